Background: an optimization exercise with open tools, aiming at small area, a short achievable clock period and few clock cycles. Do not read the settings as production practice.
At most, simulation tests tie the RTL to the original design; equivalence was not proved.
The runs stand in the order in which they began. Some may have run side by side, so a run need not build on the results above it, and the first need not be the original design.
Not every run is shown, and edits may drop behaviour that the tests do not exercise.
Only the layout flow was run in runs 5 and 7; the RTL was not checked for function there.
Power is estimated from default activity; no workload was simulated.

File: design/flow/design.v
module profile_gen#(parameter SPEED_BITS=50) (
    input clk,
    input rst,
    input acc_step,
    output reg busy,
    output reg done,
    output reg signed [SPEED_BITS-1:0] speed_0,
    output reg signed [SPEED_BITS-1:0] speed_1,
    output reg signed [SPEED_BITS-1:0] speed_2,
    output reg signed [SPEED_BITS-1:0] speed_3,
    output reg signed [SPEED_BITS-1:0] speed_4,
    output reg signed [SPEED_BITS-1:0] speed_5,
    output reg signed [SPEED_BITS-1:0] speed_6,
    output reg signed [SPEED_BITS-1:0] speed_7,
    input [7:0] param_addr,
    input [31:0] param_in,
    input param_write_hi,
    input param_write_lo,
    input [7:0] abort,
    output reg [7:0] pending_aborts,
    output reg [7:0] done_aborts
);
    reg reg_write;
    reg [7:0] reg_addr;
    reg signed [63:0] reg_in;
    wire signed [63:0] reg_out;
    reg [31:0] mem0 [0:71];
    reg [31:0] mem1 [0:71];
    reg [7:0] addrB;
    wire [6:0] param_idx = {1'b0, param_addr[7:5], 3'b000} + {4'b0, param_addr[7:5]} + {2'b0, param_addr[4:0]};
    wire param_ok = (param_addr[4:0] < 5'd9);
    wire [6:0] reg_idx = {1'b0, reg_addr[7:5], 3'b000} + {4'b0, reg_addr[7:5]} + {2'b0, reg_addr[4:0]};
    wire [6:0] rd_idx = {1'b0, addrB[7:5], 3'b000} + {4'b0, addrB[7:5]} + {2'b0, addrB[4:0]};
    wire rd_ok = (addrB[4:0] < 5'd9);
    assign reg_out[31:0] = rd_ok ? mem0[rd_idx] : 32'd0;
    assign reg_out[63:32] = rd_ok ? mem1[rd_idx] : 32'd0;
    always @(posedge clk) begin
        if (param_write_lo && param_ok)
            mem0[param_idx] <= param_in;
        if (param_write_hi && param_ok)
            mem1[param_idx] <= param_in;
        if (reg_write && reg_addr[4:0] < 5'd9) begin
            mem0[reg_idx] <= reg_in[31:0];
            mem1[reg_idx] <= reg_in[63:32];
        end
        addrB <= reg_addr;
    end
    reg [7:0] next_done_aborts;
    always @(posedge clk) begin
        if (rst)
            pending_aborts <= 0;
        else
            pending_aborts <= (pending_aborts | abort) & ~done_aborts;
    end
    reg [5:0] state;
    reg [5:0] next_state;
    reg [2:0] channel;
    reg [2:0] next_channel;
    reg [4:0] reg_num;
    reg [4:0] next_reg_num;
    reg [7:0] next_abort_in_progress;
    reg [7:0] abort_in_progress;
    reg signed [63:0] arg0;
    reg signed [63:0] next_arg0;
    reg signed [63:0] arg1;
    reg signed [63:0] next_arg1;
    reg [63:0] next_speed_value;
    reg next_speed_stb;
    reg [63:0] next_reg_in;
    reg next_reg_write;
    reg next_busy;
    reg next_done;
    reg target_v_set;
    reg next_target_v_set;
    wire signed [63:0] args_sum;
    wire signed [63:0] args_sum_2;
    assign args_sum = arg0+arg1;
    assign args_sum_2 = {args_sum[63], args_sum[63:1]};
    localparam
        S_INIT=0,
        S_START=1,
        S_NEXT=2,
        S_READ_STATUS=3,
        S_READ_STATUS2=4,
        S_SAVE_V=5,
        S_START_ABORT=6,
        R_STATUS=0,
        R_V_EFF=1,
        R_V_IN=2,
        R_V_OUT=3,
        R_A=4,
        R_J=5,
        R_JJ=6,
        R_TARGET_V=7,
        R_ABORT_A=8,
        STATUS_ENABLE_BIT=0,
        STATUS_ENABLE_MASK=32'h1 << STATUS_ENABLE_BIT,
        STATUS_TARGET_V_BIT=0,
        STATUS_TARGET_V_MASK=32'h1 << STATUS_TARGET_V_BIT;
    always @(*) begin
        next_state <= state;
        next_channel <= channel;
        next_arg0 <= arg0;
        next_arg1 <= arg1;
        next_busy <= busy;
        next_target_v_set <= target_v_set;
        next_abort_in_progress <= abort_in_progress;
        next_reg_num <= 0;
        next_reg_in <= 0;
        next_reg_write <= 0;
        next_speed_value <= 0;
        next_speed_stb <= 0;
        next_done_aborts <= 0;
        next_done <= 0;
        if (rst) begin
            next_state <= S_INIT;
            next_channel <= 0;
            next_arg0 <= 0;
            next_arg1 <= 0;
            next_busy <= 0;
            next_target_v_set <= 0;
            next_abort_in_progress <= 0;
        end
        else begin
            case (state)
                S_INIT: begin
                    if (acc_step) begin
                        next_channel <= 0;
                        next_reg_num <= R_STATUS;   
                        next_state <= S_READ_STATUS;
                        next_busy <= 1;
                    end
                end
                S_READ_STATUS: begin
                    next_state <= S_READ_STATUS2;
                end
                S_READ_STATUS2: begin
                    if (!reg_out[0]) begin
                        if (pending_aborts[channel]) begin
                            next_abort_in_progress[channel] <= 0;
                            next_done_aborts[channel] <= 1;
                        end
                        if (channel == 7) begin
                            next_state <= S_INIT;
                            next_busy <= 0;
                            next_done <= 1;
                        end
                        else begin
                            next_channel <= channel+1;
                            next_reg_num <= R_STATUS;
                            next_state <= S_READ_STATUS;
                        end
                    end
                    else if (pending_aborts[channel] && !abort_in_progress[channel]) begin
                        next_reg_num <= R_STATUS;
                        next_reg_in <= reg_out | 32'b10;  
                        next_reg_write <= 1;
                        next_abort_in_progress[channel] <= 1;
                        next_state <= S_START_ABORT;
                    end
                    else begin
                        next_target_v_set <= reg_out[1];
                        next_reg_num <= R_JJ;
                        next_state <= S_START;
                    end
                end
                S_START: begin   
                    next_reg_num <= R_J;
                    next_state <= 10;
                end
                10: begin
                    next_arg0 <= reg_out;   
                    next_state <= state+1;
                end
                11: begin
                    next_arg1 <= reg_out;   
                    next_state <= state+1;
                end
                12: begin
                    next_reg_num <= R_J;
                    next_reg_in <= args_sum;  
                    next_reg_write <= 1;
                    next_state <= state+1;
                end
                13: begin   
                    next_reg_num <= R_A;
                    next_state <= state+1;
                end
                14: begin   
                    next_state <= state+1;
                end
                15: begin   
                    next_arg0 <= reg_out;   
                    next_state <= state+1;
                end
                16: begin
                    next_reg_num <= R_A;
                    next_reg_in <= args_sum;  
                    next_reg_write <= 1;
                    next_state <= state+1;
                end
                17: begin   
                    next_reg_num <= R_V_OUT;
                    next_state <= state+1;
                end
                18: begin   
                    next_state <= state+1;
                end
                19: begin
                    next_arg1 <= reg_out;
                    next_reg_num <= R_V_IN;
                    next_reg_in <= reg_out;
                    next_reg_write <= 1;
                    next_state <= state+1;
                end
                20: begin
                    if (target_v_set) begin
                        next_reg_num <= R_TARGET_V;
                        next_state <= state+1;
                    end
                    else begin
                        next_arg0 <= args_sum;
                        next_reg_num <= R_V_OUT;
                        next_reg_in <= args_sum;
                        next_reg_write <= 1;
                        next_state <= S_SAVE_V;
                    end
                end
                21: begin
                    next_state <= state+1;
                end
                22: begin
                    if (((arg1 <= reg_out) && (reg_out <= args_sum)) || ((args_sum <= reg_out) && (reg_out <= arg1))) begin
                        next_arg0 <= reg_out;
                        next_reg_num <= R_A;
                        next_reg_in <= 0;
                        next_reg_write <= 1;
                        if (abort_in_progress[channel] && (arg1 == reg_out)) begin
                            next_abort_in_progress[channel] <= 0;
                            next_done_aborts[channel] <= 1;
                        end
                        next_state <= state+1;
                    end
                    else begin
                        next_arg0 <= args_sum;
                        next_reg_num <= R_V_OUT;
                        next_reg_in <= args_sum;
                        next_reg_write <= 1;
                        next_state <= S_SAVE_V;
                    end
                end
                23: begin
                    next_reg_num <= R_J;
                    next_reg_in <= 0;
                    next_reg_write <= 1;
                    next_state <= state+1;
                end
                24: begin
                    next_reg_num <= R_JJ;
                    next_reg_in <= 0;
                    next_reg_write <= 1;
                    next_state <= state+1;
                end
                25: begin
                    next_reg_num <= R_V_OUT;
                    next_reg_in <= arg0;
                    next_reg_write <= 1;
                    next_state <= S_SAVE_V;
                end
                S_SAVE_V: begin
                    next_reg_num <= R_V_EFF;
                    next_reg_in <= args_sum_2;  
                    next_reg_write <= 1;
                    next_state <= S_NEXT;
                    next_speed_value <= args_sum_2;
                    next_speed_stb <= 1;
                end
                S_NEXT: begin
                    next_arg0 <= 0;
                    next_arg1 <= 0;
                    if (channel == 7) begin
                        next_state <= S_INIT;
                        next_busy <= 0;
                        next_done <= 1;
                    end
                    else begin
                        next_channel <= channel+1;
                        next_reg_num <= R_STATUS;
                        next_state <= S_READ_STATUS;
                    end
                end
                S_START_ABORT: begin
                    next_reg_num <= R_ABORT_A;
                    next_state <= 40;
                end
                40: begin
                    next_reg_num <= R_JJ;
                    next_reg_in <= 0;
                    next_reg_write <= 1;
                    next_state <= state+1;
                end
                41: begin
                    next_arg0 <= reg_out;
                    next_reg_num <= R_V_OUT;
                    next_state <= state+1;
                end
                42: begin
                    next_reg_num <= R_J;
                    next_reg_in <= 0;
                    next_reg_write <= 1;
                    next_state <= state+1;
                end
                43: begin
                    if (arg0 == 0)
                        next_arg0 <= -reg_out;
                    else if (reg_out > 0)
                        next_arg0 <= -arg0;
                    next_reg_num <= R_TARGET_V;
                    next_reg_in <= 0;
                    next_reg_write <= 1;
                    next_state <= state+1;
                end
                44: begin
                    next_reg_num <= R_A;
                    next_reg_in <= arg0;
                    next_reg_write <= 1;
                    next_state <= state+1;
                end
                45: begin
                    next_reg_num <= R_STATUS;
                    next_state <= S_READ_STATUS;
                end
            endcase
        end
    end
    always @(posedge clk) begin
        state <= next_state;
        channel <= next_channel;
        arg0 <= next_arg0;
        arg1 <= next_arg1;
        busy <= next_busy;
        done <= next_done;
        target_v_set <= next_target_v_set;
        done_aborts <= next_done_aborts;
        abort_in_progress <= next_abort_in_progress;
        reg_num <= next_reg_num;
        reg_in <= next_reg_in;
        reg_write <= next_reg_write;
        reg_addr <= {next_channel, next_reg_num};
    end
    always @(posedge clk) begin
        if (rst) begin
            speed_0 <= 0;
            speed_1 <= 0;
            speed_2 <= 0;
            speed_3 <= 0;
            speed_4 <= 0;
            speed_5 <= 0;
            speed_6 <= 0;
            speed_7 <= 0;
        end
        else if (next_speed_stb)
            case (next_channel)
                0: speed_0 <= next_speed_value[SPEED_BITS-1:0];
                1: speed_1 <= next_speed_value[SPEED_BITS-1:0];
                2: speed_2 <= next_speed_value[SPEED_BITS-1:0];
                3: speed_3 <= next_speed_value[SPEED_BITS-1:0];
                4: speed_4 <= next_speed_value[SPEED_BITS-1:0];
                5: speed_5 <= next_speed_value[SPEED_BITS-1:0];
                6: speed_6 <= next_speed_value[SPEED_BITS-1:0];
                7: speed_7 <= next_speed_value[SPEED_BITS-1:0];
            endcase
    end
endmodule
File: design/flow/run.sh
#!/bin/bash
# synth_recipe.tcl (not shown) runs the flow's synth.tcl, then flattens the netlist and writes it again
# the make line also repeats each setting of config.mk as NAME=value (left out here)
make -C /OpenROAD-flow-scripts/flow DESIGN_CONFIG=/design/flow/config.mk WORK_HOME=/design/flow/orfs CLKGATE_MAP_FILE= SYNTH_SCRIPT=/design/flow/synth_recipe.tcl finish
File: design/flow/config.mk
export PLATFORM = sky130hd
export DESIGN_NAME = profile_gen
export DESIGN_NICKNAME = profile_gen
export VERILOG_FILES = /design/flow/design.v
export SDC_FILE = /design/flow/constraint.sdc
export NUM_CORES = 8
export LEC_CHECK = 0
export CAP_MARGIN = 20
export CORE_MARGIN = 2
export CORE_UTILIZATION = 22
export GPL_ROUTABILITY_DRIVEN = 1
export PLACE_DENSITY = 0.4
export SLEW_MARGIN = 20
File: design/flow/constraint.sdc
create_clock -name core_clock -period 12.0 [get_ports {clk}]
set_input_delay 2.4000 -clock core_clock [delete_from_list [all_inputs] [get_ports {clk}]]
set_output_delay 2.4000 -clock core_clock [all_outputs]
set_load 0.01 [all_outputs]
==> qor.csv, run 1 <==
metric;value;unit
outcome;complete, no violations;
Fin Setup TNS;0;ps
Async SR Flop Fraction;0;%
RSZ-0062 raised after global routing;no;
Vert. Die Dim;1.096;mm
Clock Path Buffers;5;
first-pass GRT wire length;1914;mm
sequential area share after synthesis;57.60;%
met2 wire len;627.9;mm
sw frac;35.16;%
I/O pin cnt;471;
initial antenna violation count;158;
max cap viols;0;
worst skew pair latency;1140;ps
Max Used Layer;met5;
clk sink count;5248;
Final period util;90.32;%
layout cell share with drive strength beyond 1;14.11;%
fmax;92.27;MHz
Switch Pwr;0.01950;W
antenna viol nets, final;0;
largest net degree at the start of global routing;182;
DRT Wirelength;1458;mm
H-tree levels;6;
Tightest Pin Transition;1285;ps
cell mode on critical path;buf_12;
CP max stage cell;a2111oi_2;
Initial Utilization;22.05;%
Post-CTS Setup Bufs;0;
Final Max Tran Viols;0;
Clk pin slew, worst setup/hold paths;70;ps
top cell type's share of synthesized area;52.72;%
Flop pwr share;36.7;%
WL met3;171.5;mm
Num CTS Buffers;641;
DRT Pass-1 Iters;9;
wire per inst;35.09;um
Max VDD drop;0.0001200;V
Crit Path Max Fanout;62;
power per standard cell area;179.8;nW/um^2
ys flop type;edfxtp_1;
FF+latch count, synth;5248;
CP Class;register to register;
CTS tree;done;
DP Wirelength;926.5;mm
Fin Clk Skew;117.2;ps
Die Wd;1.096;mm
Fin Hold WS;451.7;ps
vias in the first global route;201300;
LEAKAGE;112.2;nW
mean post-synth cell area;10.36;um^2
Layout area overhead;17.55;%
syn_nets;25600;
Multi-input gate area;104800;um^2
Cell Rows;401;
critical path endpoint category;register;
max incr delay on CP;1200;ps
FF+latch area;151400;um^2
clock share of power;34.6;%
Total GRT Usage;23.37;%
Hold Buf Count CTS;0;
gpl congestion;0.9444;
met1 wire length;562.3;mm
filler instances;124700;
number of synthesized flops with an enable pin;4608;
DR vias/cell;5.153;
combinational share of power;28.6;%
Arr. time, crit path;11730;ps
final hold violation count;0;
largest area contributor in the netlist;edfxtp_1;
Mapped Cells;25330;
top post-synthesis cells by area;edfxtp_1 (53%), nand2_1 (18%), mux4_2 (11%);
Syn. warnings;1;
final number of setup-violating endpoints;0;
DRC viols;0;
post_cts resized;0;
CP Launch Type;register;
input/output buffers;470;
Pint;0.03596;W
Iter 0 DRT Violations;34350;
post-synth design cell area;262500;um^2
min-delay worst type;register to register;
Final min period;10840;ps
die area;1202000;um^2
max_slew headroom;14.32;%
core box area;1191000;um^2
DR vias;214000;
Synth cell types;105;
total congestion overflow;0;
worst path required time;12890;ps
CTS Root Cell;clkbuf_16;
fin nets;25330;
-- layout make-up --
cell class | instances | area share (%)
Antenna cell | 81 | 0.06570
Clock buffer | 842 | 5.633
Clock inverter | 272 | 0.7068
Inverter | 189 | 0.2299
Multi-Input combinational cell | 17670 | 33.98
Sequential cell | 5248 | 49.08
Tap cell | 15920 | 6.455
Timing Repair Buffer | 1315 | 3.852
-- worst max-delay path, delay by kind of cell, from the launching register on --
family,cells,cell delay (ps)
and+or+nand+nor,7,3010
AOI/OAI and AO/OA,8,2620
buffers and inverters,7,1700
adders and majority gates,2,1480
DFF,1,680
xor gates and xnor gates,1,650
muxes,1,200
-- layer usage --
metal  global-route usage [%]  vias up
li1                         -    87110
met1                    29.83   109600
met2                    35.43    14390
met3                    6.985     2880
met4                    12.79       66
met5                        0        -
-- stage by stage --
stage               worst slack (ps)  total power, W  util [%]  std cells  instance area, um^2
finish                          1162         0.05546     25.91      41530               308500
global route                    1129         0.05657     25.90      41470               308400
CTS                             1493         0.05514     25.89      41450               308200
detailed placement              1589         0.03607     24.25      40330               288700
global placement                1047         0.03610     24.22      40320               288300
floorplan                       4251         0.02899         -      25330               262500
-- path summary, 6_finish.rpt --
check	from	endpoint	slack, ps	cells past startpoint
setup reg to reg	addrB[6]$_DFF_P_	reg_in[55]$_SDFF_PP0_	1160	26
hold reg to reg	speed_7[22]$_SDFFE_PP0P_	speed_7[22]$_SDFFE_PP0P_	450	2
hold / removal	speed_7[22]$_SDFFE_PP0P_	speed_7[22]$_SDFFE_PP0P_	450	2
setup / recovery	addrB[6]$_DFF_P_	reg_in[55]$_SDFF_PP0_	1160	26
-- Yosys cell counts (38+ instances only) --
cell type and n:
buf_2 172, nand3_1 226, nor3_1 112, and3_1 58
xor2_1 50, a31oi_1 123, and2_1 69, or3_1 38
nand4_1 133, buf_1 300, xnor2_1 80, nor4_1 54
edfxtp_1 4608, a21o_1 62, a21oi_1 465, buf_4 85
mux2i_1 270, a211oi_1 59, a22oi_1 96, a221oi_1 55
inv_1 186, dfxtp_1 640, buf_6 72, o21ai_1 44
o21ai_0 376, clkbuf_1 1586, mux4_2 1275, ha_1 215
nand2_1 12610, nor2_1 654
-- logic make-up (layout without fill, tap and decap cells) --
| group | Yosys count | count (layout) | synth area share (%) |
|---|---|---|---|
| AND/OR/NAND/NOR | 14090 | 14090 | 20.87 |
| adder cells (fa/ha/maj) | 219 | 219 | 1.055 |
| AO/OA/AOI/OAI | 1648 | 1648 | 4.044 |
| other | 0 | 81 | 0 |
| buffers and inverters | 2410 | 2618 | 3.884 |
| multiplexers | 1578 | 1578 | 12.11 |
| flip-flops | 5248 | 5248 | 57.60 |
| XOR/XNOR | 131 | 131 | 0.4400 |
-- power groups by stage --
stage               sequential (W)  combinational (W)  clock (W)
CTS                         0.0203             0.0154     0.0194
detailed placement          0.0207             0.0153          0
global placement            0.0207             0.0154          0
global route                0.0204             0.0162     0.0200
finish                      0.0204             0.0159     0.0192
floorplan                   0.0206            0.00841          0
-- registers in the layout (all words and copies together), names as in the netlist, named ones only --
name,flops
speed_0,50
speed_6,50
addrB,7
target_v_set,1
reg_addr,5
done,1
speed_2,50
arg0,64
done_aborts,8
arg1,64
mem1,2304
reg_in,64
mem0,2304
speed_5,50
speed_1,50
channel,2
reg_write,1
state,6
speed_4,50
speed_7,50
speed_3,50
busy,1
pending_aborts,8
-- cell usage in the layout, fill, tap and decap left out, types with 57 or more instances in the layout --
| master | count |
|---|---|
| clkbuf_1 | 164 |
| xnor2_1 | 77 |
| clkinv_1 | 140 |
| nand2_4 | 58 |
| ha_1 | 214 |
| nor2_1 | 575 |
| nand4_1 | 133 |
| and2_1 | 61 |
| buf_12 | 57 |
| nand2_1 | 12510 |
| o21ai_4 | 146 |
| nor2_4 | 67 |
| mux2i_1 | 265 |
| a22oi_1 | 96 |
| a21oi_1 | 460 |
| nor3_1 | 92 |
| dfxtp_4 | 64 |
| dfxtp_1 | 574 |
| nand3_1 | 221 |
| edfxtp_1 | 4608 |
| buf_4 | 804 |
| a21o_1 | 61 |
| mux4_2 | 1275 |
| clkbuf_16 | 660 |
| o21ai_0 | 226 |
| a31oi_1 | 118 |
| clkinv_2 | 67 |
| diode_2 | 81 |
| clkdlybuf4s50_1 | 437 |
| inv_1 | 185 |
Testbench counts, summed over its fixed seeds: cycles 249,876.
==> inputs of run 2 (changes only) <==
==> design/flow/design.v (replaced) <==
module profile_gen#(parameter SPEED_BITS=50) (
    input clk,
    input rst,
    input acc_step,
    output reg busy,
    output reg done,
    output [SPEED_BITS-1:0] speed_0,
    output [SPEED_BITS-1:0] speed_1,
    output [SPEED_BITS-1:0] speed_2,
    output [SPEED_BITS-1:0] speed_3,
    output [SPEED_BITS-1:0] speed_4,
    output [SPEED_BITS-1:0] speed_5,
    output [SPEED_BITS-1:0] speed_6,
    output [SPEED_BITS-1:0] speed_7,
    input [7:0] param_addr,
    input [31:0] param_in,
    input param_write_hi,
    input param_write_lo,
    input [7:0] abort,
    output reg [7:0] pending_aborts,
    output reg [7:0] done_aborts
);
    reg [7:0] en;        
    reg [7:0] tv;        
    reg [7:0] aip;
    reg ph2;
    wire [7:0] start_ab = en & pending_aborts & ~aip;
    wire any_start = |start_ab;
    wire go_abort = acc_step & any_start;
    wire go_step = (acc_step & ~any_start) | ph2;
    wire [7:0] hit, fin;
    wire [SPEED_BITS-1:0] spd [0:7];
    assign speed_0 = spd[0];
    assign speed_1 = spd[1];
    assign speed_2 = spd[2];
    assign speed_3 = spd[3];
    assign speed_4 = spd[4];
    assign speed_5 = spd[5];
    assign speed_6 = spd[6];
    assign speed_7 = spd[7];
    wire [2:0] wch = param_addr[7:5];
    wire [4:0] wword = param_addr[4:0];
    genvar c;
    generate
        for (c = 0; c < 8; c = c + 1) begin : ch
            reg signed [63:0] V, A, J, JJ, T, AB;
            reg [SPEED_BITS-1:0] speed;
            assign spd[c] = speed;
            wire sel = (wch == c);
            wire wlo = param_write_lo & sel;
            wire whi = param_write_hi & sel;
            wire [64:0] sumx = {1'b0, A} + {1'b0, V};
            wire [63:0] sum = sumx[63:0];
            wire [63:0] nT = ~T;
            wire [63:0] cs_s = A ^ V ^ nT;
            wire [63:0] cs_c = (A & V) | (A & nT) | (V & nT);
            wire [65:0] full = {2'b0, cs_s} + {1'b0, cs_c, 1'b1};
            wire c_st = full[64] ^ sumx[64];
            wire lt_st = (sum[63] != T[63]) ? sum[63] : ~c_st;
            wire eq_st = &(cs_s ^ {cs_c[62:0], 1'b0});
            wire lt_vt = (V < T);
            wire eq_vt = (V == T);
            wire le1 = lt_vt | eq_vt;       
            wire le4 = ~lt_vt;              
            wire le2 = ~lt_st;              
            wire le3 = lt_st | eq_st;       
            assign hit[c] = tv[c] & ((le1 & le2) | (le3 & le4));
            assign fin[c] = hit[c] & aip[c] & eq_vt;
            wire signed [63:0] nv = hit[c] ? T : sum;
            wire [50:0] spT = T[50:0] + V[50:0];
            wire [49:0] spS = A[50:1] + V[49:0];
            wire [SPEED_BITS-1:0] nspeed = hit[c] ? spT[50:1] : spS;
            wire signed [63:0] nJ = hit[c] ? 64'd0 : J + JJ;
            wire signed [63:0] nA = hit[c] ? 64'd0 : A + J;
            wire ab_z = (AB == 0);
            wire [63:0] abX = ab_z ? V : AB;
            wire ab_neg = ab_z | (V > 64'sd0);
            wire signed [63:0] abA = (abX ^ {64{ab_neg}}) + {63'd0, ab_neg};
            wire stp = go_step & en[c];
            wire sab = go_abort & start_ab[c];
            always @(posedge clk) begin
                if (wlo && wword == 5'd3) V[31:0] <= param_in;
                else if (whi && wword == 5'd3) V[63:32] <= param_in;
                else if (stp) V <= nv;
                if (wlo && wword == 5'd4) A[31:0] <= param_in;
                else if (whi && wword == 5'd4) A[63:32] <= param_in;
                else if (sab) A <= abA;
                else if (stp) A <= nA;
                if (wlo && wword == 5'd5) J[31:0] <= param_in;
                else if (whi && wword == 5'd5) J[63:32] <= param_in;
                else if (sab) J <= 0;
                else if (stp) J <= nJ;
                if (wlo && wword == 5'd6) JJ[31:0] <= param_in;
                else if (whi && wword == 5'd6) JJ[63:32] <= param_in;
                else if (sab || (stp && hit[c])) JJ <= 0;
                if (wlo && wword == 5'd7) T[31:0] <= param_in;
                else if (whi && wword == 5'd7) T[63:32] <= param_in;
                else if (sab) T <= 0;
                if (wlo && wword == 5'd8) AB[31:0] <= param_in;
                else if (whi && wword == 5'd8) AB[63:32] <= param_in;
                if (wlo && wword == 5'd0) begin
                    en[c] <= param_in[0];
                    tv[c] <= param_in[1];
                end else if (sab)
                    tv[c] <= 1'b1;
                if (rst)
                    speed <= 0;
                else if (stp)
                    speed <= nspeed;
            end
        end
    endgenerate
    wire [7:0] dab = go_step ? ((~en & pending_aborts) | (en & fin)) : 8'd0;
    always @(posedge clk) begin
        if (rst) begin
            busy <= 0;
            done <= 0;
            ph2 <= 0;
            done_aborts <= 0;
            pending_aborts <= 0;
            aip <= 0;
        end else begin
            busy <= go_abort;
            ph2 <= go_abort;
            done <= go_step;
            done_aborts <= dab;
            pending_aborts <= (pending_aborts | abort) & ~dab;
            aip <= (aip | (go_abort ? start_ab : 8'd0)) & ~dab;
        end
    end
endmodule
--- a/design/flow/config.mk
+++ b/design/flow/config.mk
@@ -9,5 +9,6 @@
 export CORE_MARGIN = 2
-export CORE_UTILIZATION = 22
+export CORE_UTILIZATION = 45
 export GPL_ROUTABILITY_DRIVEN = 1
-export PLACE_DENSITY = 0.4
+export PLACE_DENSITY = 0.6
+export SETUP_SLACK_MARGIN = 5
 export SLEW_MARGIN = 20
==> run 2 against run 1 <==
  * Still clean on timing, DRC and antenna
  * Clock-buffer cell count fell by 298
  * Global-route usage up 9.2 points
  * Flip-flop and latch count down 1734
  * Synthesized area is 25% higher
  * Synthesized cell count is 50% higher
  * Clock skew decreased by 48 ps
  * Largest cell class is now multi-input combinational cells
==> qor.csv, run 2 <==
metric;value;unit
commonest non-fill, non-tap cell in the layout;a21oi_1;
Fin Setup TNS;0;ps
Mapped Cells;38020;
GR Util met3;6.221;%
Crit Path Max Fanout;41;
GRT Max-Usage Layer;met2;
Min-Delay Path Depth;2;
Initial Utilization;45.11;%
Final period util;57.06;%
CP startpoint;ch[0].V[1]$_DFFE_PP_;
Max VDD drop;0.0001381;V
gpl congestion;0.9647;
top post-synthesis cells by area;edfxtp_1 (28%), ha_1 (13%), a21oi_1 (5.8%);
Reg-to-Reg Start;ch[0].V[1]$_DFFE_PP_;
Pint;0.03519;W
H-tree levels;5;
CTS tree;done;
DRT Wirelength;1258;mm
post-synth design cell area;327400;um^2
input/output buffers;470;
dpl cells;46750;
largest area contributor in the netlist;edfxtp_1;
filler instances;68910;
Fin Clk Skew;69.04;ps
Final Max Tran Viols;0;
max cap viols;0;
Die Wd;856.9;um
fmax;146.0;MHz
DRT Pass-1 Iters;7;
clk sink count;3514;
Clk pin slew, worst setup/hold paths;60;ps
RSZ-0062 raised after global routing;yes;
most frequent cells in the layout;a21oi_1 (3,791), ha_1 (3,336), nor2_1 (3,141);
Hold Buf Count CTS;0;
DR vias/cell;6.230;
die area;734300;um^2
Iter 0 DRT Violations;36250;
Num CTS Buffers;442;
Total GRT Usage;32.53;%
CP Class;register to register;
combinational share of power;46.7;%
Clock Path Buffers;4;
LEAKAGE;149.2;nW
Synth top cells by count;a21oi_1 (3,810), ha_1 (3,336), nor2_1 (3,253);
worst skew pair latency;1140;ps
DR vias;296800;
Synth cell types;115;
sw frac;41.26;%
Async SR Flop Fraction;0;%
DRC viols;0;
Vert. Die Dim;856.9;um
Cell Rows;313;
number of synthesized flops with an enable pin;3088;
Flop pwr share;29.4;%
antenna viol nets, final;0;
reg2reg end;ch[0].speed[28]$_SDFFE_PP0P_;
first-pass GRT wire length;1826;mm
min-delay worst type;register to register;
critical path endpoint category;register;
FF+latch count, synth;3514;
total congestion overflow;0;
wire per inst;26.41;um
outcome;complete, no violations;
syn_nets;41960;
Syn. warnings;1;
Finished Layout Cells;47650;
Hold Startpoint;ch[1].speed[8]$_SDFFE_PP0P_;
Switch Pwr;0.02472;W
CTS Root Cell;clkbuf_16;
top cell type's share of synthesized area;28.32;%
final hold violation count;0;
core box area;725700;um^2
FF-to-FF setup slack;5150;ps
final number of setup-violating endpoints;0;
worst path required time;12960;ps
met1 Resource Use GR;46.28;%
layout cell share with drive strength beyond 1;4.635;%
mean post-synth cell area;8.611;um^2
hold endpoint;ch[1].speed[8]$_SDFFE_PP0P_;
Layout area overhead;9.489;%
sequential area share after synthesis;30.93;%
Tightest Pin Transition;1286;ps
Arr. time, crit path;7810;ps
largest net degree at the start of global routing;193;
fin nets;41560;
met2 Use GR;48.86;%
CP Launch Type;register;
initial antenna violation count;77;
ys flop type;edfxtp_1;
most frequent cell after synthesis;a21oi_1;
DP Wirelength;913.7;mm
power per standard cell area;167.1;nW/um^2
max_slew headroom;13.48;%
Worst R2R Path Depth;18;
Final min period;6848;ps
I/O pin cnt;471;
clock share of power;23.9;%
vias in the first global route;277100;
==> run 2: changes by cell type in the layout (fill, tap and decap cells not counted), moves of 1520 or more <==
cell / delta
a21oi_1: +3331
edfxtp_1: -1520
ha_1: +3122
inv_1: +2644
nand2_1: -9961
nor2_1: +2566
o21ai_0: +1850
xnor2_1: +1535
==> run 2: power by group through the flow <==
stage / sequential [W] / combinational [W] / clock (W)
after floorplan: 0.0166 / 0.0208 / 0
after global placement: 0.0177 / 0.0268 / 0
after detailed placement: 0.0178 / 0.0272 / 0
after CTS: 0.0175 / 0.0275 / 0.0145
after global routing: 0.0177 / 0.0310 / 0.0149
final: 0.0176 / 0.0280 / 0.0143
==> run 2: worst max-delay path, cell delays in order (launching register included) <==
cell and delay, ps:
edfxtp_1 500, inv_1 340, fa_1 280, nand2b_1 150, a21oi_1 150, o41ai_2 450, a211oi_2 220, o21ai_0 510
a211o_1 260, nand3_1 250, o31a_1 380, a21o_1 300, o41ai_1 450, o21ai_0 200, a32oi_1 370, o2111a_4 810
buf_4 570, nor3_1 140, a311o_1 340
==> run 2: what timing repair did <==
action | in CTS | in global routing
buffers inserted | 0 | 10
pin swaps | 1 | 5
gates resized for setup | 16 | 46
cloned | 1 | 4
setup endpoints to repair | 512 | 651
==> run 2: per-layer routing <==
layer / wire, um / vias to the layer above / share of wire (%)
met5: 103 / - / 0.0082
met4: 55090 / 16 / 4.4
met3: 129700 / 2159 / 10
met2: 530500 / 14340 / 42
met1: 542900 / 142400 / 43
li1: - / 137900 / -
==> run 2: worst max path at each step <==
stage / end / cells after the start
2_1_floorplan: ch[4].JJ[32]$_SDFFCE_PN0P_ / 20
3_3_place_gp: ch[0].A[54]$_DFFE_PP_ / 17
3_5_place_dp: ch[0].A[54]$_DFFE_PP_ / 17
4_1_cts: ch[0].A[54]$_DFFE_PP_ / 17
5_1_grt: ch[0].speed[20]$_SDFFE_PP0P_ / 19
6_report: ch[0].speed[28]$_SDFFE_PP0P_ / 18
==> run 2: per-stage QoR <==
step	area [um^2]	total power [W]	setup WS [ps]	hold WS [ps]	utilization, %
floorplan	327400	0.03733	5015	463.1	-
global placement	342500	0.04457	4505	437.7	47.19
detailed placement	342600	0.04500	4476	445.9	47.22
CTS	357700	0.05945	4973	454.5	49.29
global route	358300	0.06356	4919	470.3	49.38
finish	358400	0.05991	5152	451.1	49.39
==> run 2: layout make-up <==
| class | count | area, um^2 | area share (%) |
|---|---|---|---|
| sequential | 3514 | 101300 | 28.25 |
| antenna | 44 | 110.1 | 0.03072 |
| inverter | 2831 | 10630 | 2.967 |
| clock inverter | 279 | 3078 | 0.8587 |
| multi-input combinational | 29860 | 210300 | 58.68 |
| clock buffer | 544 | 11830 | 3.301 |
| timing repair buffer | 973 | 9181 | 2.561 |
| tap | 9607 | 12020 | 3.354 |
==> run 2: logic make-up after synthesis <==
family,after synthesis,synth area share [%]
adders and majority gates,3892,16.14
xor gates and xnor gates,2550,6.822
buffers and inverters,4652,5.373
and+or+nand+nor,11250,16.74
AOI/OAI and AO/OA,12000,23.50
DFF,3514,30.93
muxes,161,0.4988
Testbench counts for the RTL of run 2, summed over its fixed seeds: cycles 1,991.
==> inputs of run 3 (changes only) <==
--- a/design/flow/design.v
+++ b/design/flow/design.v
@@ -25,2 +25,3 @@
     reg [7:0] aip;
+    reg [7:0] aci;
     reg ph2;
@@ -51,29 +52,8 @@
             wire whi = param_write_hi & sel;
-            wire [64:0] sumx = {1'b0, A} + {1'b0, V};
-            wire [63:0] sum = sumx[63:0];
-            wire [63:0] nT = ~T;
-            wire [63:0] cs_s = A ^ V ^ nT;
-            wire [63:0] cs_c = (A & V) | (A & nT) | (V & nT);
-            wire [65:0] full = {2'b0, cs_s} + {1'b0, cs_c, 1'b1};
-            wire c_st = full[64] ^ sumx[64];
-            wire lt_st = (sum[63] != T[63]) ? sum[63] : ~c_st;
-            wire eq_st = &(cs_s ^ {cs_c[62:0], 1'b0});
-            wire lt_vt = (V < T);
-            wire eq_vt = (V == T);
-            wire le1 = lt_vt | eq_vt;       
-            wire le4 = ~lt_vt;              
-            wire le2 = ~lt_st;              
-            wire le3 = lt_st | eq_st;       
-            assign hit[c] = tv[c] & ((le1 & le2) | (le3 & le4));
-            assign fin[c] = hit[c] & aip[c] & eq_vt;
-            wire signed [63:0] nv = hit[c] ? T : sum;
-            wire [50:0] spT = T[50:0] + V[50:0];
-            wire [49:0] spS = A[50:1] + V[49:0];
-            wire [SPEED_BITS-1:0] nspeed = hit[c] ? spT[50:1] : spS;
-            wire signed [63:0] nJ = hit[c] ? 64'd0 : J + JJ;
-            wire signed [63:0] nA = hit[c] ? 64'd0 : A + J;
-            wire ab_z = (AB == 0);
-            wire [63:0] abX = ab_z ? V : AB;
-            wire ab_neg = ab_z | (V > 64'sd0);
-            wire signed [63:0] abA = (abX ^ {64{ab_neg}}) + {63'd0, ab_neg};
+            wire [63:0] nv, nA, nJ, abA;
+            wire [SPEED_BITS-1:0] nspeed;
+            wire ab_neg;
+            chan_dp u_dp (.V(V), .A(A), .J(J), .JJ(JJ), .T(T), .AB(AB), .aci(aci[c]),
+                          .tv(tv[c]), .aip(aip[c]), .hit(hit[c]), .fin(fin[c]), .nv(nv),
+                          .nA(nA), .nJ(nJ), .nspeed(nspeed), .abA(abA), .ab_neg(ab_neg));
             wire stp = go_step & en[c];
@@ -88,2 +68,5 @@
                 else if (stp) A <= nA;
+                if ((wlo || whi) && wword == 5'd4) aci[c] <= 1'b0;
+                else if (sab) aci[c] <= ab_neg;
+                else if (stp) aci[c] <= 1'b0;
                 if (wlo && wword == 5'd5) J[31:0] <= param_in;
@@ -131 +114,94 @@
 endmodule
+module chan_dp (
+    input [63:0] V,
+    input [63:0] A,
+    input [63:0] J,
+    input [63:0] JJ,
+    input [63:0] T,
+    input [63:0] AB,
+    input aci,
+    input tv,
+    input aip,
+    output hit,
+    output fin,
+    output [63:0] nv,
+    output [63:0] nA,
+    output [63:0] nJ,
+    output [49:0] nspeed,
+    output [63:0] abA,
+    output ab_neg
+);
+    wire [63:0] sum;
+    wire c_av;
+    pg_add #(64) u_sum (.a(A), .b(V), .ci(aci), .s(sum), .co(c_av));
+    wire [63:0] nT = ~T;
+    wire [63:0] cs_s = A ^ V ^ nT;
+    wire [63:0] cs_c = (A & V) | (A & nT) | (V & nT);
+    wire [63:0] cs_y = {cs_c[62:0], aci};
+    wire [63:0] unused_f;
+    wire co_f;
+    pg_add #(64) u_full (.a(cs_s), .b(cs_y), .ci(1'b1), .s(unused_f), .co(co_f));
+    wire c_st = cs_c[63] ^ co_f ^ c_av;
+    wire lt_st = (sum[63] != T[63]) ? sum[63] : ~c_st;
+    wire eq_st = &(cs_s ^ cs_y);
+    wire [63:0] unused_v;
+    wire co_v;
+    pg_add #(64) u_vt (.a(V), .b(nT), .ci(1'b1), .s(unused_v), .co(co_v));
+    wire lt_vt = (V[63] != T[63]) ? V[63] : ~co_v;
+    wire eq_vt = (V == T);
+    wire le1 = lt_vt | eq_vt;       
+    wire le4 = ~lt_vt;              
+    wire le2 = ~lt_st;              
+    wire le3 = lt_st | eq_st;       
+    assign hit = tv & ((le1 & le2) | (le3 & le4));
+    assign fin = hit & aip & eq_vt;
+    assign nv = hit ? T : sum;
+    wire [50:0] spT;
+    wire co_t;
+    pg_add #(51) u_spt (.a(T[50:0]), .b(V[50:0]), .ci(1'b0), .s(spT), .co(co_t));
+    wire [49:0] spS;
+    wire co_s;
+    pg_add #(50) u_sps (.a(A[50:1]), .b(V[49:0]), .ci(A[0] & aci), .s(spS), .co(co_s));
+    assign nspeed = hit ? spT[50:1] : spS;
+    wire [63:0] aj, jjj;
+    wire co_aj, co_jj;
+    pg_add #(64) u_aj (.a(A), .b(J), .ci(aci), .s(aj), .co(co_aj));
+    pg_add #(64) u_jj (.a(J), .b(JJ), .ci(1'b0), .s(jjj), .co(co_jj));
+    assign nJ = hit ? 64'd0 : jjj;
+    assign nA = hit ? 64'd0 : aj;
+    wire ab_z = ~|AB;
+    wire [63:0] abX = ab_z ? V : AB;
+    assign ab_neg = ab_z | (~V[63] & (|V));
+    assign abA = abX ^ {64{ab_neg}};
+endmodule
+module pg_add #(parameter N = 64, parameter L = 6) (
+    input [N-1:0] a,
+    input [N-1:0] b,
+    input ci,
+    output [N-1:0] s,
+    output co
+);
+    wire [(L+1)*N-1:0] g;
+    wire [(L+1)*N-1:0] p;
+    wire [N-1:0] p0 = a ^ b;
+    assign g[N-1:1] = a[N-1:1] & b[N-1:1];
+    assign g[0] = (a[0] & b[0]) | (p0[0] & ci);
+    assign p[N-1:0] = p0;
+    genvar k, i;
+    generate
+        for (k = 0; k < L; k = k + 1) begin : lv
+            for (i = 0; i < N; i = i + 1) begin : bt
+                if ((i >> k) & 1) begin : m
+                    localparam integer J = ((i >> k) << k) - 1;
+                    assign g[(k+1)*N+i] = g[k*N+i] | (p[k*N+i] & g[k*N+J]);
+                    assign p[(k+1)*N+i] = p[k*N+i] & p[k*N+J];
+                end else begin : t
+                    assign g[(k+1)*N+i] = g[k*N+i];
+                    assign p[(k+1)*N+i] = p[k*N+i];
+                end
+            end
+        end
+    endgenerate
+    assign s = p0 ^ {g[L*N+N-2:L*N], ci};
+    assign co = g[L*N+N-1];
+endmodule
==> run 3 against run 2 <==
  * Now fails the layout checks on antenna rules
  * Flip-flop and latch count up 8
  * Setup slack better by 4.0 ps
  * Largest cell class unchanged
  * Largest power group unchanged
  * Critical path type unchanged
  * Cell count down 18%
==> qor.csv, run 3 <==
metric;value;unit
antenna viol nets, final;1;
mean post-synth cell area;9.383;um^2
DRT Pass-1 Iters;9;
most frequent cell after synthesis;ha_1;
fin nets;34480;
worst path required time;12930;ps
ys flop type;edfxtp_1;
final number of setup-violating endpoints;0;
CP startpoint;ch[4].V[0]$_DFFE_PP_;
Die Wd;800.2;um
Multi-input gate area;169900;um^2
Clock Path Buffers;4;
total congestion overflow;0;
Finished Core Util;49.81;%
Hold Startpoint;ch[3].speed[23]$_SDFFE_PP0P_;
Fail Reasons;antenna rules;
CP Class;register to register;
Total GRT Usage;30.90;%
FF+latch count, synth;3522;
DR vias;237000;
core box area;632100;um^2
sequential area share after synthesis;35.55;%
Fin Clk Skew;55.52;ps
clk sink count;3522;
CP Buf/Inv Count;4;
fmax;146.1;MHz
Num CTS Buffers;429;
power per standard cell area;159.5;nW/um^2
RSZ-0062 raised after global routing;no;
layout cell share with drive strength beyond 1;4.949;%
Final min period;6843;ps
Arr. time, crit path;7770;ps
Initial Utilization;45.13;%
min-delay worst type;register to register;
top post-synthesis cells by area;edfxtp_1 (33%), ha_1 (14%), fa_1 (5.4%);
Fin Setup TNS;0;ps
post-synth design cell area;285300;um^2
Layout area overhead;10.37;%
Synth cell types;108;
DRC viols;0;
Final period util;57.03;%
syn_nets;34500;
largest net degree at the start of global routing;177;
I/O pin cnt;471;
cell family with most CP delay;compound AO/OA/AOI/OAI gates;
Max VDD drop;0.0001315;V
FF+latch area;101400;um^2
outcome;complete, but fails checks;
most frequent cells in the layout;ha_1 (3,272), edfxtp_1 (3,088), inv_1 (2,757);
DRT Wirelength;1025;mm
CTS tree;done;
H-tree levels;5;
Fin Hold WS;450.7;ps
final hold violation count;0;
max incr delay on CP;640;ps
Syn. warnings;1;
worst skew pair latency;1090;ps
Vert. Die Dim;800.2;um
largest area contributor in the netlist;edfxtp_1;
Cell Rows;292;
Clk pin slew, worst setup/hold paths;60;ps
max cap viols;0;
input/output buffers;470;
Iter 0 DRT Violations;28310;
Final Max Tran Viols;0;
max_slew headroom;12.19;%
Crit Path Max Fanout;55;
Reg-to-Reg Start;ch[4].V[0]$_DFFE_PP_;
filler instances;58590;
commonest non-fill, non-tap cell in the layout;ha_1;
wire per inst;26.16;um
critical path endpoint category;register;
LEAKAGE;133.0;nW
vias in the first global route;225800;
top cell type's share of synthesized area;32.51;%
number of synthesized flops with an enable pin;3088;
DR vias/cell;6.049;
Async SR Flop Fraction;0;%
first-pass GRT wire length;1494;mm
CP Launch Type;register;
die area;640300;um^2
CP max stage cell;a2111oi_0;
CTS Root Cell;clkbuf_16;
initial antenna violation count;68;
gpl congestion;0.9538;
worst-path cell chain;inv_1, fa_1, inv_1, fa_1, a211oi_1, o21ai_1, a21oi_1, or3_1, a2111oi_0, or3b_1, a21o_1, a31o_1, a2111oi_0, nor4_2, mux2i_4, buf_6, nand2_2, nor2_2, buf_4, a22o_1;
DP Wirelength;732.2;mm
Synth top cells by count;ha_1 (3,272), edfxtp_1 (3,088), nor2_1 (2,820);
Mapped Cells;30400;
Tightest Pin Transition;1312;ps
-- run 3: changes by cell type after synthesis, moves of 231 or more --
cell,delta
nor2_1,-433
nand2_1,-710
a221oi_1,+231
clkbuf_1,-462
nand3_1,-370
nor3_1,-332
xnor2_1,-456
a22oi_1,-323
o21ai_0,-596
a21oi_1,-1204
a21o_1,-555
-- run 3: area by class of cell --
type | instances | area share [%]
Clock buffer | 550 | 3.716
Tap cell | 8379 | 3.330
Timing Repair Buffer | 878 | 2.622
Sequential cell | 3522 | 32.21
Clock inverter | 254 | 0.8298
Antenna cell | 44 | 0.03497
Multi-Input combinational cell | 22800 | 53.97
Inverter | 2757 | 3.287
-- run 3: cell families (layout without fill, tap and decap cells) --
family | after synthesis | count (layout) | share of synthesized area (%)
XOR/XNOR | 1878 | 1878 | 5.776
other | 0 | 44 | 0
AND/OR/NAND/NOR | 8461 | 8463 | 14.26
flip-flops | 3522 | 3522 | 35.55
adder cells (fa/ha/maj) | 4049 | 4049 | 19.80
AO/OA/AOI/OAI | 8203 | 8205 | 18.46
multiplexers | 200 | 200 | 0.7088
buffers and inverters | 4089 | 4439 | 5.447
-- run 3: what timing repair did --
action	in CTS	in global routing
hold buffers	0	0
gates resized for setup	4	24
cloned	1	4
setup buffers	0	2
pin swaps	1	1
endpoints found under the setup margin	88	537
-- run 3: routing by layer --
metal,global-route usage (%),share of wire [%]
met5,0,0.0083
met4,13.84,5.2
met3,5.064,9.7
met2,47.00,43
met1,43.27,42
-- run 3: worst paths after layout --
path / cells past startpoint / slack (ps) / endpoint
min: 2 / 450 / ch[3].speed[23]$_SDFFE_PP0P_
max reg2reg: 20 / 5160 / ch[4].J[55]$_DFFE_PP_
max: 20 / 5160 / ch[4].J[55]$_DFFE_PP_
min reg2reg: 2 / 450 / ch[3].speed[23]$_SDFFE_PP0P_
-- run 3: stage by stage --
step                instances  area [um^2]  setup slack, ps  power (W)
floorplan               30400       285300             5414    0.03072
global placement        38310       299800             4882    0.03591
detailed placement      38320       300000             4804    0.03634
CTS                     39120       314300             5010    0.05004
global route            39150       314800             5017    0.05315
finish                  39180       314900             5157    0.05023
-- run 3: worst min-delay path, delay by kind of cell (launching register included) --
kind | cells | cell delay, ps
AOI/OAI and AO/OA | 1 | 50
and+or+nand+nor | 1 | 40
DFF | 1 | 320
-- run 3: where the power goes --
part           internal, W  total [W]  switching (W)
logic              0.00837     0.0196         0.0112
clock network      0.00778     0.0137        0.00588
registers           0.0151     0.0170        0.00185
total               0.0313     0.0502         0.0190
Testbench counts for the RTL of run 3, summed over its fixed seeds: cycles 1,991.
==> inputs of run 4 (changes only) <==
==> design/flow/flow/run.sh (new file) <==
#!/bin/bash
# Standard ORFS layout (standard.sh, synthesis unchanged), with
# timing repair aimed below the 12 ns clock so that the achieved period,
# not only the 12 ns constraint, is optimised. Logs: flow.log here, and
# each ORFS step's own log under orfs/logs/.
set -euo pipefail
export SETUP_SLACK_MARGIN=7
bash standard.sh > flow.log 2>&1
==> design/flow/standard.sh (new file) <==
#!/bin/bash
# synth_recipe.tcl (not shown) runs the flow's synth.tcl, then flattens the netlist and writes it again
# the make line also repeats each setting of config.mk as NAME=value (left out here)
make -C /OpenROAD-flow-scripts/flow DESIGN_CONFIG=/design/flow/config.mk WORK_HOME=/design/flow/orfs CLKGATE_MAP_FILE= SYNTH_SCRIPT=/design/flow/synth_recipe.tcl "${@:-finish}"
--- a/design/flow/config.mk
+++ b/design/flow/config.mk
@@ -12,3 +12,2 @@
 export PLACE_DENSITY = 0.6
-export SETUP_SLACK_MARGIN = 5
 export SLEW_MARGIN = 20
removed: design/flow/run.sh
==> run 4 against run 3 <==
  * Now clean on timing, DRC and antenna
  * Fmax increased by 29%
  * Die area unchanged
  * Combinational power rose by 32%
  * Critical path type unchanged
  * Power increased by 12%
  * Utilization rose by 5.0 points
  * Setup slack gained 1500 ps
  * Hold slack worse by 3.7 ps
  * Non-clock buffer count up 1237
  * Clock-buffer cell count up 33
  * Synthesized area unchanged
  * Synthesized cell count unchanged
  * Design area is 10% higher
==> qor.csv, run 4 <==
metric;value;unit
outcome;complete, no violations;
commonest non-fill, non-tap cell in the layout;ha_1;
Total GRT Usage;33.15;%
Async SR Flop Fraction;0;%
first-pass GRT wire length;1584;mm
Layout area overhead;21.36;%
DRT Wirelength;1148;mm
Finished Layout Cells;40520;
mean post-synth cell area;9.383;um^2
Synth top cells by count;ha_1 (3,272), edfxtp_1 (3,088), nor2_1 (2,820);
Clock Path Buffers;4;
DRC viols;0;
most frequent cell after synthesis;ha_1;
layout cell share with drive strength beyond 1;14.40;%
dpl cells;38300;
Vert. Die Dim;800.2;um
filler instances;55410;
ys flop type;edfxtp_1;
fin nets;35800;
critical path endpoint category;register;
antenna viol nets, final;0;
CP Class;register to register;
max cap viols;0;
max incr delay on CP;520;ps
H-tree levels;5;
Fin Clk Skew;80.63;ps
largest net degree at the start of global routing;83;
Fin Setup TNS;0;ps
DR vias/cell;6.218;
sequential area share after synthesis;35.55;%
Tot Pwr;0.05650;W
Finished Core Util;54.77;%
Mapped Cells;30400;
Syn. warnings;1;
syn_nets;34500;
Max VDD drop;0.0001523;V
DRT Pass-1 Iters;7;
final number of setup-violating endpoints;0;
LEAKAGE;145.5;nW
FF+latch count, synth;3522;
RSZ-0062 raised after global routing;yes;
gpl congestion;0.9596;
Iter 0 DRT Violations;32520;
Final Max Tran Viols;0;
input/output buffers;470;
DR vias;252000;
Initial Utilization;45.13;%
CTS tree;done;
Clk pin slew, worst setup/hold paths;60;ps
most frequent cells in the layout;ha_1 (3,253), edfxtp_1 (3,088), inv_1 (2,706);
Final period util;44.11;%
CP Buf/Inv Count;9;
Num CTS Buffers;433;
Tightest Pin Transition;1285;ps
die area;640300;um^2
core box area;632100;um^2
worst-path cell chain;buf_6, inv_4, fa_2, inv_2, fa_2, a211o_1, a21boi_2, a211o_1, a2111o_1, a211oi_4, buf_6, o311ai_4, a21oi_4, o221a_2, a211oi_2, or4_4, and2_4, buf_12, a21oi_4, buf_6, o22ai_4, buf_12, buf_12, buf_16;
fmax;188.9;MHz
Die Wd;800.2;um
Arr. time, crit path;6120;ps
vias in the first global route;234400;
number of synthesized flops with an enable pin;3088;
cell family with most CP delay;compound AO/OA/AOI/OAI gates;
worst skew pair latency;1130;ps
wire per inst;28.33;um
max_slew headroom;13.54;%
final hold violation count;0;
power per standard cell area;163.2;nW/um^2
initial antenna violation count;81;
I/O pin cnt;471;
Cell Rows;292;
Synth cell types;108;
clk sink count;3522;
min-delay worst type;register to register;
top post-synthesis cells by area;edfxtp_1 (33%), ha_1 (14%), fa_1 (5.4%);
Final min period;5294;ps
post-synth design cell area;285300;um^2
CTS Root Cell;clkbuf_16;
CP max stage cell;a2111o_1;
CP Launch Type;register;
largest area contributor in the netlist;edfxtp_1;
total congestion overflow;0;
top cell type's share of synthesized area;32.51;%
worst path required time;12820;ps
DP Wirelength;737.0;mm
Crit Path Max Fanout;5;
==> run 4: cell types whose count changed in the layout (fill, tap and decap cells not counted), sizes merged, moves of 11 or more <==
cell / previous run / this run
buf: 421 / 1525
a21oi: 2609 / 2620
clkbuf: 571 / 735
diode: 44 / 68
nor2: 2825 / 2849
clkinv: 169 / 140
==> run 4: cell families (layout without fill, tap and decap cells) <==
family                   after synthesis  in the layout  share of synthesized area, %
adder cells (fa/ha/maj)             4049           4049                         19.80
flip-flops                          3522           3522                         35.55
AND/OR/NAND/NOR                     8461           8508                         14.26
multiplexers                         200            205                        0.7088
XOR/XNOR                            1878           1878                         5.776
AO/OA/AOI/OAI                       8203           8226                         18.46
other                                  0             68                             0
buffers and inverters               4089           5688                         5.447
==> run 4: cell type report <==
class	count	area (um^2)	area share, %
diodes	68	170.2	0.04915
clock buffers	583	11940	3.449
clock inverters	233	2643	0.7633
inverters	2757	10350	2.991
multi-input cells	22870	183500	53.00
flip-flops and latches	3522	101400	29.30
well taps	8379	10480	3.028
repair buffers	2115	25680	7.419
==> run 4: final timing paths <==
| kind | endpoint | from | cells after the start | slack (ps) |
|---|---|---|---|---|
| worst max-delay path | ch[1].JJ[20]$_SDFFCE_PN0P_ | ch[1].A[0]$_DFFE_PP_ | 24 | 6710 |
| worst min-delay path | ch[3].speed[45]$_SDFFE_PP0P_ | ch[3].speed[45]$_SDFFE_PP0P_ | 2 | 450 |
| worst max register to register | ch[1].JJ[20]$_SDFFCE_PN0P_ | ch[1].A[0]$_DFFE_PP_ | 24 | 6710 |
| worst min register to register | ch[3].speed[45]$_SDFFE_PP0P_ | ch[3].speed[45]$_SDFFE_PP0P_ | 2 | 450 |
==> run 4: where the power goes <==
part	internal [W]	switching, W	leakage [nW]
clock network	0.00789	0.00603	7.04
registers	0.0151	0.00159	31.8
logic	0.0116	0.0143	107
==> run 4: what timing repair did <==
| action | 4_1_cts | 5_1_grt |
|---|---|---|
| gates cloned | 171 | 194 |
| endpoints found under the hold margin | 0 | 0 |
| pin swaps | 353 | 1145 |
| gates resized for setup | 936 | 2718 |
| setup buffers | 584 | 394 |
| hold buffers | 0 | 0 |
| endpoints found under the setup margin | 4339 | 2907 |
==> run 4: worst min-delay path, cell delays in order, from the launching register on <==
cell,delay (ps)
dfxtp_1,310
nand2_1,50
o21ai_1,50
==> run 4: metal layers <==
metal	global-route usage (%)	part of all wire, %	wire length, um
met1	44.75	39	448200
met2	50.62	43	498600
met3	5.971	11	124400
met4	17.82	6.7	76610
met5	0	0.0098	113
==> run 4: stage by stage <==
stage / hold WS (ps) / setup WS (ps) / area (um^2)
final: 447.1 / 6706 / 346200
after global routing: 466.5 / 6621 / 346100
after CTS: 454.9 / 6735 / 327700
after detailed placement: 442.1 / 4755 / 300200
after global placement: 439.7 / 4826 / 299800
after floorplan: 463.1 / 6744 / 286000
==> inputs of run 5 (changes only) <==
--- a/design/flow/design.v
+++ b/design/flow/design.v
@@ -133,25 +133,42 @@
 );
-    wire [63:0] sum;
-    wire c_av;
-    pg_add #(64) u_sum (.a(A), .b(V), .ci(aci), .s(sum), .co(c_av));
-    wire [63:0] nT = ~T;
-    wire [63:0] cs_s = A ^ V ^ nT;
-    wire [63:0] cs_c = (A & V) | (A & nT) | (V & nT);
+    wire [63:0] g0 = A & V;
+    wire [63:0] p0 = A ^ V;
+    wire [64:0] c_sum;
+    pg_carry #(64) u_sum (.g(g0), .p(p0), .ci(aci), .c(c_sum));
+    wire [63:0] sum = p0 ^ c_sum[63:0];
+    wire c_av = c_sum[64];
+    wire [63:0] cs_s = ~(p0 ^ T);
+    wire [63:0] cs_c = g0 | (p0 & ~T);
     wire [63:0] cs_y = {cs_c[62:0], aci};
-    wire [63:0] unused_f;
-    wire co_f;
-    pg_add #(64) u_full (.a(cs_s), .b(cs_y), .ci(1'b1), .s(unused_f), .co(co_f));
-    wire c_st = cs_c[63] ^ co_f ^ c_av;
-    wire lt_st = (sum[63] != T[63]) ? sum[63] : ~c_st;
-    wire eq_st = &(cs_s ^ cs_y);
-    wire [63:0] unused_v;
-    wire co_v;
-    pg_add #(64) u_vt (.a(V), .b(nT), .ci(1'b1), .s(unused_v), .co(co_v));
-    wire lt_vt = (V[63] != T[63]) ? V[63] : ~co_v;
-    wire eq_vt = (V == T);
+    wire gf, pf;
+    pg_group #(64) u_full (.g(cs_s & cs_y), .p(cs_s ^ cs_y), .G(gf), .P(pf));
+    wire gv, pv;
+    pg_group #(64) u_vt (.g(V & ~T), .p(~(V ^ T)), .G(gv), .P(pv));
+    wire sd_vt = V[63] ^ T[63];
+    wire lt_vt = sd_vt ? V[63] : ~(gv | pv);    
+    wire eq_vt = pv;
     wire le1 = lt_vt | eq_vt;       
     wire le4 = ~lt_vt;              
-    wire le2 = ~lt_st;              
-    wire le3 = lt_st | eq_st;       
-    assign hit = tv & ((le1 & le2) | (le3 & le4));
+    wire h0_00 = hit_case(1'b0, 1'b0, 1'b0);
+    wire h0_01 = hit_case(1'b0, 1'b0, 1'b1);
+    wire h0_11 = hit_case(1'b0, 1'b1, 1'b1);
+    wire h1_00 = hit_case(1'b1, 1'b0, 1'b0);
+    wire h1_01 = hit_case(1'b1, 1'b0, 1'b1);
+    wire h1_11 = hit_case(1'b1, 1'b1, 1'b1);
+    wire h0 = gf ? h0_11 : (pf ? h0_01 : h0_00);
+    wire h1 = gf ? h1_11 : (pf ? h1_01 : h1_00);
+    assign hit = c_sum[63] ? h1 : h0;
+    function hit_case(input x, input gfv, input gpv);
+        reg s63, cav, c_st1, c_st0, sd, lt_st, gt_st;
+        begin
+            s63 = p0[63] ^ x;
+            cav = g0[63] | (p0[63] & x);
+            c_st1 = cs_c[63] ^ gpv ^ cav;
+            c_st0 = cs_c[63] ^ gfv ^ cav;
+            sd = s63 ^ T[63];
+            lt_st = sd ? s63 : ~c_st1;      
+            gt_st = sd ? T[63] : c_st0;     
+            hit_case = tv & ((le1 & ~lt_st) | (~gt_st & le4));
+        end
+    endfunction
     assign fin = hit & aip & eq_vt;
@@ -176,2 +193,49 @@
 endmodule
+module pg_carry #(parameter N = 64, parameter L = 6) (
+    input [N-1:0] g,
+    input [N-1:0] p,
+    input ci,
+    output [N:0] c
+);
+    wire [(L+1)*N-1:0] gg;
+    wire [(L+1)*N-1:0] pp;
+    assign gg[N-1:1] = g[N-1:1];
+    assign gg[0] = g[0] | (p[0] & ci);
+    assign pp[N-1:0] = p;
+    genvar k, i;
+    generate
+        for (k = 0; k < L; k = k + 1) begin : lv
+            for (i = 0; i < N; i = i + 1) begin : bt
+                if ((i >> k) & 1) begin : m
+                    localparam integer J = ((i >> k) << k) - 1;
+                    assign gg[(k+1)*N+i] = gg[k*N+i] | (pp[k*N+i] & gg[k*N+J]);
+                    assign pp[(k+1)*N+i] = pp[k*N+i] & pp[k*N+J];
+                end else begin : t
+                    assign gg[(k+1)*N+i] = gg[k*N+i];
+                    assign pp[(k+1)*N+i] = pp[k*N+i];
+                end
+            end
+        end
+    endgenerate
+    assign c = {gg[L*N+N-1:L*N], ci};
+endmodule
+module pg_group #(parameter N = 64) (
+    input [N-1:0] g,
+    input [N-1:0] p,
+    output G,
+    output P
+);
+    generate
+        if (N == 1) begin : leaf
+            assign G = g[0];
+            assign P = p[0];
+        end else begin : node
+            wire gh, ph, gl, pl;
+            pg_group #(N/2) hi (.g(g[N-1:N/2]), .p(p[N-1:N/2]), .G(gh), .P(ph));
+            pg_group #(N/2) lo (.g(g[N/2-1:0]), .p(p[N/2-1:0]), .G(gl), .P(pl));
+            assign G = gh | (ph & gl);
+            assign P = ph & pl;
+        end
+    endgenerate
+endmodule
 module pg_add #(parameter N = 64, parameter L = 6) (
==> run 5 against run 4 <==
  * Still clean on timing, DRC and antenna
  * Cell count down 1.9%
  * Die area down 0.70%
  * Fmax rose by 1.4%
  * Utilization fell by 1.3 points
  * Highest routed layer unchanged
==> qor.csv, run 5 <==
metric;value;unit
initial antenna violation count;77;
top cell type's share of synthesized area;32.73;%
input/output buffers;470;
dpl cells;37580;
Total GRT Usage;33.11;%
vias in the first global route;227600;
clk sink count;3522;
DRT Pass-1 Iters;8;
wire per inst;28.43;um
DRT Wirelength;1130;mm
first-pass GRT wire length;1571;mm
Synth top cells by count;ha_1 (3,288), edfxtp_1 (3,088), nor2_1 (2,875);
fin nets;35090;
CTS Root Cell;clkbuf_16;
gpl congestion;0.9508;
most frequent cells in the layout;ha_1 (3,279), edfxtp_1 (3,088), nor2_1 (2,673);
DR vias;246300;
fin worst setup slack;6781;ps
critical path endpoint category;register;
syn_nets;33800;
Vert. Die Dim;797.4;um
Async SR Flop Fraction;0;%
Clock Path Buffers;4;
number of synthesized flops with an enable pin;3088;
Num CTS Buffers;434;
Max VDD drop;0.0001289;V
worst slack, placed;4851;ps
min-delay worst type;register to register;
layout cell share with drive strength beyond 1;12.83;%
Mapped Cells;29680;
Finished Core Util;53.49;%
sequential area share after synthesis;35.80;%
CP Class;register to register;
Final min period;5219;ps
most frequent cell after synthesis;ha_1;
Die Wd;797.4;um
DRC viols;0;
fmax;191.6;MHz
Synth cell types;119;
antenna viol nets, final;0;
Syn. warnings;2;
Tightest Pin Transition;1208;ps
Fin Clk Skew;85.66;ps
max_slew headroom;18.78;%
die area;635900;um^2
Cell Rows;291;
Iter 0 DRT Violations;32700;
outcome;complete, no violations;
Crit Path Max Fanout;6;
worst skew pair latency;1100;ps
Final Max Tran Viols;0;
max cap viols;0;
FF+latch count, synth;3522;
DR vias/cell;6.195;
mean post-synth cell area;9.544;um^2
Clk pin slew, worst setup/hold paths;60;ps
LEAKAGE;138.4;nW
Tot Pwr;0.05659;W
power per standard cell area;168.6;nW/um^2
top post-synthesis cells by area;edfxtp_1 (33%), ha_1 (15%), fa_1 (5.5%);
total congestion overflow;0;
largest net degree at the start of global routing;87;
Final period util;43.50;%
final hold violation count;0;
H-tree levels;5;
Initial Utilization;45.13;%
largest area contributor in the netlist;edfxtp_1;
Finished Layout Cells;39750;
CP Launch Type;register;
worst path required time;12770;ps
RSZ-0062 raised after global routing;yes;
Fin Setup TNS;0;ps
final number of setup-violating endpoints;0;
commonest non-fill, non-tap cell in the layout;ha_1;
core box area;627700;um^2
I/O pin cnt;471;
Arr. time, crit path;5990;ps
post-synth design cell area;283300;um^2
DP Wirelength;743.3;mm
Layout area overhead;18.52;%
ys flop type;edfxtp_1;
CTS tree;done;
==> run 5: power breakdown <==
group | internal [W] | total (W) | switching (W)
clock network | 0.00794 | 0.0139 | 0.00599
registers | 0.0152 | 0.0169 | 0.00169
logic | 0.0113 | 0.0257 | 0.0144
==> run 5: per-layer routing <==
layer  vias to the layer above  routed length (um)  global-route usage [%]
met5                         -                 210                       0
met4                        28               50960                   12.21
met3                      2231              150000                   8.828
met2                     14070              462600                   47.56
met1                    119600              466300                   47.59
li1                     110400                   -                       -
==> run 5: worst max-delay path, stage by stage, from the launching register on <==
cell	delay, ps
edfxtp_1	430
inv_2	110
fa_2	190
inv_2	40
fa_2	410
a211oi_2	250
nor2_2	100
o21a_2	260
o2111ai_4	270
a21oi_2	100
o211a_1	300
o211a_1	270
o2111a_1	300
o21ai_2	220
a21oi_2	100
a21o_4	260
mux2_8	380
nor2_4	170
buf_12	160
nor3_4	50
buf_6	140
nor2_4	180
clkbuf_16	200
==> run 5: layout make-up <==
cell class,instances,area [um^2]
antenna,56,140.1
clock buffer,577,12010
clock inverter,234,2566
fill,55900,292000
inverter,1771,6661
multi-input combinational,23090,179600
sequential,3522,101400
tap,8350,10450
timing repair buffer,2149,22840
==> run 5: final timing paths <==
| path | startpoint | endpoint | slack, ps | depth (start not counted) |
|---|---|---|---|---|
| setup / recovery | ch[3].V[0]$_DFFE_PP_ | ch[3].JJ[58]$_SDFFCE_PN0P_ | 6780 | 22 |
| hold / removal | ch[3].speed[5]$_SDFFE_PP0P_ | ch[3].speed[5]$_SDFFE_PP0P_ | 450 | 2 |
| setup reg to reg | ch[3].V[0]$_DFFE_PP_ | ch[3].JJ[58]$_SDFFCE_PN0P_ | 6780 | 22 |
| hold reg to reg | ch[3].speed[5]$_SDFFE_PP0P_ | ch[3].speed[5]$_SDFFE_PP0P_ | 450 | 2 |
==> run 5: kinds of logic (layout without fill, tap and decap cells) <==
family          Yosys count  in the layout  share of synthesized area (%)
xor+xnor               2060           2060                          6.369
fa+ha+maj              4064           4064                          20.01
mux                     214            216                         0.7694
simple gates           8495           8522                          14.27
compound gates         8210           8228                          18.53
flops                  3522           3522                          35.80
buf+inv                3117           4731                          4.255
other cells               0             56                              0
==> run 5: per-stage QoR <==
stage	area, um^2	hold slack [ps]
after floorplan	283900	463.1
after global placement	297900	440.9
after detailed placement	298100	443.4
after CTS	322200	452.4
after global routing	335600	469.9
final	335700	447.8
==> run 5: what timing repair did <==
item,4_1_cts,5_1_grt
resized for setup,621,1492
cloned,97,144
setup endpoints to repair,3842,3339
pin swaps,175,600
hold buffers,0,0
setup buffers,559,498
==> inputs of run 6 (changes only) <==
--- a/design/flow/design.v
+++ b/design/flow/design.v
@@ -26,2 +26,3 @@
     reg [7:0] aci;
+    reg [7:0] z;         
     reg ph2;
@@ -55,3 +56,3 @@
             wire ab_neg;
-            chan_dp u_dp (.V(V), .A(A), .J(J), .JJ(JJ), .T(T), .AB(AB), .aci(aci[c]),
+            chan_dp u_dp (.V(V), .A(A), .J(J), .JJ(JJ), .T(T), .AB(AB), .aci(aci[c]), .z(z[c]),
                           .tv(tv[c]), .aip(aip[c]), .hit(hit[c]), .fin(fin[c]), .nv(nv),
@@ -60,2 +61,3 @@
             wire sab = go_abort & start_ab[c];
+            wire mat = z[c] & ~stp & ~sab;
             always @(posedge clk) begin
@@ -65,5 +67,9 @@
                 if (wlo && wword == 5'd4) A[31:0] <= param_in;
-                else if (whi && wword == 5'd4) A[63:32] <= param_in;
-                else if (sab) A <= abA;
-                else if (stp) A <= nA;
+                else if (sab) A[31:0] <= abA[31:0];
+                else if (stp) A[31:0] <= nA[31:0];
+                else if (mat) A[31:0] <= 0;
+                if (whi && wword == 5'd4) A[63:32] <= param_in;
+                else if (sab) A[63:32] <= abA[63:32];
+                else if (stp) A[63:32] <= nA[63:32];
+                else if (mat) A[63:32] <= 0;
                 if ((wlo || whi) && wword == 5'd4) aci[c] <= 1'b0;
@@ -72,8 +78,13 @@
                 if (wlo && wword == 5'd5) J[31:0] <= param_in;
-                else if (whi && wword == 5'd5) J[63:32] <= param_in;
-                else if (sab) J <= 0;
-                else if (stp) J <= nJ;
+                else if (sab || mat) J[31:0] <= 0;
+                else if (stp) J[31:0] <= nJ[31:0];
+                if (whi && wword == 5'd5) J[63:32] <= param_in;
+                else if (sab || mat) J[63:32] <= 0;
+                else if (stp) J[63:32] <= nJ[63:32];
                 if (wlo && wword == 5'd6) JJ[31:0] <= param_in;
-                else if (whi && wword == 5'd6) JJ[63:32] <= param_in;
-                else if (sab || (stp && hit[c])) JJ <= 0;
+                else if (sab || mat) JJ[31:0] <= 0;
+                if (whi && wword == 5'd6) JJ[63:32] <= param_in;
+                else if (sab || mat) JJ[63:32] <= 0;
+                if (sab || mat) z[c] <= 1'b0;
+                else if (stp) z[c] <= hit[c];
                 if (wlo && wword == 5'd7) T[31:0] <= param_in;
@@ -122,2 +133,3 @@
     input aci,
+    input z,
     input tv,
@@ -159,3 +171,3 @@
     wire h1 = gf ? h1_11 : (pf ? h1_01 : h1_00);
-    assign hit = c_sum[63] ? h1 : h0;
+    assign hit = z | (c_sum[63] ? h1 : h0);
     function hit_case(input x, input gfv, input gpv);
@@ -186,4 +198,4 @@
     pg_add #(64) u_jj (.a(J), .b(JJ), .ci(1'b0), .s(jjj), .co(co_jj));
-    assign nJ = hit ? 64'd0 : jjj;
-    assign nA = hit ? 64'd0 : aj;
+    assign nJ = jjj;
+    assign nA = aj;
     wire ab_z = ~|AB;
==> run 6 against run 5 <==
  * Synthesized cell count down 1.1%
  * Clock-buffer cell count is 48 lower
  * Wire length shrank 6.2%
  * Via count shrank 3.8%
  * Flip-flop and latch count up 8
  * Global-route usage down 1.4 points
  * Combinational power shrank 41%
  * Synthesized area down 0.15%
  * Critical endpoint is now ch[4].speed[42]$_SDFFE_PP0P_
==> qor.csv, run 6 <==
metric;value;unit
outcome;complete, no violations;
input/output buffers;470;
commonest non-fill, non-tap cell in the layout;ha_1;
Crit Path Max Fanout;7;
DRT Pass-1 Iters;6;
Worst R2R Path Depth;19;
Final period util;42.64;%
antenna viol nets, final;0;
fmax;195.4;MHz
first-pass GRT wire length;1515;mm
most frequent cell after synthesis;ha_1;
cell family with most CP delay;simple AND/OR/NAND/NOR gates;
CP Launch Type;register;
Initial Utilization;45.11;%
clk sink count;3530;
final hold violation count;0;
Arr. time, crit path;6100;ps
worst path required time;12980;ps
Total GRT Usage;31.73;%
most frequent cells in the layout;ha_1 (3,275), edfxtp_1 (3,088), nor2_1 (2,934);
CP Class;register to register;
RSZ-0062 raised after global routing;yes;
number of synthesized flops with an enable pin;3088;
fin worst setup slack;6883;ps
crit path capture;ch[4].speed[42]$_SDFFE_PP0P_;
largest area contributor in the netlist;edfxtp_1;
Synth cell types;104;
Vert. Die Dim;796.8;um
ys flop type;edfxtp_1;
wire per inst;27.18;um
top post-synthesis cells by area;edfxtp_1 (33%), ha_1 (15%), fa_1 (5.5%);
Synth Area in XOR/XNOR;7.407;%
DR vias;236900;
largest net degree at the start of global routing;110;
worst skew pair latency;1120;ps
WP depth;19;
core box area;627000;um^2
FF+latch count, synth;3530;
initial antenna violation count;75;
Tot Pwr;0.04471;W
CTS Root Cell;clkbuf_16;
Final min period;5117;ps
max incr delay on CP;600;ps
Mapped Cells;29340;
final number of setup-violating endpoints;0;
Iter 0 DRT Violations;29040;
total congestion overflow;0;
Synth Area in Adders;20.04;%
post-synthesis compound-gate area fraction;17.81;%
Syn. warnings;2;
I/O pin cnt;471;
LEAKAGE;137.6;nW
critical path endpoint category;register;
gpl congestion;0.9403;
max cap viols;0;
layout cell share with drive strength beyond 1;9.610;%
Cell Rows;291;
Max VDD drop;0.0001442;V
min-delay worst type;register to register;
worst slack, placed;4540;ps
filler instances;56880;
power per standard cell area;137.7;nW/um^2
DR vias/cell;6.073;
max_slew headroom;12.66;%
Tightest Pin Transition;1296;ps
Hold Buf Count CTS;0;
Reg-to-Reg Start;ch[4].A[63]$_DFFE_PP_;
fin nets;34340;
reg2reg end;ch[4].speed[42]$_SDFFE_PP0P_;
top cell type's share of synthesized area;32.78;%
sequential area share after synthesis;35.91;%
Async SR Flop Fraction;0;%
mux contribution to synthesized area;0.6494;%
Post-Synth Simple-Gate Area;13.98;%
DRT Wirelength;1060;mm
Die Wd;796.8;um
largest family of logic cells by synthesized area;adder cells;
Finished Core Util;51.81;%
Layout area overhead;14.84;%
Final Max Tran Viols;0;
CP max stage cell;fa_2;
Fin Clk Skew;90.69;ps
Clk pin slew, worst setup/hold paths;60;ps
CP Buf/Inv Count;5;
DP Wirelength;726.4;mm
Clock Path Buffers;4;
post-synth design cell area;282800;um^2
DRC viols;0;
FF-to-FF setup slack;6880;ps
vias in the first global route;224200;
mean post-synth cell area;9.639;um^2
CTS tree;done;
CP startpoint;ch[4].A[63]$_DFFE_PP_;
worst-path cell chain;inv_2, fa_2, inv_2, ha_4, nand4_1, nor3_4, nand2_2, or4_4, or4_1, nor3b_4, xor2_1, mux2_4, o221ai_4, a31o_4, buf_12, buf_12, buf_16, mux2i_1, a22o_1;
Num CTS Buffers;430;
Synth top cells by count;ha_1 (3,288), nor2_1 (3,090), edfxtp_1 (3,088);
die area;634900;um^2
syn_nets;33460;
Fin Setup TNS;0;ps
H-tree levels;5;
-- run 6: tightest hold or removal path: stages, from the launching register on --
cell and delay, ps:
dfxtp_1 310, nand2_1 50, o21ai_1 50
-- run 6: layout make-up --
cell class | instances | area (um^2) | share of cell area [%]
flip-flops and latches | 3530 | 101600 | 31.27
repair buffers | 1739 | 16750 | 5.156
inverters | 1802 | 6769 | 2.084
well taps | 8350 | 10450 | 3.216
diodes | 58 | 145.1 | 0.04468
multi-input cells | 22720 | 174600 | 53.75
clock inverters | 280 | 3107 | 0.9564
clock buffers | 529 | 11420 | 3.514
-- run 6: repair_timing --
item	CTS	global route
pin swaps	89	222
endpoints found under the setup margin	1857	1564
resized for setup	416	563
buffers inserted	294	476
gates cloned	49	46
-- run 6: worst min path at each step --
| stage | startpoint | end | cells after the start | slack (ps) |
|---|---|---|---|---|
| floorplan | aip[0]$_SDFF_PP0_ | pending_aborts[0]$_SDFF_PP0_ | 1 | 450 |
| global placement | ch[0].speed[2]$_SDFFE_PP0P_ | ch[0].speed[2]$_SDFFE_PP0P_ | 2 | 430 |
| detailed placement | ch[0].speed[2]$_SDFFE_PP0P_ | ch[0].speed[2]$_SDFFE_PP0P_ | 2 | 440 |
| CTS | ch[6].speed[31]$_SDFFE_PP0P_ | ch[6].speed[31]$_SDFFE_PP0P_ | 2 | 450 |
| global route | ch[6].speed[31]$_SDFFE_PP0P_ | ch[6].speed[31]$_SDFFE_PP0P_ | 2 | 470 |
| finish | ch[6].speed[14]$_SDFFE_PP0P_ | ch[6].speed[14]$_SDFFE_PP0P_ | 2 | 440 |
-- run 6: kinds of logic (layout without fill, tap and decap cells) --
family / Yosys count / in the layout
AO/OA/AOI/OAI: 7793 / 7801
XOR/XNOR: 2392 / 2392
adder cells (fa/ha/maj): 4064 / 4064
buffers and inverters: 3110 / 4350
flip-flops: 3530 / 3530
multiplexers: 182 / 182
other: 0 / 58
AND/OR/NAND/NOR: 8272 / 8283
-- run 6: routing by layer --
layer | routed length, um | track usage [%]
met5 | 68 | 0
met3 | 109700 | 5.603
met4 | 49990 | 12.87
met2 | 458600 | 48.44
met1 | 441800 | 44.58
-- run 6: power breakdown --
group	leakage, nW	internal (W)	total [W]	switching, W
registers	31.9	0.0145	0.0157	0.00120
logic	98.7	0.00653	0.0152	0.00864
clock network	7.01	0.00786	0.0138	0.00598
-- run 6: per-stage QoR --
stage               hold WS, ps  instance area [um^2]  std cells
floorplan                 449.1                283100      29340
global placement          429.2                297400      37270
detailed placement        437.1                297600      37270
CTS                       447.4                317600      38430
global route              466.9                324700      38960
finish                    443.5                324800      39010
Testbench counts for the RTL of run 6, summed over its fixed seeds: cycles 1,991.
==> inputs of run 7 (changes only) <==
--- a/design/flow/design.v
+++ b/design/flow/design.v
@@ -64,4 +64,7 @@
                 if (wlo && wword == 5'd3) V[31:0] <= param_in;
-                else if (whi && wword == 5'd3) V[63:32] <= param_in;
-                else if (stp) V <= nv;
+                else if (stp) V[31:0] <= nv[31:0];
+                else if (mat) V[31:0] <= T[31:0];
+                if (whi && wword == 5'd3) V[63:32] <= param_in;
+                else if (stp) V[63:32] <= nv[63:32];
+                else if (mat) V[63:32] <= T[63:32];
                 if (wlo && wword == 5'd4) A[31:0] <= param_in;
@@ -185,4 +188,4 @@
     endfunction
-    assign fin = hit & aip & eq_vt;
-    assign nv = hit ? T : sum;
+    assign fin = aip & (z | (hit & eq_vt));
+    assign nv = sum;
     wire [50:0] spT;
@@ -193,3 +196,4 @@
     pg_add #(50) u_sps (.a(A[50:1]), .b(V[49:0]), .ci(A[0] & aci), .s(spS), .co(co_s));
-    assign nspeed = hit ? spT[50:1] : spS;
+    wire [49:0] spT_z = z ? T[49:0] : spT[50:1];
+    assign nspeed = hit ? spT_z : spS;
     wire [63:0] aj, jjj;
==> design/flow/flow/run.sh (replaced) <==
#!/bin/bash
# Standard ORFS layout (standard.sh, synthesis unchanged), with
# timing repair aimed below the 12 ns clock so that the achieved period,
# not only the 12 ns constraint, is optimised, and plain buffers (not
# delay cells) on the ports. Logs: flow.log here, and each ORFS step's
# own log under orfs/logs/.
set -euo pipefail
export SETUP_SLACK_MARGIN=7
export BUFFER_PORTS_ARGS="-buffer_cell sky130_fd_sc_hd__buf_2"
bash standard.sh > flow.log 2>&1
--- a/design/flow/config.mk
+++ b/design/flow/config.mk
@@ -10,2 +10,5 @@
 export CORE_UTILIZATION = 45
+export CTS_BUF_LIST = sky130_fd_sc_hd__clkbuf_16
+export CTS_CLUSTER_DIAMETER = 80
+export CTS_CLUSTER_SIZE = 20
 export GPL_ROUTABILITY_DRIVEN = 1
==> run 7 against run 6 <==
  * Clock power down 18%
  * Global-route usage up 0.22 points
  * Flip-flop and latch count unchanged
  * Hold slack barely moved
  * Critical path depth grew 7
  * Largest power group unchanged
  * Largest cell class unchanged
  * Clock skew fell by 34 ps
  * Sequential power fell by 3%
  * Fmax down 2.4%
  * Setup slack worse by 120 ps
  * Power fell by 15%
  * Cell count up 1.7%
==> qor.csv, run 7 <==
metric;value;unit
max cap viols;0;
fin nets;35060;
Syn. warnings;2;
Tot Pwr;0.03810;W
clk sink count;3530;
FF+latch count, synth;3530;
fmax;190.8;MHz
Clk pin slew, worst setup/hold paths;70;ps
reg2reg end;aip[3]$_SDFF_PP0_;
core box area;635700;um^2
sequential area share after synthesis;35.44;%
top post-synthesis cells by area;edfxtp_1 (32%), ha_1 (14%), fa_1 (5.4%);
Num CTS Buffers;309;
first-pass GRT wire length;1550;mm
mean post-synth cell area;9.431;um^2
commonest non-fill, non-tap cell in the layout;ha_1;
DR vias;241800;
Total GRT Usage;31.95;%
CP startpoint;ch[3].A[0]$_DFFE_PP_;
Async SR Flop Fraction;0;%
Worst R2R Path Depth;26;
Iter 0 DRT Violations;28210;
final number of setup-violating endpoints;0;
layout cell share with drive strength beyond 1;10.80;%
Die Wd;802.1;um
post-synth design cell area;286600;um^2
Synth cell types;119;
crit path capture;aip[3]$_SDFF_PP0_;
die area;643400;um^2
syn_nets;34510;
Finished Core Util;50.74;%
CTS tree;done;
power per standard cell area;118.1;nW/um^2
Tightest Pin Transition;1368;ps
Cell Rows;293;
Initial Utilization;45.09;%
total congestion overflow;0;
DRT Wirelength;1078;mm
vias in the first global route;228600;
Final period util;43.67;%
most frequent cells in the layout;ha_1 (3,280), edfxtp_1 (3,088), nor2_1 (3,073);
worst path required time;12960;ps
Fin Setup TNS;0;ps
outcome;complete, no violations;
critical path endpoint category;register;
final hold violation count;0;
gpl congestion;0.9345;
LEAKAGE;135.8;nW
CP Class;register to register;
I/O pin cnt;471;
ys flop type;edfxtp_1;
Synth top cells by count;ha_1 (3,288), nor2_1 (3,235), edfxtp_1 (3,088);
H-tree levels;5;
Clock Path Buffers;4;
DRT Pass-1 Iters;8;
top cell type's share of synthesized area;32.35;%
DR vias/cell;6.098;
Crit Path Max Fanout;5;
largest net degree at the start of global routing;111;
Final Max Tran Viols;0;
number of synthesized flops with an enable pin;3088;
RSZ-0062 raised after global routing;yes;
Final min period;5240;ps
CTS Root Cell;clkbuf_16;
FF-to-FF setup slack;6760;ps
DRC viols;0;
initial antenna violation count;87;
DP Wirelength;743.7;mm
input/output buffers;470;
largest area contributor in the netlist;edfxtp_1;
Max VDD drop;0.0001288;V
Mapped Cells;30390;
min-delay worst type;register to register;
CP Launch Type;register;
most frequent cell after synthesis;ha_1;
Vert. Die Dim;802.1;um
antenna viol nets, final;0;
Arr. time, crit path;6200;ps
Fin Clk Skew;56.53;ps
worst skew pair latency;1060;ps
wire per inst;27.19;um
Layout area overhead;12.53;%
Reg-to-Reg Start;ch[3].A[0]$_DFFE_PP_;
max_slew headroom;8.812;%
run 7: cell types whose count changed in the layout (fill, tap and decap cells not counted), moves of 190 or more:
cell,delta
a22o_1,-190
clkdlybuf4s50_1,-432
buf_2,+436
a21oi_1,+376
nand2_1,+208
o21ai_0,+215
run 7: metrics by stage:
step	std cells	cell area [um^2]	hold WS (ps)	worst slack, ps
global route	39620	322400	458.6	6638
finish	39660	322500	443.8	6760
detailed placement	38290	298800	434.9	4957
floorplan	30390	286800	462.5	6195
CTS	39210	315600	453.4	6737
global placement	38280	298600	430.0	4939
run 7: repair_timing:
action,in CTS,in global routing
buffers inserted,314,363
endpoints found under the setup margin,2276,1374
hold buffers,0,0
pin swaps,202,463
endpoints found under the hold margin,0,0
cloned,42,25
gates resized for setup,617,919
run 7: area by class of cell:
type                       instances  area [um^2]
clock buffer                     322         8058
antenna                           53        132.6
timing repair buffer            1621        13680
tap                             8407        10520
fill                           58390       313100
clock inverter                   242         2648
inverter                        1774         6685
multi-input combinational      23710       179200
sequential                      3530       101600
run 7: logic make-up after synthesis:
kind of cell,synth area share (%)
xor+xnor,7.043
fa+ha+maj,19.77
mux,0.5932
buf+inv,4.214
simple gates,14.39
compound gates,18.55
flops,35.44
run 7: per-layer routing:
layer	part of all wire, %	vias up	track usage, %
met5	0.013	-	0
met4	5.1	22	13.84
met3	9.4	2038	5.120
met2	44	11140	50.02
met1	41	117900	43.82
li1	-	110700	-
run 7: how the worst min path moves through the flow:
stage,start,slack [ps],endpoint,cells past startpoint
2_1_floorplan,ch[3].speed[13]$_SDFFE_PP0P_,460,ch[3].speed[13]$_SDFFE_PP0P_,2
3_3_place_gp,ch[3].speed[13]$_SDFFE_PP0P_,430,ch[3].speed[13]$_SDFFE_PP0P_,2
3_5_place_dp,ch[3].speed[39]$_SDFFE_PP0P_,430,ch[3].speed[39]$_SDFFE_PP0P_,2
4_1_cts,ch[2].speed[2]$_SDFFE_PP0P_,450,ch[2].speed[2]$_SDFFE_PP0P_,2
5_1_grt,ch[5].speed[27]$_SDFFE_PP0P_,460,ch[5].speed[27]$_SDFFE_PP0P_,2
6_report,ch[5].speed[27]$_SDFFE_PP0P_,440,ch[5].speed[27]$_SDFFE_PP0P_,2
run 7: power by group:
| part | internal [W] | switching, W | total (W) |
|---|---|---|---|
| clock network | 0.00547 | 0.00581 | 0.0113 |
| registers | 0.0142 | 0.00103 | 0.0152 |
| logic | 0.00492 | 0.00668 | 0.0116 |
run 7: critical path, stage by stage, from the launching register on:
cell	delay [ps]
edfxtp_1	390
buf_6	120
inv_4	30
fa_2	330
inv_2	70
fa_2	220
a211oi_2	80
o211a_1	290
nor4_4	390
o2111ai_2	220
a31oi_4	270
o211ai_1	110
buf_4	180
a2111oi_4	280
buf_4	200
o2111ai_4	140
a32oi_2	260
a31o_4	220
buf_12	100
o31ai_4	60
buf_12	160
buf_12	130
buf_16	150
a211oi_2	370
or2_1	180
o21ai_1	80
nor2_1	140
==> inputs of run 8 (changes only) <==
--- a/design/flow/design.v
+++ b/design/flow/design.v
@@ -64,7 +64,4 @@
                 if (wlo && wword == 5'd3) V[31:0] <= param_in;
-                else if (stp) V[31:0] <= nv[31:0];
-                else if (mat) V[31:0] <= T[31:0];
-                if (whi && wword == 5'd3) V[63:32] <= param_in;
-                else if (stp) V[63:32] <= nv[63:32];
-                else if (mat) V[63:32] <= T[63:32];
+                else if (whi && wword == 5'd3) V[63:32] <= param_in;
+                else if (stp) V <= nv;
                 if (wlo && wword == 5'd4) A[31:0] <= param_in;
@@ -188,4 +185,4 @@
     endfunction
-    assign fin = aip & (z | (hit & eq_vt));
-    assign nv = sum;
+    assign fin = hit & aip & eq_vt;
+    assign nv = hit ? T : sum;
     wire [50:0] spT;
@@ -196,4 +193,3 @@
     pg_add #(50) u_sps (.a(A[50:1]), .b(V[49:0]), .ci(A[0] & aci), .s(spS), .co(co_s));
-    wire [49:0] spT_z = z ? T[49:0] : spT[50:1];
-    assign nspeed = hit ? spT_z : spS;
+    assign nspeed = hit ? spT[50:1] : spS;
     wire [63:0] aj, jjj;
--- a/design/flow/config.mk
+++ b/design/flow/config.mk
@@ -9,3 +9,3 @@
 export CORE_MARGIN = 2
-export CORE_UTILIZATION = 45
+export CORE_UTILIZATION = 60
 export CTS_BUF_LIST = sky130_fd_sc_hd__clkbuf_16
@@ -14,3 +14,3 @@
 export GPL_ROUTABILITY_DRIVEN = 1
-export PLACE_DENSITY = 0.6
+export PLACE_DENSITY = 0.7
 export SLEW_MARGIN = 20
==> run 8 against run 7 <==
  * Via count decreased by 0.31%
  * Setup slack improved by 83 ps
  * Synthesized cell count decreased by 3.5%
  * Hold slack worse by 7.6 ps
  * Synthesized area fell by 1.3%
  * Critical path type unchanged
  * Critical endpoint is now ch[6].V[29]$_DFFE_PP_
==> qor.csv, run 8 <==
metric;value;unit
outcome;complete, no violations;
die area;476900;um^2
most frequent cells in the layout;ha_1 (3,277), edfxtp_1 (3,088), nor2_1 (2,949);
first-pass GRT wire length;1474;mm
Iter 0 DRT Violations;32680;
sequential area share after synthesis;35.91;%
Synth Area in Adders;20.04;%
top post-synthesis cells by area;edfxtp_1 (33%), ha_1 (15%), fa_1 (5.5%);
Final period util;42.97;%
critical path endpoint category;register;
Clk pin slew, worst setup/hold paths;90;ps
Worst R2R Path Depth;18;
CP Launch Type;register;
Crit Path Max Fanout;7;
reg2reg end;ch[6].V[29]$_DFFE_PP_;
Vert. Die Dim;690.6;um
RSZ-0062 raised after global routing;yes;
fmax;193.9;MHz
Synth top cells by count;ha_1 (3,288), nor2_1 (3,090), edfxtp_1 (3,088);
total congestion overflow;0;
Tightest Pin Transition;1245;ps
wire per inst;28.09;um
Async SR Flop Fraction;0;%
Total GRT Usage;41.00;%
largest net degree at the start of global routing;82;
largest family of logic cells by synthesized area;adder cells;
hold endpoint;ch[6].speed[31]$_SDFFE_PP0P_;
Final Max Tran Viols;0;
antenna viol nets, final;0;
LEAKAGE;135.3;nW
top cell type's share of synthesized area;32.78;%
input/output buffers;470;
Cell Rows;252;
Min-Delay Path Depth;2;
DRT Pass-1 Iters;9;
max_slew headroom;16.09;%
FF-to-FF setup slack;6840;ps
power per standard cell area;127.6;nW/um^2
I/O pin cnt;471;
Final min period;5157;ps
min-delay worst type;register to register;
Reg-to-Reg Start;ch[6].A[27]$_DFFE_PP_;
largest area contributor in the netlist;edfxtp_1;
commonest non-fill, non-tap cell in the layout;ha_1;
clk sink count;3530;
post-synth design cell area;282800;um^2
fin nets;34160;
number of synthesized flops with an enable pin;3088;
CTS tree;done;
DRC viols;0;
Die Wd;690.6;um
worst skew pair latency;1060;ps
Synth cell types;104;
final number of setup-violating endpoints;0;
DR vias;241100;
mean post-synth cell area;9.639;um^2
Initial Utilization;60.16;%
Post-Synth Simple-Gate Area;13.98;%
CP Class;register to register;
Fin Hold WS;436.2;ps
Layout area overhead;10.60;%
Max VDD drop;0.0001454;V
Syn. warnings;2;
CTS Root Cell;clkbuf_16;
Synth Area in XOR/XNOR;7.407;%
core box area;470100;um^2
Hold Buf Count CTS;0;
vias in the first global route;224100;
DR vias/cell;6.602;
final hold violation count;0;
DP Wirelength;703.3;mm
Num CTS Buffers;241;
Hold Startpoint;ch[6].speed[31]$_SDFFE_PP0P_;
Fin Clk Skew;51.58;ps
syn_nets;33460;
mux contribution to synthesized area;0.6494;%
worst path required time;12790;ps
layout cell share with drive strength beyond 1;10.09;%
most frequent cell after synthesis;ha_1;
filler instances;37750;
Arr. time, crit path;5940;ps
Fin Setup TNS;0;ps
post-synthesis compound-gate area fraction;17.81;%
H-tree levels;4;
DRT Wirelength;1026;mm
gpl congestion;0.9920;
Finished Core Util;66.54;%
initial antenna violation count;67;
FF+latch count, synth;3530;
max cap viols;0;
Clock Path Buffers;4;
ys flop type;edfxtp_1;
Mapped Cells;29340;
-- run 8: changes by cell type in the layout (fill, tap and decap cells not counted), sizes merged, moves of 141 or more --
cell and change:
a22o +191, nor2 -150, a21oi -383, o21ai -397, nand2 -247, buf +141
-- run 8: logic make-up (layout without fill, tap and decap cells) --
logic type      Yosys count  after routing
compound gates         7793           7802
xor+xnor               2392           2392
fa+ha+maj              4064           4064
buf+inv                3110           3989
flops                  3530           3530
mux                     182            182
other cells               0             54
simple gates           8272           8278
-- run 8: power breakdown --
part | leakage, nW | total (W) | switching, W | internal, W
logic | 99.3 | 0.0150 | 0.00868 | 0.00636
clock network | 4.06 | 0.00921 | 0.00507 | 0.00414
registers | 31.9 | 0.0157 | 0.00117 | 0.0145
-- run 8: routing by layer --
layer	track usage (%)	part of all wire [%]	wire length, um	vias up
li1	-	-	-	107400
met1	57.40	39	401500	116300
met2	59.97	42	431800	14810
met3	9.645	13	134900	2537
met4	19.53	5.6	57300	28
met5	0	0.019	198	-
-- run 8: worst max-delay path by stage --
stage / to / startpoint / cells after the start / slack, ps
finish: ch[6].V[29]$_DFFE_PP_ / ch[6].A[27]$_DFFE_PP_ / 18 / 6840
global route: ch[6].V[29]$_DFFE_PP_ / ch[6].V[0]$_DFFE_PP_ / 22 / 6820
CTS: ch[6].V[35]$_DFFE_PP_ / ch[6].A[17]$_DFFE_PP_ / 19 / 6950
detailed placement: ch[1].V[16]$_DFFE_PP_ / ch[1].V[0]$_DFFE_PP_ / 17 / 4970
global placement: ch[1].V[16]$_DFFE_PP_ / ch[1].V[0]$_DFFE_PP_ / 17 / 5050
floorplan: ch[3].AB[32]$_DFFE_PP_ / param_addr[1] / 5 / 6930
-- run 8: repair_timing --
item	in CTS	in global routing
setup endpoints to repair	1518	1078
gates cloned	43	25
buffers inserted	259	536
resized for setup	410	473
pin swaps	80	240
-- run 8: worst max-delay path, cell delays in order (launching register included) --
cell and delay, ps:
edfxtp_1 550, inv_2 90, fa_1 570, inv_2 50, ha_4 260, nand4_1 150
or4_1 560, o211ai_1 190, nand4_1 270, and4bb_2 350, o31ai_2 100, xnor2_1 120
mux2_2 280, o2111a_2 280, or3_4 440, buf_6 160, clkbuf_16 190, mux2i_1 180
a21oi_1 80
-- run 8: through the flow --
stage	setup WS [ps]	area [um^2]	cells	power, W
2_1_floorplan	6933	283100	29340	0.02523
3_3_place_gp	5053	292400	35140	0.02882
3_5_place_dp	4968	292700	35160	0.02913
4_1_cts	6945	305700	35890	0.03879
5_1_grt	6816	312700	36470	0.04164
6_report	6843	312800	36510	0.03992
-- run 8: final cells by class --
type,count,area (um^2),area share [%]
sequential,3530,101600,32.47
clock inverter,179,1543,0.4932
multi-input combinational,22720,174300,55.73
antenna,54,135.1,0.04320
tap,6223,7786,2.489
timing repair buffer,1754,14330,4.580
clock buffer,254,6356,2.032
inverter,1802,6766,2.163
Testbench counts for the RTL of run 8, summed over its fixed seeds: cycles 1,991.
==> inputs of run 9 (changes only) <==
--- a/design/flow/design.v
+++ b/design/flow/design.v
@@ -155,9 +155,10 @@
     wire gf, pf;
-    pg_group #(64) u_full (.g(cs_s & cs_y), .p(cs_s ^ cs_y), .G(gf), .P(pf));
+    pg_group #(64) u_full (.g(cs_s & cs_y), .p(cs_s | cs_y), .G(gf), .P(pf));
     wire gv, pv;
-    pg_group #(64) u_vt (.g(V & ~T), .p(~(V ^ T)), .G(gv), .P(pv));
+    pg_group #(64) u_vt (.g(V & ~T), .p(V | ~T), .G(gv), .P(pv));
     wire sd_vt = V[63] ^ T[63];
     wire lt_vt = sd_vt ? V[63] : ~(gv | pv);    
-    wire eq_vt = pv;
-    wire le1 = lt_vt | eq_vt;       
+    wire gt_vt = sd_vt ? T[63] : gv;            
+    wire eq_vt = pv & ~gv;
+    wire le1 = ~gt_vt;              
     wire le4 = ~lt_vt;              
==> run 9 against run 8 <==
  * Clock power up 6.9%
  * Synthesized area up 1.3%
  * Hold slack better by 13 ps
  * Synthesized cell count up 2.2%
  * Still clean
  * Cell count up 2.7%
  * Power up 2.5%
  * Register-to-register slack better by 20 ps
  * Highest routed layer unchanged
  * Clock-buffer cell count up 26
  * Sequential share of layout area down 0.86 points
==> qor.csv, run 9 <==
metric;value;unit
max_slew headroom;15.68;%
Layout area overhead;12.15;%
Die Wd;695.1;um
vias in the first global route;228800;
most frequent cells in the layout;edfxtp_1 (3,088), ha_1 (3,071), nor2_1 (2,766);
Final period util;42.77;%
syn_nets;33890;
input/output buffers;470;
LEAKAGE;134.2;nW
final instance area;321400;um^2
crit path capture;ch[4].V[38]$_DFFE_PP_;
layout cell share with drive strength beyond 1;11.45;%
die area;483100;um^2
first-pass GRT wire length;1483;mm
post-synth design cell area;286500;um^2
DRT Wirelength;1043;mm
Fin Clk Skew;53.11;ps
critical path endpoint category;register;
Synth cell types;101;
largest area contributor in the netlist;edfxtp_1;
commonest non-fill, non-tap cell in the layout;edfxtp_1;
top cell type's share of synthesized area;32.36;%
worst path required time;12790;ps
Synth top cells by count;edfxtp_1 (3,088), ha_1 (3,072), nor2_1 (2,934);
FF+latch count, synth;3530;
total congestion overflow;0;
Clock Path Buffers;4;
Tot Pwr;0.04091;W
min-delay worst type;register to register;
I/O pin cnt;471;
fmax;194.8;MHz
CP max stage cell;fa_2;
clk sink count;3530;
mean post-synth cell area;9.555;um^2
Hold Buf Count CTS;0;
Async SR Flop Fraction;0;%
reg2reg end;ch[4].V[38]$_DFFE_PP_;
CP Class;register to register;
Syn. warnings;2;
ys flop type;edfxtp_1;
H-tree levels;5;
worst skew pair latency;1040;ps
Arr. time, crit path;5920;ps
CTS Root Cell;clkbuf_16;
Fin Setup TNS;0;ps
number of synthesized flops with an enable pin;3088;
worst-path cell chain;buf_4, fa_2, o22ai_2, o32ai_2, maj3_2, maj3_2, maj3_2, maj3_2, o211ai_4, nand2_4, o21a_1, o21ai_2, a311oi_4, buf_4, mux2i_4, buf_6, buf_4, buf_12, a21oi_1, o31a_1;
Iter 0 DRT Violations;33080;
wire per inst;27.80;um
largest net degree at the start of global routing;85;
CP Launch Type;register;
DR vias;247100;
DRT Pass-1 Iters;8;
initial antenna violation count;57;
GRT Max-Usage Layer;met2;
met2 Use GR;60.78;%
outcome;complete, no violations;
dpl cell area;296600;um^2
Finished Core Util;67.63;%
FF-to-FF setup slack;6870;ps
final hold violation count;0;
RSZ-0062 raised after global routing;yes;
Mapped Cells;29990;
Max VDD drop;0.0001180;V
gpl congestion;0.9945;
Final min period;5133;ps
Final Max Tran Viols;0;
Clk pin slew, worst setup/hold paths;80;ps
Cell Rows;253;
power per standard cell area;127.3;nW/um^2
Vert. Die Dim;695.1;um
Num CTS Buffers;264;
Total GRT Usage;40.70;%
sequential area share after synthesis;35.45;%
CTS tree;done;
cell mode on critical path;maj3_2;
Multi-input gate area;178300;um^2
max cap viols;0;
CP startpoint;ch[4].A[27]$_DFFE_PP_;
Worst R2R Path Depth;20;
Reg-to-Reg Start;ch[4].A[27]$_DFFE_PP_;
Initial Utilization;60.31;%
top post-synthesis cells by area;edfxtp_1 (32%), ha_1 (13%), fa_1 (5.4%);
met1 Resource Use GR;55.24;%
antenna viol nets, final;0;
max incr delay on CP;500;ps
final number of setup-violating endpoints;0;
DRC viols;0;
Tightest Pin Transition;1265;ps
filler instances;37510;
DP Wirelength;702.5;mm
most frequent cell after synthesis;edfxtp_1;
GR Util met3;8.734;%
DR vias/cell;6.587;
fin nets;34790;
core box area;475100;um^2
FF+latch area;101600;um^2
Crit Path Max Fanout;6;
## run 9: cell families after synthesis
logic type	synth area share (%)
and+or+nand+nor	14.43
adders and majority gates	19.08
muxes	1.082
xor gates and xnor gates	7.045
AOI/OAI and AO/OA	18.43
DFF	35.45
buffers and inverters	4.495
## run 9: layout make-up
class / count / area share [%]
Antenna cell: 48 / 0.03738
Clock buffer: 280 / 2.180
Clock inverter: 186 / 0.5490
Inverter: 2074 / 2.429
Multi-Input combinational cell: 23090 / 55.47
Sequential cell: 3530 / 31.61
Tap cell: 6375 / 2.482
Timing Repair Buffer: 1931 / 5.236
## run 9: critical path: cells and delay by family, from the launching register on
kind	cells	cell delay, ps
AOI/OAI and AO/OA	8	1530
adders and majority gates	5	1740
buffers and inverters	5	830
DFF	1	410
muxes	1	230
and+or+nand+nor	1	120
## run 9: worst min path at each step
stage / from / endpoint / slack (ps) / depth (start not counted)
floorplan: aip[7]$_SDFF_PP0_ / aip[7]$_SDFF_PP0_ / 460 / 2
global placement: ch[7].speed[38]$_SDFFE_PP0P_ / ch[7].speed[38]$_SDFFE_PP0P_ / 430 / 2
detailed placement: ch[6].speed[47]$_SDFFE_PP0P_ / ch[6].speed[47]$_SDFFE_PP0P_ / 440 / 2
CTS: ch[3].speed[14]$_SDFFE_PP0P_ / ch[3].speed[14]$_SDFFE_PP0P_ / 450 / 2
global route: ch[2].speed[30]$_SDFFE_PP0P_ / ch[2].speed[30]$_SDFFE_PP0P_ / 470 / 2
finish: ch[6].speed[24]$_SDFFE_PP0P_ / ch[6].speed[24]$_SDFFE_PP0P_ / 450 / 2
## run 9: timing repair
item,CTS,global route
resized for setup,482,862
endpoints found under the setup margin,1823,1257
pin swaps,118,411
gates cloned,44,92
setup buffers,422,480
## run 9: where the power goes
part	switching (W)	leakage [nW]	internal, W
Combinational	0.00876	97.3	0.00663
Sequential	0.00115	32.5	0.0145
Clock	0.00521	4.43	0.00464
Total	0.0151	134	0.0258
## run 9: stage by stage
step / setup WS (ps) / hold slack, ps / instances
final: 6867 / 448.7 / 37510
after CTS: 6955 / 450.5 / 36880
after global placement: 4570 / 429.1 / 35950
after floorplan: 6437 / 463.3 / 29990
after global routing: 6793 / 469.2 / 37470
after detailed placement: 4491 / 436.0 / 35950
## run 9: per-layer routing
layer,vias up,part of all wire (%)
met5,-,0.011
met4,18,6.5
met3,2844,12
met2,15020,43
met1,118900,38
li1,110300,-
Testbench counts for the RTL of run 9, summed over its fixed seeds: cycles 1,991.
==> inputs of run 10 (changes only) <==
--- a/design/flow/design.v
+++ b/design/flow/design.v
@@ -155,10 +155,9 @@
     wire gf, pf;
-    pg_group #(64) u_full (.g(cs_s & cs_y), .p(cs_s | cs_y), .G(gf), .P(pf));
+    pg_group #(64) u_full (.g(cs_s & cs_y), .p(cs_s ^ cs_y), .G(gf), .P(pf));
     wire gv, pv;
-    pg_group #(64) u_vt (.g(V & ~T), .p(V | ~T), .G(gv), .P(pv));
+    pg_group #(64) u_vt (.g(V & ~T), .p(~(V ^ T)), .G(gv), .P(pv));
     wire sd_vt = V[63] ^ T[63];
     wire lt_vt = sd_vt ? V[63] : ~(gv | pv);    
-    wire gt_vt = sd_vt ? T[63] : gv;            
-    wire eq_vt = pv & ~gv;
-    wire le1 = ~gt_vt;              
+    wire eq_vt = pv;
+    wire le1 = lt_vt | eq_vt;       
     wire le4 = ~lt_vt;              
--- a/design/flow/config.mk
+++ b/design/flow/config.mk
@@ -9,3 +9,3 @@
 export CORE_MARGIN = 2
-export CORE_UTILIZATION = 60
+export CORE_UTILIZATION = 70
 export CTS_BUF_LIST = sky130_fd_sc_hd__clkbuf_16
@@ -14,3 +14,3 @@
 export GPL_ROUTABILITY_DRIVEN = 1
-export PLACE_DENSITY = 0.7
+export PLACE_DENSITY = 0.8
 export SLEW_MARGIN = 20
==> run 10 against run 9 <==
  * Register-to-register slack got worse by 60 ps
  * Critical endpoint is now ch[5].speed[44]$_SDFFE_PP0P_
  * Synthesized area is 1.3% lower
  * Cell count down 4.8%
  * First-iteration DRC count increased by 13%
  * Power fell by 3.2%
  * Clock-buffer cell count decreased by 45
  * Die area shrank 15%
  * Non-clock buffer count is 152 lower
  * Synthesized cell count shrank 2.2%
  * Utilization is 9.7 points higher
  * Hold slack worse by 8.2 ps
==> qor.csv, run 10 <==
metric;value;unit
outcome;complete, no violations;
Synth cell types;104;
total congestion overflow;0;
most frequent cell after synthesis;ha_1;
Syn. warnings;2;
Fin Clk Skew;73.73;ps
max_slew headroom;5.276;%
DP Wirelength;677.9;mm
Finished Core Util;77.36;%
filler instances;27460;
first-pass GRT wire length;1447;mm
LEAKAGE;135.2;nW
DRT Wirelength;1012;mm
syn_nets;33460;
Vert. Die Dim;639.7;um
Arr. time, crit path;6180;ps
max cap viols;0;
final hold violation count;0;
Crit Path Max Fanout;7;
top cell type's share of synthesized area;32.78;%
RSZ-0062 raised after global routing;yes;
fmax;192.4;MHz
top post-synthesis cells by area;edfxtp_1 (33%), ha_1 (15%), fa_1 (5.5%);
worst path required time;12980;ps
Multi-input gate area;174400;um^2
commonest non-fill, non-tap cell in the layout;ha_1;
Iter 0 DRT Violations;37360;
Fin Setup TNS;0;ps
layout cell share with drive strength beyond 1;10.08;%
clk sink count;3530;
core box area;402600;um^2
DR vias;247000;
Final period util;43.30;%
Clk pin slew, worst setup/hold paths;90;ps
sw frac;37.64;%
Num CTS Buffers;225;
Final Max Tran Viols;0;
clock share of power;21.8;%
Total GRT Usage;46.92;%
fin nets;34180;
Clock Path Buffers;4;
CTS tree;done;
initial antenna violation count;66;
worst skew pair latency;1080;ps
number of synthesized flops with an enable pin;3088;
post-synth design cell area;282800;um^2
CP Class;register to register;
DRC viols;0;
wire per inst;28.34;um
largest net degree at the start of global routing;101;
DRT Pass-1 Iters;10;
largest area contributor in the netlist;edfxtp_1;
ys flop type;edfxtp_1;
Async SR Flop Fraction;0;%
Mapped Cells;29340;
critical path endpoint category;register;
Hold Buf Count CTS;0;
Die Wd;639.7;um
Layout area overhead;10.12;%
combinational share of power;38.7;%
Fin Hold WS;440.5;ps
Final min period;5196;ps
Max VDD drop;0.0001417;V
vias in the first global route;229300;
input/output buffers;470;
sequential area share after synthesis;35.91;%
antenna viol nets, final;0;
Switch Pwr;0.01490;W
Initial Utilization;70.25;%
gpl congestion;1.009;
Synth top cells by count;ha_1 (3,288), nor2_1 (3,090), edfxtp_1 (3,088);
power per standard cell area;127.1;nW/um^2
DR vias/cell;6.916;
H-tree levels;4;
final number of setup-violating endpoints;0;
most frequent cells in the layout;ha_1 (3,273), edfxtp_1 (3,088), nor2_1 (2,940);
min-delay worst type;register to register;
CP Launch Type;register;
Tightest Pin Transition;1421;ps
die area;409200;um^2
mean post-synth cell area;9.639;um^2
Pint;0.02469;W
I/O pin cnt;471;
Flop pwr share;39.5;%
Cell Rows;233;
CTS Root Cell;clkbuf_16;
FF+latch area;101600;um^2
FF+latch count, synth;3530;
[run 10: cell types whose count changed after synthesis, sizes merged, moves of 156 or more]
cell | previous run | this run
ha | 3072 | 3288
inv | 2074 | 1802
a21o | 762 | 1154
a21oi | 2452 | 2675
nor2 | 2934 | 3090
nand4 | 255 | 421
[run 10: power groups by stage]
stage                     Sequential [W]  Combinational, W  Clock (W)
final                             0.0156            0.0153    0.00862
after global routing              0.0157            0.0165    0.00888
after CTS                         0.0156            0.0139    0.00850
after detailed placement          0.0160            0.0130          0
after global placement            0.0160            0.0126          0
after floorplan                   0.0154           0.00978          0
[run 10: layer usage]
metal | routed length [um] | global-route usage [%]
met1 | 357900 | 62.16
met2 | 416700 | 67.26
met3 | 161100 | 14.45
met4 | 76290 | 28.70
met5 | 344 | 0.2127
[run 10: per-stage QoR]
| step | setup slack, ps | area [um^2] | cells | power [W] |
|---|---|---|---|---|
| floorplan | 6933 | 283100 | 29340 | 0.02523 |
| global placement | 5083 | 291300 | 34310 | 0.02859 |
| detailed placement | 4983 | 291400 | 34320 | 0.02903 |
| CTS | 6986 | 303900 | 35070 | 0.03802 |
| global route | 6661 | 311300 | 35660 | 0.04109 |
| finish | 6804 | 311500 | 35720 | 0.03960 |
[run 10: critical path: stages (launching register included)]
cell      delay [ps]
edfxtp_1         620
fa_1             550
ha_1             320
nand3_1          130
nor3_1           500
nand3_1          340
o21ai_0          310
and2_4           200
o21ai_0           70
a31oi_1          250
a221o_1          230
a21oi_4           80
buf_12           150
buf_4            130
a221o_4          450
buf_4            200
a21oi_2          390
a22o_1           190
[run 10: repair_timing]
action | CTS | global route
buffers inserted | 302 | 512
endpoints found under the setup margin | 2035 | 1400
resized for setup | 400 | 531
pin swaps | 91 | 227
cloned | 42 | 56
[run 10: path summary, 6_finish.rpt]
kind,end,slack [ps],start,cells past startpoint
worst max-delay path,ch[5].speed[44]$_SDFFE_PP0P_,6800,ch[5].V[14]$_DFFE_PP_,17
worst max register to register,ch[5].speed[44]$_SDFFE_PP0P_,6800,ch[5].V[14]$_DFFE_PP_,17
worst min-delay path,ch[6].speed[7]$_SDFFE_PP0P_,440,ch[6].speed[7]$_SDFFE_PP0P_,2
worst min register to register,ch[6].speed[7]$_SDFFE_PP0P_,440,ch[6].speed[7]$_SDFFE_PP0P_,2
[run 10: final cells by class]
cell class                 count  share of cell area, %
antenna                       69                0.05544
inverter                    1802                  2.173
clock inverter               175                 0.3997
sequential                  3530                  32.61
tap                         5405                  2.171
timing repair buffer        1779                  4.715
multi-input combinational  22720                  55.98
clock buffer                 235                  1.888
[run 10: logic make-up (layout without fill, tap and decap cells)]
logic type | Yosys count | count (layout) | share of synthesized area, %
mux | 182 | 182 | 0.6494
flops | 3530 | 3530 | 35.91
xor+xnor | 2392 | 2392 | 7.407
fa+ha+maj | 4064 | 4064 | 20.04
compound gates | 7793 | 7805 | 17.81
simple gates | 8272 | 8279 | 13.98
buf+inv | 3110 | 3991 | 4.205
other cells | 0 | 69 | 0
Testbench counts for the RTL of run 10, summed over its fixed seeds: cycles 1,991.
==> inputs of run 11 (changes only) <==
--- a/design/flow/config.mk
+++ b/design/flow/config.mk
@@ -9,8 +9,8 @@
 export CORE_MARGIN = 2
-export CORE_UTILIZATION = 70
+export CORE_UTILIZATION = 60
 export CTS_BUF_LIST = sky130_fd_sc_hd__clkbuf_16
-export CTS_CLUSTER_DIAMETER = 80
-export CTS_CLUSTER_SIZE = 20
-export GPL_ROUTABILITY_DRIVEN = 1
-export PLACE_DENSITY = 0.8
+export CTS_CLUSTER_DIAMETER = 90
+export CTS_CLUSTER_SIZE = 24
+export GPL_ROUTABILITY_DRIVEN = 0
+export PLACE_DENSITY = 0.7
 export SLEW_MARGIN = 20
==> run 11 against run 10 <==
  * Sequential power about the same
  * Design area increased by 0.25%
  * Via count decreased by 2.3%
  * Global-route usage decreased by 7.0 points
  * Synthesized cell count unchanged
  * Fmax increased by 0.80%
  * Wire length decreased by 0.37%
  * Setup slack improved by 41 ps
  * Largest cell class unchanged
  * Highest routed layer unchanged
  * Sequential share of layout area decreased by 0.081 points
  * Cell count increased by 1.8%
  * Non-clock buffer count decreased by 103
==> qor.csv, run 11 <==
metric;value;unit
outcome;complete, no violations;
wire per inst;27.73;um
Arr. time, crit path;6090;ps
commonest non-fill, non-tap cell in the layout;ha_1;
initial antenna violation count;68;
worst skew pair latency;1040;ps
fin nets;34060;
vias in the first global route;225100;
Flop pwr share;40.0;%
antenna viol nets, final;0;
Iter 0 DRT Violations;35000;
Synth top cells by count;ha_1 (3,288), nor2_1 (3,090), edfxtp_1 (3,088);
Initial Utilization;60.16;%
Max VDD drop;0.0001518;V
DRT Pass-1 Iters;6;
largest area contributor in the netlist;edfxtp_1;
DR vias/cell;6.634;
Switch Pwr;0.01481;W
Async SR Flop Fraction;0;%
Vert. Die Dim;690.6;um
worst slack, placed;4633;ps
clock share of power;21.2;%
Multi-input gate area;175100;um^2
CP Class;register to register;
DP Wirelength;686.1;mm
H-tree levels;4;
I/O pin cnt;471;
Synth cell types;104;
first-pass GRT wire length;1446;mm
fin worst setup slack;6845;ps
final number of setup-violating endpoints;0;
final hold violation count;0;
post-synth design cell area;282800;um^2
max cap viols;0;
Tightest Pin Transition;1435;ps
Final min period;5155;ps
core box area;470100;um^2
Clk pin slew, worst setup/hold paths;100;ps
Cell Rows;252;
combinational share of power;38.9;%
Total GRT Usage;39.97;%
RSZ-0062 raised after global routing;yes;
Final period util;42.96;%
syn_nets;33460;
Fin Setup TNS;0;ps
FF+latch area;101600;um^2
mean post-synth cell area;9.639;um^2
input/output buffers;470;
DRT Wirelength;1008;mm
number of synthesized flops with an enable pin;3088;
most frequent cells in the layout;ha_1 (3,280), edfxtp_1 (3,088), nor2_1 (2,886);
LEAKAGE;134.3;nW
Clock Path Buffers;4;
CP Launch Type;register;
min-delay worst type;register to register;
sequential area share after synthesis;35.91;%
ys flop type;edfxtp_1;
CTS tree;done;
DR vias;241300;
CTS Root Cell;clkbuf_16;
sw frac;37.74;%
Die Wd;690.6;um
fmax;194.0;MHz
Mapped Cells;29340;
power per standard cell area;125.7;nW/um^2
Fin Clk Skew;58.81;ps
die area;476900;um^2
max_slew headroom;4.315;%
Pint;0.02443;W
Syn. warnings;2;
clk sink count;3530;
top cell type's share of synthesized area;32.78;%
Num CTS Buffers;202;
DRC viols;0;
total congestion overflow;0;
critical path endpoint category;register;
Final Max Tran Viols;0;
Crit Path Max Fanout;8;
Hold Buf Count CTS;0;
most frequent cell after synthesis;ha_1;
largest net degree at the start of global routing;99;
filler instances;37390;
layout cell share with drive strength beyond 1;10.16;%
top post-synthesis cells by area;edfxtp_1 (33%), ha_1 (15%), fa_1 (5.5%);
FF+latch count, synth;3530;
Layout area overhead;10.39;%
worst path required time;12940;ps
==> run 11: cell counts after synthesis <==
No cell type changed its count.
==> run 11: cells by family (layout without fill, tap and decap cells) <==
logic type      Yosys count  in the layout  synth area share (%)
compound gates         7793           7812                 17.81
other cells               0             58                     0
mux                     182            182                0.6494
fa+ha+maj              4064           4064                 20.04
buf+inv                3110           3833                 4.205
simple gates           8272           8278                 13.98
flops                  3530           3530                 35.91
xor+xnor               2392           2392                 7.407
==> run 11: worst max-delay path, cell delays in order (launching register included) <==
cell,delay [ps]
edfxtp_1,590
inv_1,120
fa_1,540
inv_1,40
ha_1,290
nand2_1,70
nor2_1,430
nand4_1,220
a21oi_1,260
nor3_2,120
o311ai_2,360
xor2_1,110
mux2_2,290
a211o_4,360
o211a_4,290
buf_12,130
buf_12,140
buf_12,160
nor2_4,120
nand3_1,140
a21oi_4,260
==> run 11: layer usage <==
layer  global-route usage, %  routed length, um  up-vias
met3                   10.74             141700     2846
met2                   58.87             424400    15610
met1                   54.51             382200   115800
met5                 0.04000                309        -
met4                   19.53              59910       20
li1                        -                  -   107100
==> run 11: layout make-up <==
type,instances,area share (%)
multi-input cells,22730,56.08
flip-flops and latches,3530,32.53
repair buffers,1676,4.556
well taps,6223,2.494
inverters,1802,2.171
clock buffers,207,1.659
clock inverters,148,0.4556
diodes,58,0.04648
==> run 11: per-stage QoR <==
stage	cells	util (%)	power, W	hold WS [ps]	cell area [um^2]
floorplan	29340	-	0.02523	449.1	283100
global placement	35130	62.19	0.02872	426.8	292400
detailed placement	35140	62.23	0.02908	431.1	292500
CTS	35820	64.77	0.03785	441.7	304500
global route	36320	66.39	0.04096	451.5	312100
finish	36370	66.42	0.03923	439.4	312200
==> run 11: what timing repair did <==
item	CTS	global route
gates resized for setup	409	799
hold endpoints to repair	0	0
buffers inserted	284	420
gates cloned	43	62
setup endpoints to repair	1699	1075
pin swaps	102	255
==> run 11: path summary, 6_finish.rpt <==
path / end / cells after the start / startpoint / slack [ps]
min: ch[6].speed[31]$_SDFFE_PP0P_ / 2 / ch[6].speed[31]$_SDFFE_PP0P_ / 440
min reg2reg: ch[6].speed[31]$_SDFFE_PP0P_ / 2 / ch[6].speed[31]$_SDFFE_PP0P_ / 440
max reg2reg: done_aborts[2]$_SDFF_PP0_ / 20 / ch[2].V[11]$_DFFE_PP_ / 6840
max: done_aborts[2]$_SDFF_PP0_ / 20 / ch[2].V[11]$_DFFE_PP_ / 6840
==> run 11: power groups by stage <==
stage | clock network (W) | logic, W | registers (W)
floorplan | 0 | 0.00978 | 0.0154
global placement | 0 | 0.0127 | 0.0160
detailed placement | 0 | 0.0130 | 0.0160
CTS | 0.00828 | 0.0139 | 0.0157
global route | 0.00866 | 0.0166 | 0.0157
finish | 0.00830 | 0.0153 | 0.0157
==> inputs of run 12 (changes only) <==
--- a/design/flow/config.mk
+++ b/design/flow/config.mk
@@ -13,3 +13,3 @@
 export CTS_CLUSTER_SIZE = 24
-export GPL_ROUTABILITY_DRIVEN = 0
+export GPL_ROUTABILITY_DRIVEN = 1
 export PLACE_DENSITY = 0.7
==> run 12 against run 11 <==
  * Critical path type unchanged
  * Global-route usage is 0.98 points higher
  * Power rose by 0.15%
  * First-iteration DRC count is 8.0% lower
  * Cell count is 0.28% higher
==> qor.csv, run 12 <==
metric;value;unit
outcome;complete, no violations;
total congestion overflow;0;
max_slew headroom;13.10;%
Multi-input gate area;174200;um^2
sw frac;37.69;%
Hold Buf Count CTS;0;
final hold violation count;0;
sequential area share after synthesis;35.91;%
Flop pwr share;39.9;%
CP Launch Type;register;
Synth top cells by count;ha_1 (3,288), nor2_1 (3,090), edfxtp_1 (3,088);
Vert. Die Dim;690.6;um
post-synth design cell area;282800;um^2
most frequent cells in the layout;ha_1 (3,279), edfxtp_1 (3,088), nor2_1 (2,950);
Arr. time, crit path;5830;ps
Mapped Cells;29340;
CTS Root Cell;clkbuf_16;
Iter 0 DRT Violations;32190;
Fin Setup TNS;0;ps
Final period util;42.32;%
Final min period;5078;ps
critical path endpoint category;register;
Syn. warnings;2;
first-pass GRT wire length;1472;mm
Switch Pwr;0.01481;W
die area;476900;um^2
top post-synthesis cells by area;edfxtp_1 (33%), ha_1 (15%), fa_1 (5.5%);
Initial Utilization;60.16;%
Clock Path Buffers;4;
number of synthesized flops with an enable pin;3088;
worst path required time;12760;ps
vias in the first global route;223700;
clk sink count;3530;
antenna viol nets, final;0;
wire per inst;28.13;um
initial antenna violation count;65;
Num CTS Buffers;207;
FF+latch area;101600;um^2
gpl congestion;0.9920;
DRC viols;0;
DP Wirelength;703.3;mm
Pint;0.02448;W
top cell type's share of synthesized area;32.78;%
ys flop type;edfxtp_1;
DRT Pass-1 Iters;7;
mean post-synth cell area;9.639;um^2
combinational share of power;38.3;%
final number of setup-violating endpoints;0;
Cell Rows;252;
worst skew pair latency;1060;ps
Fin Clk Skew;59.50;ps
largest net degree at the start of global routing;82;
Final Max Tran Viols;0;
Finished Core Util;66.39;%
Max VDD drop;0.0001313;V
max cap viols;0;
LEAKAGE;134.9;nW
Clk pin slew, worst setup/hold paths;100;ps
DRT Wirelength;1026;mm
clock share of power;21.8;%
DR vias/cell;6.604;
DR vias;240900;
largest area contributor in the netlist;edfxtp_1;
FF+latch count, synth;3530;
H-tree levels;4;
Tightest Pin Transition;1290;ps
Layout area overhead;10.34;%
Synth cell types;104;
fmax;196.9;MHz
syn_nets;33460;
core box area;470100;um^2
CP Class;register to register;
commonest non-fill, non-tap cell in the layout;ha_1;
CTS tree;done;
layout cell share with drive strength beyond 1;10.01;%
Die Wd;690.6;um
RSZ-0062 raised after global routing;yes;
fin nets;34160;
filler instances;37890;
Crit Path Max Fanout;6;
Total GRT Usage;40.95;%
Async SR Flop Fraction;0;%
power per standard cell area;125.9;nW/um^2
I/O pin cnt;471;
most frequent cell after synthesis;ha_1;
input/output buffers;470;
min-delay worst type;register to register;
## run 12: cell count changes in the layout (fill, tap and decap cells not counted), sizes merged, moves of 2 or more
cell / delta
o211a: -8
a221o: -2
inv: +17
clkinv: -7
buf: +106
clkbuf: +2
bufbuf: +6
diode: -16
clkinvlp: +2
## run 12: worst max-delay path, stage by stage (launching register included)
cell      delay, ps
edfxtp_1        580
fa_1            540
ha_1            330
nand4_1         180
or4_1           580
o211ai_1        170
nand4_1         280
and4bb_2        360
o31ai_2         100
xnor2_1         110
mux2_2          270
o2111a_2        280
nor3_4          180
buf_6           220
buf_6           160
buf_16          140
nor3_1           50
a31oi_1         170
o21ai_1          80
## run 12: power groups by stage
stage                     combinational [W]  clock, W  sequential (W)
after floorplan                     0.00978         0          0.0154
after global placement               0.0128         0          0.0160
after detailed placement             0.0131         0          0.0161
after CTS                            0.0139   0.00857          0.0157
after global routing                 0.0164   0.00892          0.0157
final                                0.0151   0.00857          0.0157
## run 12: what timing repair did
| action | in CTS | in global routing |
|---|---|---|
| buffers inserted | 272 | 543 |
| endpoints found under the setup margin | 1549 | 1207 |
| gates resized for setup | 397 | 447 |
| pin swaps | 78 | 184 |
| cloned | 43 | 35 |
## run 12: area by class of cell
cell class                      count  share of cell area [%]
Clock inverter                    161                  0.5152
Inverter                         1802                   2.168
Timing Repair Buffer             1783                   4.723
Tap cell                         6223                   2.495
Clock buffer                      214                   1.716
Sequential cell                  3530                   32.55
Antenna cell                       42                 0.03368
Multi-Input combinational cell  22720                   55.80
## run 12: stage by stage
stage | power (W) | instances | cell area, um^2 | setup WS (ps) | hold slack [ps]
after detailed placement | 0.02913 | 35160 | 292700 | 4968 | 430.1
after global placement | 0.02882 | 35140 | 292400 | 5053 | 420.4
after CTS | 0.03818 | 35850 | 304900 | 6934 | 442.7
final | 0.03929 | 36470 | 312100 | 6922 | 437.1
after floorplan | 0.02523 | 29340 | 283100 | 6933 | 449.1
after global routing | 0.04101 | 36430 | 312000 | 6890 | 472.1
## run 12: worst paths after layout
kind / end / from / slack [ps] / depth (start not counted)
hold reg to reg: ch[6].speed[31]$_SDFFE_PP0P_ / ch[6].speed[31]$_SDFFE_PP0P_ / 440 / 2
setup / recovery: ch[6].V[35]$_DFFE_PP_ / ch[6].A[29]$_DFFE_PP_ / 6920 / 18
hold / removal: ch[6].speed[31]$_SDFFE_PP0P_ / ch[6].speed[31]$_SDFFE_PP0P_ / 440 / 2
setup reg to reg: ch[6].V[35]$_DFFE_PP_ / ch[6].A[29]$_DFFE_PP_ / 6920 / 18
## run 12: layer usage
layer	global-route usage [%]	share of wire [%]	vias to the layer above
met2	59.78	42	14850
met1	57.14	39	116100
li1	-	-	107300
met5	0	0.028	-
met4	19.46	5.8	34
met3	10.06	13	2589
## run 12: cells by family after synthesis
family | synth area share, %
mux | 0.6494
fa+ha+maj | 20.04
flops | 35.91
xor+xnor | 7.407
simple gates | 13.98
buf+inv | 4.205
compound gates | 17.81
==> inputs of run 13 (changes only) <==
--- a/design/flow/design.v
+++ b/design/flow/design.v
@@ -155,9 +155,10 @@
     wire gf, pf;
-    pg_group #(64) u_full (.g(cs_s & cs_y), .p(cs_s ^ cs_y), .G(gf), .P(pf));
+    pg_group #(64) u_full (.g(cs_s & cs_y), .p(cs_s | cs_y), .G(gf), .P(pf));
     wire gv, pv;
-    pg_group #(64) u_vt (.g(V & ~T), .p(~(V ^ T)), .G(gv), .P(pv));
+    pg_group #(64) u_vt (.g(V & ~T), .p(V | ~T), .G(gv), .P(pv));
     wire sd_vt = V[63] ^ T[63];
     wire lt_vt = sd_vt ? V[63] : ~(gv | pv);    
-    wire eq_vt = pv;
-    wire le1 = lt_vt | eq_vt;       
+    wire gt_vt = sd_vt ? T[63] : gv;            
+    wire eq_vt = pv & ~gv;
+    wire le1 = ~gt_vt;              
     wire le4 = ~lt_vt;              
==> run 13 against run 12 <==
  * Still clean
  * Via count is 2.1% higher
  * Hold slack better by 12 ps
  * Cell count is 2.6% higher
  * Wire length is 0.97% higher
  * Global-route usage is 0.38 points lower
  * Clock power is 0.7% lower
  * Setup slack worse by 80 ps
  * Synthesized area is 1.3% higher
  * Largest power group unchanged
  * Highest routed layer unchanged
==> qor.csv, run 13 <==
metric;value;unit
fin worst setup slack;6842;ps
ys flop type;edfxtp_1;
DP Wirelength;702.5;mm
largest family of logic cells by synthesized area;adder cells;
vias in the first global route;227500;
max_slew headroom;16.10;%
most frequent cell after synthesis;edfxtp_1;
top cell type's share of synthesized area;32.36;%
Clock Path Buffers;4;
most frequent cells in the layout;edfxtp_1 (3,088), ha_1 (3,072), nor2_1 (2,800);
Syn. warnings;2;
Layout area overhead;11.19;%
RSZ-0062 raised after global routing;yes;
mux contribution to synthesized area;1.082;%
Final min period;5158;ps
cell family with most CP delay;compound AO/OA/AOI/OAI gates;
largest area contributor in the netlist;edfxtp_1;
power per standard cell area;123.6;nW/um^2
worst skew pair latency;1050;ps
DRT Wirelength;1036;mm
largest net degree at the start of global routing;85;
syn_nets;33890;
CP Buf/Inv Count;5;
die area;483100;um^2
post-synthesis compound-gate area fraction;18.43;%
DR vias/cell;6.575;
I/O pin cnt;471;
filler instances;37830;
Fin Clk Skew;73.18;ps
dpl cell area;296600;um^2
Final Max Tran Viols;0;
max incr delay on CP;560;ps
FF+latch area;101600;um^2
max cap viols;0;
fmax;193.9;MHz
final hold violation count;0;
DRC viols;0;
final instance area;318600;um^2
Post-Synth Simple-Gate Area;14.43;%
FF+latch count, synth;3530;
Final period util;42.98;%
CP max stage cell;fa_1;
clk sink count;3530;
CP Class;register to register;
CTS Root Cell;clkbuf_16;
Max VDD drop;0.0001221;V
Vert. Die Dim;695.1;um
Cell Rows;253;
layout cell share with drive strength beyond 1;10.88;%
gpl congestion;0.9945;
antenna viol nets, final;0;
Iter 0 DRT Violations;32800;
initial antenna violation count;62;
Async SR Flop Fraction;0;%
wire per inst;27.68;um
top post-synthesis cells by area;edfxtp_1 (32%), ha_1 (13%), fa_1 (5.4%);
Mapped Cells;29990;
Multi-input gate area;177700;um^2
Total GRT Usage;40.57;%
core box area;475100;um^2
total congestion overflow;0;
worst slack, placed;4491;ps
H-tree levels;4;
Synth Area in Adders;19.08;%
critical path endpoint category;register;
LEAKAGE;133.1;nW
Clk pin slew, worst setup/hold paths;110;ps
Hold Buf Count CTS;0;
Synth Area in XOR/XNOR;7.045;%
worst-path cell chain;inv_1, fa_1, a222oi_1, buf_4, a221o_1, maj3_1, a32oi_1, a31oi_2, o211ai_4, nand2_4, o21a_1, o21ai_2, a311oi_4, mux2_8, buf_12, buf_12, nor2_4, buf_12, o311ai_2;
CTS tree;done;
Crit Path Max Fanout;6;
Synth cell types;101;
first-pass GRT wire length;1477;mm
worst path required time;12780;ps
CP Launch Type;register;
post-synth design cell area;286500;um^2
Arr. time, crit path;5940;ps
sequential area share after synthesis;35.45;%
final number of setup-violating endpoints;0;
Initial Utilization;60.31;%
Num CTS Buffers;207;
fin nets;34750;
commonest non-fill, non-tap cell in the layout;edfxtp_1;
number of synthesized flops with an enable pin;3088;
Die Wd;695.1;um
Synth top cells by count;edfxtp_1 (3,088), ha_1 (3,072), nor2_1 (2,934);
input/output buffers;470;
mean post-synth cell area;9.555;um^2
outcome;complete, no violations;
Tightest Pin Transition;1259;ps
DRT Pass-1 Iters;8;
min-delay worst type;register to register;
DR vias;246100;
Fin Setup TNS;0;ps
cell mode on critical path;buf_12;
-- run 13: cell types whose count changed after synthesis, sizes merged, moves of 105 or more --
cell	delta
a21oi	-223
o22ai	+105
nand4	-166
ha	-216
nor2	-156
inv	+272
a22oi	+106
a21o	-392
mux2i	+109
a211oi	+109
-- run 13: layout make-up --
cell class,count,share of cell area (%)
Clock buffer,213,1.673
Multi-Input combinational cell,23090,55.79
Timing Repair Buffer,1943,5.184
Inverter,2074,2.448
Tap cell,6375,2.504
Antenna cell,44,0.03456
Sequential cell,3530,31.89
Clock inverter,155,0.4819
-- run 13: timing repair --
| item | in CTS | in global routing |
|---|---|---|
| buffers inserted | 415 | 521 |
| gates cloned | 45 | 72 |
| endpoints found under the setup margin | 1855 | 1297 |
| pin swaps | 118 | 302 |
| gates resized for setup | 487 | 663 |
-- run 13: final timing paths --
kind	from	end	slack [ps]	cells past startpoint
worst min-delay path	ch[7].speed[45]$_SDFFE_PP0P_	ch[7].speed[45]$_SDFFE_PP0P_	450	2
worst max-delay path	ch[4].A[10]$_DFFE_PP_	ch[4].V[15]$_DFFE_PP_	6840	19
worst min register to register	ch[7].speed[45]$_SDFFE_PP0P_	ch[7].speed[45]$_SDFFE_PP0P_	450	2
worst max register to register	ch[4].A[10]$_DFFE_PP_	ch[4].V[15]$_DFFE_PP_	6840	19
-- run 13: metrics by stage --
step | instances | hold slack (ps) | utilization (%) | power, W
after global placement | 35950 | 429.1 | 62.39 | 0.02872
after detailed placement | 35950 | 436.0 | 62.42 | 0.02902
after floorplan | 29990 | 463.3 | - | 0.02532
final | 37430 | 448.6 | 67.05 | 0.03939
after CTS | 36780 | 453.1 | 65.26 | 0.03805
after global routing | 37400 | 472.4 | 67.04 | 0.04106
-- run 13: logic make-up after synthesis --
family,after synthesis
simple gates,8547
compound gates,8002
fa+ha+maj,3916
flops,3530
buf+inv,3383
xor+xnor,2305
mux,306
-- run 13: tightest hold or removal path: stages (launching register included) --
cell and delay [ps]:
dfxtp_1 310, nand2_1 40, o21ai_1 50
-- run 13: report_power, final --
part	internal, W	switching, W
clock	0.00357	0.00494
sequential	0.0145	0.00114
combinational	0.00655	0.00868
-- run 13: routing by layer --
layer	GRT usage, %	routed length, um
met4	21.49	68970
met1	55.38	396700
met5	0	288
met2	60.90	442200
met3	8.213	128000
Testbench counts for the RTL of run 13, summed over its fixed seeds: cycles 1,991.
==> inputs of run 14 (changes only) <==
--- a/design/flow/design.v
+++ b/design/flow/design.v
@@ -155,10 +155,9 @@
     wire gf, pf;
-    pg_group #(64) u_full (.g(cs_s & cs_y), .p(cs_s | cs_y), .G(gf), .P(pf));
+    pg_group #(64) u_full (.g(cs_s & cs_y), .p(cs_s ^ cs_y), .G(gf), .P(pf));
     wire gv, pv;
-    pg_group #(64) u_vt (.g(V & ~T), .p(V | ~T), .G(gv), .P(pv));
+    pg_group #(64) u_vt (.g(V & ~T), .p(~(V ^ T)), .G(gv), .P(pv));
     wire sd_vt = V[63] ^ T[63];
     wire lt_vt = sd_vt ? V[63] : ~(gv | pv);    
-    wire gt_vt = sd_vt ? T[63] : gv;            
-    wire eq_vt = pv & ~gv;
-    wire le1 = ~gt_vt;              
+    wire eq_vt = pv;
+    wire le1 = lt_vt | eq_vt;       
     wire le4 = ~lt_vt;              
--- a/design/flow/config.mk
+++ b/design/flow/config.mk
@@ -16 +16,2 @@
 export SLEW_MARGIN = 20
+export TNS_END_PERCENT = 20
==> run 14 against run 13 <==
  * Utilization down 1.2 points
  * Flip-flop and latch count unchanged
  * Hold slack lost 11 ps
  * Setup slack got worse by 150 ps
  * Clock-buffer cell count increased by 4
  * Power fell by 1.1%
  * Clock skew fell by 17 ps
  * Cell count down 2.9%
  * First-iteration DRC count grew 3.1%
  * Design area fell by 2.8%
  * Highest routed layer unchanged
  * Non-clock buffer count down 296
  * Synthesized area fell by 1.3%
==> qor.csv, run 14 <==
metric;value;unit
top post-synthesis cells by area;edfxtp_1 (33%), ha_1 (15%), fa_1 (5.5%);
worst slack, placed;5233;ps
number of synthesized flops with an enable pin;3088;
max cap viols;0;
I/O pin cnt;471;
Clock Path Buffers;4;
H-tree levels;4;
critical path endpoint category;register;
core box area;470100;um^2
DR vias/cell;6.574;
initial antenna violation count;61;
CTS tree;done;
fmax;188.4;MHz
total congestion overflow;0;
Crit Path Max Fanout;18;
Syn. warnings;2;
mean post-synth cell area;9.639;um^2
Hold Startpoint;ch[6].speed[31]$_SDFFE_PP0P_;
CTS Root Cell;clkbuf_16;
Max VDD drop;0.0001212;V
reg2reg end;ch[1].A[39]$_DFFE_PP_;
Worst R2R Path Depth;10;
Finished Layout Cells;36350;
CP Launch Type;register;
vias in the first global route;222800;
FF-to-FF setup slack;6690;ps
layout cell share with drive strength beyond 1;9.212;%
LEAKAGE;133.9;nW
power per standard cell area;125.7;nW/um^2
final number of setup-violating endpoints;0;
worst path required time;12730;ps
Iter 0 DRT Violations;33800;
Reg-to-Reg Start;pending_aborts[6]$_SDFF_PP0_;
most frequent cell after synthesis;ha_1;
Vert. Die Dim;690.6;um
Synth top cells by count;ha_1 (3,288), nor2_1 (3,090), edfxtp_1 (3,088);
Min-Delay Path Depth;2;
min-delay worst type;register to register;
hold endpoint;ch[6].speed[31]$_SDFFE_PP0P_;
largest net degree at the start of global routing;101;
Arr. time, crit path;6030;ps
top cell type's share of synthesized area;32.78;%
Total GRT Usage;40.53;%
outcome;complete, no violations;
ys flop type;edfxtp_1;
Die Wd;690.6;um
Layout area overhead;9.506;%
antenna viol nets, final;0;
Final min period;5307;ps
final hold violation count;0;
most frequent cells in the layout;ha_1 (3,276), edfxtp_1 (3,088), nor2_1 (2,959);
Cell Rows;252;
Async SR Flop Fraction;0;%
clk sink count;3530;
Fin Setup TNS;0;ps
commonest non-fill, non-tap cell in the layout;ha_1;
DRT Pass-1 Iters;7;
DR vias;239000;
sequential area share after synthesis;35.91;%
dpl cells;35150;
DRT Wirelength;1015;mm
max_slew headroom;14.54;%
first-pass GRT wire length;1459;mm
worst skew pair latency;1040;ps
Num CTS Buffers;206;
Final period util;44.23;%
Tightest Pin Transition;1270;ps
wire per inst;27.92;um
input/output buffers;470;
largest area contributor in the netlist;edfxtp_1;
RSZ-0062 raised after global routing;yes;
fin worst setup slack;6693;ps
syn_nets;33460;
Clk pin slew, worst setup/hold paths;90;ps
Initial Utilization;60.16;%
FF+latch count, synth;3530;
die area;476900;um^2
post-synth design cell area;282800;um^2
gpl congestion;0.9925;
Fin Clk Skew;56.06;ps
filler instances;38030;
fin nets;34020;
Final Max Tran Viols;0;
DRC viols;0;
Synth cell types;104;
CP Class;register to register;
DP Wirelength;698.2;mm
Mapped Cells;29340;
run 14: power by group:
group / leakage (nW) / switching (W) / internal, W / total [W]
clock: 3.49 / 0.00495 / 0.00356 / 0.00852
combinational: 98.5 / 0.00855 / 0.00621 / 0.0148
sequential: 31.9 / 0.00119 / 0.0145 / 0.0157
total: 134 / 0.0147 / 0.0243 / 0.0389
run 14: worst max-delay path: stages, from the launching register on:
cell	delay, ps
dfxtp_1	560
nand2_1	110
nor2_1	710
or4_1	480
nor4_2	120
a21o_4	430
buf_6	300
and2_2	260
nor3_1	720
nand2_1	780
buf_4	490
run 14: cell type report:
class	instances	area, um^2	area share, %
Clock buffer	217	5430	1.753
Sequential cell	3530	101600	32.80
Timing Repair Buffer	1647	13120	4.237
Tap cell	6223	7786	2.514
Clock inverter	154	1451	0.4686
Antenna cell	55	137.6	0.04444
Inverter	1802	6769	2.185
Multi-Input combinational cell	22720	173500	56.00
run 14: logic make-up (layout without fill, tap and decap cells):
kind of cell | after synthesis | in the layout | share of synthesized area [%]
compound gates | 7793 | 7804 | 17.81
xor+xnor | 2392 | 2392 | 7.407
fa+ha+maj | 4064 | 4064 | 20.04
buf+inv | 3110 | 3820 | 4.205
flops | 3530 | 3530 | 35.91
mux | 182 | 182 | 0.6494
other cells | 0 | 55 | 0
simple gates | 8272 | 8278 | 13.98
run 14: repair_timing:
action	in CTS	in global routing
gates cloned	39	25
hold buffers	0	0
pin swaps	58	137
resized for setup	296	344
endpoints found under the setup margin	1300	1273
buffers inserted	209	494
run 14: worst max-delay path by stage:
stage / startpoint / to / depth (start not counted)
after detailed placement: ch[7].V[0]$_DFFE_PP_ / ch[7].V[39]$_DFFE_PP_ / 20
final: pending_aborts[6]$_SDFF_PP0_ / ch[1].A[39]$_DFFE_PP_ / 10
after floorplan: param_addr[3] / ch[1].V[32]$_DFFE_PP_ / 7
after global placement: acc_step / ch[1].A[62]$_DFFE_PP_ / 10
after global routing: ch[2].V[0]$_DFFE_PP_ / ch[2].speed[36]$_SDFFE_PP0P_ / 20
after CTS: ch[0].V[2]$_DFFE_PP_ / ch[0].speed[49]$_SDFFE_PP0P_ / 16
run 14: routing by layer:
metal | vias to the layer above | routed length (um) | global-route usage (%)
li1 | 107100 | - | -
met1 | 114800 | 399100 | 56.63
met2 | 14600 | 425100 | 59.61
met3 | 2443 | 133000 | 9.726
met4 | 18 | 57170 | 18.52
met5 | - | 318 | 0
run 14: stage by stage:
step | hold slack [ps] | util (%) | power (W) | area (um^2)
6_report | 437.7 | 65.88 | 0.03895 | 309700
5_1_grt | 465.6 | 65.86 | 0.04068 | 309600
4_1_cts | 439.9 | 64.57 | 0.03797 | 303500
3_5_place_dp | 426.5 | 62.24 | 0.02910 | 292600
3_3_place_gp | 427.0 | 62.21 | 0.02880 | 292500
2_1_floorplan | 449.1 | - | 0.02523 | 282900
Testbench counts for the RTL of run 14, summed over its fixed seeds: cycles 1,991.
==> inputs of run 15 (changes only) <==
--- a/design/flow/config.mk
+++ b/design/flow/config.mk
@@ -9,3 +9,3 @@
 export CORE_MARGIN = 2
-export CORE_UTILIZATION = 60
+export CORE_UTILIZATION = 65
 export CTS_BUF_LIST = sky130_fd_sc_hd__clkbuf_16
@@ -14,4 +14,3 @@
 export GPL_ROUTABILITY_DRIVEN = 1
-export PLACE_DENSITY = 0.7
+export PLACE_DENSITY = 0.75
 export SLEW_MARGIN = 20
-export TNS_END_PERCENT = 20
==> run 15 against run 14 <==
  * Still clean
  * Power up 1.2%
  * Clock-buffer cell count decreased by 6
  * Synthesized cell count unchanged
  * Combinational power rose by 3%
  * Setup slack lost 56 ps
  * Clock skew rose by 5.4 ps
  * Critical endpoint is now ch[5].speed[42]$_SDFFE_PP0P_
  * Largest cell class unchanged
  * Highest routed layer unchanged
==> qor.csv, run 15 <==
metric;value;unit
Async SR Flop Fraction;0;%
Cell Rows;242;
top post-synthesis cells by area;edfxtp_1 (33%), ha_1 (15%), fa_1 (5.5%);
first-pass GRT wire length;1452;mm
Clock Path Buffers;4;
FF+latch count, synth;3530;
CP Launch Type;register;
clk sink count;3530;
clock share of power;21.6;%
RSZ-0062 raised after global routing;yes;
Iter 0 DRT Violations;33590;
final hold violation count;0;
initial antenna violation count;64;
ys flop type;edfxtp_1;
Total GRT Usage;43.63;%
worst-path cell chain;fa_1, ha_1, nand3_1, o22ai_1, nor2_1, o21ai_1, a221oi_2, nand3_2, or3_4, a31oi_4, a221o_1, a21oi_2, a221o_4, buf_4, buf_4, clkbuf_16, o21ai_1, a22o_1;
final number of setup-violating endpoints;0;
outcome;complete, no violations;
max incr delay on CP;560;ps
DRT Pass-1 Iters;9;
Mapped Cells;29340;
fin nets;34040;
power per standard cell area;126.6;nW/um^2
die area;440400;um^2
mean post-synth cell area;9.639;um^2
CP max stage cell;edfxtp_1;
max_slew headroom;16.70;%
Max VDD drop;0.0001424;V
worst skew pair latency;1060;ps
crit path capture;ch[5].speed[42]$_SDFFE_PP0P_;
min-delay worst type;register to register;
Finished Core Util;71.72;%
Layout area overhead;10.02;%
Vert. Die Dim;663.7;um
Switch Pwr;0.01485;W
gpl congestion;0.9922;
Clk pin slew, worst setup/hold paths;110;ps
DRT Wirelength;1008;mm
DP Wirelength;687.1;mm
most frequent cell after synthesis;ha_1;
critical path endpoint category;register;
most frequent cells in the layout;ha_1 (3,279), edfxtp_1 (3,088), nor2_1 (2,924);
Worst R2R Path Depth;18;
Synth top cells by count;ha_1 (3,288), nor2_1 (3,090), edfxtp_1 (3,088);
top cell type's share of synthesized area;32.78;%
DR vias;241600;
post-synth design cell area;282800;um^2
core box area;433900;um^2
Reg-to-Reg Start;ch[5].A[18]$_DFFE_PP_;
commonest non-fill, non-tap cell in the layout;ha_1;
CTS tree;done;
total congestion overflow;0;
WP depth;18;
cell family with most CP delay;compound AO/OA/AOI/OAI gates;
Initial Utilization;65.19;%
sequential area share after synthesis;35.91;%
DRC viols;0;
Fin Clk Skew;61.47;ps
Fin Setup TNS;0;ps
largest area contributor in the netlist;edfxtp_1;
combinational share of power;38.6;%
Num CTS Buffers;205;
number of synthesized flops with an enable pin;3088;
max cap viols;0;
H-tree levels;4;
Final Max Tran Viols;0;
Arr. time, crit path;6320;ps
CP Class;register to register;
FF-to-FF setup slack;6640;ps
syn_nets;33460;
largest net degree at the start of global routing;95;
layout cell share with drive strength beyond 1;9.868;%
I/O pin cnt;471;
Pint;0.02455;W
CTS Root Cell;clkbuf_16;
LEAKAGE;134.4;nW
Final period util;44.69;%
worst path required time;12950;ps
input/output buffers;470;
wire per inst;28.11;um
Synth cell types;104;
Die Wd;663.7;um
antenna viol nets, final;0;
fmax;186.5;MHz
Tightest Pin Transition;1250;ps
CP startpoint;ch[5].A[18]$_DFFE_PP_;
Flop pwr share;39.8;%
reg2reg end;ch[5].speed[42]$_SDFFE_PP0P_;
sw frac;37.68;%
CP Buf/Inv Count;3;
Crit Path Max Fanout;6;
Syn. warnings;2;
vias in the first global route;225700;
Final min period;5363;ps
DR vias/cell;6.740;
run 15: worst register-to-register path: cells and delay by family (launching register included):
kind / cells / cell delay, ps
AND/OR/NAND/NOR: 4 / 1050
adder cells (fa/ha/maj): 2 / 850
AO/OA/AOI/OAI: 9 / 2270
buffers and inverters: 3 / 550
flip-flops: 1 / 560
run 15: cells by family after synthesis:
group / after synthesis / share of synthesized area (%)
and+or+nand+nor: 8272 / 13.98
buffers and inverters: 3110 / 4.205
xor gates and xnor gates: 2392 / 7.407
muxes: 182 / 0.6494
adders and majority gates: 4064 / 20.04
DFF: 3530 / 35.91
AOI/OAI and AO/OA: 7793 / 17.81
run 15: stage by stage:
stage               area, um^2  power (W)  setup WS, ps  instances  hold slack (ps)
floorplan               283100    0.02523          6933      29340            449.1
global placement        291700    0.02871          4633      34640            427.4
detailed placement      292000    0.02907          4592      34660            430.7
CTS                     304500    0.03812          6904      35340            442.4
global route            311100    0.04106          6587      35820            467.9
finish                  311200    0.03940          6637      35850            445.4
run 15: worst min path at each step:
stage	start	end	slack, ps	cells past startpoint
after floorplan	aip[0]$_SDFF_PP0_	pending_aborts[0]$_SDFF_PP0_	450	1
after global placement	ch[6].speed[31]$_SDFFE_PP0P_	ch[6].speed[31]$_SDFFE_PP0P_	430	2
after detailed placement	ch[6].speed[31]$_SDFFE_PP0P_	ch[6].speed[31]$_SDFFE_PP0P_	430	2
after CTS	ch[6].speed[31]$_SDFFE_PP0P_	ch[6].speed[31]$_SDFFE_PP0P_	440	2
after global routing	ch[0].speed[2]$_SDFFE_PP0P_	ch[0].speed[2]$_SDFFE_PP0P_	470	2
final	ch[6].speed[14]$_SDFFE_PP0P_	ch[6].speed[14]$_SDFFE_PP0P_	450	2
run 15: timing repair:
action / 4_1_cts / 5_1_grt
setup endpoints to repair: 2007 / 1201
buffers inserted: 268 / 428
gates resized for setup: 477 / 567
hold buffers: 0 / 0
pin swaps: 98 / 261
gates cloned: 49 / 41
run 15: per-layer routing:
metal	track usage (%)	vias to the layer above	part of all wire (%)
li1	-	107000	-
met1	59.77	115600	38
met2	63.85	15970	42
met3	11.23	3004	14
met4	22.54	32	6.4
met5	0.01085	-	0.038
run 15: cell type report:
type	instances	area [um^2]
inverter	1802	6769
timing repair buffer	1663	14070
fill	32460	122700
sequential	3530	101600
clock inverter	151	1570
clock buffer	211	5280
antenna	41	102.6
multi-input combinational	22720	174600
tap	5734	7174
run 15: power by group through the flow:
stage / clock network (W) / registers (W) / logic [W]
3_3_place_gp: 0 / 0.0160 / 0.0127
3_5_place_dp: 0 / 0.0160 / 0.0131
6_report: 0.00852 / 0.0157 / 0.0152
4_1_cts: 0.00847 / 0.0157 / 0.0140
5_1_grt: 0.00883 / 0.0157 / 0.0165
2_1_floorplan: 0 / 0.0154 / 0.00978
==> inputs of run 16 (changes only) <==
--- a/design/flow/flow/run.sh
+++ b/design/flow/flow/run.sh
@@ -7,3 +7,3 @@
 set -euo pipefail
-export SETUP_SLACK_MARGIN=7
+export SETUP_SLACK_MARGIN=7.2
 export BUFFER_PORTS_ARGS="-buffer_cell sky130_fd_sc_hd__buf_2"
--- a/design/flow/config.mk
+++ b/design/flow/config.mk
@@ -9,3 +9,3 @@
 export CORE_MARGIN = 2
-export CORE_UTILIZATION = 65
+export CORE_UTILIZATION = 60
 export CTS_BUF_LIST = sky130_fd_sc_hd__clkbuf_16
@@ -14,3 +14,3 @@
 export GPL_ROUTABILITY_DRIVEN = 1
-export PLACE_DENSITY = 0.75
+export PLACE_DENSITY = 0.7
 export SLEW_MARGIN = 20
==> run 16 against run 15 <==
  * Fmax increased by 0.94%
  * Sequential share of layout area shrank 1.2 points
  * Global-route usage fell by 2.0 points
  * Largest power group is now combinational cells
  * Clock power is 1% higher
  * Hold slack worse by 1.2 ps
  * Still clean
  * Clock-buffer cell count grew 5
  * Setup slack improved by 50 ps
  * Sequential power about the same
==> qor.csv, run 16 <==
metric;value;unit
outcome;complete, no violations;
mux contribution to synthesized area;0.6494;%
worst path required time;12800;ps
layout cell share with drive strength beyond 1;14.06;%
post-synthesis compound-gate area fraction;17.81;%
CP Class;register to register;
WP depth;20;
first-pass GRT wire length;1496;mm
top post-synthesis cells by area;edfxtp_1 (33%), ha_1 (15%), fa_1 (5.5%);
reg2reg end;ch[6].V[16]$_DFFE_PP_;
Layout area overhead;14.38;%
final number of setup-violating endpoints;0;
DRT Pass-1 Iters;6;
total congestion overflow;0;
power per standard cell area;127.9;nW/um^2
DRC viols;0;
DR vias;247600;
Async SR Flop Fraction;0;%
met1 Resource Use GR;56.44;%
FF-to-FF setup slack;6690;ps
sequential area share after synthesis;35.91;%
Worst R2R Path Depth;20;
gpl congestion;0.9882;
DP Wirelength;695.8;mm
core box area;470100;um^2
FF+latch area;101600;um^2
Final min period;5313;ps
final hold violation count;0;
Finished Core Util;68.82;%
met2 Use GR;60.72;%
Num CTS Buffers;208;
Post-Synth Simple-Gate Area;13.98;%
Synth top cells by count;ha_1 (3,288), nor2_1 (3,090), edfxtp_1 (3,088);
Clk pin slew, worst setup/hold paths;90;ps
min-delay worst type;register to register;
ys flop type;edfxtp_1;
worst-path cell chain;inv_1, fa_1, inv_1, ha_1, nand4_1, nor4_2, nand4_1, buf_4, o31ai_4, xnor2_2, a211oi_2, a2111oi_4, buf_4, or3_4, buf_6, buf_6, buf_16, mux2i_1, nand2_1, nand2_1;
Tightest Pin Transition;1272;ps
H-tree levels;4;
top cell type's share of synthesized area;32.78;%
Vert. Die Dim;690.6;um
DRT Wirelength;1069;mm
most frequent cells in the layout;ha_1 (3,269), edfxtp_1 (3,088), nor2_1 (2,732);
Syn. warnings;2;
antenna viol nets, final;0;
vias in the first global route;228600;
Synth cell types;104;
most frequent cell after synthesis;ha_1;
Iter 0 DRT Violations;35270;
commonest non-fill, non-tap cell in the layout;ha_1;
syn_nets;33460;
Synth Area in Adders;20.04;%
Die Wd;690.6;um
max_slew headroom;14.44;%
DR vias/cell;6.714;
Final Max Tran Viols;0;
largest area contributor in the netlist;edfxtp_1;
GRT Max-Usage Layer;met2;
post-synth design cell area;282800;um^2
Total GRT Usage;41.63;%
max incr delay on CP;560;ps
fin nets;34550;
max cap viols;0;
initial antenna violation count;71;
Arr. time, crit path;6110;ps
CP Buf/Inv Count;7;
Initial Utilization;60.16;%
largest net degree at the start of global routing;96;
Multi-input gate area;179900;um^2
Hold Startpoint;ch[6].speed[31]$_SDFFE_PP0P_;
RSZ-0062 raised after global routing;yes;
CTS Root Cell;clkbuf_16;
Clock Path Buffers;4;
FF+latch count, synth;3530;
I/O pin cnt;471;
worst skew pair latency;1060;ps
CP Launch Type;register;
CP max stage cell;fa_1;
wire per inst;28.99;um
mean post-synth cell area;9.639;um^2
LEAKAGE;139.0;nW
hold endpoint;ch[6].speed[31]$_SDFFE_PP0P_;
Crit Path Max Fanout;5;
input/output buffers;470;
critical path endpoint category;register;
Max VDD drop;0.0001941;V
die area;476900;um^2
Cell Rows;252;
Final period util;44.28;%
number of synthesized flops with an enable pin;3088;
Min-Delay Path Depth;2;
Fin Hold WS;444.2;ps
Reg-to-Reg Start;ch[6].A[31]$_DFFE_PP_;
Fin Setup TNS;0;ps
Fin Clk Skew;71.18;ps
cell family with most CP delay;simple AND/OR/NAND/NOR gates;
Mapped Cells;29340;
fmax;188.2;MHz
Synth Area in XOR/XNOR;7.407;%
CTS tree;done;
clk sink count;3530;
filler instances;35920;
GR Util met3;11.10;%
largest family of logic cells by synthesized area;adder cells;
## run 16: cell counts after synthesis
No cell type changed its count.
## run 16: power breakdown
part | internal, W | total (W) | switching (W)
Clock | 0.00360 | 0.00862 | 0.00502
Combinational | 0.00735 | 0.0171 | 0.00978
Sequential | 0.0145 | 0.0156 | 0.00112
## run 16: through the flow
step           cell area [um^2]  setup slack, ps  cells  total power [W]
3_3_place_gp             292300             5034  35120          0.02879
4_1_cts                  310400             6935  36220          0.03890
5_1_grt                  323400             6704  36810          0.04294
6_report                 323500             6687  36870          0.04137
2_1_floorplan            283200             6614  29340          0.02523
3_5_place_dp             292600             4873  35130          0.02913
## run 16: layer usage
| layer | wire, um | up-vias |
|---|---|---|
| met5 | 351 | - |
| met1 | 396800 | 118900 |
| met3 | 151700 | 3421 |
| met2 | 445900 | 17020 |
| li1 | - | 108200 |
| met4 | 74080 | 22 |
## run 16: worst reg2reg max path, stage by stage, from the launching register on
cell and delay, ps:
edfxtp_1 430, inv_1 110, fa_1 560, inv_1 70, ha_1 320, nand4_1 180, nor4_2 560, nand4_1 370
buf_4 260, o31ai_4 380, xnor2_2 120, a211oi_2 340, a2111oi_4 60, buf_4 160, or3_4 470, buf_6 160
buf_6 110, buf_16 140, mux2i_1 120, nand2_1 90, nand2_1 70
## run 16: kinds of logic (layout without fill, tap and decap cells)
kind of cell / after synthesis / after routing
simple gates: 8272 / 8287
compound gates: 7793 / 7820
fa+ha+maj: 4064 / 4064
flops: 3530 / 3530
buf+inv: 3110 / 4310
xor+xnor: 2392 / 2392
mux: 182 / 182
other cells: 0 / 64
## run 16: area by class of cell
| class | instances | area share [%] |
|---|---|---|
| multi-input combinational | 22750 | 55.61 |
| clock inverter | 150 | 0.4788 |
| clock buffer | 216 | 1.671 |
| sequential | 3530 | 31.40 |
| inverter | 1802 | 2.094 |
| antenna | 64 | 0.04950 |
| timing repair buffer | 2142 | 6.286 |
| tap | 6223 | 2.407 |
## run 16: worst max-delay path by stage
| stage | startpoint | endpoint | slack, ps |
|---|---|---|---|
| after global routing | ch[6].A[31]$_DFFE_PP_ | ch[6].V[16]$_DFFE_PP_ | 6700 |
| after global placement | ch[7].V[0]$_DFFE_PP_ | ch[7].V[20]$_DFFE_PP_ | 5030 |
| after floorplan | param_addr[3] | ch[4].T[0]$_SDFFCE_PN0P_ | 6610 |
| after detailed placement | ch[7].V[0]$_DFFE_PP_ | ch[7].speed[10]$_SDFFE_PP0P_ | 4870 |
| final | ch[6].A[31]$_DFFE_PP_ | ch[6].V[16]$_DFFE_PP_ | 6690 |
| after CTS | ch[5].A[43]$_DFFE_PP_ | ch[5].speed[42]$_SDFFE_PP0P_ | 6940 |
## run 16: what timing repair did
item	in CTS	in global routing
pin swaps	246	721
hold buffers	0	0
resized for setup	863	1834
setup buffers	620	452
gates cloned	99	133
endpoints found under the setup margin	2414	1934

separate check: timing with driven ports:
In the flow no input, the clock included, has a driving cell. The finished layouts below were timed again as built, in two steps. Step 1 sets driving cells, clkbuf_16 on the clock port and buf_2 on the other inputs (assumed; they add their load-dependent delay and slew). Step 2 adds t to the input delays and takes it off the output delays; t is the mean of the earliest and latest rising clock arrival at the registers after step 1. Input paths then give back, and output paths get back, about the clock's delay inside the block. Slacks: ideal / step 1 / step 2; pairs: ideal / step 1.
| run | shift t [ns] | slack for setup (ns) | worst setup path at the end | worst register clock-pin slew, ns |
|---|---|---|---|---|
| run 1 | 1.240 | 1.162 / 1.162 / 1.162 | register to register | 0.07 / 0.07 |
| run 2 | 1.252 | 5.152 / 5.152 / 4.941 | input to register | 0.07 / 0.07 |
| run 3 | 1.208 | 5.157 / 5.157 / 4.738 | input to register | 0.07 / 0.07 |
| run 4 | 1.237 | 6.706 / 6.706 / 5.596 | input to register | 0.07 / 0.07 |
| run 5 | 1.197 | 6.781 / 6.781 / 5.693 | input to register | 0.07 / 0.07 |
| run 6 | 1.230 | 6.883 / 6.883 / 5.828 | input to register | 0.07 / 0.07 |
| run 7 | 1.184 | 6.760 / 6.760 / 5.864 | input to register | 0.10 / 0.10 |
| run 8 | 1.183 | 6.843 / 6.843 / 6.012 | input to register | 0.10 / 0.10 |
| run 9 | 1.159 | 6.867 / 6.867 / 5.912 | input to register | 0.10 / 0.10 |
| run 10 | 1.177 | 6.804 / 6.804 / 5.842 | input to register | 0.10 / 0.10 |
| run 11 | 1.143 | 6.845 / 6.845 / 5.949 | input to register | 0.12 / 0.12 |
| run 12 | 1.159 | 6.922 / 6.922 / 5.996 | input to register | 0.12 / 0.12 |
| run 13 | 1.143 | 6.842 / 6.842 / 5.921 | input to register | 0.11 / 0.11 |
| run 14 | 1.147 | 6.693 / 6.693 / 5.671 | input to register | 0.11 / 0.11 |
| run 15 | 1.158 | 6.637 / 6.637 / 5.872 | input to register | 0.11 / 0.11 |
| run 16 | 1.171 | 6.687 / 6.687 / 6.081 | input to register | 0.12 / 0.12 |
The setup slack of run 4, which loses most, moves by 0.000 ns with the drivers and by -1.110 ns with both steps.
